Source: an optimization exercise on an open RTL-to-GDS flow (aim: small area). Production flows keep margins and buffers that such runs may drop.
At most, simulation tests tie the RTL to the original design; equivalence was not proved.
The runs stand in the order in which they began. Some may have run side by side, so a run need not build on the results above it, and the first need not be the original design.
Not every run is shown, and edits may drop behaviour that the tests do not exercise.
For runs 3 to 5, only the layout was checked, not whether the RTL still works.
In runs 7, 8 and 10 to 14 the design's own scripts or RTL, not TritonCTS, make the clock network.
No driver is modelled on the clock port, so clock power and skew are understated where the tree is cut down; a real chip needs a root buffer or a tree.

==> design/flow/design.v <==
`timescale 1ns / 1ps
module block_controller(
	input clk,  
	input bright,
	input rst,
	input left, input right, input p2left, input p2right,
	input two_player,
	input ack,
	input [9:0] hCount, vCount,
	output reg [11:0] rgb,
	output reg [15:0] score,
	output reg [15:0] p2score,
	output reg[15:0] highscore
   );
	wire block_fill;
	wire paddle, paddle2;
	wire line_1, line_2, line_3, line_4, line_5, line_6, line_7, line_8, line_9;
	reg [9:0] xpos, ypos;
	reg [9:0] PL, PR, PC, PY;
	reg [9:0] P2L, P2R, P2Y;
	reg [1:0] game_state;
	reg [11:0] background;
	parameter RED   = 12'b1111_0000_0000;
	parameter BLUE  = 12'b0000_0000_1111;
	parameter GREEN  = 12'b0000_1111_0000;	
	parameter TURQOUISE = 12'b0000_1111_1111;
	parameter YELLOW = 12'b1111_1111_0000;
    localparam  
      INI   = 2'b00,
      START = 2'b01,
      DONE  = 2'b10,
      TWO = 2'b11,
      UNKN  = 2'bxx;
	localparam ball_width = 10;  
	localparam ball_height = 10; 
	localparam paddle_length = 50;
	localparam paddle_2_length = 50; 
	integer dx, dy;
	integer debounce;
	always@ (*) begin
    	if(~bright )	 
			rgb = 12'b0000_0000_0000;
		else if (paddle) 
			rgb = RED;
		else if (paddle2 & (game_state == TWO))
		    rgb = GREEN;
		else if(line_1 || line_2 || line_3 || line_4 || line_5 || line_6 || line_7 || line_8 || line_9)
				rgb = BLUE;
		else	
			rgb=background;
	end
	assign paddle =  vCount>=(PY) && vCount<=(PY + 10) && hCount>=(PL) && hCount<=(PR);
	assign paddle2 = vCount<=(P2Y) && vCount>=(P2Y - 10) && hCount>=(P2L) && hCount<=(P2R);
	assign line_1 = hCount == xpos && vCount == ypos+4;
	assign line_2 = hCount>=(xpos-2) && hCount<=(xpos+2)&& vCount==(ypos+3);
	assign line_3 = hCount>=(xpos-3) && hCount<=(xpos+3)&& vCount==(ypos+2);
	assign line_4 = hCount>=(xpos-4) && hCount<=(xpos+4)&& vCount==(ypos+1);
	assign line_5 = hCount>=(xpos-4) && hCount<=(xpos+4)&& vCount==(ypos);
	assign line_6 = hCount>=(xpos-4) && hCount<=(xpos+4)&& vCount==(ypos-1);
	assign line_7 = hCount>=(xpos-3) && hCount<=(xpos+3)&& vCount==(ypos-2);
	assign line_8 = hCount>=(xpos-2) && hCount<=(xpos+2)&& vCount==(ypos-3);
	assign line_9 = hCount == xpos && vCount == (ypos-4);
	always@(posedge clk, posedge rst) 
	begin
		if(rst)
		begin 
			game_state <= INI;
			background <= 12'b1111_1111_1111;
			score <= 0;
			highscore <=0;
			xpos<=450;
			ypos<=150;
			dx = 0;
			dy = 1;
		end
		else begin
			if (game_state == INI)
			begin
			if(two_player)
			     game_state <= TWO;
			else
			     game_state <= START;
			 score <= 0; 
			 p2score <=0;
			 xpos<=450;
			 ypos<=150;
			 PL <= 450 - paddle_length/2;
			 PR <= 450 + paddle_length/2;
			 PY <= 450;
			 P2L <= 450 - paddle_length/2;
			 P2R <= 450 + paddle_length/2;
			 P2Y <= 100;
			 debounce = 0;
			end
			else if (game_state == START)
				begin
				xpos <= xpos + dx;
				ypos <= ypos + dy;
				if(debounce !=0)
				begin
				debounce = debounce -1;
				end
				if (ypos <= (35 + ball_height/2)+1) 
				    begin
				    if (debounce ==0)
				       begin
					   dy = dy*-1;
					   end
				    debounce = 10;
				    end
				if (xpos <= (144 + ball_width/2)+1) 
				    begin
				    if (debounce ==0)
				       begin
					   dx = dx*-1;
					   end
				    debounce = 10;
				    end
				if (xpos >= (783 - ball_width/2)+1) 
				    begin
				    if (debounce ==0)
				       begin
					   dx = dx*-1;
					   end
					debounce = 10;
					end
				if( (ypos >= (PY- ball_height/2)) && ( xpos < PL || xpos > PR))
				    begin
					game_state <= DONE;
					end
				if( (ypos >= (PY- ball_height/2)) && ( xpos >= PL &&  xpos <= PR))
					begin
					if(debounce ==0)
					begin
					   score <= score +1;
					   background <= TURQOUISE;
					   if (background == TURQOUISE)
					       background <= YELLOW;
					end
					debounce = 10;
					if( PR - xpos > 40 && PR -xpos <= 50)
					begin
					   dy = -1;
					   dx = -2;
					end
					if( PR - xpos > 30 && PR -xpos <= 40)
					begin
					   dy = -1;
					   dx = -1;
					end
					if( PR - xpos >= 20 && PR -xpos <= 30)
					begin
					   dx = 0;
					   dy = -2;
					end
					if( PR - xpos >= 10 && PR -xpos < 20)
					begin
					   dx = 1;
					   dy = -1;
					end
					if( PR - xpos >= 0 && PR -xpos < 10)
					begin
					   dx = 2;
					   dy = -1;
					end
					end
				if(right) begin
					if(PR <= 793)  
					begin
						PR<=PR+2;
						PL<=PL+2;
					end
				end
				else if(left) begin
					if(PL >= 144)  
						begin
						PR<=PR-2;
						PL<=PL-2;
						end
				end
				end
				else if(game_state == TWO)
				begin
				xpos <= xpos + dx;
				ypos <= ypos + dy;
				if(debounce !=0)
				begin
				debounce = debounce -1;
				end
				if (xpos <= (144 + ball_width/2)+1) 
				    begin
				    if (debounce ==0)
				       begin
					   dx = dx*-1;
					   end
				    debounce = 10;
				    end
				if (xpos >= (783 - ball_width/2)+1) 
				    begin
				    if (debounce ==0)
				       begin
					   dx = dx*-1;
					   end
					debounce = 10;
					end
				if( (ypos >= (PY- ball_height/2)) && ( xpos < PL || xpos > PR))
				    begin
					game_state <= DONE;
					end
				else if( (ypos >= (PY- ball_height/2)) && ( xpos >= PL &&  xpos <= PR))
					begin
					if(debounce ==0)
					begin
					   background <= 12'b0000_1111_1111;
					   score <= score +1;
					end
					debounce = 10;
					if( PR - xpos > 40 && PR -xpos <= 50)
					begin
					   dy = -1;
					   dx = -2;
					end
					if( PR - xpos > 30 && PR -xpos <= 40)
					begin
					   dy = -1;
					   dx = -1;
					end
					if( PR - xpos >= 20 && PR -xpos <= 30)
					begin
					   dx = 0;
					   dy = -2;
					end
					if( PR - xpos >= 10 && PR -xpos < 20)
					begin
					   dx = 1;
					   dy = -1;
					end
					if( PR - xpos >= 0 && PR -xpos < 10)
					begin
					   dx = 2;
					   dy = -1;
					end
					end
				if( (ypos <= (P2Y + ball_height/2)) && ( xpos < P2L || xpos > P2R))
				    begin
					game_state <= DONE;
					end
				if( (ypos <= (P2Y + ball_height/2)) && ( xpos >= P2L &&  xpos <= P2R))
				    begin
					if(debounce ==0)
					begin
					   background <= 12'b1111_1111_0000;
					   score <= score +1;
					end
					debounce = 10;
					if( P2R - xpos > 40 && P2R -xpos <= 50)
					begin
					   dy = 1;
					   dx = -2;
					end
					if( P2R - xpos > 30 && P2R -xpos <= 40)
					begin
					   dy = 1;
					   dx = -1;
					end
					if( P2R - xpos >= 20 && P2R -xpos <= 30)
					begin
					   dx = 0;
					   dy = 2;
					end
					if( P2R - xpos >= 10 && P2R -xpos < 20)
					begin
					   dx = 1;
					   dy = 1;
					end
					if( P2R - xpos >= 0 && P2R -xpos < 10)
					begin
					   dx = 2;
					   dy = 1;
					end
					end
				if(right) begin
					if(PR <= 793)  
					begin
						PR<=PR+2;
						PL<=PL+2;
					end
				end
				else if(left) begin
					if(PL >= 144)  
						begin
						PR<=PR-2;
						PL<=PL-2;
						end
				end
				if(p2right) begin
				    if(P2R <= 793)  
					begin
						P2R<=P2R+2;
						P2L<=P2L+2;
					end
				end
				else if(p2left) begin
				    if(P2L >= 144)  
					begin
						P2R<=P2R-2;
						P2L<=P2L-2;
					end
				end
				end
				else if(game_state == DONE)
				begin
				    if (score > highscore)
				        highscore <= score;
				    if(ack)
				        game_state <= INI;
				end
		end
	end
endmodule
==> design/flow/run.sh <==
#!/bin/bash
# synth_recipe.tcl (not shown) runs the flow's synth.tcl, then flattens the netlist and writes it again
# the make line also repeats each setting of config.mk as NAME=value (left out here)
make -C /OpenROAD-flow-scripts/flow DESIGN_CONFIG=/design/flow/config.mk WORK_HOME=/design/flow/orfs CLKGATE_MAP_FILE= SYNTH_SCRIPT=/design/flow/synth_recipe.tcl finish
==> design/flow/config.mk <==
export PLATFORM = sky130hd
export DESIGN_NAME = block_controller
export DESIGN_NICKNAME = block_controller
export VERILOG_FILES = /design/flow/design.v
export SDC_FILE = /design/flow/constraint.sdc
export NUM_CORES = 4
export LEC_CHECK = 0
export CAP_MARGIN = 20
export CORE_MARGIN = 2
export CORE_UTILIZATION = 40
export SLEW_MARGIN = 20
==> design/flow/constraint.sdc <==
create_clock -name core_clock -period 10.0 [get_ports {clk}]
set_input_delay 2.0000 -clock core_clock [delete_from_list [all_inputs] [get_ports {clk}]]
set_output_delay 2.0000 -clock core_clock [all_outputs]
set_load 0.01 [all_outputs]
==> insert_results.sql, run 1 <==
INSERT INTO impl_metrics (metric_group, metric, value, unit) VALUES
('timing', 'clock_skew', '0.01384', 'ns'),
('floorplan', 'core.rowCount', '76', ''),
('finish', 'multi_input_area', '12390', 'sq um'),
('synth', 'synth_top_cells_by_area', 'sky130_fd_sc_hd__ha_1, sky130_fd_sc_hd__edfxtp_1, sky130_fd_sc_hd__dfrtp_1, sky130_fd_sc_hd__xnor2_1, sky130_fd_sc_hd__nor2_1', ''),
('worst_hold_path', 'class_of_the_most_critical_hold_timing_path', 'reg -> reg', ''),
('clocking', 'clock-root-buffer', 'sky130_fd_sc_hd__clkbuf_16', ''),
('floorplan', 'core-area', '42980', 'sq um'),
('finish', 'antennaDiodeCount', '0', ''),
('floorplan', 'die_width', '212.6', 'um'),
('drt', 'routed_wirelength', '54.31', 'mm'),
('worst_setup_path', 'required_arrival_time_at_the_worst_endpoint', '8.00', 'ns'),
('worst_setup_path', 'critical_path_class', 'in -> out', ''),
('floorplan', 'start_util', '0.4048', ''),
('worst_setup_path', 'worstSetupStartpointType', 'input port', ''),
('synth', 'synthFlopType', 'sky130_fd_sc_hd__edfxtp_1', ''),
('global_route', 'grt_pass1_vias', '15780', ''),
('timing', 'post-route-period-util', '0.8424', ''),
('floorplan', 'io_pins', '89', ''),
('drt', 'vias', '16560', ''),
('synth', 'ys_seq_elements', '154', ''),
('place', 'place.detailed.hpwl', '41.24', 'mm'),
('clocking', 'clk-insertion-delay-late', '0.46', 'ns'),
('floorplan', 'die_height', '212.6', 'um'),
('timing', 'finalMaxSlewViolations', '0', ''),
('synth', 'synthDistinctLibCells', '86', ''),
('place', 'place.gp.congestion', '0.9601', ''),
('drt', 'drt_pre_antenna_iters', '5', ''),
('synth', 'register_area_share_after_synthesis', '0.2426', ''),
('synth', 'synth.cells.most_frequent', 'sky130_fd_sc_hd__ha_1, sky130_fd_sc_hd__nor2_1, sky130_fd_sc_hd__nand2_1', ''),
('synth', 'post_syn_area', '17400', 'sq um'),
('worst_setup_path', 'timing.critical_path.to_type', 'primary output', ''),
('timing', 'min_period', '8.424', 'ns'),
('finish', 'fillers', '4274', ''),
('global_route', 'antenna_found_initial', '1', ''),
('worst_setup_path', 'critical_path_arrival', '6.42', 'ns'),
('timing', 'rsz_0062_raised_after_global_routing', 'no', ''),
('drt', 'drt_drc_violations_left', '0', ''),
('global_route', 'globalRouteTotalUtil', '0.2427', ''),
('finish', 'regArea', '4220', 'sq um'),
('clocking', 'htree_num_levels', '4', ''),
('timing', 'setup_viol', '0', ''),
('synth', 'async_reset_ff_frac', '0.5584', ''),
('clocking', 'postCtsSetupBuffers', '0', ''),
('timing', 'tns', '0', 'ns'),
('clocking', 'cts-buffers-inserted', '17', ''),
('global_route', 'overflow', '0', ''),
('timing', 'hold_viol_final', '0', ''),
('clocking', 'tritoncts', 'done', ''),
('synth', 'synthMostInstantiatedCell', 'sky130_fd_sc_hd__ha_1', ''),
('global_route', 'grt_first_pass_wirelength', '86.60', 'mm'),
('clocking', 'cts-resized-gates', '0', ''),
('clocking', 'holdBufCountCts', '0', ''),
('timing', 'timing_worst_slew_pin_value', '1.053', 'ns'),
('drt', 'antenna_left', '0', ''),
('place', 'buffer_ports.inserted', '72', ''),
('global_route', 'grt_start_max_net_pins', '53', ''),
('run_status', 'outcome', 'timing/DRC/antenna clean', ''),
('synth', 'synth_area_per_cell', '8.134', 'sq um'),
('floorplan', 'die_area', '45180', 'sq um'),
('drt', 'drtIter0Drc', '1351', ''),
('clocking', 'clock_sink_count', '154', ''),
('synth', 'number_of_enable_type_register_cells_in_the_synthesized_netlist', '68', ''),
('finish', 'utilization', '0.4469', ''),
('finish', 'share_of_layout_cells_above_drive_strength_1', '0.05535', ''),
('synth', 'post-synth-top-area-cell', 'sky130_fd_sc_hd__ha_1', ''),
('clocking', 'clock_path_buffers', '2', ''),
('worst_setup_path', 'path_max_fanout', '9', ''),
('timing', 'hold_slack', '0.4802', 'ns'),
('synth', 'synthesis.yosys.warnings', '1', ''),
('drt', 'routed_wire_length_per_instance', '19.60', 'um'),
('job', 'maxCapViolCount', '0', ''),
('timing', 'maximum_operating_frequency', '0.1187', 'GHz'),
('clocking', 'clk_pin_slew', '0.06', 'ns'),
('finish', 'area_growth', '10.39', '%'),
('timing', 'timing.slew.headroom', '0.2912', ''),
('synth', 'yosys.area.top_type_share', '0.1525', ''),
('finish', 'nets_finish', '2419', ''),
('synth', 'synth_cells', '2139', ''),
('drt', 'avgViaCountPerCell', '5.976', '');
-- state kept, by name (all words and copies together), names as in the netlist --
signal,count
game_state,2
xpos,10
dx,10
PL,9
P2R,9
dy,10
debounce,32
P2L,9
ypos,10
score,16
background,12
PR,9
highscore,16
-- area by class of cell --
class                      count  area share
multi-input combinational   1788      0.6452
sequential                   154      0.2197
tap                          585     0.03811
inverter                     123     0.02417
timing repair buffer          90     0.04456
clock buffer                  20     0.02391
clock inverter                11    0.004365
-- critical path, stage by stage --
cell	delay, ns
sky130_fd_sc_hd__clkdlybuf4s50_1	0.76
sky130_fd_sc_hd__ha_1	0.32
sky130_fd_sc_hd__a21o_1	0.18
sky130_fd_sc_hd__a21o_1	0.17
sky130_fd_sc_hd__a21o_1	0.17
sky130_fd_sc_hd__a21o_1	0.18
sky130_fd_sc_hd__a21o_1	0.18
sky130_fd_sc_hd__a21o_1	0.18
sky130_fd_sc_hd__a21o_1	0.18
sky130_fd_sc_hd__a21o_1	0.19
sky130_fd_sc_hd__a21oi_1	0.34
sky130_fd_sc_hd__or3_1	0.41
sky130_fd_sc_hd__nor3b_1	0.44
sky130_fd_sc_hd__a21o_1	0.18
sky130_fd_sc_hd__clkdlybuf4s50_1	0.55
-- cell usage in the layout (no fill, tap or decap), types with 15 or more instances in the layout --
cell type and n:
sky130_fd_sc_hd__dfstp_2 21, sky130_fd_sc_hd__nor2_1 189, sky130_fd_sc_hd__or3_1 27, sky130_fd_sc_hd__nand2_1 162, sky130_fd_sc_hd__o31ai_1 15, sky130_fd_sc_hd__inv_1 116, sky130_fd_sc_hd__a21oi_1 140, sky130_fd_sc_hd__o21a_1 44
sky130_fd_sc_hd__edfxtp_1 68, sky130_fd_sc_hd__and3_1 18, sky130_fd_sc_hd__nand2b_1 28, sky130_fd_sc_hd__nor4_1 35, sky130_fd_sc_hd__dfrtp_1 65, sky130_fd_sc_hd__xnor2_1 136, sky130_fd_sc_hd__clkdlybuf4s50_1 72, sky130_fd_sc_hd__a211oi_1 22
sky130_fd_sc_hd__nand3_1 70, sky130_fd_sc_hd__xor2_1 47, sky130_fd_sc_hd__nand4_1 46, sky130_fd_sc_hd__clkbuf_16 18, sky130_fd_sc_hd__o21ai_0 118, sky130_fd_sc_hd__nor2b_1 25, sky130_fd_sc_hd__a21o_1 69, sky130_fd_sc_hd__a31oi_1 33
sky130_fd_sc_hd__conb_1 16, sky130_fd_sc_hd__ha_1 212, sky130_fd_sc_hd__mux2_2 17, sky130_fd_sc_hd__nor3_1 71, sky130_fd_sc_hd__buf_4 18, sky130_fd_sc_hd__or4_1 15
-- per-stage QoR --
stage / cells / setup slack (ns) / instance area (sq um)
after floorplan: 2154 / 3.405 / 17460
after global placement: 2740 / 1.725 / 18660
after detailed placement: 2740 / 1.633 / 18660
after CTS: 2771 / 1.604 / 19200
after global routing: 2771 / 1.275 / 19210
final: 2771 / 1.576 / 19210
-- final timing paths --
kind                                           startpoint                   endpoint  slack, ns  cells after the start
worst min-delay path            background[7]$_DFFE_PP1P_  background[7]$_DFFE_PP1P_       0.48                      2
max in group asynchronous                             rst          dy[4]$_DFFE_PP0P_       6.72                      3
worst max register to register  debounce[0]$_SDFFCE_PP0P_          dx[8]$_DFFE_PP0P_       3.80                     17
worst min register to register  background[7]$_DFFE_PP1P_  background[7]$_DFFE_PP1P_       0.48                      2
min in group asynchronous                             rst       score[0]$_DFFE_PP0P_       2.21                      2
worst max-delay path                            hCount[1]                     rgb[8]       1.58                     15
-- routing by layer --
layer,GRT usage,share of wire,vias to the layer above
li1,-,-,7944
met1,0.3213,0.45,8010
met2,0.4046,0.47,510
met3,0.03663,0.055,93
met4,0.07958,0.027,2
met5,0,0.00024,-
-- cells by family (layout without fill, tap and decap cells) --
logic type               after synthesis  in the layout  synth area share
XOR/XNOR                             183            183           0.09212
adder cells (fa/ha/maj)              216            216            0.1571
buffers and inverters                212            244           0.04962
AND/OR/NAND/NOR                      758            758            0.2208
flip-flops                           154            154            0.2426
AO/OA/AOI/OAI                        590            590            0.2220
other                                  1             16         0.0002155
multiplexers                          25             25           0.01560
Power of run 1 is not shown: the default activity estimate is doubtful for this run.
==> run 2: changes to the inputs <==
==> design/flow/design.v (replaced) <==
`timescale 1ns / 1ps
module block_controller(
	input clk,
	input bright,
	input rst,
	input left, input right, input p2left, input p2right,
	input two_player,
	input ack,
	input [9:0] hCount, vCount,
	output [11:0] rgb,
	output reg [15:0] score,
	output [15:0] p2score,
	output reg [15:0] highscore
   );
	localparam INI = 2'b00, START = 2'b01, DONE = 2'b10, TWO = 2'b11;
	function [10:0] sub10;
		input [9:0] a, b;
		integer i; reg br;
		begin
			br = 1'b0;
			for (i = 0; i < 10; i = i + 1) begin
				sub10[i] = a[i] ^ b[i] ^ br;
				br = (~a[i] & b[i]) | (~(a[i] ^ b[i]) & br);
			end
			sub10[10] = br;
		end
	endfunction
	function [9:0] add10;
		input [9:0] a, b;
		integer i; reg c;
		begin
			c = 1'b0;
			for (i = 0; i < 10; i = i + 1) begin
				add10[i] = a[i] ^ b[i] ^ c;
				c = (a[i] & b[i]) | ((a[i] ^ b[i]) & c);
			end
		end
	endfunction
	function le10;
		input [9:0] a, k;
		integer i; reg r;
		begin
			r = 1'b1;
			for (i = 0; i < 10; i = i + 1)
				r = (~a[i] & k[i]) | (~(a[i] ^ k[i]) & r);
			le10 = r;
		end
	endfunction
	function gt16;
		input [15:0] a, b;
		integer i; reg r;
		begin
			r = 1'b0;
			for (i = 0; i < 16; i = i + 1)
				r = (a[i] & ~b[i]) | (~(a[i] ^ b[i]) & r);
			gt16 = r;
		end
	endfunction
	function [8:0] step9;
		input [8:0] p;
		input en, down;
		integer i; reg t;
		begin
			t = en;
			for (i = 0; i < 9; i = i + 1) begin
				step9[i] = p[i] ^ t;
				t = t & (p[i] ^ down);
			end
		end
	endfunction
	function [15:0] inc16;
		input [15:0] s;
		input en;
		integer i; reg t;
		begin
			t = en;
			for (i = 0; i < 16; i = i + 1) begin
				inc16[i] = s[i] ^ t;
				t = t & s[i];
			end
		end
	endfunction
	reg [1:0] game_state;
	reg [9:0] xpos, ypos;
	reg [8:0] p1, p2;           
	reg nbg_r, nbg_b;           
	reg dx_s;                   
	reg [1:0] dx_m;
	reg dy_s, dy_m;             
	reg [3:0] debounce;
	assign p2score = 16'd0;
	wire in_ini   = game_state == INI;
	wire in_start = game_state == START;
	wire in_two   = game_state == TWO;
	wire in_done  = game_state == DONE;
	wire in_play  = game_state[0];
	wire v_p1 = ~le10(vCount, 10'd449) & le10(vCount, 10'd460);
	wire v_p2 = ~le10(vCount, 10'd89)  & le10(vCount, 10'd100);
	wire [8:0] pr_sel = vCount[8] ? p1 : p2;
	wire [10:0] hq = sub10({1'b0, hCount[9:1]}, {1'b0, pr_sel});    
	wire h_pad = ~hq[10] & ~|hq[9:5] & le10({5'd0, hq[4:0]}, 10'd25) & (hCount[0] | |hq[4:0]);
	wire paddle  = v_p1 & h_pad;
	wire paddle2 = v_p2 & h_pad & in_two;
	wire [10:0] bh = sub10(hCount, xpos);
	wire [10:0] bv = sub10(vCount, ypos);
	wire h_in = bh[10] ? &bh[9:2] : (~|bh[9:3] & ~(bh[2] & (bh[1] | bh[0])));
	wire v_in = bv[10] ? &bv[9:2] : (~|bv[9:3] & ~(bv[2] & (bv[1] | bv[0])));
	wire [2:0] ah = {bh[10] ? ~(bh[1] | bh[0]) : bh[2], bh[1] ^ (bh[10] & bh[0]), bh[0]};
	wire [2:0] av = {bv[10] ? ~(bv[1] | bv[0]) : bv[2], bv[1] ^ (bv[10] & bv[0]), bv[0]};
	wire xge2 = |xpos[9:1];
	wire xge4 = |xpos[9:2];
	wire xge3 = xge4 | (xpos[1] & xpos[0]);
	reg shape;
	always @(*) begin
		case (av)
			3'd0, 3'd1: shape = xge4;
			3'd2: shape = ~(ah[2] & ~ah[1] & ~ah[0]) & xge3;
			3'd3: shape = ~ah[2] & ~(ah[1] & ah[0]) & xge2;
			default: shape = ah == 3'd0;
		endcase
	end
	wire ball = h_in & v_in & shape;
	wire r = paddle | (~paddle2 & ~ball & ~nbg_r);
	wire g = ~paddle & (paddle2 | ~ball);
	wire b = ~paddle & ~paddle2 & (ball | ~nbg_b);
	assign rgb = bright ? {{4{r}}, {4{g}}, {4{b}}} : 12'd0;
	wire db_ok = ~|debounce[3:1];                 
	wire db_b1 = ~debounce[0] & ~db_ok;
	wire db_b2 = db_b1 & ~debounce[1];
	wire db_b3 = db_b2 & ~debounce[2];
	wire [3:0] db_dec = {debounce[3] ^ db_b3, debounce[2] ^ db_b2, debounce[1] ^ db_b1,
	                     debounce[0] ^ (debounce[0] | ~db_ok)};
	wire top   = in_start & le10(ypos, 10'd41);
	wire wall  = le10(xpos, 10'd150) | ~le10(xpos, 10'd778);
	wire zone1 = ~le10(ypos, 10'd444);
	wire zone2 = in_two & le10(ypos, 10'd105);
	wire [8:0] pg_sel = zone1 ? p1 : p2;
	wire [10:0] gq = sub10({1'b0, xpos[9:1]}, {1'b0, pg_sel});      
	wire on_pad = ~gq[10] & ~|gq[9:5] & le10({5'd0, gq[4:0]}, 10'd25) & (xpos[0] | |gq[4:0]);
	wire hit  = (zone1 | zone2) & on_pad;
	wire miss = (zone1 | zone2) & ~on_pad;
	wire bump = db_ok & ~top & ~wall;             
	wire [9:0] u = {4'd0, gq[4:0], xpos[0]};
	wire r0 = le10(u, 10'd10);       
	wire r1 = le10(u, 10'd20);       
	wire r2 = le10(u, 10'd31);       
	wire r3 = le10(u, 10'd41);       
	wire nx_s = r1;
	wire [1:0] nx_m = {r0 | ~r3, r1 & ~r0 | r3 & ~r2};
	wire ny_m = r2 & ~r1;
	wire [9:0] dxv = {{8{dx_s & |dx_m}}, dx_m[1] | (dx_s & dx_m[0]), dx_m[0]};
	wire [9:0] dyv = {{8{dy_s}}, dy_m | dy_s, ~dy_m};
	wire p1_up = right & le10({1'b0, p1}, 10'd371);
	wire p1_dn = ~right & left & ~le10({1'b0, p1}, 10'd71);
	wire p2_up = p2right & le10({1'b0, p2}, 10'd371);
	wire p2_dn = ~p2right & p2left & ~le10({1'b0, p2}, 10'd71);
	always @(posedge clk, posedge rst) begin
		if (rst) begin
			game_state <= INI;
			nbg_r <= 1'b0; nbg_b <= 1'b0;
			score <= 16'd0;
			highscore <= 16'd0;
			dx_s <= 1'b0; dx_m <= 2'd0;
			dy_s <= 1'b0; dy_m <= 1'b0;
		end else begin
			case (game_state)
			INI: begin
				game_state <= two_player ? TWO : START;
				score <= 16'd0;
			end
			DONE: begin
				if (gt16(score, highscore)) highscore <= score;
				if (ack) game_state <= INI;
			end
			default: begin
				if (miss) game_state <= DONE;
				if (hit) begin
					dx_s <= nx_s; dx_m <= nx_m;
					dy_s <= zone1; dy_m <= ny_m;
				end else begin
					if (top & db_ok) dy_s <= ~dy_s;
					if (wall & db_ok & ~top) dx_s <= ~dx_s;
				end
				if (hit & bump) begin
					score <= inc16(score, 1'b1);
					if (in_start) begin
						nbg_r <= ~nbg_r; nbg_b <= nbg_r;
					end else begin
						nbg_r <= zone1; nbg_b <= ~zone1;
					end
				end
			end
			endcase
		end
	end
	always @(posedge clk) begin
		if (in_ini) begin
			xpos <= 10'd450;
			ypos <= 10'd150;
			p1 <= 9'd212;
			p2 <= 9'd212;
			debounce <= 4'd0;
		end else begin
			if (in_play) begin
				xpos <= add10(xpos, dxv);
				ypos <= add10(ypos, dyv);
				if (top | wall | hit) debounce <= 4'd10;
				else debounce <= db_dec;
				p1 <= step9(p1, p1_up | p1_dn, p1_dn);
			end
			p2 <= step9(p2, p2_up | p2_dn, p2_dn);
		end
	end
endmodule
==> insert_results.sql, run 2 <==
INSERT INTO impl_metrics (metric_group, metric, value, unit) VALUES
('worst_setup_path', 'critical_path_class', 'in -> out', ''),
('synth', 'synthFlopType', 'sky130_fd_sc_hd__dfxtp_1', ''),
('timing', 'setup_viol', '0', ''),
('finish', 'commonest_non_fill_non_tap_cell_in_the_layout', 'sky130_fd_sc_hd__inv_1', ''),
('clocking', 'cts-buffers-inserted', '9', ''),
('timing', 'rsz_0062_raised_after_global_routing', 'no', ''),
('synth', 'async_reset_ff_frac', '0.4940', ''),
('worst_setup_path', 'critical-path-top-cell-by-count', 'sky130_fd_sc_hd__fa_2', ''),
('drt', 'drtIter0Drc', '343', ''),
('synth', 'yosys.area.top_type_share', '0.1462', ''),
('synth', 'post_syn_area', '7018', 'sq um'),
('finish', 'area_growth', '16.30', '%'),
('worst_hold_path', 'class_of_the_most_critical_hold_timing_path', 'reg -> reg', ''),
('clocking', 'clk_pin_slew', '0.06', 'ns'),
('global_route', 'top_usage_layer', 'met2', ''),
('place', 'place.gp.congestion', '0.8768', ''),
('drt', 'avgViaCountPerCell', '5.649', ''),
('global_route', 'overflow', '0', ''),
('worst_setup_path', 'timing.critical_path.to_type', 'primary output', ''),
('global_route', 'grt_pass1_vias', '5798', ''),
('place', 'buffer_ports.inserted', '72', ''),
('drt', 'routed_wirelength', '18.01', 'mm'),
('synth', 'synth_top_cells_by_area', 'sky130_fd_sc_hd__dfrtp_1, sky130_fd_sc_hd__fa_1, sky130_fd_sc_hd__dfxtp_1, sky130_fd_sc_hd__ha_1, sky130_fd_sc_hd__mux2i_1', ''),
('floorplan', 'core-area', '17240', 'sq um'),
('place', 'preCtsSetupSlack', '-0.5562', 'ns'),
('worst_setup_path', 'crit_chain', 'clkdlybuf4s50_1, inv_1, ha_1, inv_1, fa_2, fa_2, fa_2, fa_2, fa_1, fa_1, fa_2, fa_1, fa_1, or4b_1, a211oi_2, o221ai_2, nor4b_2, o2bb2ai_2, buf_2', ''),
('timing', 'hold_slack', '0.4999', 'ns'),
('clocking', 'clock_path_buffers', '2', ''),
('synth', 'ys_seq_elements', '83', ''),
('global_route', 'grt_met3_use', '0.03095', ''),
('floorplan', 'die_area', '18620', 'sq um'),
('synth', 'synth_area_per_cell', '9.186', 'sq um'),
('timing', 'worst_slack', '0.2615', 'ns'),
('floorplan', 'io_pins', '89', ''),
('timing', 'timing_worst_slew_pin_value', '0.9849', 'ns'),
('synth', 'synthMostInstantiatedCell', 'sky130_fd_sc_hd__inv_1', ''),
('place', 'place.detailed.hpwl', '13.55', 'mm'),
('timing', 'min_period', '9.739', 'ns'),
('worst_setup_path', 'path_max_fanout', '4', ''),
('floorplan', 'die_height', '136.5', 'um'),
('finish', 'multi_input_area', '4668', 'sq um'),
('synth', 'synth.cells.most_frequent', 'sky130_fd_sc_hd__inv_1, sky130_fd_sc_hd__nand2_1, sky130_fd_sc_hd__fa_1', ''),
('global_route', 'antenna_found_initial', '0', ''),
('worst_setup_path', 'critical_path_arrival', '7.74', 'ns'),
('global_route', 'grt_start_max_net_pins', '45', ''),
('timing', 'finalMaxSlewViolations', '0', ''),
('finish', 'nets_finish', '923', ''),
('floorplan', 'start_util', '0.4072', ''),
('drt', 'antenna_left', '0', ''),
('drt', 'routed_wire_length_per_instance', '17.37', 'um'),
('timing', 'post-route-period-util', '0.9739', ''),
('drt', 'vias', '5858', ''),
('global_route', 'globalRouteTotalUtil', '0.2023', ''),
('clocking', 'htree_num_levels', '3', ''),
('synth', 'synthDistinctLibCells', '70', ''),
('timing', 'hold_viol_final', '0', ''),
('job', 'maxCapViolCount', '0', ''),
('clocking', 'clk-insertion-delay-late', '0.35', 'ns'),
('timing', 'timing.slew.headroom', '0.3390', ''),
('timing', 'maximum_operating_frequency', '0.1027', 'GHz'),
('finish', 'stdcell_area', '8162', 'sq um'),
('synth', 'number_of_enable_type_register_cells_in_the_synthesized_netlist', '0', ''),
('synth', 'register_area_share_after_synthesis', '0.2660', ''),
('global_route', 'grtUsageMet1', '0.2708', ''),
('finish', 'antennaDiodeCount', '0', ''),
('finish', 'regArea', '1867', 'sq um'),
('place', 'detailed_place.area', '7794', 'sq um'),
('finish', 'share_of_layout_cells_above_drive_strength_1', '0.08867', ''),
('finish', 'fillers', '1597', ''),
('clocking', 'clock-root-buffer', 'sky130_fd_sc_hd__clkbuf_16', ''),
('drt', 'drt_drc_violations_left', '0', ''),
('drt', 'drt_pre_antenna_iters', '5', ''),
('timing', 'clock_skew', '0.009236', 'ns'),
('floorplan', 'die_width', '136.5', 'um'),
('global_route', 'grt_first_pass_wirelength', '29.73', 'mm'),
('worst_setup_path', 'worst_path_largest_cell_delay', '0.55', 'ns'),
('run_status', 'outcome', 'timing/DRC/antenna clean', ''),
('worst_setup_path', 'critical_path.slowest_cell', 'sky130_fd_sc_hd__or4b_1', ''),
('synth', 'post-synth-top-area-cell', 'sky130_fd_sc_hd__dfrtp_1', ''),
('worst_setup_path', 'worstSetupStartpointType', 'input port', ''),
('finish', 'most-common-layout-cells', 'sky130_fd_sc_hd__inv_1, sky130_fd_sc_hd__nand2_1, sky130_fd_sc_hd__clkdlybuf4s50_1, sky130_fd_sc_hd__nand3_1, sky130_fd_sc_hd__fa_1', ''),
('clocking', 'clock_sink_count', '83', ''),
('floorplan', 'core.rowCount', '48', ''),
('synth', 'synthesis.yosys.warnings', '1', ''),
('global_route', 'grtUsageMet2', '0.3428', ''),
('worst_setup_path', 'required_arrival_time_at_the_worst_endpoint', '8.00', 'ns'),
('clocking', 'tritoncts', 'done', ''),
('synth', 'synth_cells', '764', '');
-- run 2: changes by cell type after synthesis, moves of 44 or more --
cell / delta
sky130_fd_sc_hd__edfxtp_1: -68
sky130_fd_sc_hd__xor2_1: -44
sky130_fd_sc_hd__o21ai_0: -94
sky130_fd_sc_hd__nand2_1: -101
sky130_fd_sc_hd__fa_1: +46
sky130_fd_sc_hd__ha_1: -175
sky130_fd_sc_hd__inv_1: -52
sky130_fd_sc_hd__xnor2_1: -125
sky130_fd_sc_hd__nor3_1: -58
sky130_fd_sc_hd__nor2_1: -156
sky130_fd_sc_hd__a21oi_1: -123
sky130_fd_sc_hd__a21o_1: -62
-- run 2: final timing paths --
check | slack (ns) | end | cells past startpoint | startpoint
worst max-delay path | 0.26 | rgb[2] | 19 | hCount[0]
worst min-delay path | 0.50 | debounce[2]$_SDFFE_PP0P_ | 1 | debounce[2]$_SDFFE_PP0P_
worst max register to register | 4.02 | nbg_r$_DFFE_PP0P_ | 23 | ypos[4]$_SDFFE_PP1P_
worst min register to register | 0.50 | debounce[2]$_SDFFE_PP0P_ | 1 | debounce[2]$_SDFFE_PP0P_
max in group asynchronous | 7.54 | dy_m$_DFFE_PP0P_ | 3 | rst
min in group asynchronous | 2.08 | score[2]$_DFFE_PP0P_ | 3 | rst
-- run 2: kinds of logic (layout without fill, tap and decap cells) --
family                   after synthesis  count (layout)  share of synthesized area
AO/OA/AOI/OAI                        174             174                     0.1836
XOR/XNOR                              14              14                    0.01747
multiplexers                          42              42                    0.06222
AND/OR/NAND/NOR                      233             233                     0.1742
flip-flops                            83              83                     0.2660
adder cells (fa/ha/maj)               87              87                     0.2086
buffers and inverters                130             163                    0.08736
other                                  1              16                  0.0005343
-- run 2: final cells by class --
type	count	area share
clock buffer	11	0.02974
clock inverter	5	0.007665
inverter	65	0.02989
multi-input combinational	566	0.5720
sequential	83	0.2287
tap	225	0.03449
timing repair buffer	82	0.09750
-- run 2: worst max-delay path: cells and delay by family --
kind / cells / cell delay [ns]
fa+ha+maj: 10 / 3.53
simple gates: 2 / 0.85
buf+inv: 4 / 0.72
compound gates: 3 / 0.62
-- run 2: per-layer routing --
metal | wire length (um) | share of wire | vias up
met2 | 8911 | 0.49 | 140
li1 | - | - | 2794
met4 | 253 | 0.014 | 0
met1 | 8190 | 0.45 | 2903
met5 | 0 | 0 | -
met3 | 657 | 0.036 | 21
-- run 2: metrics by stage --
stage | TNS, ns | cells | utilization
finish | 0 | 1037 | 0.4735
global route | 0 | 1037 | 0.4735
floorplan | 0 | 779 | -
global placement | -0.8510 | 1019 | 0.4513
detailed placement | -3.443 | 1020 | 0.4522
CTS | 0 | 1036 | 0.4718
-- run 2: repair_timing --
action	CTS	global route
pin swaps	3	5
setup endpoints to repair	12	12
hold buffers	0	0
setup buffers	0	1
gates resized for setup	18	20
gates cloned	0	0
Power of run 2 is not shown: the default activity estimate is doubtful for this run.
==> run 3: changes to the inputs <==
--- a/design/flow/design.v
+++ b/design/flow/design.v
@@ -27,2 +27,15 @@
 	endfunction
+	function [10:0] addc10;
+		input [9:0] a, b;
+		input cin;
+		integer i; reg c;
+		begin
+			c = cin;
+			for (i = 0; i < 10; i = i + 1) begin
+				addc10[i] = a[i] ^ b[i] ^ c;
+				c = (a[i] & b[i]) | ((a[i] ^ b[i]) & c);
+			end
+			addc10[10] = c;
+		end
+	endfunction
 	function [9:0] add10;
@@ -83,3 +96,3 @@
 	reg [1:0] game_state;
-	reg [9:0] xpos, ypos;
+	reg [9:0] nx, ny;           
 	reg [8:0] p1, p2;           
@@ -98,9 +111,11 @@
 	wire v_p2 = ~le10(vCount, 10'd89)  & le10(vCount, 10'd100);
-	wire [8:0] pr_sel = vCount[8] ? p1 : p2;
-	wire [10:0] hq = sub10({1'b0, hCount[9:1]}, {1'b0, pr_sel});    
-	wire h_pad = ~hq[10] & ~|hq[9:5] & le10({5'd0, hq[4:0]}, 10'd25) & (hCount[0] | |hq[4:0]);
+	wire [8:0] npr_sel = ~(vCount[8] ? p1 : p2);
+	wire [10:0] hq = addc10({1'b0, hCount[9:1]}, {1'b1, npr_sel}, 1'b1);    
+	wire h_pad = ~hq[9] & ~|hq[8:5] & le10({5'd0, hq[4:0]}, 10'd25) & (hCount[0] | |hq[4:0]);
 	wire paddle  = v_p1 & h_pad;
 	wire paddle2 = v_p2 & h_pad & in_two;
-	wire [10:0] bh = sub10(hCount, xpos);
-	wire [10:0] bv = sub10(vCount, ypos);
+	wire [10:0] ch = addc10(hCount, nx, 1'b1);    
+	wire [10:0] cv = addc10(vCount, ny, 1'b1);    
+	wire [10:0] bh = {~ch[10], ch[9:0]};
+	wire [10:0] bv = {~cv[10], cv[9:0]};
 	wire h_in = bh[10] ? &bh[9:2] : (~|bh[9:3] & ~(bh[2] & (bh[1] | bh[0])));
@@ -109,5 +124,5 @@
 	wire [2:0] av = {bv[10] ? ~(bv[1] | bv[0]) : bv[2], bv[1] ^ (bv[10] & bv[0]), bv[0]};
-	wire xge2 = |xpos[9:1];
-	wire xge4 = |xpos[9:2];
-	wire xge3 = xge4 | (xpos[1] & xpos[0]);
+	wire xge2 = ~&nx[9:1];
+	wire xge4 = ~&nx[9:2];
+	wire xge3 = ~(&nx[9:2] & (nx[1] | nx[0]));
 	reg shape;
@@ -132,9 +147,12 @@
 	                     debounce[0] ^ (debounce[0] | ~db_ok)};
-	wire top   = in_start & le10(ypos, 10'd41);
-	wire wall  = le10(xpos, 10'd150) | ~le10(xpos, 10'd778);
-	wire zone1 = ~le10(ypos, 10'd444);
-	wire zone2 = in_two & le10(ypos, 10'd105);
+	wire x0    = ~nx[0];
+	wire top   = in_start & ~le10(ny, 10'd981);       
+	wire wall  = ~le10(nx, 10'd872) | le10(nx, 10'd244);   
+	wire zone1 = le10(ny, 10'd578);                   
+	wire zone2 = in_two & ~le10(ny, 10'd917);         
 	wire [8:0] pg_sel = zone1 ? p1 : p2;
-	wire [10:0] gq = sub10({1'b0, xpos[9:1]}, {1'b0, pg_sel});      
-	wire on_pad = ~gq[10] & ~|gq[9:5] & le10({5'd0, gq[4:0]}, 10'd25) & (xpos[0] | |gq[4:0]);
+	wire [10:0] gf = addc10({1'b0, pg_sel}, {1'b1, nx[9:1]}, 1'b1);
+	wire f_zero = ~|gf[8:0];
+	wire [4:0] gq5 = ~gf[4:0] + 5'd1;
+	wire on_pad = (f_zero & x0) | (gf[9] & &gf[8:5] & le10({5'd0, gq5}, 10'd25));
 	wire hit  = (zone1 | zone2) & on_pad;
@@ -142,3 +160,3 @@
 	wire bump = db_ok & ~top & ~wall;             
-	wire [9:0] u = {4'd0, gq[4:0], xpos[0]};
+	wire [9:0] u = {4'd0, gq5, x0};
 	wire r0 = le10(u, 10'd10);       
@@ -150,4 +168,4 @@
 	wire ny_m = r2 & ~r1;
-	wire [9:0] dxv = {{8{dx_s & |dx_m}}, dx_m[1] | (dx_s & dx_m[0]), dx_m[0]};
-	wire [9:0] dyv = {{8{dy_s}}, dy_m | dy_s, ~dy_m};
+	wire [9:0] ndxv = {{8{~dx_s & |dx_m}}, dx_m[1] | (~dx_s & dx_m[0]), dx_m[0]};
+	wire [9:0] ndyv = {{8{~dy_s}}, dy_m | ~dy_s, ~dy_m};
 	wire p1_up = right & le10({1'b0, p1}, 10'd371);
@@ -197,4 +215,4 @@
 		if (in_ini) begin
-			xpos <= 10'd450;
-			ypos <= 10'd150;
+			nx <= ~10'd450;
+			ny <= ~10'd150;
 			p1 <= 9'd212;
@@ -204,4 +222,4 @@
 			if (in_play) begin
-				xpos <= add10(xpos, dxv);
-				ypos <= add10(ypos, dyv);
+				nx <= add10(nx, ndxv);
+				ny <= add10(ny, ndyv);
 				if (top | wall | hit) debounce <= 4'd10;
==> design/flow/flow/run.sh (new file) <==
#!/bin/bash
# Own layout flow: the standard flow (standard.sh: standard synthesis, floorplan, power grid,
# placement, CTS, routing), with these changes to how the layout is made:
#  - the buffers that ABC inserted during synthesis are removed at floorplan,
#  - every input and output port still gets its own buffer, but a sky130_fd_sc_hd__buf_1,
#  - CTS builds the tree from small clock buffers and adds no dummy loads.
# Each step's full output goes to a log file of its own in this folder.
set -euo pipefail
bash standard.sh synth > log_synth.txt 2>&1
bash standard.sh \
  REMOVE_ABC_BUFFERS=1 \
  "BUFFER_PORTS_ARGS=-buffer_cell sky130_fd_sc_hd__buf_1" \
  "CTS_ARGS=-sink_clustering_enable -repair_clock_nets -dont_use_dummy_load -buf_list sky130_fd_sc_hd__clkbuf_8" \
  finish > log_layout.txt 2>&1
==> design/flow/standard.sh (new file) <==
#!/bin/bash
# synth_recipe.tcl (not shown) runs the flow's synth.tcl, then flattens the netlist and writes it again
# the make line also repeats each setting of config.mk as NAME=value (left out here)
make -C /OpenROAD-flow-scripts/flow DESIGN_CONFIG=/design/flow/config.mk WORK_HOME=/design/flow/orfs CLKGATE_MAP_FILE= SYNTH_SCRIPT=/design/flow/synth_recipe.tcl "${@:-finish}"
--- a/design/flow/config.mk
+++ b/design/flow/config.mk
@@ -9,3 +9,3 @@
 export CORE_MARGIN = 2
-export CORE_UTILIZATION = 40
+export CORE_UTILIZATION = 60
 export SLEW_MARGIN = 20
removed: design/flow/run.sh
==> insert_results.sql, run 3 <==
INSERT INTO impl_metrics (metric_group, metric, value, unit) VALUES
('floorplan', 'start_util', '0.6166', ''),
('floorplan', 'die_width', '109.8', 'um'),
('worst_setup_path', 'critical_path.slowest_cell', 'sky130_fd_sc_hd__or4_1', ''),
('synth', 'post-synth-top-area-cell', 'sky130_fd_sc_hd__dfrtp_1', ''),
('global_route', 'grt_first_pass_wirelength', '24.70', 'mm'),
('global_route', 'top_usage_layer', 'met2', ''),
('timing', 'clock_skew', '0.01395', 'ns'),
('synth', 'synth_area_per_cell', '8.857', 'sq um'),
('timing', 'rsz_0062_raised_after_global_routing', 'no', ''),
('timing', 'timing.slew.headroom', '0.2786', ''),
('floorplan', 'core-area', '10890', 'sq um'),
('timing', 'maximum_operating_frequency', '0.1058', 'GHz'),
('worst_setup_path', 'worstSetupStartpointType', 'input port', ''),
('synth', 'yosys.area.top_type_share', '0.1528', ''),
('synth', 'post_syn_area', '6714', 'sq um'),
('synth', 'synthFlopType', 'sky130_fd_sc_hd__dfxtp_1', ''),
('run_status', 'outcome', 'timing/DRC/antenna clean', ''),
('place', 'place.gp.congestion', '0.8945', ''),
('worst_setup_path', 'critical-path-top-cell-by-count', 'sky130_fd_sc_hd__fa_1', ''),
('clocking', 'postCtsSetupBuffers', '0', ''),
('drt', 'routed_wire_length_per_instance', '15.83', 'um'),
('synth', 'number_of_enable_type_register_cells_in_the_synthesized_netlist', '0', ''),
('floorplan', 'io_pins', '89', ''),
('timing', 'hold_viol_final', '0', ''),
('global_route', 'grt_pass1_vias', '5168', ''),
('drt', 'drt_drc_violations_left', '0', ''),
('synth', 'synth_top_cells_by_area', 'sky130_fd_sc_hd__dfrtp_1, sky130_fd_sc_hd__fa_1, sky130_fd_sc_hd__dfxtp_1, sky130_fd_sc_hd__ha_1, sky130_fd_sc_hd__mux2_2', ''),
('synth', 'ys_seq_elements', '83', ''),
('timing', 'tns', '0', 'ns'),
('place', 'buffer_ports.inserted', '72', ''),
('worst_setup_path', 'reg2reg_setup_slack', '3.09', 'ns'),
('finish', 'nets_finish', '918', ''),
('clocking', 'cts-resized-gates', '0', ''),
('clocking', 'clock-root-buffer', 'sky130_fd_sc_hd__clkbuf_8', ''),
('clocking', 'clk-insertion-delay-late', '0.37', 'ns'),
('synth', 'register_area_share_after_synthesis', '0.2780', ''),
('finish', 'antennaDiodeCount', '0', ''),
('worst_setup_path', 'worst_path_largest_cell_delay', '0.53', 'ns'),
('worst_setup_path', 'critical_path.top_delay_family', 'adder cells', ''),
('finish', 'area_growth', '5.013', '%'),
('worst_hold_path', 'class_of_the_most_critical_hold_timing_path', 'reg -> reg', ''),
('worst_setup_path', 'reg2reg_to', 'score[15]$_DFFE_PP0P_', ''),
('finish', 'most-common-layout-cells', 'sky130_fd_sc_hd__inv_1, sky130_fd_sc_hd__buf_1, sky130_fd_sc_hd__nand2_1, sky130_fd_sc_hd__fa_1, sky130_fd_sc_hd__a21oi_1', ''),
('timing', 'min_period', '9.453', 'ns'),
('worst_setup_path', 'crit_chain', 'buf_1, inv_1, ha_1, inv_1, fa_1, inv_1, fa_1, fa_1, fa_1, fa_1, fa_1, fa_1, fa_1, inv_1, fa_1, or4_1, o21ai_0, o2111ai_1, a211oi_1, buf_1', ''),
('worst_setup_path', 'reg2reg_depth', '21', ''),
('clocking', 'htree_num_levels', '3', ''),
('drt', 'routed_wirelength', '14.85', 'mm'),
('worst_setup_path', 'setup.worst_path.end', 'rgb[3]', ''),
('finish', 'commonest_non_fill_non_tap_cell_in_the_layout', 'sky130_fd_sc_hd__inv_1', ''),
('timing', 'post-route-period-util', '0.9453', ''),
('worst_setup_path', 'critical_path_buf_inv_count', '6', ''),
('global_route', 'grtUsageMet2', '0.4452', ''),
('worst_setup_path', 'crit_cells', '20', ''),
('global_route', 'antenna_found_initial', '0', ''),
('synth', 'synthDistinctLibCells', '64', ''),
('global_route', 'globalRouteTotalUtil', '0.2634', ''),
('floorplan', 'die_area', '12050', 'sq um'),
('global_route', 'overflow', '0', ''),
('global_route', 'grt_met3_use', '0.04209', ''),
('worst_setup_path', 'timing.critical_path.to_type', 'primary output', ''),
('synth', 'synthesis.yosys.warnings', '1', ''),
('drt', 'vias', '5450', ''),
('clocking', 'clock_sink_count', '83', ''),
('clocking', 'cts-buffers-inserted', '9', ''),
('timing', 'timing_worst_slew_pin_value', '1.080', 'ns'),
('worst_setup_path', 'required_arrival_time_at_the_worst_endpoint', '8.00', 'ns'),
('worst_setup_path', 'critical_path_arrival', '7.45', 'ns'),
('global_route', 'grt_start_max_net_pins', '64', ''),
('synth', 'synth.cells.most_frequent', 'sky130_fd_sc_hd__inv_1, sky130_fd_sc_hd__nand2_1, sky130_fd_sc_hd__fa_1', ''),
('worst_setup_path', 'path_max_fanout', '4', ''),
('drt', 'drt_pre_antenna_iters', '5', ''),
('drt', 'avgViaCountPerCell', '5.810', ''),
('floorplan', 'die_height', '109.8', 'um'),
('synth', 'async_reset_ff_frac', '0.4940', ''),
('timing', 'finalMaxSlewViolations', '0', ''),
('worst_setup_path', 'critical_path.startpoint', 'vCount[0]', ''),
('synth', 'synth_cells', '758', ''),
('synth', 'synthMostInstantiatedCell', 'sky130_fd_sc_hd__inv_1', ''),
('global_route', 'grtUsageMet1', '0.3411', ''),
('worst_setup_path', 'critical_path_class', 'in -> out', ''),
('timing', 'setup_viol', '0', ''),
('place', 'place.detailed.hpwl', '11.42', 'mm'),
('clocking', 'holdBufCountCts', '0', ''),
('job', 'maxCapViolCount', '0', ''),
('drt', 'drtIter0Drc', '331', ''),
('clocking', 'tritoncts', 'done', ''),
('floorplan', 'core.rowCount', '38', ''),
('clocking', 'clk_pin_slew', '0.08', 'ns'),
('clocking', 'clock_path_buffers', '2', ''),
('finish', 'share_of_layout_cells_above_drive_strength_1', '0.07143', ''),
('drt', 'antenna_left', '0', ''),
('worst_setup_path', 'worst_r2r_startpoint', 'ny[2]$_SDFFE_PP0P_', '');
-- run 3: how the worst min path moves through the flow --
stage | from | end | slack, ns | cells past startpoint
6_report | ny[4]$_SDFFE_PP0P_ | ny[4]$_SDFFE_PP0P_ | 0.48 | 2
3_5_place_dp | ny[4]$_SDFFE_PP0P_ | ny[4]$_SDFFE_PP0P_ | 0.47 | 2
3_3_place_gp | ny[4]$_SDFFE_PP0P_ | ny[4]$_SDFFE_PP0P_ | 0.46 | 2
2_1_floorplan | ny[4]$_SDFFE_PP0P_ | ny[4]$_SDFFE_PP0P_ | 0.44 | 2
4_1_cts | ny[4]$_SDFFE_PP0P_ | ny[4]$_SDFFE_PP0P_ | 0.48 | 2
5_1_grt | ny[4]$_SDFFE_PP0P_ | ny[4]$_SDFFE_PP0P_ | 0.51 | 2
-- run 3: layout make-up --
type / instances / area, sq um
Tap cell: 140 / 175.2
Inverter: 80 / 300.3
Fill cell: 949 / 3837
Clock buffer: 9 / 123.9
Timing Repair Buffer: 80 / 330.3
Multi-Input combinational cell: 546 / 4254
Sequential cell: 83 / 1867
-- run 3: logic make-up (layout without fill, tap and decap cells) --
logic type | after synthesis | in the layout | synth area share
simple gates | 222 | 222 | 0.1632
compound gates | 161 | 161 | 0.1517
buf+inv | 144 | 169 | 0.09672
fa+ha+maj | 89 | 89 | 0.2218
flops | 83 | 83 | 0.2780
mux | 38 | 38 | 0.06187
xor+xnor | 20 | 20 | 0.02609
other cells | 1 | 16 | 0.0005585
-- run 3: metal layers --
metal / up-vias / part of all wire
met5: - / 0
met4: 0 / 0.020
met2: 150 / 0.49
li1: 2646 / -
met3: 25 / 0.046
met1: 2629 / 0.44
-- run 3: worst min-delay path, stage by stage (launching register included) --
cell and delay (ns):
sky130_fd_sc_hd__dfxtp_1 0.33, sky130_fd_sc_hd__nand2_1 0.06, sky130_fd_sc_hd__mux2i_1 0.05
-- run 3: per-stage QoR --
stage / instances / utilization / hold slack [ns] / setup slack (ns) / area, sq um
3_3_place_gp: 929 / 0.6362 / 0.4590 / 0.7962 / 6927
4_1_cts: 938 / 0.6476 / 0.4789 / 0.5641 / 7051
3_5_place_dp: 929 / 0.6362 / 0.4657 / 0.5351 / 6927
5_1_grt: 938 / 0.6476 / 0.5101 / 0.2539 / 7051
2_1_floorplan: 709 / - / 0.4431 / 0.5954 / 6421
6_report: 938 / 0.6476 / 0.4800 / 0.5469 / 7051
Power of run 3 is not shown: the default activity estimate is doubtful for this run.
==> run 4: changes to the inputs <==
--- a/design/flow/flow/run.sh
+++ b/design/flow/flow/run.sh
@@ -1,4 +1,5 @@
 #!/bin/bash
-# Own layout flow: the standard flow (standard.sh: standard synthesis, floorplan, power grid,
-# placement, CTS, routing), with these changes to how the layout is made:
+# Own layout flow: the standard flow (standard.sh) with these changes to how the layout is made:
+#  - after the standard synthesis, the logic between the registers is re-mapped by ABC for area
+#    (remap.tcl, area.abc); registers keep the standard synthesis's names and cell types,
 #  - the buffers that ABC inserted during synthesis are removed at floorplan,
@@ -8,3 +9,8 @@
 set -euo pipefail
+RES=orfs/results/$FLOW_PLATFORM/block_controller/base
 bash standard.sh synth > log_synth.txt 2>&1
+cp $RES/1_2_yosys.v $RES/1_2_yosys.std.v
+export REMAP_DONT_USE="$(grep -o -- '-dont_use [A-Za-z0-9_]*' orfs/logs/$FLOW_PLATFORM/block_controller/base/1_2_yosys.log | awk '{print $2}' | sort -u | tr '\n' ' ')"
+yosys -c flow/remap.tcl > log_remap.txt 2>&1
+touch $RES/1_2_yosys.v
 bash standard.sh \
==> design/flow/flow/area.abc (new file) <==
strash
dch -f
amap
topo
==> design/flow/flow/remap.tcl (new file) <==
# Re-map the combinational logic of the standard synthesis netlist for area.
# The registers (instance names, cell types and connections) are left exactly as the standard
# synthesis made them; only the logic between them is re-mapped by ABC with an area script.
yosys -import
set lib $::env(FLOW_HOME)/platforms/$::env(FLOW_PLATFORM)/lib/sky130_fd_sc_hd__tt_025C_1v80.lib
set res orfs/results/$::env(FLOW_PLATFORM)/block_controller/base
set dont_use {}
foreach c $::env(REMAP_DONT_USE) { lappend dont_use -dont_use $c }
read_liberty -ignore_miss_func -ignore_miss_dir $lib
read_verilog $res/1_2_yosys.std.v
hierarchy -top $::env(FLOW_TOP)
setattr -mod -set keep_hierarchy 1 sky130_fd_sc_hd__df* sky130_fd_sc_hd__edf* sky130_fd_sc_hd__sdf*
flatten
opt -purge
abc -liberty $lib -script flow/area.abc {*}$dont_use
opt_clean -purge
hilomap -singleton -hicell sky130_fd_sc_hd__conb_1 HI -locell sky130_fd_sc_hd__conb_1 LO
opt_clean -purge
stat -liberty $lib
select $::env(FLOW_TOP)
write_verilog -noattr -noexpr -nohex -nodec -selected $res/1_2_yosys.v
==> insert_results.sql, run 4 <==
INSERT INTO impl_metrics (metric_group, metric, value, unit) VALUES
('timing', 'maximum_operating_frequency', '0.1189', 'GHz'),
('timing', 'rsz_0062_raised_after_global_routing', 'no', ''),
('drt', 'drtIter0Drc', '436', ''),
('drt', 'avgViaCountPerCell', '6.093', ''),
('worst_setup_path', 'critical_path_class', 'in -> out', ''),
('clocking', 'clock_path_buffers', '2', ''),
('floorplan', 'core.rowCount', '36', ''),
('worst_setup_path', 'path_max_fanout', '4', ''),
('worst_setup_path', 'critical_path.top_delay_family', 'compound AO/OA/AOI/OAI gates', ''),
('worst_setup_path', 'critical_path_buf_inv_count', '5', ''),
('finish', 'share_of_layout_cells_above_drive_strength_1', '0.01509', ''),
('job', 'maxCapViolCount', '0', ''),
('clocking', 'clk_pin_slew', '0.06', 'ns'),
('worst_setup_path', 'critical_path_arrival', '6.41', 'ns'),
('timing', 'finalMaxSlewViolations', '0', ''),
('clocking', 'tritoncts', 'done', ''),
('worst_setup_path', 'worstSetupStartpointType', 'input port', ''),
('worst_setup_path', 'required_arrival_time_at_the_worst_endpoint', '8.00', 'ns'),
('global_route', 'grt_pass1_vias', '5864', ''),
('drt', 'routed_wirelength', '16.75', 'mm'),
('clocking', 'cts-buffers-inserted', '9', ''),
('synth', 'synthesis.yosys.warnings', '1', ''),
('place', 'buffer_ports.inserted', '72', ''),
('clocking', 'clk-insertion-delay-late', '0.37', 'ns'),
('finish', 'fillers', '909', ''),
('global_route', 'globalRouteTotalUtil', '0.3163', ''),
('clocking', 'holdBufCountCts', '0', ''),
('worst_setup_path', 'crit_chain', 'buf_1, clkinv_1, o22ai_1, o22ai_1, a222oi_1, o22ai_1, a222oi_1, nor2_1, nor2_1, nor2_1, a21oi_1, nor2_1, nor2_1, o21ai_0, nor3_1, nand3_1, nor3_1, a21oi_1, nor3_1, clkinv_1, nor2b_1, clkinv_1, a211oi_1, buf_1', ''),
('finish', 'antennaDiodeCount', '0', ''),
('floorplan', 'start_util', '0.6077', ''),
('global_route', 'grt_first_pass_wirelength', '26.47', 'mm'),
('floorplan', 'core-area', '9639', 'sq um'),
('finish', 'nets_finish', '1025', ''),
('drt', 'vias', '6867', ''),
('synth', 'synth_area_per_cell', '6.567', 'sq um'),
('place', 'place.gp.congestion', '0.9205', ''),
('floorplan', 'die_height', '102.8', 'um'),
('global_route', 'antenna_found_initial', '0', ''),
('clocking', 'clock_sink_count', '83', ''),
('timing', 'tns', '0', 'ns'),
('timing', 'timing_worst_slew_pin_value', '0.8329', 'ns'),
('timing', 'setup_viol', '0', ''),
('finish', 'commonest_non_fill_non_tap_cell_in_the_layout', 'sky130_fd_sc_hd__nor2_1', ''),
('timing', 'clock_skew', '0.03555', 'ns'),
('timing', 'post-route-period-util', '0.8409', ''),
('worst_setup_path', 'critical-path-top-cell-by-count', 'sky130_fd_sc_hd__nor2_1', ''),
('finish', 'area_growth', '11.30', '%'),
('worst_setup_path', 'critical_path.slowest_cell', 'sky130_fd_sc_hd__a222oi_1', ''),
('synth', 'synth_cells', '892', ''),
('run_status', 'outcome', 'timing/DRC/antenna clean', ''),
('drt', 'drt_drc_violations_left', '0', ''),
('global_route', 'overflow', '0', ''),
('worst_setup_path', 'timing.critical_path.to_type', 'primary output', ''),
('clocking', 'clock-root-buffer', 'sky130_fd_sc_hd__clkbuf_8', ''),
('global_route', 'grt_start_max_net_pins', '42', ''),
('floorplan', 'die_area', '10570', 'sq um'),
('clocking', 'htree_num_levels', '3', ''),
('finish', 'most-common-layout-cells', 'sky130_fd_sc_hd__nor2_1, sky130_fd_sc_hd__clkinv_1, sky130_fd_sc_hd__o21ai_0, sky130_fd_sc_hd__a21oi_1, sky130_fd_sc_hd__buf_1', ''),
('timing', 'timing.slew.headroom', '0.4434', ''),
('floorplan', 'io_pins', '89', ''),
('timing', 'hold_viol_final', '0', ''),
('timing', 'min_period', '8.409', 'ns'),
('synth', 'post_syn_area', '5858', 'sq um'),
('place', 'place.detailed.hpwl', '12.97', 'mm'),
('worst_hold_path', 'class_of_the_most_critical_hold_timing_path', 'reg -> reg', ''),
('drt', 'drt_pre_antenna_iters', '5', ''),
('clocking', 'cts-resized-gates', '0', ''),
('floorplan', 'die_width', '102.8', 'um'),
('drt', 'routed_wire_length_per_instance', '14.86', 'um'),
('worst_setup_path', 'worst_path_largest_cell_delay', '0.45', 'ns'),
('drt', 'antenna_left', '0', ''),
('clocking', 'postCtsSetupBuffers', '0', '');
run 4: metrics by stage:
stage	hold WS [ns]	setup WS (ns)	utilization	std cells	area, sq um
finish	0.4739	1.591	0.6764	1127	6520
global route	0.5068	0.8562	0.6764	1127	6520
CTS	0.4746	1.633	0.6764	1127	6520
detailed placement	0.4630	1.657	0.6636	1118	6396
global placement	0.4592	1.823	0.6636	1118	6396
floorplan	0.4500	1.892	-	907	5914
run 4: final timing paths:
| kind | from | to | slack (ns) | cells past startpoint |
|---|---|---|---|---|
| worst max-delay path | hCount[1] | rgb[0] | 1.59 | 24 |
| worst min-delay path | debounce[3]$_SDFFE_PP0P_ | debounce[3]$_SDFFE_PP0P_ | 0.47 | 2 |
| worst max register to register | ny[3]$_SDFFE_PP1P_ | score[15]$_DFFE_PP0P_ | 3.49 | 31 |
| worst min register to register | debounce[3]$_SDFFE_PP0P_ | debounce[3]$_SDFFE_PP0P_ | 0.47 | 2 |
| max in group asynchronous | rst | score[15]$_DFFE_PP0P_ | 7.90 | 3 |
| min in group asynchronous | rst | score[6]$_DFFE_PP0P_ | 1.70 | 3 |
run 4: layout make-up:
type | instances | area, sq um | area share
multi-input combinational | 699 | 3578 | 0.5488
sequential | 83 | 1867 | 0.2863
inverter | 125 | 469.2 | 0.07196
timing repair buffer | 78 | 315.3 | 0.04836
tap | 133 | 166.4 | 0.02552
clock buffer | 9 | 123.9 | 0.01900
run 4: worst min-delay path, cell delays in order, from the launching register on:
cell                       delay [ns]
sky130_fd_sc_hd__dfxtp_1         0.31
sky130_fd_sc_hd__clkinv_1        0.04
sky130_fd_sc_hd__o32ai_1         0.07
run 4: routing by layer:
layer,routed length (um),track usage,up-vias
met5,0,0,-
met4,529,0.1285,0
met1,7218,0.4266,3140
li1,-,-,3406
met2,7683,0.5123,274
met3,1317,0.04610,47
Power of run 4 is not shown: the default activity estimate is doubtful for this run.
==> run 5: changes to the inputs <==
--- a/design/flow/flow/run.sh
+++ b/design/flow/flow/run.sh
@@ -6,3 +6,4 @@
 #  - every input and output port still gets its own buffer, but a sky130_fd_sc_hd__buf_1,
-#  - CTS builds the tree from small clock buffers and adds no dummy loads.
+#  - CTS builds the tree from a few clock buffers and adds no dummy loads,
+#  - the constant outputs share one tie cell.
 # Each step's full output goes to a log file of its own in this folder.
@@ -18,3 +19,4 @@
   "BUFFER_PORTS_ARGS=-buffer_cell sky130_fd_sc_hd__buf_1" \
-  "CTS_ARGS=-sink_clustering_enable -repair_clock_nets -dont_use_dummy_load -buf_list sky130_fd_sc_hd__clkbuf_8" \
+  "CTS_ARGS=-sink_clustering_enable -repair_clock_nets -dont_use_dummy_load -buf_list sky130_fd_sc_hd__clkbuf_16 -sink_clustering_size 30 -sink_clustering_max_diameter 150" \
+  SKIP_REPAIR_TIE_FANOUT=1 \
   finish > log_layout.txt 2>&1
==> design/flow/flow/area.abc (replaced) <==
strash
&get -n
&deepsyn -T 60
&put
dch -f
amap
topo
==> insert_results.sql, run 5 <==
INSERT INTO impl_metrics (metric_group, metric, value, unit) VALUES
('timing', 'clock_skew', '0.01562', 'ns'),
('floorplan', 'start_util', '0.6123', ''),
('global_route', 'globalRouteTotalUtil', '0.3185', ''),
('timing', 'tns', '0', 'ns'),
('timing', 'maximum_operating_frequency', '0.1270', 'GHz'),
('place', 'placed_cells', '945', ''),
('place', 'place.gp.congestion', '0.9936', ''),
('finish', 'fillers', '775', ''),
('worst_setup_path', 'required_arrival_time_at_the_worst_endpoint', '10.21', 'ns'),
('drt', 'antenna_left', '0', ''),
('finish', 'nets_finish', '877', ''),
('global_route', 'overflow', '0', ''),
('timing', 'hold_viol_final', '0', ''),
('floorplan', 'die_width', '97.64', 'um'),
('finish', 'share_of_layout_cells_above_drive_strength_1', '0.01418', ''),
('timing', 'min_period', '7.874', 'ns'),
('drt', 'vias', '5889', ''),
('synth', 'synth_area_per_cell', '6.896', 'sq um'),
('floorplan', 'io_pins', '89', ''),
('global_route', 'grt_start_max_net_pins', '41', ''),
('clocking', 'clock-root-buffer', 'sky130_fd_sc_hd__clkbuf_16', ''),
('drt', 'drtIter0Drc', '393', ''),
('clocking', 'clock_path_buffers', '2', ''),
('synth', 'synthesis.yosys.warnings', '1', ''),
('finish', 'most-common-layout-cells', 'sky130_fd_sc_hd__nor2_1, sky130_fd_sc_hd__clkinv_1, sky130_fd_sc_hd__a21oi_1, sky130_fd_sc_hd__buf_1, sky130_fd_sc_hd__o21ai_0', ''),
('synth', 'post_syn_area', '5261', 'sq um'),
('place', 'place.detailed.hpwl', '11.31', 'mm'),
('clocking', 'tritoncts', 'done', ''),
('floorplan', 'core-area', '8593', 'sq um'),
('drt', 'drt_drc_violations_left', '0', ''),
('worst_setup_path', 'worst_path_largest_cell_delay', '0.77', 'ns'),
('finish', 'antennaDiodeCount', '0', ''),
('worst_setup_path', 'path_max_fanout', '13', ''),
('finish', 'utilization', '0.6878', ''),
('clocking', 'cts-buffers-inserted', '9', ''),
('timing', 'post-route-period-util', '0.7874', ''),
('clocking', 'holdBufCountCts', '0', ''),
('timing', 'timing_worst_slew_pin_value', '0.9586', 'ns'),
('clocking', 'clk-insertion-delay-late', '0.34', 'ns'),
('floorplan', 'core.rowCount', '34', ''),
('finish', 'area_growth', '12.34', '%'),
('clocking', 'postCtsSetupBuffers', '0', ''),
('drt', 'routed_wirelength', '14.77', 'mm'),
('global_route', 'grt_pass1_vias', '5582', ''),
('clocking', 'clock_sink_count', '83', ''),
('place', 'buffer_ports.inserted', '72', ''),
('clocking', 'clk_pin_slew', '0.06', 'ns'),
('synth', 'synth_cells', '763', ''),
('drt', 'routed_wire_length_per_instance', '15.48', 'um'),
('clocking', 'cts-resized-gates', '0', ''),
('timing', 'timing.slew.headroom', '0.3609', ''),
('finish', 'layoutNonFillerInstCount', '954', ''),
('global_route', 'antenna_found_initial', '0', ''),
('floorplan', 'die_height', '97.64', 'um'),
('worst_hold_path', 'class_of_the_most_critical_hold_timing_path', 'reg -> reg', ''),
('worst_setup_path', 'critical_path_arrival', '8.09', 'ns'),
('floorplan', 'die_area', '9534', 'sq um'),
('timing', 'rsz_0062_raised_after_global_routing', 'no', ''),
('clocking', 'htree_num_levels', '3', ''),
('worst_setup_path', 'critical_path.slowest_cell', 'sky130_fd_sc_hd__a21oi_1', ''),
('drt', 'avgViaCountPerCell', '6.173', ''),
('global_route', 'grt_first_pass_wirelength', '25.14', 'mm'),
('job', 'maxCapViolCount', '0', ''),
('worst_setup_path', 'timing.critical_path.to_type', 'register', ''),
('run_status', 'outcome', 'timing/DRC/antenna clean', ''),
('finish', 'regArea', '1867', 'sq um'),
('worst_setup_path', 'worstSetupStartpointType', 'register', ''),
('drt', 'drt_pre_antenna_iters', '5', ''),
('finish', 'multi_input_area', '2944', 'sq um'),
('worst_setup_path', 'critical_path_class', 'reg -> reg', ''),
('timing', 'setup_viol', '0', ''),
('finish', 'commonest_non_fill_non_tap_cell_in_the_layout', 'sky130_fd_sc_hd__nor2_1', ''),
('timing', 'finalMaxSlewViolations', '0', '');
==> run 5: final timing paths <==
kind,startpoint,to,slack [ns],cells after the start
min,debounce[0]$_SDFFE_PP0P_,debounce[0]$_SDFFE_PP0P_,0.49,2
min reg2reg,debounce[0]$_SDFFE_PP0P_,debounce[0]$_SDFFE_PP0P_,0.49,2
min in group asynchronous,rst,highscore[7]$_DFFE_PP0P_,1.47,2
max,ny[1]$_SDFFE_PP0P_,score[15]$_DFFE_PP0P_,2.13,36
max in group asynchronous,rst,nbg_b$_DFFE_PP0P_,7.87,3
max reg2reg,ny[1]$_SDFFE_PP0P_,score[15]$_DFFE_PP0P_,2.13,36
==> run 5: layout make-up <==
type,instances,share of cell area
Multi-Input combinational cell,559,0.4981
Sequential cell,83,0.3158
Inverter,121,0.07684
Timing Repair Buffer,74,0.04826
Clock buffer,9,0.03810
Tap cell,108,0.02286
==> run 5: worst max-delay path, delay by kind of cell, from the launching register on <==
kind                   cells  cell delay [ns]
buffers and inverters      5             1.10
AND/OR/NAND/NOR           21             3.54
AO/OA/AOI/OAI             10             2.70
flip-flops                 1             0.44
==> run 5: per-stage QoR <==
step	hold WS (ns)	setup WS, ns	cell area [sq um]
4_1_cts	0.4892	2.271	5909
3_5_place_dp	0.4815	2.317	5684
3_3_place_gp	0.4738	2.524	5684
5_1_grt	0.5123	1.133	5911
2_1_floorplan	0.4504	2.355	5261
6_report	0.4911	2.126	5911
==> run 5: per-layer routing <==
| layer | vias up | wire [um] | global-route usage |
|---|---|---|---|
| met5 | - | 0 | 0 |
| li1 | 2920 | - | - |
| met2 | 266 | 7178 | 0.5464 |
| met3 | 53 | 952 | 0.05468 |
| met4 | 0 | 599 | 0.1560 |
| met1 | 2650 | 6036 | 0.3858 |
Power of run 5 is not shown: the default activity estimate is doubtful for this run.
==> run 6: changes to the inputs <==
--- a/design/flow/design.v
+++ b/design/flow/design.v
@@ -99,5 +99,4 @@
 	reg nbg_r, nbg_b;           
-	reg dx_s;                   
-	reg [1:0] dx_m;
-	reg dy_s, dy_m;             
+	reg dx_s, dy_s;             
+	reg [1:0] dm;
 	reg [3:0] debounce;
@@ -166,4 +165,5 @@
 	wire nx_s = r1;
-	wire [1:0] nx_m = {r0 | ~r3, r1 & ~r0 | r3 & ~r2};
-	wire ny_m = r2 & ~r1;
+	wire [1:0] n_dm = {r0 | ~r3 | (r2 & ~r1), (r1 & ~r0) | (r3 & ~r2) | (r2 & ~r1)};
+	wire [1:0] dx_m = {dm[1] & ~dm[0], dm[0] & ~dm[1]};
+	wire dy_m = &dm;
 	wire [9:0] ndxv = {{8{~dx_s & |dx_m}}, dx_m[1] | (~dx_s & dx_m[0]), dx_m[0]};
@@ -180,4 +180,3 @@
 			highscore <= 16'd0;
-			dx_s <= 1'b0; dx_m <= 2'd0;
-			dy_s <= 1'b0; dy_m <= 1'b0;
+			dx_s <= 1'b0; dy_s <= 1'b0; dm <= 2'd0;
 		end else begin
@@ -195,4 +194,3 @@
 				if (hit) begin
-					dx_s <= nx_s; dx_m <= nx_m;
-					dy_s <= zone1; dy_m <= ny_m;
+					dx_s <= nx_s; dy_s <= zone1; dm <= n_dm;
 				end else begin
--- a/design/flow/flow/run.sh
+++ b/design/flow/flow/run.sh
@@ -19,3 +19,3 @@
   "BUFFER_PORTS_ARGS=-buffer_cell sky130_fd_sc_hd__buf_1" \
-  "CTS_ARGS=-sink_clustering_enable -repair_clock_nets -dont_use_dummy_load -buf_list sky130_fd_sc_hd__clkbuf_16 -sink_clustering_size 30 -sink_clustering_max_diameter 150" \
+  "CTS_ARGS=-sink_clustering_enable -repair_clock_nets -dont_use_dummy_load -buf_list sky130_fd_sc_hd__clkbuf_8" \
   SKIP_REPAIR_TIE_FANOUT=1 \
==> insert_results.sql, run 6 <==
INSERT INTO impl_metrics (metric_group, metric, value, unit) VALUES
('timing', 'timing_worst_slew_pin_value', '0.9915', 'ns'),
('timing', 'post-route-period-util', '0.8105', ''),
('finish', 'antennaDiodeCount', '0', ''),
('clocking', 'cts-resized-gates', '0', ''),
('drt', 'vias', '5991', ''),
('timing', 'rsz_0062_raised_after_global_routing', 'no', ''),
('worst_setup_path', 'critical_path.top_delay_family', 'compound AO/OA/AOI/OAI gates', ''),
('worst_setup_path', 'worst_r2r_startpoint', 'ny[1]$_SDFFE_PP0P_', ''),
('synth', 'synthesis.yosys.warnings', '1', ''),
('timing', 'clock_skew', '0.03138', 'ns'),
('floorplan', 'core-area', '8678', 'sq um'),
('clocking', 'htree_num_levels', '3', ''),
('clocking', 'tritoncts', 'done', ''),
('clocking', 'cts-buffers-inserted', '9', ''),
('finish', 'most-common-layout-cells', 'sky130_fd_sc_hd__nor2_1, sky130_fd_sc_hd__clkinv_1, sky130_fd_sc_hd__buf_1, sky130_fd_sc_hd__a21oi_1, sky130_fd_sc_hd__o21ai_0', ''),
('place', 'buffer_ports.inserted', '72', ''),
('floorplan', 'core.rowCount', '34', ''),
('floorplan', 'io_pins', '89', ''),
('floorplan', 'start_util', '0.6153', ''),
('timing', 'setup_viol', '0', ''),
('worst_setup_path', 'path_max_fanout', '13', ''),
('job', 'maxCapViolCount', '0', ''),
('worst_setup_path', 'worstSetupStartpointType', 'input port', ''),
('floorplan', 'die_width', '98.34', 'um'),
('drt', 'routed_wirelength', '15.07', 'mm'),
('finish', 'share_of_layout_cells_above_drive_strength_1', '0.01501', ''),
('timing', 'maximum_operating_frequency', '0.1234', 'GHz'),
('global_route', 'grt_first_pass_wirelength', '24.81', 'mm'),
('worst_hold_path', 'min_from', 'debounce[0]$_SDFFE_PP0P_', ''),
('run_status', 'outcome', 'timing/DRC/antenna clean', ''),
('timing', 'finalMaxSlewViolations', '0', ''),
('global_route', 'globalRouteTotalUtil', '0.3102', ''),
('timing', 'hold_slack', '0.4872', 'ns'),
('worst_setup_path', 'timing.critical_path.to_type', 'primary output', ''),
('clocking', 'clock_sink_count', '82', ''),
('clocking', 'postCtsSetupBuffers', '0', ''),
('worst_setup_path', 'critical_path_buf_inv_count', '4', ''),
('timing', 'timing.slew.headroom', '0.3390', ''),
('worst_setup_path', 'worst_path_largest_cell_delay', '0.83', 'ns'),
('timing', 'min_period', '8.105', 'ns'),
('worst_setup_path', 'critical_path.startpoint', 'vCount[8]', ''),
('floorplan', 'die_height', '98.34', 'um'),
('finish', 'commonest_non_fill_non_tap_cell_in_the_layout', 'sky130_fd_sc_hd__nor2_1', ''),
('worst_setup_path', 'critical_path_arrival', '6.10', 'ns'),
('timing', 'hold_viol_final', '0', ''),
('drt', 'drtIter0Drc', '463', ''),
('worst_setup_path', 'required_arrival_time_at_the_worst_endpoint', '8.00', 'ns'),
('synth', 'synth_area_per_cell', '6.829', 'sq um'),
('drt', 'drt_drc_violations_left', '0', ''),
('place', 'place.gp.congestion', '0.9748', ''),
('drt', 'drt_pre_antenna_iters', '6', ''),
('clocking', 'clock-root-buffer', 'sky130_fd_sc_hd__clkbuf_8', ''),
('timing', 'tns', '0', 'ns'),
('drt', 'antenna_left', '0', ''),
('worst_hold_path', 'class_of_the_most_critical_hold_timing_path', 'reg -> reg', ''),
('synth', 'synth_cells', '782', ''),
('worst_setup_path', 'crit_chain', 'buf_1, clkinv_1, o22ai_1, o22ai_1, or4_1, a2111oi_0, o221a_1, a31oi_1, nor4_1, clkinv_1, a2111oi_0, buf_1', ''),
('clocking', 'clock_path_buffers', '2', ''),
('place', 'place.detailed.hpwl', '11.71', 'mm'),
('floorplan', 'die_area', '9671', 'sq um'),
('worst_setup_path', 'critical_path_class', 'in -> out', ''),
('clocking', 'holdBufCountCts', '0', ''),
('worst_setup_path', 'critical_path.slowest_cell', 'sky130_fd_sc_hd__a2111oi_0', ''),
('clocking', 'clk-insertion-delay-late', '0.36', 'ns'),
('global_route', 'grt_start_max_net_pins', '41', ''),
('drt', 'avgViaCountPerCell', '6.151', ''),
('finish', 'nets_finish', '897', ''),
('drt', 'routed_wire_length_per_instance', '15.48', 'um'),
('global_route', 'grt_pass1_vias', '5352', ''),
('finish', 'area_growth', '10.38', '%'),
('global_route', 'antenna_found_initial', '0', ''),
('clocking', 'clk_pin_slew', '0.07', 'ns'),
('synth', 'post_syn_area', '5340', 'sq um'),
('global_route', 'overflow', '0', '');
[run 6: worst reg2reg max path: cells and delay by family (launching register included)]
kind	cells	cell delay, ns
and+or+nand+nor	21	3.76
buffers and inverters	4	0.96
AOI/OAI and AO/OA	11	2.49
DFF	1	0.43
[run 6: cell type report]
| class | count | area, sq um |
|---|---|---|
| well taps | 108 | 135.1 |
| multi-input cells | 574 | 3028 |
| inverters | 126 | 473.0 |
| fillers | 781 | 2784 |
| clock buffers | 9 | 123.9 |
| flip-flops and latches | 82 | 1842 |
| repair buffers | 75 | 292.8 |
[run 6: routing by layer]
layer,global-route usage,part of all wire
met5,0,0
met4,0.1012,0.030
met3,0.04366,0.088
met2,0.4997,0.45
met1,0.4324,0.43
[run 6: final timing paths]
kind	to	slack (ns)	depth (start not counted)
hold reg to reg	debounce[0]$_SDFFE_PP0P_	0.49	1
max in group asynchronous	score[8]$_DFFE_PP0P_	7.90	3
setup reg to reg	score[15]$_DFFE_PP0P_	2.25	36
setup / recovery	rgb[3]	1.90	12
hold / removal	debounce[0]$_SDFFE_PP0P_	0.49	1
min in group asynchronous	score[1]$_DFFE_PP0P_	1.72	3
[run 6: stage by stage]
step | setup slack [ns] | instances | cell area (sq um) | utilization
5_1_grt | 1.092 | 974 | 5894 | 0.6792
4_1_cts | 2.004 | 974 | 5894 | 0.6792
3_3_place_gp | 2.216 | 965 | 5771 | 0.6649
6_report | 1.895 | 974 | 5894 | 0.6792
3_5_place_dp | 2.011 | 965 | 5771 | 0.6649
2_1_floorplan | 1.989 | 782 | 5340 | -
Power of run 6 is not shown: the default activity estimate is doubtful for this run.
==> run 7: changes to the inputs <==
==> design/flow/flow/run.sh (replaced) <==
#!/bin/bash
# Own layout flow: the standard flow (standard.sh) with these changes to how the layout is made:
#  - after the standard synthesis, the logic between the registers is re-mapped by ABC for area
#    (remap.tcl): four runs of ABC's deep synthesis with different seeds, then an area mapping;
#    the smallest result is kept. Registers keep the standard synthesis's names and cell types,
#  - the buffers that ABC inserted during synthesis are removed at floorplan,
#  - every input and output port still gets its own buffer, but a sky130_fd_sc_hd__buf_1,
#  - the clock tree is a root buffer and six clock buffers (cts_tree.tcl), each
#    driving one group of nearby registers, in place of TritonCTS,
#  - the constant outputs share one tie cell.
# Each step's full output goes to a log file of its own in this folder.
set -euo pipefail
RES=orfs/results/$FLOW_PLATFORM/block_controller/base
export CLK_COLS=3 CLK_ROWS=2 CLK_BUF=sky130_fd_sc_hd__clkbuf_8 CLK_ROOT=sky130_fd_sc_hd__clkbuf_4
bash standard.sh synth > log_synth.txt 2>&1
cp $RES/1_2_yosys.v $RES/1_2_yosys.std.v
export REMAP_DONT_USE="$(grep -o -- '-dont_use [A-Za-z0-9_]*' orfs/logs/$FLOW_PLATFORM/block_controller/base/1_2_yosys.log | awk '{print $2}' | sort -u | tr '\n' ' ')"
mkdir -p remap
for s in 1 2 3 4; do
  printf 'strash\n&get -n\n&deepsyn -T 180 -S %s\n&put\ndch -f\namap\ntopo\n' $s > remap/area_$s.abc
  REMAP_SCRIPT=remap/area_$s.abc REMAP_OUT=remap/net_$s.v yosys -c flow/remap.tcl > log_remap_$s.txt 2>&1 &
done
wait
best=""; best_area=""
for s in 1 2 3 4; do
  a=$(grep "Chip area for top module" remap/net_$s.v.stat | awk '{print $NF}')
  echo "seed $s: $a" >> log_remap_pick.txt
  if [[ -z "$best" ]] || python3 -c "import sys; sys.exit(0 if $a < $best_area else 1)"; then best=$s; best_area=$a; fi
done
echo "kept seed $best ($best_area)" >> log_remap_pick.txt
cp remap/net_$best.v $RES/1_2_yosys.v
touch $RES/1_2_yosys.v
bash standard.sh \
  REMOVE_ABC_BUFFERS=1 \
  "BUFFER_PORTS_ARGS=-buffer_cell sky130_fd_sc_hd__buf_1" \
  PRE_CTS_TCL=$PWD/flow/cts_tree.tcl \
  SKIP_REPAIR_TIE_FANOUT=1 \
  finish > log_layout.txt 2>&1
==> design/flow/flow/cts_tree.tcl (new file) <==
# Simple balanced clock tree, used in place of TritonCTS for this small design:
# the registers are split by position into a grid of groups of about equal size, each group is
# driven by one clock buffer placed at its centre, and a root buffer at the centre drives those
# buffers from the clock port.
# Every register gets its clock through exactly one buffer of the same type.
proc my_small_clock_tree { } {
  set bufname [expr { [info exists ::env(CLK_BUF)] ? $::env(CLK_BUF) : "sky130_fd_sc_hd__clkbuf_8" }]
  set block [ord::get_db_block]
  set clknet [$block findNet clk]
  set master [[ord::get_db] findMaster $bufname]
  set sinks {}
  set sink_iterms [$clknet getITerms]
  set root_net $clknet
  if { [info exists ::env(CLK_ROOT)] && $::env(CLK_ROOT) != "" } {
    set rinst [odb::dbInst_create $block [[ord::get_db] findMaster $::env(CLK_ROOT)] "clkbuf_tree_root"]
    set root_net [odb::dbNet_create $block "clknet_tree_root"]
    $root_net setSigType CLOCK
    [$rinst findITerm A] connect $clknet
    [$rinst findITerm X] connect $root_net
  }
  set rx 0; set ry 0
  foreach it $sink_iterms {
    set inst [$it getInst]
    set loc [$inst getLocation]
    lappend sinks [list [lindex $loc 0] [lindex $loc 1] $it]
  }
  # split into a grid of CLK_COLS x CLK_ROWS groups of about equal count
  set cols [expr { [info exists ::env(CLK_COLS)] ? $::env(CLK_COLS) : 2 }]
  set rows [expr { [info exists ::env(CLK_ROWS)] ? $::env(CLK_ROWS) : 2 }]
  set sinks [lsort -integer -index 0 $sinks]
  set n [llength $sinks]
  set g 0
  for { set c 0 } { $c < $cols } { incr c } {
    set col [lsort -integer -index 1 [lrange $sinks [expr { $c * $n / $cols }] [expr { ($c + 1) * $n / $cols - 1 }]]]
    set m [llength $col]
    for { set r 0 } { $r < $rows } { incr r } {
      set part [lrange $col [expr { $r * $m / $rows }] [expr { ($r + 1) * $m / $rows - 1 }]]
      set sx 0; set sy 0
      foreach s $part { incr sx [lindex $s 0]; incr sy [lindex $s 1] }
      set cx [expr { $sx / [llength $part] }]
      set cy [expr { $sy / [llength $part] }]
      set inst [odb::dbInst_create $block $master "clkbuf_tree_$g"]
      set net [odb::dbNet_create $block "clknet_tree_$g"]
      $net setSigType CLOCK
      [$inst findITerm A] connect $root_net
      [$inst findITerm X] connect $net
      foreach s $part {
        set it [lindex $s 2]
        $it disconnect
        $it connect $net
      }
      $inst setLocation $cx $cy
      $inst setPlacementStatus PLACED
      incr g
      incr rx $cx; incr ry $cy
    }
  }
  if { [info exists rinst] } {
    $rinst setLocation [expr { $rx / $g }] [expr { $ry / $g }]
    $rinst setPlacementStatus PLACED
  }
  set_propagated_clock [all_clocks]
}
rename clock_tree_synthesis orig_clock_tree_synthesis
proc clock_tree_synthesis { args } { my_small_clock_tree }
--- a/design/flow/flow/remap.tcl
+++ b/design/flow/flow/remap.tcl
@@ -2,3 +2,4 @@
 # The registers (instance names, cell types and connections) are left exactly as the standard
-# synthesis made them; only the logic between them is re-mapped by ABC with an area script.
+# synthesis made them; only the logic between them is re-mapped by ABC with an area script
+# (REMAP_SCRIPT), and the result is written to REMAP_OUT.
 yosys -import
@@ -14,3 +15,3 @@
 opt -purge
-abc -liberty $lib -script flow/area.abc {*}$dont_use
+abc -liberty $lib -script $::env(REMAP_SCRIPT) {*}$dont_use
 opt_clean -purge
@@ -18,4 +19,4 @@
 opt_clean -purge
-stat -liberty $lib
+tee -o $::env(REMAP_OUT).stat stat -liberty $lib
 select $::env(FLOW_TOP)
-write_verilog -noattr -noexpr -nohex -nodec -selected $res/1_2_yosys.v
+write_verilog -noattr -noexpr -nohex -nodec -selected $::env(REMAP_OUT)
removed: design/flow/flow/area.abc
==> insert_results.sql, run 7 <==
INSERT INTO impl_metrics (metric_group, metric, value, unit) VALUES
('run_status', 'outcome', 'timing/DRC/antenna clean', ''),
('clocking', 'clk-insertion-delay-late', '0.42', 'ns'),
('worst_setup_path', 'critical_path_class', 'in -> out', ''),
('timing', 'timing.slew.headroom', '0.3921', ''),
('drt', 'drt_drc_violations_left', '0', ''),
('worst_setup_path', 'crit_cells', '15', ''),
('finish', 'nets_finish', '857', ''),
('place', 'place.detailed.hpwl', '10.91', 'mm'),
('timing', 'rsz_0062_raised_after_global_routing', 'no', ''),
('clocking', 'cts-resized-gates', '0', ''),
('worst_setup_path', 'critical_path.top_delay_family', 'simple AND/OR/NAND/NOR gates', ''),
('synth', 'synthesis.yosys.warnings', '1', ''),
('floorplan', 'core-area', '8299', 'sq um'),
('finish', 'share_of_layout_cells_above_drive_strength_1', '0.01211', ''),
('finish', 'most-common-layout-cells', 'sky130_fd_sc_hd__nor2_1, sky130_fd_sc_hd__clkinv_1, sky130_fd_sc_hd__buf_1, sky130_fd_sc_hd__a21oi_1, sky130_fd_sc_hd__o21ai_0', ''),
('drt', 'routed-wl-met2', '6.546', 'mm'),
('job', 'maxCapViolCount', '0', ''),
('synth', 'post_syn_area', '5177', 'sq um'),
('place', 'preCtsSetupSlack', '2.087', 'ns'),
('place', 'place.gp.congestion', '0.9034', ''),
('timing', 'hold_viol_final', '0', ''),
('floorplan', 'start_util', '0.6239', ''),
('floorplan', 'die_height', '96.89', 'um'),
('worst_setup_path', 'worst_path_largest_cell_delay', '0.59', 'ns'),
('drt', 'drtIter0Drc', '386', ''),
('place', 'placed_cells', '924', ''),
('drt', 'met3RoutedLength', '1.119', 'mm'),
('place', 'buffer_ports.inserted', '72', ''),
('timing', 'post-route-period-util', '0.8153', ''),
('global_route', 'grt_start_max_net_pins', '41', ''),
('worst_setup_path', 'path_max_fanout', '14', ''),
('worst_setup_path', 'critical_path.slowest_cell', 'sky130_fd_sc_hd__or4_1', ''),
('floorplan', 'die_area', '9388', 'sq um'),
('timing', 'timing_worst_slew_pin_value', '0.9100', 'ns'),
('drt', 'maxUsedRoutingLayer', 'met4', ''),
('clocking', 'clk_pin_slew', '0.09', 'ns'),
('worst_setup_path', 'crit_chain', 'buf_1, clkinv_1, o22ai_1, nor2_1, a21oi_1, a21boi_0, o21ai_0, nor2b_1, a21oi_1, a2111oi_0, or4_1, nor4_1, nor2_1, nor3_1, buf_1', ''),
('worst_setup_path', 'worstSetupStartpointType', 'input port', ''),
('timing', 'worst_slack', '1.847', 'ns'),
('timing', 'min_period', '8.153', 'ns'),
('finish', 'layoutNonFillerInstCount', '931', ''),
('global_route', 'grt_pass1_vias', '5100', ''),
('worst_setup_path', 'timing.critical_path.to_type', 'primary output', ''),
('synth', 'synth_cells', '745', ''),
('synth', 'synth_area_per_cell', '6.950', 'sq um'),
('worst_setup_path', 'reg2reg_to', 'score[15]$_DFFE_PP0P_', ''),
('worst_setup_path', 'worst_r2r_startpoint', 'ny[5]$_SDFFE_PP1P_', ''),
('finish', 'commonest_non_fill_non_tap_cell_in_the_layout', 'sky130_fd_sc_hd__nor2_1', ''),
('worst_setup_path', 'setup.worst_path.end', 'rgb[6]', ''),
('drt', 'routed_wirelength', '14.31', 'mm'),
('worst_setup_path', 'required_arrival_time_at_the_worst_endpoint', '8.00', 'ns'),
('clocking', 'holdBufCountCts', '0', ''),
('worst_setup_path', 'critical_path_buf_inv_count', '3', ''),
('finish', 'antennaDiodeCount', '0', ''),
('drt', 'antenna_left', '0', ''),
('timing', 'clock_skew', '0.01219', 'ns'),
('drt', 'wirelength_met1', '6.445', 'mm'),
('drt', 'drt_pre_antenna_iters', '7', ''),
('worst_setup_path', 'reg2reg_depth', '42', ''),
('floorplan', 'die_width', '96.89', 'um'),
('drt', 'routed_wire_length_per_instance', '15.37', 'um'),
('finish', 'area_growth', '9.836', '%'),
('timing', 'maximum_operating_frequency', '0.1227', 'GHz'),
('timing', 'tns', '0', 'ns'),
('timing', 'setup_viol', '0', ''),
('drt', 'avgViaCountPerCell', '6.129', ''),
('timing', 'finalMaxSlewViolations', '0', ''),
('global_route', 'grt_first_pass_wirelength', '23.93', 'mm'),
('global_route', 'antenna_found_initial', '0', ''),
('worst_setup_path', 'critical_path.startpoint', 'vCount[8]', ''),
('timing', 'hold_slack', '0.5211', 'ns'),
('drt', 'vias', '5706', ''),
('floorplan', 'core.rowCount', '33', ''),
('worst_setup_path', 'critical_path_arrival', '6.15', 'ns'),
('worst_hold_path', 'class_of_the_most_critical_hold_timing_path', 'reg -> reg', ''),
('worst_setup_path', 'reg2reg_setup_slack', '2.35', 'ns'),
('floorplan', 'io_pins', '89', ''),
('global_route', 'globalRouteTotalUtil', '0.2949', ''),
('clocking', 'postCtsSetupBuffers', '0', ''),
('global_route', 'overflow', '0', '');
run 7: cell count changes in the layout (fill, tap and decap cells not counted), moves of 6 or more:
cell and delta:
sky130_fd_sc_hd__clkinv_1 -28, sky130_fd_sc_hd__o21a_1 +8, sky130_fd_sc_hd__nor2_1 -31, sky130_fd_sc_hd__nand2_1 +11, sky130_fd_sc_hd__o21ai_0 +6, sky130_fd_sc_hd__o32ai_1 -7
sky130_fd_sc_hd__a21oi_1 +6
run 7: how the worst min path moves through the flow:
stage                                        start                       end  slack (ns)  depth (start not counted)
after floorplan                 ny[4]$_SDFFE_PP0P_        ny[4]$_SDFFE_PP0P_        0.46                          1
after global placement          ny[4]$_SDFFE_PP0P_        ny[4]$_SDFFE_PP0P_        0.47                          1
after detailed placement  debounce[0]$_SDFFE_PP0P_  debounce[0]$_SDFFE_PP0P_        0.50                          1
after CTS                 debounce[0]$_SDFFE_PP0P_  debounce[0]$_SDFFE_PP0P_        0.52                          1
after global routing            ny[4]$_SDFFE_PP0P_        ny[4]$_SDFFE_PP0P_        0.54                          1
final                           ny[4]$_SDFFE_PP0P_        ny[4]$_SDFFE_PP0P_        0.52                          1
run 7: area by class of cell:
class                      instances  area [sq um]
tap                              105         131.4
multi-input combinational        565          2970
buffer                             7         90.09
fill                             740          2613
sequential                        82          1842
timing repair buffer              74         285.3
inverter                          98         367.9
run 7: metal layers:
metal / vias up / track usage
met5: - / 0
met4: 0 / 0.03684
met3: 23 / 0.03035
met2: 231 / 0.5000
met1: 2570 / 0.4218
li1: 2882 / -
run 7: per-stage QoR:
step | utilization | cell area [sq um]
2_1_floorplan | - | 5177
3_3_place_gp | 0.6744 | 5597
3_5_place_dp | 0.6744 | 5597
4_1_cts | 0.6852 | 5687
5_1_grt | 0.6852 | 5687
6_report | 0.6852 | 5687
Power of run 7 is not shown: the default activity estimate is doubtful for this run.
==> run 8: changes to the inputs <==
--- a/design/flow/design.v
+++ b/design/flow/design.v
@@ -59,2 +59,12 @@
 			le10 = r;
+		end
+	endfunction
+	function le11;
+		input [10:0] a, k;
+		integer i; reg r;
+		begin
+			r = 1'b1;
+			for (i = 0; i < 11; i = i + 1)
+				r = (~a[i] & k[i]) | (~(a[i] ^ k[i]) & r);
+			le11 = r;
 		end
@@ -115,20 +125,18 @@
 	wire paddle2 = v_p2 & h_pad & in_two;
-	wire [10:0] ch = addc10(hCount, nx, 1'b1);    
-	wire [10:0] cv = addc10(vCount, ny, 1'b1);    
-	wire [10:0] bh = {~ch[10], ch[9:0]};
-	wire [10:0] bv = {~cv[10], cv[9:0]};
-	wire h_in = bh[10] ? &bh[9:2] : (~|bh[9:3] & ~(bh[2] & (bh[1] | bh[0])));
-	wire v_in = bv[10] ? &bv[9:2] : (~|bv[9:3] & ~(bv[2] & (bv[1] | bv[0])));
-	wire [2:0] ah = {bh[10] ? ~(bh[1] | bh[0]) : bh[2], bh[1] ^ (bh[10] & bh[0]), bh[0]};
-	wire [2:0] av = {bv[10] ? ~(bv[1] | bv[0]) : bv[2], bv[1] ^ (bv[10] & bv[0]), bv[0]};
-	wire xge2 = ~&nx[9:1];
-	wire xge4 = ~&nx[9:2];
-	wire xge3 = ~(&nx[9:2] & (nx[1] | nx[0]));
+	wire xge4 = |nx[9:2];
+	wire yge4 = |ny[9:2];
+	wire xge3 = xge4 | ~|nx[1:0];
+	wire xge2 = xge4 | ~nx[1];
+	wire [10:0] sh = addc10(hCount, nx, 1'b1);
+	wire [10:0] sv = addc10(vCount, ny, 1'b1);
+	wire h_in = (sh[10] == xge4) & ~|sh[9:4] & ~(sh[3] & |sh[2:0]);
+	wire v_in = (sv[10] == yge4) & ~|sv[9:4] & ~(sv[3] & |sv[2:0]);
+	wire [3:0] a = sh[3:0];
 	reg shape;
 	always @(*) begin
-		case (av)
-			3'd0, 3'd1: shape = xge4;
-			3'd2: shape = ~(ah[2] & ~ah[1] & ~ah[0]) & xge3;
-			3'd3: shape = ~ah[2] & ~(ah[1] & ah[0]) & xge2;
-			default: shape = ah == 3'd0;
+		case (sv[3:0])
+			4'd0, 4'd8: shape = a == 4'd4;
+			4'd1, 4'd7: shape = ~le10({6'd0, a}, 10'd1) & le10({6'd0, a}, 10'd6) & xge2;
+			4'd2, 4'd6: shape = a != 4'd0 & a != 4'd8 & xge3;
+			default: shape = xge4;
 		endcase
@@ -146,12 +154,10 @@
 	                     debounce[0] ^ (debounce[0] | ~db_ok)};
-	wire x0    = ~nx[0];
-	wire top   = in_start & ~le10(ny, 10'd981);       
-	wire wall  = ~le10(nx, 10'd872) | le10(nx, 10'd244);   
-	wire zone1 = le10(ny, 10'd578);                   
-	wire zone2 = in_two & ~le10(ny, 10'd917);         
+	wire top   = in_start & (~yge4 | ~le10(ny, 10'd985));       
+	wire wall  = ~xge4 | ~le10(nx, 10'd876) | le10(nx, 10'd248);   
+	wire zone1 = yge4 & le10(ny, 10'd582);                      
+	wire zone2 = in_two & (~yge4 | ~le10(ny, 10'd921));         
 	wire [8:0] pg_sel = zone1 ? p1 : p2;
-	wire [10:0] gf = addc10({1'b0, pg_sel}, {1'b1, nx[9:1]}, 1'b1);
-	wire f_zero = ~|gf[8:0];
-	wire [4:0] gq5 = ~gf[4:0] + 5'd1;
-	wire on_pad = (f_zero & x0) | (gf[9] & &gf[8:5] & le10({5'd0, gq5}, 10'd25));
+	wire [9:0] tq = addc10({1'b0, pg_sel}, {1'b0, nx[9:1]}, 1'b0);
+	wire [10:0] t = {tq, nx[0]};
+	wire on_pad = ~le11(t, 11'd975) & le11(t, 11'd1026);
 	wire hit  = (zone1 | zone2) & on_pad;
@@ -159,7 +165,6 @@
 	wire bump = db_ok & ~top & ~wall;             
-	wire [9:0] u = {4'd0, gq5, x0};
-	wire r0 = le10(u, 10'd10);       
-	wire r1 = le10(u, 10'd20);       
-	wire r2 = le10(u, 10'd31);       
-	wire r3 = le10(u, 10'd41);       
+	wire r0 = ~le11(t, 11'd1016);    
+	wire r1 = ~le11(t, 11'd1006);    
+	wire r2 = ~le11(t, 11'd995);     
+	wire r3 = ~le11(t, 11'd985);     
 	wire nx_s = r1;
@@ -213,4 +218,4 @@
 		if (in_ini) begin
-			nx <= ~10'd450;
-			ny <= ~10'd150;
+			nx <= 10'd577;
+			ny <= 10'd877;
 			p1 <= 9'd212;
==> insert_results.sql, run 8 <==
INSERT INTO impl_metrics (metric_group, metric, value, unit) VALUES
('clocking', 'clk-insertion-delay-late', '0.44', 'ns'),
('global_route', 'overflow', '0', ''),
('drt', 'drt_drc_violations_left', '0', ''),
('timing', 'setup_viol', '0', ''),
('timing', 'timing_worst_slew_pin_value', '0.9679', 'ns'),
('floorplan', 'die_height', '96.20', 'um'),
('worst_hold_path', 'class_of_the_most_critical_hold_timing_path', 'reg -> reg', ''),
('finish', 'nets_finish', '845', ''),
('global_route', 'grtUsageMet2', '0.5000', ''),
('floorplan', 'core-area', '8217', 'sq um'),
('synth', 'synth_area_per_cell', '6.967', 'sq um'),
('worst_setup_path', 'timing.critical_path.to_type', 'register', ''),
('drt', 'routed_wirelength', '14.15', 'mm'),
('worst_setup_path', 'path_max_fanout', '11', ''),
('drt', 'routed_wire_length_per_instance', '15.40', 'um'),
('global_route', 'grt_pass1_vias', '4960', ''),
('run_status', 'outcome', 'timing/DRC/antenna clean', ''),
('place', 'buffer_ports.inserted', '72', ''),
('finish', 'antennaDiodeCount', '0', ''),
('global_route', 'grt_start_max_net_pins', '41', ''),
('global_route', 'globalRouteTotalUtil', '0.2985', ''),
('drt', 'avgViaCountPerCell', '6.194', ''),
('finish', 'most-common-layout-cells', 'sky130_fd_sc_hd__nor2_1, sky130_fd_sc_hd__clkinv_1, sky130_fd_sc_hd__a21oi_1, sky130_fd_sc_hd__buf_1, sky130_fd_sc_hd__o21ai_0', ''),
('timing', 'rsz_0062_raised_after_global_routing', 'no', ''),
('finish', 'stdcell_area', '5617', 'sq um'),
('synth', 'synthesis.yosys.warnings', '1', ''),
('floorplan', 'core.rowCount', '33', ''),
('clocking', 'clk_pin_slew', '0.09', 'ns'),
('finish', 'area_growth', '10.13', '%'),
('drt', 'drtIter0Drc', '339', ''),
('timing', 'min_period', '8.223', 'ns'),
('floorplan', 'io_pins', '89', ''),
('drt', 'vias', '5692', ''),
('finish', 'fillers', '707', ''),
('floorplan', 'start_util', '0.6207', ''),
('finish', 'share_of_layout_cells_above_drive_strength_1', '0.01351', ''),
('global_route', 'top_usage_layer', 'met2', ''),
('finish', 'commonest_non_fill_non_tap_cell_in_the_layout', 'sky130_fd_sc_hd__nor2_1', ''),
('worst_setup_path', 'required_arrival_time_at_the_worst_endpoint', '10.36', 'ns'),
('place', 'detailed_place.area', '5527', 'sq um'),
('timing', 'timing.slew.headroom', '0.3517', ''),
('worst_setup_path', 'critical_path_class', 'reg -> reg', ''),
('global_route', 'antenna_found_initial', '0', ''),
('synth', 'post_syn_area', '5100', 'sq um'),
('worst_setup_path', 'critical_path.slowest_cell', 'sky130_fd_sc_hd__nor3_1', ''),
('drt', 'drt_pre_antenna_iters', '5', ''),
('place', 'place.gp.congestion', '0.9281', ''),
('clocking', 'postCtsSetupBuffers', '0', ''),
('worst_setup_path', 'worst_path_largest_cell_delay', '0.52', 'ns'),
('timing', 'tns', '0', 'ns'),
('job', 'maxCapViolCount', '0', ''),
('worst_setup_path', 'worstSetupStartpointType', 'register', ''),
('timing', 'finalMaxSlewViolations', '0', ''),
('timing', 'post-route-period-util', '0.8223', ''),
('global_route', 'grt_met3_use', '0.03524', ''),
('global_route', 'grtUsageMet1', '0.4112', ''),
('place', 'place.detailed.hpwl', '10.84', 'mm'),
('global_route', 'grt_first_pass_wirelength', '22.33', 'mm'),
('floorplan', 'die_width', '96.20', 'um'),
('timing', 'clock_skew', '0.02437', 'ns'),
('clocking', 'cts-resized-gates', '0', ''),
('worst_setup_path', 'critical-path-top-cell-by-count', 'sky130_fd_sc_hd__nand2_1', ''),
('floorplan', 'die_area', '9253', 'sq um'),
('timing', 'hold_viol_final', '0', ''),
('timing', 'maximum_operating_frequency', '0.1216', 'GHz'),
('clocking', 'holdBufCountCts', '0', ''),
('worst_setup_path', 'critical_path_arrival', '8.58', 'ns'),
('drt', 'antenna_left', '0', ''),
('synth', 'synth_cells', '732', '');
[run 8: area by class of cell]
type	instances	area, sq um	area share
Multi-Input combinational cell	546	2870	0.5110
Sequential cell	82	1842	0.3279
Inverter	104	390.4	0.06950
Timing Repair Buffer	75	292.8	0.05213
Tap cell	105	131.4	0.02339
Buffer	7	90.09	0.01604
[run 8: layer usage]
layer | wire (um) | up-vias
li1 | - | 2806
met1 | 6191 | 2620
met2 | 6454 | 234
met3 | 1171 | 32
met4 | 335 | 0
met5 | 0 | -
[run 8: through the flow]
step                      instances  setup slack [ns]  hold slack (ns)  utilization
after CTS                       919             1.872           0.4961       0.6836
after global routing            919            0.8736           0.5294       0.6836
after detailed placement        912             1.978           0.4744       0.6726
after global placement          912             2.202           0.4657       0.6726
after floorplan                 732             2.479           0.4507            -
final                           919             1.777           0.4931       0.6836
[run 8: worst paths after layout]
check,cells after the start,startpoint,endpoint,slack (ns)
hold / removal,1,debounce[0]$_SDFFE_PP0P_,debounce[0]$_SDFFE_PP0P_,0.49
setup / recovery,41,ny[2]$_SDFFE_PP1P_,score[15]$_DFFE_PP0P_,1.78
hold reg to reg,1,debounce[0]$_SDFFE_PP0P_,debounce[0]$_SDFFE_PP0P_,0.49
max in group asynchronous,3,rst,highscore[12]$_DFFE_PP0P_,8.00
min in group asynchronous,3,rst,nbg_b$_DFFE_PP0P_,1.63
setup reg to reg,41,ny[2]$_SDFFE_PP1P_,score[15]$_DFFE_PP0P_,1.78
[run 8: critical path: cells and delay by family (launching register included)]
kind                   cells  cell delay, ns
AND/OR/NAND/NOR           20            4.14
buffers and inverters      7            1.13
flip-flops                 1            0.42
AO/OA/AOI/OAI             14            2.43
Power of run 8 is not shown: the default activity estimate is doubtful for this run.
==> run 9: changes to the inputs <==
--- a/design/flow/config.mk
+++ b/design/flow/config.mk
@@ -9,3 +9,3 @@
 export CORE_MARGIN = 2
-export CORE_UTILIZATION = 60
+export CORE_UTILIZATION = 80
 export SLEW_MARGIN = 20
==> insert_results.sql, run 9 <==
INSERT INTO impl_metrics (metric_group, metric, value, unit) VALUES
('floorplan', 'core.rowCount', '29', ''),
('synth', 'synthesis.yosys.warnings', '1', ''),
('floorplan', 'die_height', '83.84', 'um'),
('synth', 'synth_cells', '732', ''),
('floorplan', 'io_pins', '89', ''),
('floorplan', 'die_width', '83.84', 'um'),
('run_status', 'error', '[ERROR GPL-0301] Utilization 101.390 % exceeds 100%.', ''),
('run_status', 'outcome.stop_stage', 'global placement (3_3_place_gp)', ''),
('run_status', 'outcome', 'did not finish', ''),
('place', 'buffer_ports.inserted', '72', ''),
('floorplan', 'start_util', '0.8172', ''),
('synth', 'synth_area_per_cell', '6.967', 'sq um'),
('synth', 'post_syn_area', '5100', 'sq um');
==> run 10: changes to the inputs <==
--- a/design/flow/design.v
+++ b/design/flow/design.v
@@ -61,2 +61,39 @@
 	endfunction
+	function upper_zero6;
+		input [5:0] a, b;
+		input c;
+		integer i; reg r;
+		begin
+			r = (a[0] ^ b[0]) == c;
+			for (i = 1; i < 6; i = i + 1)
+				r = r & ((a[i] ^ b[i]) == (a[i-1] | b[i-1]));
+			upper_zero6 = r;
+		end
+	endfunction
+	function [1:0] upper_k6;
+		input [5:0] a, b;
+		input c;
+		integer i; reg r; reg ci; reg [5:0] k;
+		begin
+			k = 6'b000011;
+			ci = c;
+			r = 1'b1;
+			for (i = 0; i < 6; i = i + 1) begin
+				r = r & ((a[i] ^ b[i] ^ k[i]) == ci);
+				ci = (a[i] & b[i]) | ((a[i] ^ b[i]) & ~k[i]);
+			end
+			upper_k6 = {ci, r};
+		end
+	endfunction
+	function upper_zero5;
+		input [3:0] a, b;
+		input c;
+		integer i; reg r;
+		begin
+			r = (a[0] ^ b[0]) == c;
+			for (i = 1; i < 4; i = i + 1)
+				r = r & ((a[i] ^ b[i]) == (a[i-1] | b[i-1]));
+			upper_zero5 = r;
+		end
+	endfunction
 	function le11;
@@ -121,14 +158,18 @@
 	wire [8:0] npr_sel = ~(vCount[8] ? p1 : p2);
-	wire [10:0] hq = addc10({1'b0, hCount[9:1]}, {1'b1, npr_sel}, 1'b1);    
-	wire h_pad = ~hq[9] & ~|hq[8:5] & le10({5'd0, hq[4:0]}, 10'd25) & (hCount[0] | |hq[4:0]);
+	wire [10:0] hql = addc10({5'd0, hCount[5:1]}, {5'd0, npr_sel[4:0]}, 1'b1);
+	wire hq_hi0 = upper_zero5(hCount[9:6], npr_sel[8:5], hql[5]) & (hCount[9] | npr_sel[8]);
+	wire h_pad = hq_hi0 & le10({5'd0, hql[4:0]}, 10'd25) & (hCount[0] | |hql[4:0]);
 	wire paddle  = v_p1 & h_pad;
 	wire paddle2 = v_p2 & h_pad & in_two;
-	wire xge4 = |nx[9:2];
+	wire xin48 = ~|nx[9:6] & (nx[5:2] == 4'b1100);    
+	wire xge4 = ~xin48;
+	wire xge52 = ~le10(nx, 10'd51);
 	wire yge4 = |ny[9:2];
-	wire xge3 = xge4 | ~|nx[1:0];
-	wire xge2 = xge4 | ~nx[1];
-	wire [10:0] sh = addc10(hCount, nx, 1'b1);
-	wire [10:0] sv = addc10(vCount, ny, 1'b1);
-	wire h_in = (sh[10] == xge4) & ~|sh[9:4] & ~(sh[3] & |sh[2:0]);
-	wire v_in = (sv[10] == yge4) & ~|sv[9:4] & ~(sv[3] & |sv[2:0]);
+	wire xge3 = ~(xin48 & |nx[1:0]);
+	wire xge2 = ~(xin48 & nx[1]);
+	wire [10:0] sh = addc10({6'd0, hCount[3:0]}, {6'd0, nx[3:0]}, 1'b1);
+	wire [10:0] sv = addc10({6'd0, vCount[3:0]}, {6'd0, ny[3:0]}, 1'b1);
+	wire [1:0] h_up = upper_k6(hCount[9:4], nx[9:4], sh[4]);
+	wire h_in = h_up[0] & (h_up[1] == xge52) & ~(sh[3] & |sh[2:0]);
+	wire v_in = upper_zero6(vCount[9:4], ny[9:4], sv[4]) & ((vCount[9] | ny[9]) == yge4) & ~(sv[3] & |sv[2:0]);
 	wire [3:0] a = sh[3:0];
@@ -155,3 +196,3 @@
 	wire top   = in_start & (~yge4 | ~le10(ny, 10'd985));       
-	wire wall  = ~xge4 | ~le10(nx, 10'd876) | le10(nx, 10'd248);   
+	wire wall  = ~xge52 | ~le10(nx, 10'd924) | le10(nx, 10'd296);   
 	wire zone1 = yge4 & le10(ny, 10'd582);                      
@@ -159,5 +200,5 @@
 	wire [8:0] pg_sel = zone1 ? p1 : p2;
-	wire [9:0] tq = addc10({1'b0, pg_sel}, {1'b0, nx[9:1]}, 1'b0);
-	wire [10:0] t = {tq, nx[0]};
-	wire on_pad = ~le11(t, 11'd975) & le11(t, 11'd1026);
+	wire [10:0] tl = addc10({5'd0, pg_sel[4:0]}, {5'd0, nx[5:1]}, 1'b0);
+	wire [5:0] t6 = {tl[4:0], nx[0]};
+	wire on_pad = upper_zero5(pg_sel[8:5], nx[9:6], tl[5]) & (pg_sel[8] | nx[9]) & le10({4'd0, t6}, 10'd50);
 	wire hit  = (zone1 | zone2) & on_pad;
@@ -165,6 +206,6 @@
 	wire bump = db_ok & ~top & ~wall;             
-	wire r0 = ~le11(t, 11'd1016);    
-	wire r1 = ~le11(t, 11'd1006);    
-	wire r2 = ~le11(t, 11'd995);     
-	wire r3 = ~le11(t, 11'd985);     
+	wire r0 = ~le10({4'd0, t6}, 10'd40);    
+	wire r1 = ~le10({4'd0, t6}, 10'd30);    
+	wire r2 = ~le10({4'd0, t6}, 10'd19);    
+	wire r3 = ~le10({4'd0, t6}, 10'd9);     
 	wire nx_s = r1;
@@ -218,3 +259,3 @@
 		if (in_ini) begin
-			nx <= 10'd577;
+			nx <= 10'd625;
 			ny <= 10'd877;
--- a/design/flow/flow/run.sh
+++ b/design/flow/flow/run.sh
@@ -7,3 +7,3 @@
 #  - every input and output port still gets its own buffer, but a sky130_fd_sc_hd__buf_1,
-#  - the clock tree is a root buffer and six clock buffers (cts_tree.tcl), each
+#  - the clock tree is a root buffer and eight clock buffers (cts_tree.tcl), each
 #    driving one group of nearby registers, in place of TritonCTS,
@@ -13,3 +13,3 @@
 RES=orfs/results/$FLOW_PLATFORM/block_controller/base
-export CLK_COLS=3 CLK_ROWS=2 CLK_BUF=sky130_fd_sc_hd__clkbuf_8 CLK_ROOT=sky130_fd_sc_hd__clkbuf_4
+export CLK_COLS=4 CLK_ROWS=2 CLK_BUF=sky130_fd_sc_hd__clkbuf_8 CLK_ROOT=sky130_fd_sc_hd__clkbuf_4
 bash standard.sh synth > log_synth.txt 2>&1
@@ -19,3 +19,3 @@
 for s in 1 2 3 4; do
-  printf 'strash\n&get -n\n&deepsyn -T 180 -S %s\n&put\ndch -f\namap\ntopo\n' $s > remap/area_$s.abc
+  printf 'strash\n&get -n\n&deepsyn -T 300 -S %s\n&put\ndch -f\namap\ntopo\n' $s > remap/area_$s.abc
   REMAP_SCRIPT=remap/area_$s.abc REMAP_OUT=remap/net_$s.v yosys -c flow/remap.tcl > log_remap_$s.txt 2>&1 &
--- a/design/flow/config.mk
+++ b/design/flow/config.mk
@@ -9,3 +9,3 @@
 export CORE_MARGIN = 2
-export CORE_UTILIZATION = 80
+export CORE_UTILIZATION = 60
 export SLEW_MARGIN = 20
==> insert_results.sql, run 10 <==
INSERT INTO impl_metrics (metric_group, metric, value, unit) VALUES
('floorplan', 'die_area', '9098', 'sq um'),
('worst_setup_path', 'worst_path_largest_cell_delay', '0.82', 'ns'),
('clocking', 'clk_pin_slew', '0.07', 'ns'),
('place', 'place.detailed.hpwl', '10.51', 'mm'),
('drt', 'avgViaCountPerCell', '6.019', ''),
('floorplan', 'core-area', '8175', 'sq um'),
('worst_setup_path', 'worstSetupStartpointType', 'input port', ''),
('clocking', 'cts-resized-gates', '0', ''),
('floorplan', 'io_pins', '89', ''),
('floorplan', 'die_height', '95.39', 'um'),
('timing', 'setup_viol', '0', ''),
('worst_setup_path', 'critical_path_buf_inv_count', '3', ''),
('timing', 'rsz_0062_raised_after_global_routing', 'no', ''),
('finish', 'multi_input_area', '2763', 'sq um'),
('synth', 'synth_cells', '718', ''),
('run_status', 'outcome', 'timing/DRC/antenna clean', ''),
('drt', 'drt_pre_antenna_iters', '5', ''),
('timing', 'finalMaxSlewViolations', '0', ''),
('drt', 'routed_wire_length_per_instance', '15.28', 'um'),
('synth', 'synthesis.yosys.warnings', '1', ''),
('drt', 'drtIter0Drc', '453', ''),
('worst_setup_path', 'path_max_fanout', '13', ''),
('drt', 'vias', '5465', ''),
('finish', 'regArea', '1842', 'sq um'),
('global_route', 'grt_pass1_vias', '4874', ''),
('worst_setup_path', 'critical_path_class', 'in -> out', ''),
('global_route', 'overflow', '0', ''),
('worst_setup_path', 'crit_chain', 'buf_1, clkinv_1, o22ai_1, nand2_1, o21a_1, a21boi_0, a2111oi_0, a31oi_1, o21ai_0, nor4_1, a2111oi_0, buf_1', ''),
('drt', 'drt_drc_violations_left', '0', ''),
('synth', 'post_syn_area', '5011', 'sq um'),
('finish', 'share_of_layout_cells_above_drive_strength_1', '0.01868', ''),
('drt', 'routed_wirelength', '13.88', 'mm'),
('worst_hold_path', 'class_of_the_most_critical_hold_timing_path', 'reg -> reg', ''),
('timing', 'hold_slack', '0.4898', 'ns'),
('timing', 'min_period', '7.653', 'ns'),
('floorplan', 'die_width', '95.39', 'um'),
('place', 'detailed_place.area', '5449', 'sq um'),
('timing', 'timing_worst_slew_pin_value', '0.9071', 'ns'),
('floorplan', 'start_util', '0.6129', ''),
('finish', 'area_growth', '11.09', '%'),
('clocking', 'holdBufCountCts', '0', ''),
('finish', 'commonest_non_fill_non_tap_cell_in_the_layout', 'sky130_fd_sc_hd__nor2_1', ''),
('clocking', 'postCtsSetupBuffers', '0', ''),
('floorplan', 'core.rowCount', '33', ''),
('global_route', 'antenna_found_initial', '0', ''),
('worst_setup_path', 'reg2reg_setup_slack', '2.58', 'ns'),
('synth', 'synth_area_per_cell', '6.979', 'sq um'),
('timing', 'post-route-period-util', '0.7653', ''),
('worst_setup_path', 'timing.critical_path.to_type', 'primary output', ''),
('finish', 'nets_finish', '834', ''),
('worst_setup_path', 'critical_path.slowest_cell', 'sky130_fd_sc_hd__a2111oi_0', ''),
('global_route', 'grt_first_pass_wirelength', '22.37', 'mm'),
('worst_setup_path', 'critical_path_arrival', '5.65', 'ns'),
('timing', 'tns', '0', 'ns'),
('timing', 'hold_viol_final', '0', ''),
('finish', 'fillers', '741', ''),
('timing', 'timing.slew.headroom', '0.3797', ''),
('worst_setup_path', 'required_arrival_time_at_the_worst_endpoint', '8.00', 'ns'),
('global_route', 'globalRouteTotalUtil', '0.3038', ''),
('job', 'maxCapViolCount', '0', ''),
('timing', 'clock_skew', '0.01759', 'ns'),
('finish', 'antennaDiodeCount', '0', ''),
('place', 'place.gp.congestion', '0.9229', ''),
('worst_setup_path', 'critical_path.top_delay_family', 'compound AO/OA/AOI/OAI gates', ''),
('clocking', 'clk-insertion-delay-late', '0.48', 'ns'),
('drt', 'antenna_left', '0', ''),
('finish', 'most-common-layout-cells', 'sky130_fd_sc_hd__nor2_1, sky130_fd_sc_hd__clkinv_1, sky130_fd_sc_hd__buf_1, sky130_fd_sc_hd__nand2_1, sky130_fd_sc_hd__a21oi_1', ''),
('finish', 'stdcell_area', '5567', 'sq um'),
('place', 'buffer_ports.inserted', '72', ''),
('timing', 'maximum_operating_frequency', '0.1307', 'GHz'),
('global_route', 'grt_start_max_net_pins', '41', '');
-- run 10: cell type report --
type,instances,share of cell area
Buffer,9,0.02113
Multi-Input combinational cell,526,0.4963
Inverter,110,0.07417
Tap cell,105,0.02360
Timing Repair Buffer,76,0.05394
Sequential cell,82,0.3309
-- run 10: worst reg2reg max path, delay by kind of cell (launching register included) --
kind | cells | cell delay, ns
AO/OA/AOI/OAI | 11 | 2.29
buffers and inverters | 4 | 0.91
flip-flops | 1 | 0.45
AND/OR/NAND/NOR | 25 | 3.64
-- run 10: per-stage QoR --
step | cells | util | setup WS [ns]
2_1_floorplan | 718 | - | 2.524
3_3_place_gp | 899 | 0.6665 | 2.671
3_5_place_dp | 899 | 0.6665 | 2.444
4_1_cts | 908 | 0.6809 | 2.420
5_1_grt | 908 | 0.6809 | 1.629
6_report | 908 | 0.6809 | 2.347
-- run 10: worst paths after layout --
path	startpoint	end	cells after the start
max reg2reg	ny[1]$_SDFFE_PP0P_	score[15]$_DFFE_PP0P_	40
max	vCount[8]	rgb[3]	12
min in group asynchronous	rst	dy_s$_DFFE_PP0P_	3
min	debounce[0]$_SDFFE_PP0P_	debounce[0]$_SDFFE_PP0P_	2
min reg2reg	debounce[0]$_SDFFE_PP0P_	debounce[0]$_SDFFE_PP0P_	2
max in group asynchronous	rst	highscore[3]$_DFFE_PP0P_	3
-- run 10: per-layer routing --
| metal | GRT usage | wire, um | vias up |
|---|---|---|---|
| met2 | 0.5229 | 6462 | 209 |
| li1 | - | - | 2742 |
| met1 | 0.4096 | 6002 | 2490 |
| met5 | 0 | 0 | - |
| met4 | 0.06548 | 296 | 0 |
| met3 | 0.04111 | 1115 | 24 |
Power of run 10 is not shown: the default activity estimate is doubtful for this run.
==> run 11: changes to the inputs <==
--- a/design/flow/flow/run.sh
+++ b/design/flow/flow/run.sh
@@ -7,3 +7,3 @@
 #  - every input and output port still gets its own buffer, but a sky130_fd_sc_hd__buf_1,
-#  - the clock tree is a root buffer and eight clock buffers (cts_tree.tcl), each
+#  - the clock tree is four clock buffers fed by the clock port (cts_tree.tcl), each
 #    driving one group of nearby registers, in place of TritonCTS,
@@ -13,3 +13,3 @@
 RES=orfs/results/$FLOW_PLATFORM/block_controller/base
-export CLK_COLS=4 CLK_ROWS=2 CLK_BUF=sky130_fd_sc_hd__clkbuf_8 CLK_ROOT=sky130_fd_sc_hd__clkbuf_4
+export CLK_COLS=2 CLK_ROWS=2 CLK_BUF=sky130_fd_sc_hd__clkbuf_16 CLK_ROOT=
 bash standard.sh synth > log_synth.txt 2>&1
@@ -19,3 +19,3 @@
 for s in 1 2 3 4; do
-  printf 'strash\n&get -n\n&deepsyn -T 300 -S %s\n&put\ndch -f\namap\ntopo\n' $s > remap/area_$s.abc
+  printf 'strash\n&get -n\n&deepsyn -T 480 -S %s\n&put\ndch -f\namap\ntopo\n' $s > remap/area_$s.abc
   REMAP_SCRIPT=remap/area_$s.abc REMAP_OUT=remap/net_$s.v yosys -c flow/remap.tcl > log_remap_$s.txt 2>&1 &
--- a/design/flow/flow/cts_tree.tcl
+++ b/design/flow/flow/cts_tree.tcl
@@ -2,4 +2,4 @@
 # the registers are split by position into a grid of groups of about equal size, each group is
-# driven by one clock buffer placed at its centre, and a root buffer at the centre drives those
-# buffers from the clock port.
+# driven by one clock buffer placed at its centre. The clock port drives those buffers, through
+# a root buffer at the centre when CLK_ROOT names one.
 # Every register gets its clock through exactly one buffer of the same type.
==> insert_results.sql, run 11 <==
INSERT INTO impl_metrics (metric_group, metric, value, unit) VALUES
('run_status', 'outcome', 'timing/DRC/antenna clean', ''),
('worst_setup_path', 'critical_path.slowest_cell', 'sky130_fd_sc_hd__nor3b_1', ''),
('clocking', 'holdBufCountCts', '0', ''),
('global_route', 'grt_pass1_vias', '4944', ''),
('drt', 'avgViaCountPerCell', '6.139', ''),
('finish', 'area_growth', '10.76', '%'),
('synth', 'synth_area_per_cell', '7.050', 'sq um'),
('place', 'place.detailed.hpwl', '10.96', 'mm'),
('worst_hold_path', 'class_of_the_most_critical_hold_timing_path', 'reg -> reg', ''),
('synth', 'synth_cells', '714', ''),
('finish', 'nets_finish', '826', ''),
('drt', 'drt_drc_violations_left', '0', ''),
('finish', 'share_of_layout_cells_above_drive_strength_1', '0.01258', ''),
('timing', 'hold_viol_final', '0', ''),
('job', 'maxCapViolCount', '0', ''),
('worst_setup_path', 'critical_path.top_delay_family', 'simple AND/OR/NAND/NOR gates', ''),
('worst_setup_path', 'critical-path-top-cell-by-count', 'sky130_fd_sc_hd__nand2_1', ''),
('global_route', 'antenna_found_initial', '1', ''),
('floorplan', 'core.rowCount', '33', ''),
('global_route', 'grtUsageMet1', '0.4268', ''),
('timing', 'tns', '0', 'ns'),
('floorplan', 'die_area', '9138', 'sq um'),
('finish', 'commonest_non_fill_non_tap_cell_in_the_layout', 'sky130_fd_sc_hd__clkinv_1', ''),
('worst_setup_path', 'path_max_fanout', '13', ''),
('timing', 'post-route-period-util', '0.7579', ''),
('timing', 'maximum_operating_frequency', '0.1319', 'GHz'),
('clocking', 'postCtsSetupBuffers', '0', ''),
('timing', 'rsz_0062_raised_after_global_routing', 'no', ''),
('global_route', 'overflow', '0', ''),
('drt', 'vias', '5525', ''),
('clocking', 'cts-resized-gates', '0', ''),
('worst_setup_path', 'timing.critical_path.to_type', 'register', ''),
('worst_setup_path', 'critical_path_arrival', '7.66', 'ns'),
('global_route', 'top_usage_layer', 'met2', ''),
('timing', 'min_period', '7.579', 'ns'),
('worst_setup_path', 'critical_path_buf_inv_count', '6', ''),
('timing', 'timing_worst_slew_pin_value', '0.9068', 'ns'),
('timing', 'clock_skew', '0.01722', 'ns'),
('clocking', 'clk_pin_slew', '0.10', 'ns'),
('global_route', 'grt_met3_use', '0.04032', ''),
('floorplan', 'io_pins', '89', ''),
('drt', 'routed_wire_length_per_instance', '15.61', 'um'),
('finish', 'most-common-layout-cells', 'sky130_fd_sc_hd__clkinv_1, sky130_fd_sc_hd__nor2_1, sky130_fd_sc_hd__o21ai_0, sky130_fd_sc_hd__buf_1, sky130_fd_sc_hd__nand2_1', ''),
('synth', 'post_syn_area', '5034', 'sq um'),
('timing', 'finalMaxSlewViolations', '0', ''),
('place', 'buffer_ports.inserted', '72', ''),
('timing', 'setup_viol', '0', ''),
('global_route', 'globalRouteTotalUtil', '0.3024', ''),
('global_route', 'grt_first_pass_wirelength', '22.43', 'mm'),
('floorplan', 'start_util', '0.6157', ''),
('clocking', 'clk-insertion-delay-late', '0.16', 'ns'),
('global_route', 'grt_start_max_net_pins', '41', ''),
('drt', 'antenna_left', '0', ''),
('floorplan', 'core-area', '8175', 'sq um'),
('drt', 'routed_wirelength', '14.05', 'mm'),
('floorplan', 'die_height', '95.60', 'um'),
('synth', 'synthesis.yosys.warnings', '1', ''),
('global_route', 'grtUsageMet2', '0.5006', ''),
('drt', 'drt_pre_antenna_iters', '5', ''),
('timing', 'timing.slew.headroom', '0.3798', ''),
('worst_setup_path', 'worstSetupStartpointType', 'register', ''),
('place', 'place.gp.congestion', '0.9522', ''),
('worst_setup_path', 'required_arrival_time_at_the_worst_endpoint', '10.08', 'ns'),
('finish', 'antennaDiodeCount', '0', ''),
('worst_setup_path', 'worst_path_largest_cell_delay', '0.52', 'ns'),
('worst_setup_path', 'critical_path_class', 'reg -> reg', ''),
('floorplan', 'die_width', '95.60', 'um'),
('drt', 'drtIter0Drc', '299', '');
[run 11: final cells by class]
class,count,area (sq um)
inverter,123,461.7
timing repair buffer,77,307.8
tap,105,131.4
sequential,82,1842
buffer,4,100.1
multi-input combinational,509,2733
fill,753,2600
[run 11: final timing paths]
check | startpoint | cells past startpoint | to | slack [ns]
worst max-delay path | ny[3]$_SDFFE_PP1P_ | 42 | score[15]$_DFFE_PP0P_ | 2.42
worst min-delay path | p1[5]$_SDFFE_PP0P_ | 1 | p1[5]$_SDFFE_PP0P_ | 0.50
worst max register to register | ny[3]$_SDFFE_PP1P_ | 42 | score[15]$_DFFE_PP0P_ | 2.42
worst min register to register | p1[5]$_SDFFE_PP0P_ | 1 | p1[5]$_SDFFE_PP0P_ | 0.50
max in group asynchronous | rst | 3 | score[4]$_DFFE_PP0P_ | 7.73
min in group asynchronous | rst | 3 | highscore[12]$_DFFE_PP0P_ | 1.92
[run 11: per-layer routing]
layer | part of all wire | wire length (um)
met5 | 0.00093 | 13
met4 | 0.019 | 273
met3 | 0.079 | 1104
met2 | 0.46 | 6531
met1 | 0.44 | 6124
[run 11: metrics by stage]
stage               hold slack, ns  cell area, sq um  setup slack, ns  utilization  instances
global placement            0.4639              5475            2.714       0.6697        896
finish                      0.5004              5575            2.421       0.6820        900
floorplan                   0.4508              5034            2.402            -        714
global route                0.5348              5575            1.338       0.6820        900
detailed placement          0.4812              5475            2.548       0.6697        896
CTS                         0.5017              5575            2.517       0.6820        900
Power of run 11 is not shown: the default activity estimate is doubtful for this run.
==> run 12: changes to the inputs <==
--- a/design/flow/flow/run.sh
+++ b/design/flow/flow/run.sh
@@ -3,3 +3,3 @@
 #  - after the standard synthesis, the logic between the registers is re-mapped by ABC for area
-#    (remap.tcl): four runs of ABC's deep synthesis with different seeds, then an area mapping;
+#    (remap.tcl): eight runs of ABC's deep synthesis with different seeds, then an area mapping;
 #    the smallest result is kept. Registers keep the standard synthesis's names and cell types,
@@ -18,4 +18,4 @@
 mkdir -p remap
-for s in 1 2 3 4; do
-  printf 'strash\n&get -n\n&deepsyn -T 480 -S %s\n&put\ndch -f\namap\ntopo\n' $s > remap/area_$s.abc
+for s in 1 2 3 4 5 6 7 8; do
+  printf 'strash\n&get -n\n&deepsyn -T 300 -S %s\n&put\ndch -f\namap\ntopo\n' $s > remap/area_$s.abc
   REMAP_SCRIPT=remap/area_$s.abc REMAP_OUT=remap/net_$s.v yosys -c flow/remap.tcl > log_remap_$s.txt 2>&1 &
@@ -24,3 +24,3 @@
 best=""; best_area=""
-for s in 1 2 3 4; do
+for s in 1 2 3 4 5 6 7 8; do
   a=$(grep "Chip area for top module" remap/net_$s.v.stat | awk '{print $NF}')
==> insert_results.sql, run 12 <==
INSERT INTO impl_metrics (metric_group, metric, value, unit) VALUES
('run_status', 'outcome', 'timing/DRC/antenna clean', ''),
('floorplan', 'start_util', '0.6129', ''),
('clocking', 'postCtsSetupBuffers', '0', ''),
('finish', 'nets_finish', '829', ''),
('global_route', 'overflow', '0', ''),
('place', 'detailed_place.area', '5449', 'sq um'),
('finish', 'fillers', '747', ''),
('timing', 'post-route-period-util', '0.7647', ''),
('drt', 'routed-wl-met2', '6.463', 'mm'),
('job', 'maxCapViolCount', '0', ''),
('place', 'place.gp.congestion', '0.9229', ''),
('timing', 'hold_viol_final', '0', ''),
('floorplan', 'die_area', '9098', 'sq um'),
('timing', 'timing.slew.headroom', '0.3933', ''),
('place', 'place.detailed.hpwl', '10.51', 'mm'),
('clocking', 'clk_pin_slew', '0.08', 'ns'),
('synth', 'synthesis.yosys.warnings', '1', ''),
('timing', 'clock_skew', '0.01743', 'ns'),
('drt', 'maxUsedRoutingLayer', 'met4', ''),
('place', 'buffer_ports.inserted', '72', ''),
('worst_setup_path', 'crit_chain', 'buf_1, clkinv_1, o22ai_1, nand2_1, o21a_1, a21boi_0, a2111oi_0, a31oi_1, o21ai_0, nor4_1, a2111oi_0, buf_1', ''),
('clocking', 'cts-resized-gates', '0', ''),
('timing', 'min_period', '7.647', 'ns'),
('finish', 'regArea', '1842', 'sq um'),
('synth', 'post_syn_area', '5011', 'sq um'),
('worst_setup_path', 'path_max_fanout', '13', ''),
('timing', 'maximum_operating_frequency', '0.1308', 'GHz'),
('drt', 'drt_drc_violations_left', '0', ''),
('worst_setup_path', 'worst_path_largest_cell_delay', '0.80', 'ns'),
('floorplan', 'io_pins', '89', ''),
('worst_setup_path', 'required_arrival_time_at_the_worst_endpoint', '8.00', 'ns'),
('timing', 'finalMaxSlewViolations', '0', ''),
('finish', 'most-common-layout-cells', 'sky130_fd_sc_hd__nor2_1, sky130_fd_sc_hd__clkinv_1, sky130_fd_sc_hd__buf_1, sky130_fd_sc_hd__nand2_1, sky130_fd_sc_hd__a21oi_1', ''),
('worst_setup_path', 'critical_path_class', 'in -> out', ''),
('drt', 'wirelength_met1', '5.792', 'mm'),
('finish', 'multi_input_area', '2763', 'sq um'),
('synth', 'synth_cells', '718', ''),
('finish', 'area_growth', '10.74', '%'),
('drt', 'avgViaCountPerCell', '6.060', ''),
('drt', 'met3RoutedLength', '1.203', 'mm'),
('floorplan', 'die_width', '95.39', 'um'),
('worst_setup_path', 'worstSetupStartpointType', 'input port', ''),
('global_route', 'antenna_found_initial', '0', ''),
('floorplan', 'die_height', '95.39', 'um'),
('drt', 'drtIter0Drc', '385', ''),
('finish', 'commonest_non_fill_non_tap_cell_in_the_layout', 'sky130_fd_sc_hd__nor2_1', ''),
('global_route', 'globalRouteTotalUtil', '0.2985', ''),
('timing', 'tns', '0', 'ns'),
('floorplan', 'core-area', '8175', 'sq um'),
('worst_setup_path', 'critical_path.slowest_cell', 'sky130_fd_sc_hd__a2111oi_0', ''),
('timing', 'rsz_0062_raised_after_global_routing', 'no', ''),
('timing', 'timing_worst_slew_pin_value', '0.8871', 'ns'),
('drt', 'routed_wire_length_per_instance', '15.19', 'um'),
('finish', 'antennaDiodeCount', '0', ''),
('worst_setup_path', 'critical_path_arrival', '5.65', 'ns'),
('drt', 'drt_pre_antenna_iters', '6', ''),
('clocking', 'clk-insertion-delay-late', '0.16', 'ns'),
('worst_hold_path', 'class_of_the_most_critical_hold_timing_path', 'reg -> reg', ''),
('timing', 'setup_viol', '0', ''),
('finish', 'stdcell_area', '5549', 'sq um'),
('drt', 'vias', '5472', ''),
('global_route', 'grt_start_max_net_pins', '41', ''),
('global_route', 'grt_first_pass_wirelength', '22.07', 'mm'),
('global_route', 'grt_pass1_vias', '4816', ''),
('synth', 'synth_area_per_cell', '6.979', 'sq um'),
('finish', 'share_of_layout_cells_above_drive_strength_1', '0.01253', ''),
('drt', 'antenna_left', '0', ''),
('clocking', 'holdBufCountCts', '0', ''),
('floorplan', 'core.rowCount', '33', ''),
('worst_setup_path', 'timing.critical_path.to_type', 'primary output', ''),
('drt', 'routed_wirelength', '13.71', 'mm');
[run 12: final cells by class]
cell class / count / share of cell area
Buffer: 4 / 0.01804
Timing Repair Buffer: 76 / 0.05412
Inverter: 110 / 0.07441
Sequential cell: 82 / 0.3319
Multi-Input combinational cell: 526 / 0.4979
Tap cell: 105 / 0.02368
[run 12: worst paths after layout]
kind,startpoint,endpoint,slack [ns],cells after the start
setup / recovery,vCount[8],rgb[1],2.35,12
hold / removal,debounce[0]$_SDFFE_PP0P_,debounce[0]$_SDFFE_PP0P_,0.49,2
setup reg to reg,ny[1]$_SDFFE_PP0P_,score[15]$_DFFE_PP0P_,2.61,40
hold reg to reg,debounce[0]$_SDFFE_PP0P_,debounce[0]$_SDFFE_PP0P_,0.49,2
max in group asynchronous,rst,highscore[11]$_DFFE_PP0P_,7.73,3
min in group asynchronous,rst,game_state[1]$_DFFE_PP0P_,1.91,3
[run 12: through the flow]
step | utilization | instances | hold slack (ns) | setup slack [ns]
after floorplan | - | 718 | 0.4329 | 2.524
after global placement | 0.6665 | 899 | 0.4509 | 2.671
after detailed placement | 0.6665 | 899 | 0.4723 | 2.444
after CTS | 0.6788 | 903 | 0.4926 | 2.419
after global routing | 0.6788 | 903 | 0.5158 | 1.613
final | 0.6788 | 903 | 0.4913 | 2.353
[run 12: worst max-delay path, delay by kind of cell]
family	cells	cell delay, ns
buffers and inverters	3	1.01
AO/OA/AOI/OAI	7	2.36
AND/OR/NAND/NOR	2	0.27
[run 12: layer usage]
metal,GRT usage,vias to the layer above
li1,-,2736
met1,0.4099,2481
met2,0.5147,235
met3,0.03083,20
met4,0.05952,0
met5,0,-
Power of run 12 is not shown: the default activity estimate is doubtful for this run.
==> run 13: changes to the inputs <==
--- a/design/flow/flow/run.sh
+++ b/design/flow/flow/run.sh
@@ -18,3 +18,3 @@
 mkdir -p remap
-for s in 1 2 3 4 5 6 7 8; do
+for s in 4; do
   printf 'strash\n&get -n\n&deepsyn -T 300 -S %s\n&put\ndch -f\namap\ntopo\n' $s > remap/area_$s.abc
@@ -24,3 +24,3 @@
 best=""; best_area=""
-for s in 1 2 3 4 5 6 7 8; do
+for s in 4; do
   a=$(grep "Chip area for top module" remap/net_$s.v.stat | awk '{print $NF}')
--- a/design/flow/config.mk
+++ b/design/flow/config.mk
@@ -9,3 +9,3 @@
 export CORE_MARGIN = 2
-export CORE_UTILIZATION = 60
+export CORE_UTILIZATION = 70
 export SLEW_MARGIN = 20
==> insert_results.sql, run 13 <==
INSERT INTO impl_metrics (metric_group, metric, value, unit) VALUES
('worst_hold_path', 'class_of_the_most_critical_hold_timing_path', 'reg -> reg', ''),
('finish', 'antennaDiodeCount', '0', ''),
('timing', 'setup_viol', '0', ''),
('timing', 'clock_skew', '0.01900', 'ns'),
('finish', 'commonest_non_fill_non_tap_cell_in_the_layout', 'sky130_fd_sc_hd__nor2_1', ''),
('drt', 'drt_pre_antenna_iters', '5', ''),
('timing', 'min_period', '7.693', 'ns'),
('timing', 'finalMaxSlewViolations', '0', ''),
('synth', 'synth_cells', '718', ''),
('place', 'place.detailed.hpwl', '10.54', 'mm'),
('global_route', 'grt_pass1_vias', '5218', ''),
('floorplan', 'die_height', '88.61', 'um'),
('drt', 'drtIter0Drc', '581', ''),
('clocking', 'holdBufCountCts', '0', ''),
('timing', 'rsz_0062_raised_after_global_routing', 'no', ''),
('global_route', 'grt_start_max_net_pins', '41', ''),
('synth', 'synth_area_per_cell', '6.979', 'sq um'),
('worst_setup_path', 'critical_path.slowest_cell', 'sky130_fd_sc_hd__a2111oi_0', ''),
('global_route', 'antenna_found_initial', '0', ''),
('floorplan', 'core.rowCount', '30', ''),
('worst_setup_path', 'worst_path_largest_cell_delay', '0.82', 'ns'),
('finish', 'nets_finish', '829', ''),
('drt', 'vias', '5660', ''),
('place', 'buffer_ports.inserted', '72', ''),
('drt', 'routed_wire_length_per_instance', '15.72', 'um'),
('timing', 'tns', '0', 'ns'),
('timing', 'timing_worst_slew_pin_value', '0.9214', 'ns'),
('job', 'maxCapViolCount', '0', ''),
('synth', 'post_syn_area', '5011', 'sq um'),
('place', 'place.gp.congestion', '0.9555', ''),
('worst_setup_path', 'critical_path_arrival', '5.69', 'ns'),
('finish', 'fillers', '489', ''),
('timing', 'timing.slew.headroom', '0.3699', ''),
('global_route', 'overflow', '0', ''),
('drt', 'antenna_left', '0', ''),
('worst_setup_path', 'critical_path.top_delay_family', 'compound AO/OA/AOI/OAI gates', ''),
('floorplan', 'die_area', '7852', 'sq um'),
('worst_setup_path', 'crit_chain', 'buf_1, clkinv_1, o22ai_1, nand2_1, o21a_1, a21boi_0, a2111oi_0, a31oi_1, o21ai_0, nor4_1, a2111oi_0, buf_1', ''),
('timing', 'maximum_operating_frequency', '0.1300', 'GHz'),
('clocking', 'clk-insertion-delay-late', '0.16', 'ns'),
('finish', 'share_of_layout_cells_above_drive_strength_1', '0.01128', ''),
('worst_setup_path', 'required_arrival_time_at_the_worst_endpoint', '8.00', 'ns'),
('run_status', 'outcome', 'timing/DRC/antenna clean', ''),
('drt', 'avgViaCountPerCell', '6.331', ''),
('floorplan', 'die_width', '88.61', 'um'),
('clocking', 'clk_pin_slew', '0.09', 'ns'),
('drt', 'routed_wirelength', '14.06', 'mm'),
('timing', 'post-route-period-util', '0.7693', ''),
('worst_setup_path', 'timing.critical_path.to_type', 'primary output', ''),
('worst_setup_path', 'critical_path_class', 'in -> out', ''),
('floorplan', 'start_util', '0.7295', ''),
('global_route', 'globalRouteTotalUtil', '0.3576', ''),
('floorplan', 'io_pins', '89', ''),
('floorplan', 'core-area', '6869', 'sq um'),
('clocking', 'cts-resized-gates', '0', ''),
('finish', 'area_growth', '10.44', '%'),
('timing', 'hold_viol_final', '0', ''),
('clocking', 'postCtsSetupBuffers', '0', ''),
('worst_setup_path', 'worstSetupStartpointType', 'input port', ''),
('worst_setup_path', 'path_max_fanout', '13', ''),
('global_route', 'grt_first_pass_wirelength', '22.80', 'mm'),
('finish', 'most-common-layout-cells', 'sky130_fd_sc_hd__nor2_1, sky130_fd_sc_hd__clkinv_1, sky130_fd_sc_hd__buf_1, sky130_fd_sc_hd__nand2_1, sky130_fd_sc_hd__a21oi_1', ''),
('worst_setup_path', 'critical_path_buf_inv_count', '3', ''),
('synth', 'synthesis.yosys.warnings', '1', ''),
('drt', 'drt_drc_violations_left', '0', '');
-- run 13: changes by cell type in the layout (fill, tap and decap cells not counted) --
cell	before	now
sky130_fd_sc_hd__o21ai_2	1	0
sky130_fd_sc_hd__o21ai_1	0	1
-- run 13: worst paths after layout --
path	start	endpoint	slack, ns	cells past startpoint
worst min-delay path	ny[3]$_SDFFE_PP1P_	ny[3]$_SDFFE_PP1P_	0.51	1
worst max-delay path	vCount[8]	rgb[3]	2.31	12
worst min register to register	ny[3]$_SDFFE_PP1P_	ny[3]$_SDFFE_PP1P_	0.51	1
min in group asynchronous	rst	dy_s$_DFFE_PP0P_	1.92	3
worst max register to register	ny[2]$_SDFFE_PP1P_	score[15]$_DFFE_PP0P_	2.64	39
max in group asynchronous	rst	highscore[2]$_DFFE_PP0P_	7.71	3
-- run 13: through the flow --
stage                     cell area, sq um    util  hold slack, ns  cells  setup WS, ns
after floorplan                       5011       -          0.4329    718         2.524
after global placement                5434  0.7911          0.4497    890         2.819
after detailed placement              5434  0.7911          0.4826    890         2.474
after CTS                             5534  0.8056          0.5039    894         2.433
after global routing                  5534  0.8056          0.5358    894         1.638
final                                 5534  0.8056          0.5071    894         2.307
-- run 13: cell type report --
type	instances	area (sq um)	share of cell area
plain buffers	4	100.1	0.01809
inverters	110	412.9	0.07461
multi-input cells	526	2759	0.4985
flip-flops and latches	82	1842	0.3328
well taps	96	120.1	0.02170
repair buffers	76	300.3	0.05426
-- run 13: layer usage --
layer | vias to the layer above | share of wire | global-route usage
met5 | - | 0 | 0
met1 | 2593 | 0.41 | 0.4703
li1 | 2729 | - | -
met3 | 42 | 0.082 | 0.03545
met2 | 296 | 0.48 | 0.6288
met4 | 0 | 0.030 | 0.1033
Power of run 13 is not shown: the default activity estimate is doubtful for this run.
==> run 14: changes to the inputs <==
--- a/design/flow/flow/run.sh
+++ b/design/flow/flow/run.sh
@@ -7,3 +7,3 @@
 #  - every input and output port still gets its own buffer, but a sky130_fd_sc_hd__buf_1,
-#  - the clock tree is four clock buffers fed by the clock port (cts_tree.tcl), each
+#  - the clock tree is a root buffer and six clock buffers (cts_tree.tcl), each
 #    driving one group of nearby registers, in place of TritonCTS,
@@ -13,3 +13,3 @@
 RES=orfs/results/$FLOW_PLATFORM/block_controller/base
-export CLK_COLS=2 CLK_ROWS=2 CLK_BUF=sky130_fd_sc_hd__clkbuf_16 CLK_ROOT=
+export CLK_COLS=3 CLK_ROWS=2 CLK_BUF=sky130_fd_sc_hd__clkbuf_8 CLK_ROOT=sky130_fd_sc_hd__clkbuf_4
 bash standard.sh synth > log_synth.txt 2>&1
@@ -18,3 +18,3 @@
 mkdir -p remap
-for s in 4; do
+for s in 1 2 3 4 5 6 7 8; do
   printf 'strash\n&get -n\n&deepsyn -T 300 -S %s\n&put\ndch -f\namap\ntopo\n' $s > remap/area_$s.abc
@@ -24,3 +24,3 @@
 best=""; best_area=""
-for s in 4; do
+for s in 1 2 3 4 5 6 7 8; do
   a=$(grep "Chip area for top module" remap/net_$s.v.stat | awk '{print $NF}')
==> insert_results.sql, run 14 <==
INSERT INTO impl_metrics (metric_group, metric, value, unit) VALUES
('finish', 'antennaDiodeCount', '0', ''),
('drt', 'avgViaCountPerCell', '6.326', ''),
('timing', 'post-route-period-util', '0.7953', ''),
('global_route', 'grt_pass1_vias', '5052', ''),
('synth', 'post_syn_area', '5022', 'sq um'),
('drt', 'antenna_left', '0', ''),
('floorplan', 'die_width', '88.71', 'um'),
('timing', 'timing_worst_slew_pin_value', '0.9132', 'ns'),
('worst_setup_path', 'critical_path_arrival', '8.28', 'ns'),
('clocking', 'cts-resized-gates', '0', ''),
('drt', 'drt_pre_antenna_iters', '7', ''),
('worst_setup_path', 'critical_path.slowest_cell', 'sky130_fd_sc_hd__o221ai_1', ''),
('finish', 'nets_finish', '832', ''),
('run_status', 'outcome', 'timing/DRC/antenna clean', ''),
('timing', 'maximum_operating_frequency', '0.1257', 'GHz'),
('global_route', 'grt_start_max_net_pins', '41', ''),
('worst_setup_path', 'critical_path.top_delay_family', 'simple AND/OR/NAND/NOR gates', ''),
('global_route', 'grt_first_pass_wirelength', '22.11', 'mm'),
('worst_setup_path', 'worstSetupStartpointType', 'register', ''),
('timing', 'min_period', '7.953', 'ns'),
('clocking', 'postCtsSetupBuffers', '0', ''),
('finish', 'most-common-layout-cells', 'sky130_fd_sc_hd__nor2_1, sky130_fd_sc_hd__clkinv_1, sky130_fd_sc_hd__buf_1, sky130_fd_sc_hd__o21ai_0, sky130_fd_sc_hd__nand2_1', ''),
('timing', 'rsz_0062_raised_after_global_routing', 'no', ''),
('drt', 'routed_wirelength', '13.65', 'mm'),
('place', 'place.detailed.hpwl', '10.43', 'mm'),
('drt', 'drtIter0Drc', '437', ''),
('worst_setup_path', 'path_max_fanout', '12', ''),
('job', 'maxCapViolCount', '0', ''),
('clocking', 'holdBufCountCts', '0', ''),
('timing', 'timing.slew.headroom', '0.3912', ''),
('synth', 'synthesis.yosys.warnings', '1', ''),
('timing', 'hold_viol_final', '0', ''),
('worst_setup_path', 'timing.critical_path.to_type', 'register', ''),
('drt', 'drt_drc_violations_left', '0', ''),
('floorplan', 'start_util', '0.7311', ''),
('worst_setup_path', 'critical-path-top-cell-by-count', 'sky130_fd_sc_hd__nand2_1', ''),
('floorplan', 'core.rowCount', '30', ''),
('worst_setup_path', 'critical_path_class', 'reg -> reg', ''),
('finish', 'area_growth', '9.940', '%'),
('worst_setup_path', 'critical_path_buf_inv_count', '2', ''),
('timing', 'tns', '0', 'ns'),
('worst_hold_path', 'class_of_the_most_critical_hold_timing_path', 'reg -> reg', ''),
('floorplan', 'die_area', '7869', 'sq um'),
('global_route', 'antenna_found_initial', '0', ''),
('floorplan', 'core-area', '6869', 'sq um'),
('clocking', 'clk_pin_slew', '0.10', 'ns'),
('worst_setup_path', 'required_arrival_time_at_the_worst_endpoint', '10.33', 'ns'),
('floorplan', 'io_pins', '89', ''),
('finish', 'share_of_layout_cells_above_drive_strength_1', '0.01248', ''),
('timing', 'finalMaxSlewViolations', '0', ''),
('finish', 'commonest_non_fill_non_tap_cell_in_the_layout', 'sky130_fd_sc_hd__nor2_1', ''),
('place', 'place.gp.congestion', '1.075', ''),
('global_route', 'overflow', '0', ''),
('place', 'buffer_ports.inserted', '72', ''),
('synth', 'synth_cells', '720', ''),
('synth', 'synth_area_per_cell', '6.975', 'sq um'),
('clocking', 'clk-insertion-delay-late', '0.43', 'ns'),
('timing', 'clock_skew', '0.01779', 'ns'),
('drt', 'vias', '5674', ''),
('timing', 'setup_viol', '0', ''),
('floorplan', 'die_height', '88.71', 'um'),
('drt', 'routed_wire_length_per_instance', '15.22', 'um'),
('worst_setup_path', 'worst_path_largest_cell_delay', '0.72', 'ns'),
('global_route', 'globalRouteTotalUtil', '0.3424', '');
==> run 14: final cells by class <==
type                       count  area, sq um
multi-input combinational    530         2779
sequential                    82         1842
buffer                         7        90.09
tap                           96        120.1
timing repair buffer          74        285.3
fill                         528         1348
inverter                     108        405.4
==> run 14: worst paths after layout <==
| check | from | cells after the start | slack, ns | to |
|---|---|---|---|---|
| max in group asynchronous | rst | 3 | 7.99 | highscore[1]$_DFFE_PP0P_ |
| worst max register to register | ny[2]$_SDFFE_PP1P_ | 34 | 2.05 | score[15]$_DFFE_PP0P_ |
| worst min-delay path | debounce[0]$_SDFFE_PP0P_ | 2 | 0.50 | debounce[0]$_SDFFE_PP0P_ |
| worst min register to register | debounce[0]$_SDFFE_PP0P_ | 2 | 0.50 | debounce[0]$_SDFFE_PP0P_ |
| worst max-delay path | ny[2]$_SDFFE_PP1P_ | 34 | 2.05 | score[15]$_DFFE_PP0P_ |
| min in group asynchronous | rst | 3 | 1.63 | highscore[15]$_DFFE_PP0P_ |
==> run 14: tightest hold or removal path, cell delays in order (launching register included) <==
cell	delay, ns
sky130_fd_sc_hd__dfxtp_1	0.35
sky130_fd_sc_hd__a21oi_1	0.09
sky130_fd_sc_hd__clkinv_1	0.04
==> run 14: routing by layer <==
layer | share of wire | track usage
met3 | 0.095 | 0.03918
met1 | 0.42 | 0.4750
met5 | 0 | 0
met2 | 0.45 | 0.5597
met4 | 0.037 | 0.1143
==> run 14: per-stage QoR <==
step / hold slack, ns / util / std cells / cell area, sq um / setup WS, ns
final: 0.5002 / 0.8038 / 897 / 5522 / 2.047
after detailed placement: 0.4637 / 0.7905 / 890 / 5430 / 2.396
after global routing: 0.5319 / 0.8038 / 897 / 5522 / 1.011
after floorplan: 0.4329 / - / 720 / 5022 / 2.439
after CTS: 0.4937 / 0.8036 / 897 / 5520 / 2.270
after global placement: 0.4505 / 0.7905 / 890 / 5430 / 2.788
Power of run 14 is not shown: the default activity estimate is doubtful for this run.

[afterwards: timing with drivers on the ports]
The flow's constraints put no driver on any port. The routed layouts listed below were extracted and timed again, unchanged, in two steps. Step 1, drivers: a clkbuf_16 drives clk and a buf_2 each remaining input, both assumed. Step 2 also shifts input and output timing later by t, the mid clock arrival at the registers, as if the neighbouring blocks saw the same clock. Slacks: no drivers / after step 1 / after step 2; pairs: no drivers / after step 1.
| run | shift t [ns] | setup WS [ns] | hold slack, ns | worst data-port slew with drivers (ns) |
|---|---|---|---|---|
| run 1 | 0.505 | 1.576 / 1.553 / 1.553 | 0.480 / 0.480 / 0.480 | 0.08 |
| run 2 | 0.387 | 0.261 / 0.241 / 0.241 | 0.500 / 0.500 / 0.500 | 0.04 |
| run 3 | 0.397 | 0.547 / 0.515 / 0.515 | 0.480 / 0.480 / 0.480 | 0.04 |
| run 4 | 0.387 | 1.591 / 1.554 / 1.554 | 0.474 / 0.474 / 0.474 | 0.07 |
| run 5 | 0.371 | 2.126 / 2.126 / 2.126 | 0.491 / 0.491 / 0.491 | 0.04 |
| run 6 | 0.379 | 1.895 / 1.851 / 1.851 | 0.487 / 0.487 / 0.487 | 0.05 |
| run 7 | 0.443 | 1.847 / 1.822 / 1.822 | 0.521 / 0.521 / 0.521 | 0.03 |
| run 8 | 0.458 | 1.777 / 1.777 / 1.777 | 0.493 / 0.493 / 0.493 | 0.04 |
| run 10 | 0.496 | 2.347 / 2.313 / 2.313 | 0.490 / 0.490 / 0.490 | 0.04 |
| run 11 | 0.226 | 2.421 / 2.421 / 2.421 | 0.500 / 0.500 / 0.500 | 0.03 |
| run 12 | 0.230 | 2.353 / 2.320 / 2.320 | 0.491 / 0.491 / 0.491 | 0.04 |
| run 13 | 0.226 | 2.307 / 2.284 / 2.284 | 0.507 / 0.507 / 0.507 | 0.04 |
| run 14 | 0.451 | 2.047 / 2.047 / 2.047 | 0.500 / 0.500 / 0.500 | 0.05 |
After both steps setup and hold are still met in every run listed. For run 6, which loses most, drivers alone change the setup slack by -0.044 ns; drivers and shift together by -0.044 ns.
